What follows belongs to an exercise in optimizing a design on an open flow for small area; a production flow would make more cautious choices.
At most, simulation tests tie the RTL to the original design; equivalence was not proved.
Runs are listed by start time; runs that overlapped did not see each other's results, and the first one shown may already differ from the original design.
Not every run is shown, and edits may drop behaviour that the tests do not exercise.
Function not checked in runs 2 to 5, 8, 9, 11, 12 and 14: the RTL went through the layout flow alone.
In runs 5 to 18 the design's own scripts or RTL, not TritonCTS, make the clock network.
The flow treats the clock pin as an ideal source. Dropping or thinning the clock tree relies on that and would not hold on a real chip.
Power and IR drop assume default switching activity.

==> flow/design.v <==
module ALU( input [15:0] A,B,
				input [3:0] aluC,
				input carryIn,
				output [15:0] Z,
				output carryOut );
	reg [15:0] aluRes;
	reg [16:0] temp;
	assign Z = aluRes;
	assign carryOut = temp[16];
	always @ (*)
	begin
		temp = {1'b0,A} + {1'b0,B};  
		aluRes = 0;
		case(aluC)
		4'b0000:  
			aluRes = A;
		4'b0001:  
			aluRes = B;
		4'b0010:  
			aluRes = ~A;
		4'b0011:  
			aluRes = ~B;
		4'b0100:  
			aluRes = A + B;
		4'b0101:  
			aluRes = A + B + {15'b0,carryIn};
		4'b0110:  
			aluRes = A | B;	
		4'b0111:  
			aluRes = A & B;
		4'b1000:  
			aluRes = 16'h0000;
		4'b1001:  
			aluRes = 16'h0001;
		4'b1010:  
			aluRes = 16'hFFFF;
		4'b1011:  
			temp[16] = 1'b0;
		4'b1100:  
			temp[16] = 1'b1;
		4'b1101:  
			aluRes = (A>B)?16'h0001:16'h0000;
		4'b1110:  
			aluRes = (A==B)?16'h0001:16'h0000;
		4'b1111:  
			aluRes = A ^ B;
		endcase
	end
endmodule
module shifter( input [15:0] Z,
					 input [1:0] SH,
					 output [15:0] C );
	reg [15:0] shRes;
	assign C = shRes;
	always @ (*)
	begin
		case(SH)
		2'b00:  
			shRes = Z;
		2'b01:  
			shRes = Z >> 1;
		2'b10:  
			shRes = Z << 1;
		2'b11:  
			shRes = Z >>> 1;
		endcase
	end
endmodule
module carryBlock (  input CYout, 
							input clk,  
							input [3:0] aluC,      
							output reg CY);
   always @ (posedge clk)
		begin
			case(aluC)
				4'b0100:  
					CY <= CYout;
				4'b0101:  
					CY <= CYout;
				4'b1011:  
					CY <= CYout;
				4'b1100:  
					CY <= CYout;
			endcase
		end
endmodule
module ALUUnit( input CK4,
                input [15:0] A,
                input [15:0] B,
                input [3:0] aluC,
                input [1:0] SH,
                output [15:0] C,
                output CY );
	wire [15:0] Z;
	wire [15:0] shRes;
	wire carryOut;
	wire carryFlag;
	reg [15:0] OperandRegister1;
	reg [15:0] OperandRegister2;
	reg inst5;
	ALU inst1( .A(A), .B(B), .aluC(aluC), .carryIn(carryFlag),
	           .Z(Z), .carryOut(carryOut) );
	shifter inst2( .Z(Z), .SH(SH), .C(shRes) );
	carryBlock inst( .CYout(carryOut), .clk(CK4), .aluC(aluC), .CY(carryFlag) );
	always @ (posedge CK4)
		OperandRegister1 <= shRes;
	always @ (negedge CK4)
		OperandRegister2 <= OperandRegister1;
	always @ (negedge CK4)
		inst5 <= carryFlag;
	assign C = OperandRegister2;
	assign CY = inst5;
endmodule
==> flow/run.sh <==
#!/bin/bash
# synth_recipe.tcl (not shown) runs the flow's synth.tcl, then flattens the netlist and writes it again
# the make line also repeats each setting of config.mk as NAME=value (left out here)
make -C /OpenROAD-flow-scripts/flow DESIGN_CONFIG=/design/flow/config.mk WORK_HOME=/design/flow/orfs CLKGATE_MAP_FILE= SYNTH_SCRIPT=/design/flow/synth_recipe.tcl finish
==> flow/config.mk <==
export PLATFORM = sky130hd
export DESIGN_NAME = ALUUnit
export DESIGN_NICKNAME = ALUUnit
export VERILOG_FILES = /design/flow/design.v
export SDC_FILE = /design/flow/constraint.sdc
export NUM_CORES = 4
export LEC_CHECK = 0
export CAP_MARGIN = 20
export CORE_MARGIN = 2
export CORE_UTILIZATION = 40
export SLEW_MARGIN = 20
==> flow/constraint.sdc <==
create_clock -name core_clock -period 5.5 [get_ports {CK4}]
set_input_delay 1.1000 -clock core_clock [delete_from_list [all_inputs] [get_ports {CK4}]]
set_output_delay 1.1000 -clock core_clock [all_outputs]
set_load 0.01 [all_outputs]
==> impl_metrics.yaml, run 1 <==
floorplan:
  die-height_um: 107
  placementRows: 37
  start_util_pct: 41.3
  pin_count: 56
  die-area_sq_mm: 0.0115
  die_w_um: 107
  coreArea_sq_mm: 0.0103
synth:
  synth_most_common_cell: "nor2_1"
  synth_fp_nets: 669
  ys_top_cells_by_area: "dfxtp_1 (15%), ha_1 (15%), nor2_1 (6.3%)"
  synth_top_area_share_pct: 15.5
  ys_seq_area_share_pct: 16.2
  synth.avg_cell_area_sq_um: 7.36
  synth-main-ff-cell: "dfxtp_1"
  ys_ff_latch: 34
  syn_inst: 579
  ys_warn_count: 4
  synth_area_sq_mm: 0.00426
  synthArstFlopShare_pct: 0
  ys_types: 86
  yosys-top-cells-count: "nor2_1 (71), ha_1 (50), nand2_1 (49)"
  synth_edf_count: 1
  yosysTopAreaCell: "dfxtp_1"
global_route:
  grt_pass1_wl_mm: 23.8
  antenna_found_initial: 0
  track_usage_pct: 26.7
  grt_max_degree: 30
  overflow: 0
  grt_pass1_vias: 4355
min_path:
  min_path_cells: 8
  hold_class: "reg -> reg"
power:
  p_sw_share_pct: 40.7
  irDropWorstVdd_mv: 0.170
  p_int_w: 0.000588
  cellLeakagePower_nw: 2.18
  p_per_area_mw_per_mm2: 194
  p_switching_w: 0.000404
  p_comb_share_pct: 47.8
  power_frac_seq_pct: 29.7
  clkPwrFrac_pct: 22.5
worst_setup_path:
  end_kind: "output port"
  crit_chain: "clkdlybuf4s50_1"
  required_ps: 4400
  worst-path-stages: 1
  cp_top_family: "buffers and inverters"
  critPathLaunchType: "flop"
  cpPeakStageDelay_ps: 530
  reg2reg_depth: 0
  worst-path-max-fanout: 1
  worstPathArrival_ps: 3920
  cpMaxStageDelayCell: "clkdlybuf4s50_1"
  crit_type: "reg -> out"
  critPathBufInv: 1
cts:
  clkSinkCount: 34
  hold_buffers: 0
  post-cts-setup-buffers: 0
  cts_tree: "built"
  path_clk_slew_ps: 70
  cts_root_buf: "clkbuf_8"
  clockBufferDepth: 2
  clkLatencyLatePin_ps: 340
  cts_htree_levels: 2
  ctsResizeCount: 0
  cts_buffers: 5
sta:
  clock_skew_ps: 63.5
  slew_violations: 0
  setup_viol: 0
  tns_ps: 0
  relSlewSlack_pct: 26.8
  hold_violations: 0
  worst_slew_pin_slew_ps: 1090
  rsz0062_at_grt: "false"
  worst_hold_slack_ps: 1260
finish:
  drive_gt1_share_pct: 6.82
  fillers: 1039
  syn_to_final_growth_pct: 20.1
  fin_cells: 781
  fin_nets: 734
  num_antenna_cells: 0
detailed_routing:
  vias_per_cell: 6.05
  vias: 4726
  totalWireLength_mm: 15.4
  postRouteAntennaNets: 0
  post_drt_wl_per_cell_um: 19.7
  drt_iter0_markers: 346
  drt_pre_antenna_iters: 5
  drc: 0
placement:
  dp_hpwl_mm: 11.9
  io_buffers: 55
  gp_congestion: 1.00
  place_inst: 757
outcome:
  status: "finished clean"
job:
  max-cap-violations: 0
metrics by stage:
stage          cell area (sq um)  worst slack [ps]  util, %  power, W
4_1_cts                     5120               451     49.6  0.000991
3_3_place_gp                4970               825     48.2  0.000778
6_report                    5120               476     49.6  0.000992
3_5_place_dp                4970               764     48.2  0.000782
2_1_floorplan               4260              1320        -  0.000615
5_1_grt                     5120               436     49.6   0.00106
layout by cell type, fill, tap and decap left out, types with 4 or more instances in the layout:
cell type / instances
nor2_1: 71
inv_1: 62
clkdlybuf4s50_1: 55
ha_1: 50
nand2_1: 49
a21oi_1: 45
o21ai_0: 42
dfxtp_1: 33
nor3_1: 16
xnor2_1: 16
nand3_1: 13
buf_4: 12
o22ai_1: 11
a211oi_1: 10
a31oi_1: 8
mux2i_1: 8
nand4_1: 7
o21bai_1: 7
a221oi_1: 7
and2_1: 6
nand2b_1: 6
o21a_1: 6
o211ai_1: 6
a22oi_1: 5
clkbuf_8: 5
a21o_1: 4
o32ai_1: 4
nor2b_1: 4
xor2_1: 4
power groups by stage:
stage | logic [W] | clock network [W] | registers (W)
4_1_cts | 0.000465 | 0.000232 | 0.000295
3_5_place_dp | 0.000463 | 0.0000201 | 0.000299
5_1_grt | 0.000512 | 0.000247 | 0.000297
6_report | 0.000474 | 0.000224 | 0.000294
3_3_place_gp | 0.000460 | 0.0000201 | 0.000298
2_1_floorplan | 0.000287 | 0.0000201 | 0.000308
sequential cells by signal, summed over array words and instances (netlist names):
signal,cells
OperandRegister1,16
OperandRegister2,16
inst.CY,1
inst5,1
path summary, 6_finish.rpt:
kind | slack, ps | to | start
worst max-delay path | 480 | CY | inst5
worst min-delay path | 1260 | OperandRegister1[0] | inst.CY
worst min register to register | 1260 | OperandRegister1[0] | inst.CY
worst max register to register | 2260 | inst5 | inst.CY
cell families (layout without fill, tap and decap cells):
group | count (synthesis) | in the layout | share of synthesized area (%)
adders and majority gates | 51 | 51 | 15.1
AOI/OAI and AO/OA | 192 | 192 | 31.4
muxes | 9 | 9 | 2.14
xor gates and xnor gates | 20 | 20 | 4.11
DFF | 34 | 34 | 16.2
and+or+nand+nor | 200 | 200 | 24.4
buffers and inverters | 73 | 139 | 6.63
metal layers:
metal | vias to the layer above | wire length, um | track usage [%]
met1 | 2255 | 6620 | 34.7
met5 | - | 0 | 0
met4 | 0 | 437 | 9.93
li1 | 2229 | - | -
met3 | 30 | 1350 | 6.17
met2 | 212 | 7010 | 42.9
cell type report:
cell class	count	area, sq um	area share [%]
inverters	47	176	3.44
well taps	136	170	3.32
clock buffers	5	68.8	1.34
flip-flops and latches	34	691	13.5
multi-input cells	472	3290	64.3
clock inverters	20	83.8	1.64
repair buffers	67	641	12.5
==> run 2: changes to the inputs <==
==> flow/design.v (replaced) <==
module ALU( input [15:0] A,B,
				input [3:0] aluC,
				input carryIn,
				output [15:0] nZ,
				output carryOut,
				output carryLoad );
	wire o3 = aluC[3], o2 = aluC[2], o1 = aluC[1], o0 = aluC[0];
	wire x, t, no1, no2, ma, y0, y1, ny0, ny1;
	u_xor2  d0( .A(o1), .B(o0), .Y(x) );
	u_nand2 d1( .A(o3), .B(x), .Y(t) );
	u_mux2i d2( .A0(x), .A1(t), .S(o2), .Y(ny1) );
	u_inv   d3( .A(ny1), .Y(y1) );
	u_inv   d4( .A(o1), .Y(no1) );
	u_mux2i d5( .A0(no1), .A1(t), .S(o2), .Y(y0) );
	u_inv   d6( .A(y0), .Y(ny0) );
	u_inv   d7( .A(o2), .Y(no2) );
	u_o21ai d8( .A1(o3), .A2(o0), .B1(no2), .Y(ma) );
	wire ks  = ~o3 & o2 & ~o1;
	wire kp  = (~o3 & ~o2 & ~o1) | (~o3 & ~o2 & o1) | (aluC == 4'b0110) | (aluC == 4'b1010) | (aluC == 4'b1111);
	wire ke  = ~o3 & o2 & o1;
	wire kgt = (aluC == 4'b1101);
	wire keq = (aluC == 4'b1110);
	wire k1  = (aluC == 4'b1001);
	wire c0 = (aluC == 4'b0101) & carryIn;
	wire [16:0] c;       
	wire [15:0] p;
	wire [15:0] nZa;
	assign c[0] = c0;
	genvar i;
	generate for (i = 0; i < 16; i = i + 1) begin : bits
		if (i % 2 == 0) begin : ev
			aluBitEven b( .a(A[i]), .b(B[i]), .ma(ma), .ny0(ny0), .ny1(ny1),
			              .ks(ks), .kp(kp), .ke(ke),
			              .c(c[i]), .nco(c[i+1]), .p(p[i]), .nz(nZa[i]) );
		end else begin : od
			aluBitOdd b( .a(A[i]), .b(B[i]), .ma(ma), .y0(y0), .y1(y1),
			             .ks(ks), .kp(kp), .ke(ke),
			             .nc(c[i]), .co(c[i+1]), .p(p[i]), .nz(nZa[i]) );
		end
	end endgenerate
	wire allP = &p;
	wire ncmp = ~((c[16] & kgt) | (allP & keq) | k1);
	assign nZ = {nZa[15:1], nZa[0] & ncmp};
	assign carryLoad = (aluC[3:1] == 3'b010) | (aluC == 4'b1011) | (aluC == 4'b1100);
	assign carryOut = aluC[3] ? aluC[2] : (c[16] & ~allP);
endmodule
module aluBitEven( input a, b, ma, ny0, ny1, ks, kp, ke, c,
                   output nco, p, nz );
	wire nam, bm, s, e;
	u_nand2 g0( .A(a), .B(ma), .Y(nam) );
	u_mux2i g1( .A0(ny0), .A1(ny1), .S(b), .Y(bm) );
	u_xnor2 g2( .A(nam), .B(bm), .Y(p) );
	u_mux2i g3( .A0(bm), .A1(c), .S(p), .Y(nco) );
	u_xor2  g4( .A(p), .B(c), .Y(s) );
	u_nor2b g5( .A(nam), .B_N(bm), .Y(e) );
	u_a222oi g6( .A1(s), .A2(ks), .B1(p), .B2(kp), .C1(e), .C2(ke), .Y(nz) );
endmodule
module aluBitOdd( input a, b, ma, y0, y1, ks, kp, ke, nc,
                  output co, p, nz );
	wire nam, nbm, s, e;
	u_nand2 g0( .A(a), .B(ma), .Y(nam) );
	u_mux2i g1( .A0(y0), .A1(y1), .S(b), .Y(nbm) );
	u_xor2  g2( .A(nam), .B(nbm), .Y(p) );
	u_mux2i g3( .A0(nbm), .A1(nc), .S(p), .Y(co) );
	u_xnor2 g4( .A(p), .B(nc), .Y(s) );
	u_nor2  g5( .A(nam), .B(nbm), .Y(e) );
	u_a222oi g6( .A1(s), .A2(ks), .B1(p), .B2(kp), .C1(e), .C2(ke), .Y(nz) );
endmodule
module u_inv(input A, output Y); assign Y = ~A; endmodule
module u_o21ai(input A1, A2, B1, output Y); assign Y = ~((A1 | A2) & B1); endmodule
module u_nand2(input A, B, output Y); assign Y = ~(A & B); endmodule
module u_nor2(input A, B, output Y); assign Y = ~(A | B); endmodule
module u_nor2b(input A, B_N, output Y); assign Y = ~(A | ~B_N); endmodule
module u_xor2(input A, B, output Y); assign Y = A ^ B; endmodule
module u_xnor2(input A, B, output Y); assign Y = ~(A ^ B); endmodule
module u_mux2i(input A0, A1, S, output Y); assign Y = ~(S ? A1 : A0); endmodule
module u_a222oi(input A1, A2, B1, B2, C1, C2, output Y);
	assign Y = ~((A1 & A2) | (B1 & B2) | (C1 & C2));
endmodule
module shifter( input [15:0] nZ,
					 input [1:0] SH,
					 output [15:0] C );
	wire s0 = (SH == 2'b00);
	wire sR = SH[0];
	wire sL = (SH == 2'b10);
	genvar i;
	generate for (i = 1; i < 15; i = i + 1) begin : mid
		u_a222oi g( .A1(nZ[i]), .A2(s0), .B1(nZ[i+1]), .B2(sR), .C1(nZ[i-1]), .C2(sL), .Y(C[i]) );
	end endgenerate
	u_a221oi g15( .A1(nZ[15]), .A2(s0), .B1(nZ[14]), .B2(sL), .C1(sR), .Y(C[15]) );
	u_a221oi g0( .A1(nZ[0]), .A2(s0), .B1(nZ[1]), .B2(sR), .C1(sL), .Y(C[0]) );
endmodule
module u_a221oi(input A1, A2, B1, B2, C1, output Y);
	assign Y = ~((A1 & A2) | (B1 & B2) | C1);
endmodule
module ALUUnit( input CK4,
                input [15:0] A,
                input [15:0] B,
                input [3:0] aluC,
                input [1:0] SH,
                output [15:0] C,
                output CY );
	wire [15:0] nZ;
	wire [15:0] shRes;
	wire carryOut;
	wire carryLoad;
	reg carryFlag;
	reg [15:0] OperandRegister1;
	reg [15:0] OperandRegister2;
	reg inst5;
	ALU inst1( .A(A), .B(B), .aluC(aluC), .carryIn(carryFlag),
	           .nZ(nZ), .carryOut(carryOut), .carryLoad(carryLoad) );
	shifter inst2( .nZ(nZ), .SH(SH), .C(shRes) );
	always @ (posedge CK4)
		if (carryLoad)
			carryFlag <= carryOut;
	always @ (posedge CK4)
		OperandRegister1 <= shRes;
	always @ (negedge CK4)
		OperandRegister2 <= OperandRegister1;
	always @ (negedge CK4)
		inst5 <= carryFlag;
	assign C = OperandRegister2;
	assign CY = inst5;
endmodule
==> flow/flow/run.sh (new file) <==
#!/bin/bash
# Own flow: the standard layout (standard.sh) with a few ORFS hooks.
#  - every port keeps its buffer, made with the smallest buffer cell
#  - before floorplan, combinational cells go to their smallest drive
#    strength; the flow's timing repair upsizes only where timing needs it
#  - power recovery after global routing downsizes cells with slack left
set -euo pipefail
here=$(pwd)
export BUFFER_PORTS_ARGS="-buffer_cell sky130_fd_sc_hd__buf_1"
export PRE_FLOORPLAN_TCL="$here/flow/downsize.tcl"
export RECOVER_POWER=100
bash standard.sh > "$here/standard_flow.log" 2>&1
==> flow/flow/downsize.tcl (new file) <==
# Swap each combinational cell for the smallest cell of its family
# (same function and pins, e.g. a222oi_2 -> a222oi_1).
set db [ord::get_db]
set fam {}
foreach lib [$db getLibs] {
  foreach m [$lib getMasters] {
    set n [$m getName]
    if { [regexp {^(sky130_fd_sc_hd__[a-z0-9]+)_([0-9]+)$} $n -> base drive] } {
      set area [expr { [$m getWidth] * [$m getHeight] }]
      if { ![dict exists $fam $base] || $area < [lindex [dict get $fam $base] 1] || \
           ($area == [lindex [dict get $fam $base] 1] && $drive > [lindex [dict get $fam $base] 2]) } {
        dict set fam $base [list $m $area $drive]
      }
    }
  }
}
set swapped 0
foreach inst [[ord::get_db_block] getInsts] {
  set m [$inst getMaster]
  set n [$m getName]
  if { ![regexp {^(sky130_fd_sc_hd__[a-z0-9]+)_([0-9]+)$} $n -> base drive] } { continue }
  if { [regexp {^sky130_fd_sc_hd__(s?e?df|dl|sdl|clk|conb|tap|fill|decap|diode)} $n] } { continue }
  set best [lindex [dict get $fam $base] 0]
  if { [$best getName] ne $n } {
    $inst swapMaster $best
    incr swapped
  }
}
puts "downsize.tcl: swapped $swapped cells to their smallest drive strength"
==> flow/standard.sh (new file) <==
#!/bin/bash
# synth_recipe.tcl (not shown) runs the flow's synth.tcl, then flattens the netlist and writes it again
# the make line also repeats each setting of config.mk as NAME=value (left out here)
make -C /OpenROAD-flow-scripts/flow DESIGN_CONFIG=/design/flow/config.mk WORK_HOME=/design/flow/orfs CLKGATE_MAP_FILE= SYNTH_SCRIPT=/design/flow/synth_recipe.tcl "${@:-finish}"
--- a/flow/config.mk
+++ b/flow/config.mk
@@ -11 +11,3 @@
 export SLEW_MARGIN = 20
+export SYNTH_HIERARCHICAL = 1
+export SYNTH_MINIMUM_KEEP_SIZE = 0
removed: flow/run.sh
==> impl_metrics.yaml, run 2 <==
detailed_routing:
  drt_pre_antenna_iters: 10
  postRouteAntennaNets: 0
  vias: 1984
  vias_per_cell: 5.13
  totalWireLength_mm: 5.08
  drt_iter0_markers: 255
  post_drt_wl_per_cell_um: 13.1
  drc: 0
worst_setup_path:
  r2r_end: "OperandRegister1[1]"
  reg2reg_slack_ps: 1330
  critPathLaunchType: "input pin"
  critPathBufInv: 4
  crit_type: "in -> reg"
  crit_top_cell: "mux2i_1"
  worstSetupStartpoint: "aluC[0]"
  reg2reg_depth: 22
  worst-path-max-fanout: 3
  r2r-start: "carryFlag"
  end_kind: "flop"
  worstPathArrival_ps: 5360
  cp_top_family: "multiplexers"
  worst-path-stages: 26
  endpoint: "OperandRegister1[14]"
  cpPeakStageDelay_ps: 330
  cpMaxStageDelayCell: "a222oi_1"
  required_ps: 5640
sta:
  period_share_pct: 95.0
  fmax_mhz: 191
  tns_ps: 0
  relSlewSlack_pct: 38.6
  setup_viol: 0
  slew_violations: 0
  hold_violations: 0
  worst_slew_pin_slew_ps: 920
  clock_skew_ps: 48.2
  fin_crit_ps: 5220
  rsz0062_at_grt: "true"
outcome:
  status: "finished clean"
cts:
  cts_root_buf: "clkbuf_8"
  cts_tree: "built"
  cts_buffers: 5
  path_clk_slew_ps: 90
  clockBufferDepth: 2
  hold_buffers: 0
  clkLatencyLatePin_ps: 350
  clkSinkCount: 34
  cts_htree_levels: 2
global_route:
  antenna_found_initial: 0
  track_usage_pct: 18.6
  overflow: 0
  grt_pass1_wl_mm: 8.02
  grt_pass1_vias: 1734
  grt_max_degree: 19
finish:
  fin_cells: 387
  fin_util_pct: 59.6
  drive_gt1_share_pct: 26.9
  final_cell_mix: "buf_1 (52), buf_4 (42), dfxtp_1 (33)"
  final_common_cell: "buf_1"
  fin_nets: 358
  top_regs: "OperandRegister1: 16 flops, OperandRegister2: 16 flops"
  num_antenna_cells: 0
job:
  max-cap-violations: 0
placement:
  gp_congestion: 0.815
  place_inst: 356
  io_buffers: 55
  dp_hpwl_mm: 3.78
synth:
  synth_fp_nets: 255
  syn_inst: 216
  ys_warn_count: 7
power:
  power_frac_seq_pct: 30.9
  clkPwrFrac_pct: 28.1
  irDropWorstVdd_mv: 0.169
  p_sw_share_pct: 36.9
  p_comb_share_pct: 41.0
  p_per_area_mw_per_mm2: 340
  p_int_w: 0.000616
  p_switching_w: 0.000361
  cellLeakagePower_nw: 1.24
floorplan:
  die-height_um: 75.3
  start_util_pct: 42.2
  placementRows: 25
  die_w_um: 75.3
  coreArea_sq_mm: 0.00482
  pin_count: 56
  die-area_sq_mm: 0.00567
min_path:
  hold_class: "reg -> reg"
==> run 2: cell types whose count changed in the layout (fill, tap and decap cells not counted), sizes merged, moves of 13 or more <==
cell	before	now
a21oi	45	1
a222oi	1	30
buf	12	96
clkdlybuf4s50	55	0
ha	50	0
inv	64	23
mux2i	8	34
nand2	49	19
nor2	72	9
nor3	16	0
o21ai	47	5
xor2	4	17
==> run 2: layout make-up <==
| type | instances | area (sq um) |
|---|---|---|
| Fill cell | 446 | 1950 |
| Multi-Input combinational cell | 160 | 1370 |
| Sequential cell | 34 | 691 |
| Timing Repair Buffer | 97 | 542 |
| Clock inverter | 20 | 100 |
| Tap cell | 67 | 83.8 |
| Clock buffer | 5 | 68.8 |
| Inverter | 4 | 15.0 |
==> run 2: how the worst min path moves through the flow <==
stage	from	end	slack, ps	depth (start not counted)
after floorplan	carryFlag	OperandRegister1[0]	1130	7
final	carryFlag	OperandRegister1[0]	1300	7
after global placement	carryFlag	OperandRegister1[0]	1260	7
after detailed placement	carryFlag	OperandRegister1[0]	1250	7
after CTS	carryFlag	OperandRegister1[0]	1290	7
after global routing	aluC[0]	carryFlag	1370	4
==> run 2: per-layer routing <==
metal / track usage [%] / wire, um / vias to the layer above
li1: - / - / 1025
met1: 26.9 / 2460 / 880
met2: 28.8 / 2300 / 73
met3: 2.65 / 255 / 6
met4: 5.26 / 62 / 0
met5: 0 / 0 / -
==> run 2: worst register-to-register path, delay by kind of cell, from the launching register on <==
kind | cells | cell delay [ps]
simple gates | 3 | 460
flops | 1 | 370
mux | 16 | 2720
compound gates | 3 | 530
==> run 2: what timing repair did <==
action	CTS	global route
endpoints found under the setup margin	0	8
resized for setup	0	14
setup buffers	0	7
endpoints found under the hold margin	0	0
==> run 2: power by group through the flow <==
stage | logic [W] | registers [W] | clock network (W)
floorplan | 0.000230 | 0.000317 | 0.0000207
global placement | 0.000364 | 0.000305 | 0.0000207
detailed placement | 0.000368 | 0.000306 | 0.0000207
CTS | 0.000371 | 0.000303 | 0.000282
global route | 0.000437 | 0.000307 | 0.000306
finish | 0.000401 | 0.000302 | 0.000274
==> run 2: per-stage QoR <==
| step | hold slack [ps] | worst slack [ps] | total power [W] | area, sq um |
|---|---|---|---|---|
| 6_report | 1300 | 277 | 0.000977 | 2870 |
| 2_1_floorplan | 1130 | -35.4 | 0.000568 | 2120 |
| 3_5_place_dp | 1250 | -172 | 0.000695 | 2610 |
| 4_1_cts | 1290 | 140 | 0.000956 | 2770 |
| 3_3_place_gp | 1260 | -33.5 | 0.000690 | 2610 |
| 5_1_grt | 1370 | -221 | 0.00105 | 2870 |
==> run 3: changes to the inputs <==
--- a/flow/design.v
+++ b/flow/design.v
@@ -7,3 +7,3 @@
 	wire o3 = aluC[3], o2 = aluC[2], o1 = aluC[1], o0 = aluC[0];
-	wire x, t, no1, no2, ma, y0, y1, ny0, ny1;
+	wire x, t, no1, no2, ma, y0, y1, ny1;
 	u_xor2  d0( .A(o1), .B(o0), .Y(x) );
@@ -14,3 +14,2 @@
 	u_mux2i d5( .A0(no1), .A1(t), .S(o2), .Y(y0) );
-	u_inv   d6( .A(y0), .Y(ny0) );
 	u_inv   d7( .A(o2), .Y(no2) );
@@ -31,3 +30,3 @@
 		if (i % 2 == 0) begin : ev
-			aluBitEven b( .a(A[i]), .b(B[i]), .ma(ma), .ny0(ny0), .ny1(ny1),
+			aluBitEven b( .a(A[i]), .b(B[i]), .ma(ma), .y0(y0), .y1(y1),
 			              .ks(ks), .kp(kp), .ke(ke),
@@ -46,11 +45,11 @@
 endmodule
-module aluBitEven( input a, b, ma, ny0, ny1, ks, kp, ke, c,
+module aluBitEven( input a, b, ma, y0, y1, ks, kp, ke, c,
                    output nco, p, nz );
-	wire nam, bm, s, e;
-	u_nand2 g0( .A(a), .B(ma), .Y(nam) );
-	u_mux2i g1( .A0(ny0), .A1(ny1), .S(b), .Y(bm) );
-	u_xnor2 g2( .A(nam), .B(bm), .Y(p) );
-	u_mux2i g3( .A0(bm), .A1(c), .S(p), .Y(nco) );
-	u_xor2  g4( .A(p), .B(c), .Y(s) );
-	u_nor2b g5( .A(nam), .B_N(bm), .Y(e) );
+	wire nam, nbm, s, e;
+	u_nand2  g0( .A(a), .B(ma), .Y(nam) );
+	u_mux2i  g1( .A0(y0), .A1(y1), .S(b), .Y(nbm) );
+	u_xor2   g2( .A(nam), .B(nbm), .Y(p) );
+	u_nor2   g3( .A(nam), .B(nbm), .Y(e) );
+	u_a21oi  g4( .A1(p), .A2(c), .B1(e), .Y(nco) );
+	u_xor2   g5( .A(p), .B(c), .Y(s) );
 	u_a222oi g6( .A1(s), .A2(ks), .B1(p), .B2(kp), .C1(e), .C2(ke), .Y(nz) );
@@ -59,11 +58,14 @@
                   output co, p, nz );
-	wire nam, nbm, s, e;
-	u_nand2 g0( .A(a), .B(ma), .Y(nam) );
-	u_mux2i g1( .A0(y0), .A1(y1), .S(b), .Y(nbm) );
-	u_xor2  g2( .A(nam), .B(nbm), .Y(p) );
-	u_mux2i g3( .A0(nbm), .A1(nc), .S(p), .Y(co) );
-	u_xnor2 g4( .A(p), .B(nc), .Y(s) );
-	u_nor2  g5( .A(nam), .B(nbm), .Y(e) );
+	wire nam, nbm, np, s, e;
+	u_nand2  g0( .A(a), .B(ma), .Y(nam) );
+	u_mux2i  g1( .A0(y0), .A1(y1), .S(b), .Y(nbm) );
+	u_xnor2  g2( .A(nam), .B(nbm), .Y(np) );
+	u_inv    g7( .A(np), .Y(p) );
+	u_nor2   g3( .A(nam), .B(nbm), .Y(e) );
+	u_o21bai g4( .A1(np), .A2(nc), .B1_N(e), .Y(co) );
+	u_xor2   g5( .A(np), .B(nc), .Y(s) );
 	u_a222oi g6( .A1(s), .A2(ks), .B1(p), .B2(kp), .C1(e), .C2(ke), .Y(nz) );
 endmodule
+module u_a21oi(input A1, A2, B1, output Y); assign Y = ~((A1 & A2) | B1); endmodule
+module u_o21bai(input A1, A2, B1_N, output Y); assign Y = ~((A1 | A2) & ~B1_N); endmodule
 module u_inv(input A, output Y); assign Y = ~A; endmodule
--- a/flow/config.mk
+++ b/flow/config.mk
@@ -10,2 +10,3 @@
 export CORE_UTILIZATION = 40
+export GPL_TIMING_DRIVEN = 0
 export SLEW_MARGIN = 20
==> impl_metrics.yaml, run 3 <==
global_route:
  grt_max_degree: 19
  overflow: 0
  grt_pass1_vias: 1594
  antenna_found_initial: 0
  track_usage_pct: 16.6
  grt_pass1_wl_mm: 7.18
finish:
  top_regs: "OperandRegister1: 16 flops, OperandRegister2: 16 flops"
  num_antenna_cells: 0
  drive_gt1_share_pct: 21.7
  final_cell_mix: "buf_1 (68), dfxtp_1 (33), a222oi_1 (30)"
  fillers: 488
  fin_nets: 352
  fin_cells: 381
  final_area_sq_mm: 0.00262
  final_common_cell: "buf_1"
sta:
  relSlewSlack_pct: 33.4
  slew_violations: 0
  fmax_mhz: 192
  clock_skew_ps: 54.2
  fin_crit_ps: 5200
  worst_hold_slack_ps: 1300
  period_share_pct: 94.6
  worst_slew_pin_slew_ps: 998
  hold_violations: 0
  setup_viol: 0
floorplan:
  start_util_pct: 41.7
  coreArea_sq_mm: 0.00475
  pin_count: 56
  die-area_sq_mm: 0.00553
  die-height_um: 74.4
  die_w_um: 74.4
  placementRows: 25
detailed_routing:
  drt_pre_antenna_iters: 8
  vias: 1948
  drt_iter0_markers: 187
  drc: 0
  totalWireLength_mm: 4.69
  post_drt_wl_per_cell_um: 12.3
  postRouteAntennaNets: 0
  vias_per_cell: 5.11
cts:
  cts_tree: "built"
  clockBufferDepth: 2
  cts_buffers: 5
  hold_buffers: 0
  clkSinkCount: 34
  clkLatencyLatePin_ps: 340
  cts_htree_levels: 2
  path_clk_slew_ps: 80
  cts_root_buf: "clkbuf_8"
power:
  cellLeakagePower_nw: 1.11
  p_per_area_mw_per_mm2: 338
  irDropWorstVdd_mv: 0.258
worst_setup_path:
  cpPeakStageDelay_ps: 360
  crit_type: "in -> reg"
  critPathLaunchType: "input pin"
  cpMaxStageDelayCell: "a222oi_1"
  required_ps: 5610
  crit_top_cell: "a21oi_2"
  worst-path-max-fanout: 10
  end_kind: "flop"
  worstPathArrival_ps: 5310
placement:
  gp_congestion: 0.822
  place_inst: 346
  dp_hpwl_mm: 3.27
  io_buffers: 55
  post_dp_cell_area_sq_mm: 0.00230
synth:
  synth_fp_nets: 262
  ys_warn_count: 7
  syn_inst: 223
outcome:
  status: "finished clean"
job:
  max-cap-violations: 0
min_path:
  hold_class: "in -> reg"
-- run 3: changes by cell type in the layout (fill, tap and decap cells not counted), sizes merged --
cell    previous run  this run
inv               23        28
buf               96        82
xnor2             16         8
o21bai             0         8
bufinv             0         1
clkbuf             6         8
xor2              17        25
nor2               9        17
mux2i             34        18
nor2b             12         4
a21oi              1         9
-- run 3: cell type report --
class / count / area, sq um / area share (%)
Multi-Input combinational cell: 160 / 1260 / 48.2
Buffer: 17 / 65.1 / 2.49
Timing Repair Buffer: 67 / 299 / 11.4
Tap cell: 67 / 83.8 / 3.20
Inverter: 11 / 41.3 / 1.58
Sequential cell: 34 / 691 / 26.4
Clock buffer: 6 / 72.6 / 2.77
Clock inverter: 19 / 103 / 3.92
-- run 3: worst max-delay path, delay by kind of cell --
family	cells	cell delay [ps]
AOI/OAI and AO/OA	16	2600
buffers and inverters	4	630
xor gates and xnor gates	3	480
and+or+nand+nor	1	120
muxes	2	390
-- run 3: repair_timing --
action | CTS | global route
endpoints found under the setup margin | 8 | 8
gates resized for setup | 5 | 13
cloned | 0 | 0
hold endpoints to repair | 0 | 0
pin swaps | 5 | 8
setup buffers | 7 | 4
-- run 3: power breakdown --
part           switching (W)  total [W]  internal [W]  leakage (nW)
Sequential        0.00000871   0.000299      0.000291         0.287
Combinational       0.000172   0.000293      0.000121         0.694
Clock               0.000132   0.000291      0.000159         0.128
-- run 3: path summary, 6_finish.rpt --
kind                            slack (ps)      start  depth (start not counted)                   end
worst max-delay path                   300    aluC[1]                         26  OperandRegister1[14]
worst min-delay path                  1300    aluC[0]                          3             carryFlag
worst max register to register        1590  carryFlag                         21  OperandRegister1[15]
worst min register to register        1350  carryFlag                          7   OperandRegister1[0]
-- run 3: stage by stage --
| stage | TNS (ps) | power [W] | utilization [%] | worst slack, ps |
|---|---|---|---|---|
| after floorplan | 0 | 0.000515 | - | 106 |
| after global placement | -4910 | 0.000574 | 48.0 | -799 |
| after detailed placement | -5530 | 0.000579 | 48.3 | -868 |
| after CTS | 0 | 0.000871 | 53.3 | 13.7 |
| after global routing | -188 | 0.000947 | 55.0 | -65.9 |
| final | 0 | 0.000883 | 55.0 | 296 |
-- run 3: per-layer routing --
layer / wire [um] / track usage, %
met5: 0 / 0
met3: 298 / 2.03
met2: 2120 / 25.5
met1: 2200 / 23.3
met4: 61 / 7.54
==> run 4: changes to the inputs <==
--- a/flow/flow/run.sh
+++ b/flow/flow/run.sh
@@ -6,2 +6,3 @@
 #  - power recovery after global routing downsizes cells with slack left
+#  - CTS: no dummy loads, and the falling-edge registers share one clock inverter
 set -euo pipefail
@@ -11,2 +12,4 @@
 export RECOVER_POWER=100
+export PRE_CTS_TCL="$here/flow/pre_cts.tcl"
+export CTS_ARGS="-sink_clustering_enable -repair_clock_nets -dont_use_dummy_load"
 bash standard.sh > "$here/standard_flow.log" 2>&1
==> flow/flow/pre_cts.tcl (new file) <==
# Keep the falling-edge registers on one shared clock inverter instead of
# one cloned inverter per register; CTS buffers the inverted clock itself.
proc repair_clock_inverters { args } {
  puts "pre_cts.tcl: clock inverters left shared"
}
==> impl_metrics.yaml, run 4 <==
floorplan:
  die_w_um: 74.4
  die-area_sq_mm: 0.00553
  die-height_um: 74.4
  start_util_pct: 41.7
  pin_count: 56
  placementRows: 25
  coreArea_sq_mm: 0.00475
synth:
  ys_warn_count: 7
  synth_fp_nets: 262
  syn_inst: 223
detailed_routing:
  drc: 0
  drt_iter0_markers: 254
  vias: 1901
  postRouteAntennaNets: 0
  vias_per_cell: 5.22
  drt_pre_antenna_iters: 7
  post_drt_wl_per_cell_um: 12.7
  totalWireLength_mm: 4.61
finish:
  fin_util_pct: 53.8
  fillers: 487
  multi_input_area_sq_mm: 0.00125
  final_common_cell: "buf_1"
  num_antenna_cells: 0
  top_regs: "OperandRegister1: 16 flops, OperandRegister2: 16 flops"
  final_cell_mix: "buf_1 (69), dfxtp_1 (33), a222oi_1 (30)"
  final_area_sq_mm: 0.00256
  fin_nets: 338
  drive_gt1_share_pct: 16.2
  regArea_sq_um: 691
worst_setup_path:
  crit_type: "in -> reg"
  critPathLaunchType: "input pin"
  cpPeakStageDelay_ps: 390
  cpMaxStageDelayCell: "a222oi_1"
  required_ps: 5940
  crit_top_cell: "a21oi_2"
  end_kind: "flop"
  worst-path-max-fanout: 16
  worstPathArrival_ps: 5580
sta:
  fmax_mhz: 195
  hold_violations: 0
  fin_crit_ps: 5130
  relSlewSlack_pct: 36.3
  clock_skew_ps: 21.0
  setup_viol: 0
  worst_slew_pin_slew_ps: 954
  slew_violations: 0
  period_share_pct: 93.3
placement:
  io_buffers: 55
  gp_congestion: 0.822
  dp_hpwl_mm: 3.27
  post_dp_cell_area_sq_mm: 0.00230
power:
  p_per_area_mw_per_mm2: 337
  cellLeakagePower_nw: 1.03
  power_w: 0.000863
  irDropWorstVdd_mv: 0.132
cts:
  cts_tree: "built"
  clkLatencyLatePin_ps: 570
  path_clk_slew_ps: 60
min_path:
  hold_class: "in -> reg"
global_route:
  overflow: 0
  grt_pass1_wl_mm: 7.16
  grt_max_degree: 19
  antenna_found_initial: 0
  grt_pass1_vias: 1626
  track_usage_pct: 17.2
outcome:
  status: "finished clean"
job:
  max-cap-violations: 0
## run 4: changes by cell type in the layout (fill, tap and decap cells not counted)
| cell | before | now |
|---|---|---|
| clkbuf_1 | 2 | 1 |
| clkbuf_2 | 1 | 0 |
| inv_2 | 28 | 12 |
| buf_4 | 12 | 7 |
| clkbuf_8 | 5 | 12 |
| bufinv_16 | 1 | 0 |
| buf_1 | 68 | 69 |
| a21oi_2 | 8 | 7 |
| clkinv_4 | 1 | 0 |
| o21bai_2 | 5 | 3 |
| o21bai_1 | 3 | 5 |
| a21oi_1 | 1 | 2 |
## run 4: per-stage QoR
stage	hold slack, ps	worst slack (ps)	TNS (ps)	instances
floorplan	1160	106	0	223
global placement	1320	-799	-4910	345
detailed placement	1310	-868	-5530	346
CTS	1020	29.2	0	361
global route	1060	-3.41	-3.66	364
finish	1040	368	0	364
## run 4: routing by layer
| metal | up-vias | GRT usage, % | routed length [um] |
|---|---|---|---|
| li1 | 983 | - | - |
| met1 | 833 | 23.3 | 2150 |
| met2 | 81 | 25.7 | 2100 |
| met3 | 4 | 3.52 | 325 |
| met4 | 0 | 9.13 | 30 |
| met5 | - | 0 | 0 |
## run 4: area by class of cell
class                      instances  share of cell area (%)
multi-input combinational        160                    48.8
clock buffer                      12                    6.45
inverter                          12                    1.76
timing repair buffer              62                    10.2
buffer                            17                    2.49
sequential                        34                    27.0
tap                               67                    3.27
## run 4: worst max-delay path, delay by kind of cell
family          cells  cell delay [ps]
compound gates     16             2750
xor+xnor            3              520
simple gates        1              120
mux                 2              420
buf+inv             4              670
## run 4: report_power, final
group,switching (W),internal (W),leakage [nW],total (W)
sequential,0.00000840,0.000290,0.287,0.000298
combinational,0.000168,0.000113,0.657,0.000280
clock,0.0000944,0.000190,0.0905,0.000285
total,0.000270,0.000593,1.03,0.000863
## run 4: final timing paths
path,startpoint,to,slack [ps],cells after the start
setup / recovery,aluC[1],OperandRegister1[14],370,26
hold / removal,aluC[0],carryFlag,1040,3
setup reg to reg,carryFlag,OperandRegister1[14],1440,21
hold reg to reg,carryFlag,OperandRegister1[0],1330,7
## run 4: what timing repair did
item	in CTS	in global routing
endpoints found under the hold margin	0	0
hold buffers	0	0
resized for setup	3	11
pin swaps	1	6
setup endpoints to repair	5	7
setup buffers	3	3
==> run 5: changes to the inputs <==
--- a/flow/design.v
+++ b/flow/design.v
@@ -6,15 +6,12 @@
 				output carryLoad );
-	wire o3 = aluC[3], o2 = aluC[2], o1 = aluC[1], o0 = aluC[0];
-	wire x, t, no1, no2, ma, y0, y1, ny1;
-	u_xor2  d0( .A(o1), .B(o0), .Y(x) );
-	u_nand2 d1( .A(o3), .B(x), .Y(t) );
-	u_mux2i d2( .A0(x), .A1(t), .S(o2), .Y(ny1) );
-	u_inv   d3( .A(ny1), .Y(y1) );
-	u_inv   d4( .A(o1), .Y(no1) );
-	u_mux2i d5( .A0(no1), .A1(t), .S(o2), .Y(y0) );
-	u_inv   d7( .A(o2), .Y(no2) );
-	u_o21ai d8( .A1(o3), .A2(o0), .B1(no2), .Y(ma) );
-	wire ks  = ~o3 & o2 & ~o1;
-	wire kp  = (~o3 & ~o2 & ~o1) | (~o3 & ~o2 & o1) | (aluC == 4'b0110) | (aluC == 4'b1010) | (aluC == 4'b1111);
-	wire ke  = ~o3 & o2 & o1;
+	wire x, no2, a32, ma, y0, y1;
+	u_xor2  d0( .A(aluC[1]), .B(aluC[0]), .Y(x) );
+	u_inv   d1( .A(aluC[2]), .Y(no2) );
+	u_and2  d2( .A(aluC[3]), .B(aluC[2]), .X(a32) );
+	u_mux2i d3( .A0(no2), .A1(a32), .S(x), .Y(y1) );
+	u_a22o  d4( .A1(x), .A2(aluC[3]), .B1(aluC[1]), .B2(no2), .X(y0) );
+	u_o21ai d5( .A1(aluC[3]), .A2(aluC[0]), .B1(no2), .Y(ma) );
+	wire ks  = (aluC[3:1] == 3'b010);
+	wire kp  = (aluC[3:2] == 2'b00) | (aluC == 4'b0110) | (aluC == 4'b1010) | (aluC == 4'b1111);
+	wire ke  = (aluC[3:1] == 3'b011);
 	wire kgt = (aluC == 4'b1101);
@@ -22,13 +19,16 @@
 	wire k1  = (aluC == 4'b1001);
-	wire c0 = (aluC == 4'b0101) & carryIn;
 	wire [16:0] c;       
 	wire [15:0] p;
-	wire [15:0] nZa;
-	assign c[0] = c0;
+	wire nZa0;
+	assign c[0] = (aluC == 4'b0101) & carryIn;
 	genvar i;
 	generate for (i = 0; i < 16; i = i + 1) begin : bits
-		if (i % 2 == 0) begin : ev
+		if (i == 0) begin : ev0
 			aluBitEven b( .a(A[i]), .b(B[i]), .ma(ma), .y0(y0), .y1(y1),
 			              .ks(ks), .kp(kp), .ke(ke),
-			              .c(c[i]), .nco(c[i+1]), .p(p[i]), .nz(nZa[i]) );
+			              .c(c[i]), .nco(c[i+1]), .p(p[i]), .nz(nZa0) );
+		end else if (i % 2 == 0) begin : ev
+			aluBitEven b( .a(A[i]), .b(B[i]), .ma(ma), .y0(y0), .y1(y1),
+			              .ks(ks), .kp(kp), .ke(ke),
+			              .c(c[i]), .nco(c[i+1]), .p(p[i]), .nz(nZ[i]) );
 		end else begin : od
@@ -36,3 +36,3 @@
 			             .ks(ks), .kp(kp), .ke(ke),
-			             .nc(c[i]), .co(c[i+1]), .p(p[i]), .nz(nZa[i]) );
+			             .nc(c[i]), .co(c[i+1]), .p(p[i]), .nz(nZ[i]) );
 		end
@@ -41,3 +41,3 @@
 	wire ncmp = ~((c[16] & kgt) | (allP & keq) | k1);
-	assign nZ = {nZa[15:1], nZa[0] & ncmp};
+	assign nZ[0] = nZa0 & ncmp;
 	assign carryLoad = (aluC[3:1] == 3'b010) | (aluC == 4'b1011) | (aluC == 4'b1100);
@@ -68,2 +68,4 @@
 endmodule
+module u_and2(input A, B, output X); assign X = A & B; endmodule
+module u_a22o(input A1, A2, B1, B2, output X); assign X = (A1 & A2) | (B1 & B2); endmodule
 module u_a21oi(input A1, A2, B1, output Y); assign Y = ~((A1 & A2) | B1); endmodule
@@ -85,3 +87,2 @@
 	wire s0 = (SH == 2'b00);
-	wire sR = SH[0];
 	wire sL = (SH == 2'b10);
@@ -89,6 +90,6 @@
 	generate for (i = 1; i < 15; i = i + 1) begin : mid
-		u_a222oi g( .A1(nZ[i]), .A2(s0), .B1(nZ[i+1]), .B2(sR), .C1(nZ[i-1]), .C2(sL), .Y(C[i]) );
+		u_a222oi g( .A1(nZ[i]), .A2(s0), .B1(nZ[i+1]), .B2(SH[0]), .C1(nZ[i-1]), .C2(sL), .Y(C[i]) );
 	end endgenerate
-	u_a221oi g15( .A1(nZ[15]), .A2(s0), .B1(nZ[14]), .B2(sL), .C1(sR), .Y(C[15]) );
-	u_a221oi g0( .A1(nZ[0]), .A2(s0), .B1(nZ[1]), .B2(sR), .C1(sL), .Y(C[0]) );
+	u_a221oi g15( .A1(nZ[15]), .A2(s0), .B1(nZ[14]), .B2(sL), .C1(SH[0]), .Y(C[15]) );
+	u_a221oi g0( .A1(nZ[0]), .A2(s0), .B1(nZ[1]), .B2(SH[0]), .C1(sL), .Y(C[0]) );
 endmodule
==> flow/flow/run.sh (replaced) <==
#!/bin/bash
# Own flow: the standard layout (standard.sh) with a few ORFS hooks.
#  - every port keeps its buffer, made with the smallest buffer cell
#  - before floorplan, combinational cells go to their smallest drive
#    strength; the flow's timing repair upsizes only where timing needs it
#  - the clock network is built by hand (pre_cts.tcl): CK4 drives one clock
#    buffer for the rising-edge registers and the synthesis inverter for the
#    falling-edge ones
#  - power recovery after global routing downsizes cells with slack left
set -euo pipefail
here=$(pwd)
export BUFFER_PORTS_ARGS="-buffer_cell sky130_fd_sc_hd__buf_1"
export PRE_FLOORPLAN_TCL="$here/flow/downsize.tcl"
export PRE_CTS_TCL="$here/flow/pre_cts.tcl"
export FLOW_CLK_BUF=sky130_fd_sc_hd__clkbuf_8
export FLOW_CLK_INV=sky130_fd_sc_hd__clkinv_4
export RECOVER_POWER=100
bash standard.sh > "$here/standard_flow.log" 2>&1
==> flow/flow/pre_cts.tcl (replaced) <==
# Clock network built by hand instead of by CTS.  The design has 18
# rising-edge registers on CK4 and 17 falling-edge registers behind the
# clock inverter that synthesis made.  CK4 drives two cells only: one clock
# buffer for the rising-edge registers and that inverter, sized up, for the
# falling-edge ones.  Each register sees a single clock cell, so the
# registers of each edge get their clock at nearly the same time.
proc repair_clock_inverters { args } {
  puts "pre_cts.tcl: falling-edge registers keep their shared clock inverter"
}

proc my_place_near { inst iterms } {
  set n 0; set sx 0; set sy 0
  foreach it $iterms {
    set loc [[$it getInst] getLocation]
    set sx [expr { $sx + [lindex $loc 0] }]
    set sy [expr { $sy + [lindex $loc 1] }]
    incr n
  }
  $inst setLocation [expr { $sx / $n }] [expr { $sy / $n }]
  $inst setPlacementStatus PLACED
}

rename clock_tree_synthesis my_unused_clock_tree_synthesis
proc clock_tree_synthesis { args } {
  set db [ord::get_db]
  set block [ord::get_db_block]
  set ck [$block findNet CK4]
  set regs {}
  set invs {}
  foreach it [$ck getITerms] {
    set m [[$it getInst] getMaster]
    if { [$m isSequential] } {
      lappend regs $it
    } elseif { [string match "sky130_fd_sc_hd__*inv_*" [$m getName]] } {
      lappend invs $it
    } else {
      error "pre_cts.tcl: unexpected clock load [[$it getInst] getName] ([$m getName])"
    }
  }
  if { [llength $invs] != 1 } { error "pre_cts.tcl: expected one clock inverter, found [llength $invs]" }
  $ck setSigType CLOCK

  # rising edge: CK4 -> clkbuf -> registers
  set buf [odb::dbInst_create $block [$db findMaster $::env(FLOW_CLK_BUF)] clkbuf_0_CK4]
  set net [odb::dbNet_create $block clknet_0_CK4]
  $net setSigType CLOCK
  [$buf findITerm A] connect $ck
  [$buf findITerm X] connect $net
  foreach it $regs {
    $it disconnect
    $it connect $net
  }
  my_place_near $buf $regs

  # falling edge: the synthesis inverter, sized for its registers
  set inv [[lindex $invs 0] getInst]
  $inv swapMaster [$db findMaster $::env(FLOW_CLK_INV)]
  set onet [[$inv findITerm Y] getNet]
  $onet setSigType CLOCK
  set oregs {}
  foreach it [$onet getITerms] {
    if { [[$it getInst] getName] ne [$inv getName] } { lappend oregs $it }
  }
  my_place_near $inv $oregs
  puts "pre_cts.tcl: [llength $regs] rising-edge registers on [$buf getName],\
    [llength $oregs] falling-edge registers on [$inv getName]"
  set_propagated_clock [all_clocks]
}
==> impl_metrics.yaml, run 5 <==
finish:
  final_common_cell: "buf_1"
  drive_gt1_share_pct: 22.0
  final_cell_mix: "buf_1 (51), dfxtp_1 (33), a222oi_1 (30)"
  fillers: 453
  top_regs: "OperandRegister1: 16 flops, OperandRegister2: 16 flops"
  num_antenna_cells: 0
  fin_nets: 314
sta:
  clock_skew_ps: 80.5
  period_share_pct: 94.5
  setup_ws_ps: 301
  slew_violations: 0
  setup_viol: 0
  fin_crit_ps: 5200
  hold_violations: 0
  relSlewSlack_pct: 34.2
  worst_slew_pin_slew_ps: 985
  fmax_mhz: 192
power:
  p_comb_share_pct: 44.5
  power_w: 0.000669
  p_int_w: 0.000438
  clkPwrFrac_pct: 11.1
  power_frac_seq_pct: 44.4
  irDropWorstVdd_mv: 0.114
  p_per_area_mw_per_mm2: 267
  p_switching_w: 0.000231
  p_sw_share_pct: 34.6
  cellLeakagePower_nw: 1.01
floorplan:
  pin_count: 56
  start_util_pct: 40.8
  die_w_um: 72.8
  coreArea_sq_mm: 0.00463
  die-area_sq_mm: 0.00529
  die-height_um: 72.8
  placementRows: 25
synth:
  syn_inst: 200
  synth_fp_nets: 239
  ys_warn_count: 7
detailed_routing:
  drt_pre_antenna_iters: 6
  totalWireLength_mm: 4.42
  postRouteAntennaNets: 0
  post_drt_wl_per_cell_um: 13.5
  vias: 1821
  drc: 0
  drt_iter0_markers: 126
  vias_per_cell: 5.57
worst_setup_path:
  crit_top_cell: "a21oi_2"
  cpPeakStageDelay_ps: 330
  critPathBufInv: 2
  cpMaxStageDelayCell: "a222oi_1"
  r2r-start: "carryFlag"
  cp_top_family: "compound AO/OA/AOI/OAI gates"
  crit_type: "in -> reg"
  worst-path-max-fanout: 6
  critPathLaunchType: "input pin"
  required_ps: 5550
  worstSetupStartpoint: "aluC[0]"
  worstPathArrival_ps: 5250
  end_kind: "flop"
outcome:
  status: "finished clean"
global_route:
  track_usage_pct: 15.2
  grt_max_degree: 19
  overflow: 0
  grt_pass1_wl_mm: 6.67
  grt_pass1_vias: 1494
  antenna_found_initial: 0
cts:
  hold_buffers: 0
  path_clk_slew_ps: 90
  clkLatencyLatePin_ps: 150
placement:
  io_buffers: 55
  dp_hpwl_mm: 3.18
  gp_congestion: 0.819
  preCtsSetupSlack_ps: -1130
job:
  max-cap-violations: 0
min_path:
  hold_class: "reg -> reg"
  hp-start: "carryFlag"
==> run 5: cell types whose count changed in the layout (fill, tap and decap cells not counted), sizes merged, moves of 2 or more <==
cell	delta
nor2b	-2
buf	-7
nand3	-2
clkbuf	-11
inv	-3
o21ai	-2
==> run 5: path summary, 6_finish.rpt <==
check                                            to  slack [ps]  cells past startpoint
worst max-delay path            OperandRegister1[1]         300                     25
worst min register to register  OperandRegister1[0]        1330                      6
worst max register to register  OperandRegister1[1]        1690                     21
worst min-delay path            OperandRegister1[0]        1330                      6
==> run 5: repair_timing <==
item	4_1_cts	5_1_grt
gates resized for setup	13	25
buffers inserted	11	6
pin swaps	15	15
setup endpoints to repair	9	8
==> run 5: power by group through the flow <==
stage          clock network [W]  registers (W)  logic [W]
2_1_floorplan          0.0000207       0.000315   0.000168
3_3_place_gp           0.0000207       0.000304   0.000237
3_5_place_dp           0.0000207       0.000304   0.000241
4_1_cts                0.0000792       0.000298   0.000267
5_1_grt                0.0000870       0.000301   0.000325
6_report               0.0000742       0.000297   0.000297
==> run 5: worst reg2reg max path: stages (launching register included) <==
cell and delay (ps):
edfxtp_1 390, and3_1 220, a21oi_2 90, o21bai_2 190
a21oi_2 100, o21bai_2 190, a21oi_2 90, o21bai_1 230
a21oi_2 100, o21bai_2 180, a21oi_2 80, o21bai_1 230
a21oi_2 100, o21bai_2 200, a21oi_2 100, o21bai_2 200
a21oi_2 90, o21bai_1 190, nor2b_1 80, o31ai_2 240
a21oi_2 80, a222oi_1 330
==> run 5: routing by layer <==
| metal | global-route usage [%] | up-vias | share of wire [%] |
|---|---|---|---|
| met5 | 0 | - | 0 |
| met1 | 21.8 | 842 | 48 |
| met3 | 0.552 | 2 | 3.8 |
| li1 | - | 930 | - |
| met4 | 1.65 | 0 | 0.48 |
| met2 | 26.3 | 47 | 48 |
==> run 5: per-stage QoR <==
stage / area (sq um) / cells / utilization (%) / setup TNS (ps) / hold slack (ps)
CTS: 2350 / 321 / 50.9 / 0 / 1330
global placement: 2190 / 309 / 47.3 / -6380 / 1310
global route: 2500 / 327 / 54.1 / -11.0 / 1390
detailed placement: 2200 / 309 / 47.4 / -7550 / 1290
finish: 2500 / 327 / 54.1 / 0 / 1330
floorplan: 1920 / 200 / - / 0 / 1130
==> run 5: area by class of cell <==
type,instances,area (sq um),area share [%]
Tap cell,54,67.6,2.70
Multi-Input combinational cell,156,1340,53.4
Timing Repair Buffer,72,352,14.0
Buffer,1,13.8,0.550
Sequential cell,34,691,27.6
Inverter,10,42.5,1.70
==> run 6: changes to the inputs <==
--- a/flow/design.v
+++ b/flow/design.v
@@ -19,20 +19,33 @@
 	wire k1  = (aluC == 4'b1001);
-	wire [16:0] c;       
-	wire [15:0] p;
+	wire [8:0] cc;
+	wire [15:0] p, e, nam;
 	wire nZa0;
-	assign c[0] = (aluC == 4'b0101) & carryIn;
-	genvar i;
-	generate for (i = 0; i < 16; i = i + 1) begin : bits
-		if (i == 0) begin : ev0
-			aluBitEven b( .a(A[i]), .b(B[i]), .ma(ma), .y0(y0), .y1(y1),
-			              .ks(ks), .kp(kp), .ke(ke),
-			              .c(c[i]), .nco(c[i+1]), .p(p[i]), .nz(nZa0) );
-		end else if (i % 2 == 0) begin : ev
-			aluBitEven b( .a(A[i]), .b(B[i]), .ma(ma), .y0(y0), .y1(y1),
-			              .ks(ks), .kp(kp), .ke(ke),
-			              .c(c[i]), .nco(c[i+1]), .p(p[i]), .nz(nZ[i]) );
-		end else begin : od
-			aluBitOdd b( .a(A[i]), .b(B[i]), .ma(ma), .y0(y0), .y1(y1),
-			             .ks(ks), .kp(kp), .ke(ke),
-			             .nc(c[i]), .co(c[i+1]), .p(p[i]), .nz(nZ[i]) );
+	assign cc[0] = (aluC == 4'b0101) & carryIn;
+	genvar k;
+	generate for (k = 0; k < 8; k = k + 1) begin : pairs
+		if (k % 2 == 0) begin : t
+			wire nch, G, P;
+			if (k == 0) begin : b0
+				aluBitT lo( .a(A[0]), .b(B[0]), .ma(ma), .y0(y0), .y1(y1), .ks(ks), .kp(kp), .ke(ke),
+				            .c(cc[0]), .nam(nam[0]), .p(p[0]), .e(e[0]), .nz(nZa0) );
+			end else begin : bk
+				aluBitT lo( .a(A[2*k]), .b(B[2*k]), .ma(ma), .y0(y0), .y1(y1), .ks(ks), .kp(kp), .ke(ke),
+				            .c(cc[k]), .nam(nam[2*k]), .p(p[2*k]), .e(e[2*k]), .nz(nZ[2*k]) );
+			end
+			u_a21oi c1( .A1(p[2*k]), .A2(cc[k]), .B1(e[2*k]), .Y(nch) );
+			aluBitN hi( .a(A[2*k+1]), .b(B[2*k+1]), .ma(ma), .y0(y0), .y1(y1), .ks(ks), .kp(kp), .ke(ke),
+			            .nc(nch), .nam(nam[2*k+1]), .p(p[2*k+1]), .e(e[2*k+1]), .nz(nZ[2*k+1]) );
+			u_a21o  g( .A1(p[2*k+1]), .A2(e[2*k]), .B1(e[2*k+1]), .X(G) );
+			u_and2  q( .A(p[2*k+1]), .B(p[2*k]), .X(P) );
+			u_a21oi c2( .A1(P), .A2(cc[k]), .B1(G), .Y(cc[k+1]) );
+		end else begin : n
+			wire ch, nG, nP;
+			aluBitN lo( .a(A[2*k]), .b(B[2*k]), .ma(ma), .y0(y0), .y1(y1), .ks(ks), .kp(kp), .ke(ke),
+			            .nc(cc[k]), .nam(nam[2*k]), .p(p[2*k]), .e(e[2*k]), .nz(nZ[2*k]) );
+			u_mux2i c1( .A0(nam[2*k]), .A1(cc[k]), .S(p[2*k]), .Y(ch) );
+			aluBitT hi( .a(A[2*k+1]), .b(B[2*k+1]), .ma(ma), .y0(y0), .y1(y1), .ks(ks), .kp(kp), .ke(ke),
+			            .c(ch), .nam(nam[2*k+1]), .p(p[2*k+1]), .e(e[2*k+1]), .nz(nZ[2*k+1]) );
+			u_a21oi g( .A1(p[2*k+1]), .A2(e[2*k]), .B1(e[2*k+1]), .Y(nG) );
+			u_nand2 q( .A(p[2*k+1]), .B(p[2*k]), .Y(nP) );
+			u_o21ai c2( .A1(nP), .A2(cc[k]), .B1(nG), .Y(cc[k+1]) );
 		end
@@ -40,10 +53,10 @@
 	wire allP = &p;
-	wire ncmp = ~((c[16] & kgt) | (allP & keq) | k1);
+	wire ncmp = ~((cc[8] & kgt) | (allP & keq) | k1);
 	assign nZ[0] = nZa0 & ncmp;
 	assign carryLoad = (aluC[3:1] == 3'b010) | (aluC == 4'b1011) | (aluC == 4'b1100);
-	assign carryOut = aluC[3] ? aluC[2] : (c[16] & ~allP);
+	assign carryOut = aluC[3] ? aluC[2] : (cc[8] & ~allP);
 endmodule
-module aluBitEven( input a, b, ma, y0, y1, ks, kp, ke, c,
-                   output nco, p, nz );
-	wire nam, nbm, s, e;
+module aluBitT( input a, b, ma, y0, y1, ks, kp, ke, c,
+                output nam, p, e, nz );
+	wire nbm, s;
 	u_nand2  g0( .A(a), .B(ma), .Y(nam) );
@@ -52,3 +65,2 @@
 	u_nor2   g3( .A(nam), .B(nbm), .Y(e) );
-	u_a21oi  g4( .A1(p), .A2(c), .B1(e), .Y(nco) );
 	u_xor2   g5( .A(p), .B(c), .Y(s) );
@@ -56,14 +68,13 @@
 endmodule
-module aluBitOdd( input a, b, ma, y0, y1, ks, kp, ke, nc,
-                  output co, p, nz );
-	wire nam, nbm, np, s, e;
+module aluBitN( input a, b, ma, y0, y1, ks, kp, ke, nc,
+                output nam, p, e, nz );
+	wire nbm, s;
 	u_nand2  g0( .A(a), .B(ma), .Y(nam) );
 	u_mux2i  g1( .A0(y0), .A1(y1), .S(b), .Y(nbm) );
-	u_xnor2  g2( .A(nam), .B(nbm), .Y(np) );
-	u_inv    g7( .A(np), .Y(p) );
+	u_xor2   g2( .A(nam), .B(nbm), .Y(p) );
 	u_nor2   g3( .A(nam), .B(nbm), .Y(e) );
-	u_o21bai g4( .A1(np), .A2(nc), .B1_N(e), .Y(co) );
-	u_xor2   g5( .A(np), .B(nc), .Y(s) );
+	u_xnor2  g5( .A(p), .B(nc), .Y(s) );
 	u_a222oi g6( .A1(s), .A2(ks), .B1(p), .B2(kp), .C1(e), .C2(ke), .Y(nz) );
 endmodule
+module u_a21o(input A1, A2, B1, output X); assign X = (A1 & A2) | B1; endmodule
 module u_and2(input A, B, output X); assign X = A & B; endmodule
@@ -71,3 +82,2 @@
 module u_a21oi(input A1, A2, B1, output Y); assign Y = ~((A1 & A2) | B1); endmodule
-module u_o21bai(input A1, A2, B1_N, output Y); assign Y = ~((A1 | A2) & ~B1_N); endmodule
 module u_inv(input A, output Y); assign Y = ~A; endmodule
==> impl_metrics.yaml, run 6 <==
floorplan:
  start_util_pct: 41.3
  die-area_sq_mm: 0.00545
  placementRows: 25
  die_w_um: 73.8
  die-height_um: 73.8
  coreArea_sq_mm: 0.00472
  pin_count: 56
sta:
  setup_viol: 0
  relSlewSlack_pct: 36.9
  fmax_mhz: 193
  clock_skew_ps: 81.6
  rsz0062_at_grt: "false"
  period_share_pct: 94.2
  fin_crit_ps: 5180
  worst_hold_slack_ps: 1400
  worst_slew_pin_slew_ps: 945
  setup_ws_ps: 318
  hold_violations: 0
  slew_violations: 0
power:
  cellLeakagePower_nw: 0.951
  irDropWorstVdd_mv: 0.104
  p_per_area_mw_per_mm2: 275
worst_setup_path:
  worst-path-max-fanout: 16
  critPathLaunchType: "input pin"
  crit_type: "in -> reg"
  r2r-start: "carryFlag"
  worstPathArrival_ps: 5170
  required_ps: 5490
  worstSetupStartpoint: "aluC[0]"
  end_kind: "flop"
finish:
  final_cell_mix: "buf_1 (52), dfxtp_1 (33), a222oi_1 (30)"
  top_regs: "OperandRegister1: 16 flops, OperandRegister2: 16 flops"
  num_antenna_cells: 0
  drive_gt1_share_pct: 5.97
  fin_nets: 309
  final_common_cell: "buf_1"
outcome:
  status: "finished clean"
global_route:
  use_met1_pct: 24.4
  overflow: 0
  grt_pass1_vias: 1617
  use_met3_pct: 0.549
  grt_busiest_layer: "met2"
  grt_pass1_wl_mm: 7.31
  track_usage_pct: 16.3
  antenna_found_initial: 0
  grt_max_degree: 19
  use_met2_pct: 27.0
detailed_routing:
  drt_iter0_markers: 209
  vias: 1873
  drc: 0
  postRouteAntennaNets: 0
  totalWireLength_mm: 4.49
  vias_per_cell: 5.59
  post_drt_wl_per_cell_um: 13.4
  drt_pre_antenna_iters: 8
synth:
  syn_inst: 208
  synth_fp_nets: 247
  ys_warn_count: 7
placement:
  preCtsSetupSlack_ps: -585
  gp_congestion: 0.930
  io_buffers: 55
  dp_hpwl_mm: 3.38
cts:
  hold_buffers: 0
  clkLatencyLatePin_ps: 150
  path_clk_slew_ps: 100
min_path:
  hold_class: "reg -> reg"
  hp-start: "carryFlag"
job:
  max-cap-violations: 0
==> run 6: worst max-delay path, cell delays in order <==
cell,delay (ps)
clkbuf_2,170
xor2_2,230
a22o_4,350
mux2i_1,300
xor2_2,170
and2_1,160
a21oi_1,310
o21ai_1,190
a21oi_1,290
o21ai_1,170
a21oi_1,290
o21ai_1,180
a21oi_1,300
mux2i_1,140
xor2_1,180
a222oi_1,350
buf_4,180
a221oi_1,70
==> run 6: path summary, 6_finish.rpt <==
path	end	slack [ps]	depth (start not counted)
worst max-delay path	OperandRegister1[15]	320	18
worst min-delay path	OperandRegister1[0]	1400	5
worst max register to register	OperandRegister1[15]	2000	13
worst min register to register	OperandRegister1[0]	1400	5
==> run 6: per-stage QoR <==
step                power (W)  area (sq um)  cells  util, %  TNS [ps]
floorplan            0.000516          1950    208        -         0
global placement     0.000578          2240    330     47.4     -4940
detailed placement   0.000583          2260    331     47.9     -2830
CTS                  0.000646          2320    334     49.1         0
global route         0.000695          2350    335     49.8         0
finish               0.000646          2350    335     49.8         0
==> run 6: layout make-up <==
type / count / area, sq um
Fill cell: 484 / 2370
Multi-Input combinational cell: 172 / 1310
Sequential cell: 34 / 691
Tap cell: 67 / 83.8
Inverter: 2 / 12.5
Timing Repair Buffer: 59 / 239
Buffer: 1 / 13.8
==> run 6: power by group <==
part	switching, W	leakage, nW	internal [W]	total (W)
Combinational	0.000163	0.652	0.000107	0.000270
Sequential	0.00000886	0.287	0.000290	0.000299
Clock	0.0000555	0.0113	0.0000217	0.0000772
==> run 6: timing repair <==
item	in CTS	in global routing
setup endpoints to repair	6	7
setup buffers	2	1
gates cloned	0	0
gates resized for setup	4	5
pin swaps	0	2
==> run 6: routing by layer <==
metal	up-vias	share of wire, %
li1	939	-
met1	866	48
met2	64	46
met3	4	5.3
met4	0	1.0
met5	-	0
==> run 7: changes to the inputs <==
--- a/flow/design.v
+++ b/flow/design.v
@@ -14,3 +14,4 @@
 	wire ks  = (aluC[3:1] == 3'b010);
-	wire kp  = (aluC[3:2] == 2'b00) | (aluC == 4'b0110) | (aluC == 4'b1010) | (aluC == 4'b1111);
+	wire nks = ~ks;
+	wire kq  = (aluC[3:2] == 2'b00) | (aluC[3:1] == 3'b010) | (aluC == 4'b0110) | (aluC == 4'b1010) | (aluC == 4'b1111);
 	wire ke  = (aluC[3:1] == 3'b011);
@@ -28,6 +29,6 @@
 			if (k == 0) begin : b0
-				aluBitT lo( .a(A[0]), .b(B[0]), .ma(ma), .y0(y0), .y1(y1), .ks(ks), .kp(kp), .ke(ke),
+				aluBitT lo( .a(A[0]), .b(B[0]), .ma(ma), .y0(y0), .y1(y1), .kq(kq), .ke(ke), .ks(ks),
 				            .c(cc[0]), .nam(nam[0]), .p(p[0]), .e(e[0]), .nz(nZa0) );
 			end else begin : bk
-				aluBitT lo( .a(A[2*k]), .b(B[2*k]), .ma(ma), .y0(y0), .y1(y1), .ks(ks), .kp(kp), .ke(ke),
+				aluBitT lo( .a(A[2*k]), .b(B[2*k]), .ma(ma), .y0(y0), .y1(y1), .kq(kq), .ke(ke), .ks(ks),
 				            .c(cc[k]), .nam(nam[2*k]), .p(p[2*k]), .e(e[2*k]), .nz(nZ[2*k]) );
@@ -35,3 +36,3 @@
 			u_a21oi c1( .A1(p[2*k]), .A2(cc[k]), .B1(e[2*k]), .Y(nch) );
-			aluBitN hi( .a(A[2*k+1]), .b(B[2*k+1]), .ma(ma), .y0(y0), .y1(y1), .ks(ks), .kp(kp), .ke(ke),
+			aluBitN hi( .a(A[2*k+1]), .b(B[2*k+1]), .ma(ma), .y0(y0), .y1(y1), .kq(kq), .ke(ke), .nks(nks),
 			            .nc(nch), .nam(nam[2*k+1]), .p(p[2*k+1]), .e(e[2*k+1]), .nz(nZ[2*k+1]) );
@@ -42,6 +43,6 @@
 			wire ch, nG, nP;
-			aluBitN lo( .a(A[2*k]), .b(B[2*k]), .ma(ma), .y0(y0), .y1(y1), .ks(ks), .kp(kp), .ke(ke),
+			aluBitN lo( .a(A[2*k]), .b(B[2*k]), .ma(ma), .y0(y0), .y1(y1), .kq(kq), .ke(ke), .nks(nks),
 			            .nc(cc[k]), .nam(nam[2*k]), .p(p[2*k]), .e(e[2*k]), .nz(nZ[2*k]) );
 			u_mux2i c1( .A0(nam[2*k]), .A1(cc[k]), .S(p[2*k]), .Y(ch) );
-			aluBitT hi( .a(A[2*k+1]), .b(B[2*k+1]), .ma(ma), .y0(y0), .y1(y1), .ks(ks), .kp(kp), .ke(ke),
+			aluBitT hi( .a(A[2*k+1]), .b(B[2*k+1]), .ma(ma), .y0(y0), .y1(y1), .kq(kq), .ke(ke), .ks(ks),
 			            .c(ch), .nam(nam[2*k+1]), .p(p[2*k+1]), .e(e[2*k+1]), .nz(nZ[2*k+1]) );
@@ -58,5 +59,5 @@
 endmodule
-module aluBitT( input a, b, ma, y0, y1, ks, kp, ke, c,
+module aluBitT( input a, b, ma, y0, y1, kq, ke, ks, c,
                 output nam, p, e, nz );
-	wire nbm, s;
+	wire nbm, nq, ncg;
 	u_nand2  g0( .A(a), .B(ma), .Y(nam) );
@@ -65,8 +66,9 @@
 	u_nor2   g3( .A(nam), .B(nbm), .Y(e) );
-	u_xor2   g5( .A(p), .B(c), .Y(s) );
-	u_a222oi g6( .A1(s), .A2(ks), .B1(p), .B2(kp), .C1(e), .C2(ke), .Y(nz) );
+	u_a22oi  g4( .A1(p), .A2(kq), .B1(e), .B2(ke), .Y(nq) );
+	u_nand2  g5( .A(c), .B(ks), .Y(ncg) );
+	u_xnor2  g6( .A(nq), .B(ncg), .Y(nz) );
 endmodule
-module aluBitN( input a, b, ma, y0, y1, ks, kp, ke, nc,
+module aluBitN( input a, b, ma, y0, y1, kq, ke, nks, nc,
                 output nam, p, e, nz );
-	wire nbm, s;
+	wire nbm, nq, cg;
 	u_nand2  g0( .A(a), .B(ma), .Y(nam) );
@@ -75,5 +77,7 @@
 	u_nor2   g3( .A(nam), .B(nbm), .Y(e) );
-	u_xnor2  g5( .A(p), .B(nc), .Y(s) );
-	u_a222oi g6( .A1(s), .A2(ks), .B1(p), .B2(kp), .C1(e), .C2(ke), .Y(nz) );
+	u_a22oi  g4( .A1(p), .A2(kq), .B1(e), .B2(ke), .Y(nq) );
+	u_nor2   g5( .A(nc), .B(nks), .Y(cg) );
+	u_xor2   g6( .A(nq), .B(cg), .Y(nz) );
 endmodule
+module u_a22oi(input A1, A2, B1, B2, output Y); assign Y = ~((A1 & A2) | (B1 & B2)); endmodule
 module u_a21o(input A1, A2, B1, output X); assign X = (A1 & A2) | B1; endmodule
==> impl_metrics.yaml, run 7 <==
sta:
  hold_violations: 0
  slew_violations: 0
  tns_ps: 0
  fmax_mhz: 202
  relSlewSlack_pct: 29.2
  worst_slew_pin_slew_ps: 1060
  fin_crit_ps: 4940
  clock_skew_ps: 78.9
  setup_viol: 0
  period_share_pct: 89.9
  setup_ws_ps: 555
detailed_routing:
  vias: 1822
  post_drt_wl_per_cell_um: 12.4
  drt_pre_antenna_iters: 4
  vias_per_cell: 5.15
  drc: 0
  postRouteAntennaNets: 0
  drt_iter0_markers: 160
  totalWireLength_mm: 4.40
cts:
  hold_buffers: 0
  clkLatencyLatePin_ps: 150
  path_clk_slew_ps: 100
synth:
  ys_warn_count: 7
  syn_inst: 229
  synth_fp_nets: 268
worst_setup_path:
  reg2reg_slack_ps: 2160
  worst-path-max-fanout: 7
  reg2reg_depth: 0
  worstPathArrival_ps: 5000
  critPathLaunchType: "input pin"
  crit_type: "in -> reg"
  required_ps: 5560
  end_kind: "flop"
power:
  irDropWorstVdd_mv: 0.122
  cellLeakagePower_nw: 0.941
  p_per_area_mw_per_mm2: 266
finish:
  top_regs: "OperandRegister1: 16 flops, OperandRegister2: 16 flops"
  final_area_sq_mm: 0.00233
  final_common_cell: "buf_1"
  fillers: 506
  fin_nets: 328
  num_antenna_cells: 0
  drive_gt1_share_pct: 3.48
  final_cell_mix: "buf_1 (54), dfxtp_1 (33), nand2_1 (32)"
global_route:
  grt_max_degree: 19
  use_met1_pct: 22.4
  use_met3_pct: 0.678
  grt_pass1_vias: 1618
  overflow: 0
  use_met2_pct: 27.1
  track_usage_pct: 15.5
  grt_pass1_wl_mm: 7.20
  antenna_found_initial: 0
  grt_busiest_layer: "met2"
floorplan:
  die-area_sq_mm: 0.00554
  start_util_pct: 41.7
  pin_count: 56
  placementRows: 25
  die_w_um: 74.4
  coreArea_sq_mm: 0.00475
  die-height_um: 74.4
placement:
  gp_congestion: 0.903
  dp_hpwl_mm: 3.41
  io_buffers: 55
  post_dp_cell_area_sq_mm: 0.00228
  preCtsSetupSlack_ps: 27.6
job:
  max-cap-violations: 0
outcome:
  status: "finished clean"
min_path:
  min_path_cells: 5
  hold_class: "reg -> reg"
run 7: path summary, 6_finish.rpt:
kind              startpoint             endpoint
setup / recovery     aluC[0]  OperandRegister1[0]
hold / removal     carryFlag  OperandRegister1[2]
setup reg to reg   carryFlag                inst5
hold reg to reg    carryFlag  OperandRegister1[2]
run 7: per-layer routing:
layer | wire length (um) | up-vias
met1 | 2170 | 813
met2 | 1990 | 45
met4 | 49 | 0
met3 | 186 | 4
li1 | - | 960
met5 | 0 | -
run 7: where the power goes:
group | total [W] | internal, W | switching, W
Sequential | 0.000300 | 0.000292 | 0.00000856
Combinational | 0.000243 | 0.0000936 | 0.000149
Clock | 0.0000773 | 0.0000217 | 0.0000556
run 7: through the flow:
step / hold WS (ps) / instances / power (W) / utilization, %
after global routing: 1220 / 354 / 0.000669 / 49.0
after global placement: 1130 / 351 / 0.000560 / 47.8
after detailed placement: 1140 / 352 / 0.000563 / 48.0
final: 1170 / 354 / 0.000620 / 49.0
after floorplan: 1010 / 229 / 0.000499 / -
after CTS: 1160 / 353 / 0.000620 / 48.4
run 7: repair_timing:
action,4_1_cts,5_1_grt
gates resized for setup,0,3
endpoints found under the setup margin,0,5
buffers inserted,0,1
run 7: worst max-delay path: stages:
cell and delay, ps:
clkbuf_1 260, xor2_1 440, mux2i_4 360, mux2i_1 150
xor2_1 300, and2_0 180, a21oi_1 100, o21ai_1 240
a21oi_1 140, o21ai_1 240, a21oi_1 150, o21ai_1 250
a21oi_1 150, o21ai_1 200, nor2b_1 70, o31ai_1 220
a21oi_1 100, a221oi_1 340
run 7: layout make-up:
| class | count | area [sq um] | share of cell area [%] |
|---|---|---|---|
| tap | 67 | 83.8 | 3.60 |
| buffer | 2 | 17.5 | 0.752 |
| multi-input combinational | 190 | 1300 | 55.7 |
| inverter | 4 | 20.0 | 0.859 |
| timing repair buffer | 57 | 219 | 9.40 |
| sequential | 34 | 691 | 29.6 |
==> run 8: changes to the inputs <==
--- a/flow/design.v
+++ b/flow/design.v
@@ -24,36 +24,82 @@
 	assign cc[0] = (aluC == 4'b0101) & carryIn;
-	genvar k;
-	generate for (k = 0; k < 8; k = k + 1) begin : pairs
-		if (k % 2 == 0) begin : t
-			wire nch, G, P;
-			if (k == 0) begin : b0
-				aluBitT lo( .a(A[0]), .b(B[0]), .ma(ma), .y0(y0), .y1(y1), .kq(kq), .ke(ke), .ks(ks),
-				            .c(cc[0]), .nam(nam[0]), .p(p[0]), .e(e[0]), .nz(nZa0) );
-			end else begin : bk
-				aluBitT lo( .a(A[2*k]), .b(B[2*k]), .ma(ma), .y0(y0), .y1(y1), .kq(kq), .ke(ke), .ks(ks),
-				            .c(cc[k]), .nam(nam[2*k]), .p(p[2*k]), .e(e[2*k]), .nz(nZ[2*k]) );
-			end
-			u_a21oi c1( .A1(p[2*k]), .A2(cc[k]), .B1(e[2*k]), .Y(nch) );
-			aluBitN hi( .a(A[2*k+1]), .b(B[2*k+1]), .ma(ma), .y0(y0), .y1(y1), .kq(kq), .ke(ke), .nks(nks),
-			            .nc(nch), .nam(nam[2*k+1]), .p(p[2*k+1]), .e(e[2*k+1]), .nz(nZ[2*k+1]) );
-			u_a21o  g( .A1(p[2*k+1]), .A2(e[2*k]), .B1(e[2*k+1]), .X(G) );
-			u_and2  q( .A(p[2*k+1]), .B(p[2*k]), .X(P) );
-			u_a21oi c2( .A1(P), .A2(cc[k]), .B1(G), .Y(cc[k+1]) );
-		end else begin : n
-			wire ch, nG, nP;
-			aluBitN lo( .a(A[2*k]), .b(B[2*k]), .ma(ma), .y0(y0), .y1(y1), .kq(kq), .ke(ke), .nks(nks),
-			            .nc(cc[k]), .nam(nam[2*k]), .p(p[2*k]), .e(e[2*k]), .nz(nZ[2*k]) );
-			u_mux2i c1( .A0(nam[2*k]), .A1(cc[k]), .S(p[2*k]), .Y(ch) );
-			aluBitT hi( .a(A[2*k+1]), .b(B[2*k+1]), .ma(ma), .y0(y0), .y1(y1), .kq(kq), .ke(ke), .ks(ks),
-			            .c(ch), .nam(nam[2*k+1]), .p(p[2*k+1]), .e(e[2*k+1]), .nz(nZ[2*k+1]) );
-			u_a21oi g( .A1(p[2*k+1]), .A2(e[2*k]), .B1(e[2*k+1]), .Y(nG) );
-			u_nand2 q( .A(p[2*k+1]), .B(p[2*k]), .Y(nP) );
-			u_o21ai c2( .A1(nP), .A2(cc[k]), .B1(nG), .Y(cc[k+1]) );
-		end
-	end endgenerate
-	wire allP = &p;
-	wire ncmp = ~((cc[8] & kgt) | (allP & keq) | k1);
+	wire p0_nch;
+	aluBitT p0_lo( .a(A[0]), .b(B[0]), .ma(ma), .y0(y0), .y1(y1), .kq(kq), .ke(ke), .ks(ks),
+	                .c(cc[0]), .nam(nam[0]), .p(p[0]), .e(e[0]), .nz(nZa0) );
+	u_a21oi p0_c1( .A1(p[0]), .A2(cc[0]), .B1(e[0]), .Y(p0_nch) );
+	aluBitN p0_hi( .a(A[1]), .b(B[1]), .ma(ma), .y0(y0), .y1(y1), .kq(kq), .ke(ke), .nks(nks),
+	                .nc(p0_nch), .nam(nam[1]), .p(p[1]), .e(e[1]), .nz(nZ[1]) );
+	wire p0_G, p0_P;
+	u_a21o  p0_g( .A1(p[1]), .A2(e[0]), .B1(e[1]), .X(p0_G) );
+	u_and2  p0_q( .A(p[1]), .B(p[0]), .X(p0_P) );
+	u_a21oi p0_c2( .A1(p0_P), .A2(cc[0]), .B1(p0_G), .Y(cc[1]) );
+	wire p1_ch;
+	aluBitN p1_lo( .a(A[2]), .b(B[2]), .ma(ma), .y0(y0), .y1(y1), .kq(kq), .ke(ke), .nks(nks),
+	                .nc(cc[1]), .nam(nam[2]), .p(p[2]), .e(e[2]), .nz(nZ[2]) );
+	u_mux2i p1_c1( .A0(nam[2]), .A1(cc[1]), .S(p[2]), .Y(p1_ch) );
+	aluBitT p1_hi( .a(A[3]), .b(B[3]), .ma(ma), .y0(y0), .y1(y1), .kq(kq), .ke(ke), .ks(ks),
+	                .c(p1_ch), .nam(nam[3]), .p(p[3]), .e(e[3]), .nz(nZ[3]) );
+	u_a21oi p1_c2( .A1(p[3]), .A2(p1_ch), .B1(e[3]), .Y(cc[2]) );
+	wire p2_ch;
+	aluBitN p2_lo( .a(A[4]), .b(B[4]), .ma(ma), .y0(y0), .y1(y1), .kq(kq), .ke(ke), .nks(nks),
+	                .nc(cc[2]), .nam(nam[4]), .p(p[4]), .e(e[4]), .nz(nZ[4]) );
+	u_mux2i p2_c1( .A0(nam[4]), .A1(cc[2]), .S(p[4]), .Y(p2_ch) );
+	aluBitT p2_hi( .a(A[5]), .b(B[5]), .ma(ma), .y0(y0), .y1(y1), .kq(kq), .ke(ke), .ks(ks),
+	                .c(p2_ch), .nam(nam[5]), .p(p[5]), .e(e[5]), .nz(nZ[5]) );
+	wire p2_nG, p2_nP;
+	u_a21oi p2_g( .A1(p[5]), .A2(e[4]), .B1(e[5]), .Y(p2_nG) );
+	u_nand2 p2_q( .A(p[5]), .B(p[4]), .Y(p2_nP) );
+	u_o21ai p2_c2( .A1(p2_nP), .A2(cc[2]), .B1(p2_nG), .Y(cc[3]) );
+	wire p3_nch;
+	aluBitT p3_lo( .a(A[6]), .b(B[6]), .ma(ma), .y0(y0), .y1(y1), .kq(kq), .ke(ke), .ks(ks),
+	                .c(cc[3]), .nam(nam[6]), .p(p[6]), .e(e[6]), .nz(nZ[6]) );
+	u_a21oi p3_c1( .A1(p[6]), .A2(cc[3]), .B1(e[6]), .Y(p3_nch) );
+	aluBitN p3_hi( .a(A[7]), .b(B[7]), .ma(ma), .y0(y0), .y1(y1), .kq(kq), .ke(ke), .nks(nks),
+	                .nc(p3_nch), .nam(nam[7]), .p(p[7]), .e(e[7]), .nz(nZ[7]) );
+	wire p3_G, p3_P;
+	u_a21o  p3_g( .A1(p[7]), .A2(e[6]), .B1(e[7]), .X(p3_G) );
+	u_and2  p3_q( .A(p[7]), .B(p[6]), .X(p3_P) );
+	u_a21oi p3_c2( .A1(p3_P), .A2(cc[3]), .B1(p3_G), .Y(cc[4]) );
+	wire p4_ch;
+	aluBitN p4_lo( .a(A[8]), .b(B[8]), .ma(ma), .y0(y0), .y1(y1), .kq(kq), .ke(ke), .nks(nks),
+	                .nc(cc[4]), .nam(nam[8]), .p(p[8]), .e(e[8]), .nz(nZ[8]) );
+	u_mux2i p4_c1( .A0(nam[8]), .A1(cc[4]), .S(p[8]), .Y(p4_ch) );
+	aluBitT p4_hi( .a(A[9]), .b(B[9]), .ma(ma), .y0(y0), .y1(y1), .kq(kq), .ke(ke), .ks(ks),
+	                .c(p4_ch), .nam(nam[9]), .p(p[9]), .e(e[9]), .nz(nZ[9]) );
+	u_a21oi p4_c2( .A1(p[9]), .A2(p4_ch), .B1(e[9]), .Y(cc[5]) );
+	wire p5_ch;
+	aluBitN p5_lo( .a(A[10]), .b(B[10]), .ma(ma), .y0(y0), .y1(y1), .kq(kq), .ke(ke), .nks(nks),
+	                .nc(cc[5]), .nam(nam[10]), .p(p[10]), .e(e[10]), .nz(nZ[10]) );
+	u_mux2i p5_c1( .A0(nam[10]), .A1(cc[5]), .S(p[10]), .Y(p5_ch) );
+	aluBitT p5_hi( .a(A[11]), .b(B[11]), .ma(ma), .y0(y0), .y1(y1), .kq(kq), .ke(ke), .ks(ks),
+	                .c(p5_ch), .nam(nam[11]), .p(p[11]), .e(e[11]), .nz(nZ[11]) );
+	wire p5_nG, p5_nP;
+	u_a21oi p5_g( .A1(p[11]), .A2(e[10]), .B1(e[11]), .Y(p5_nG) );
+	u_nand2 p5_q( .A(p[11]), .B(p[10]), .Y(p5_nP) );
+	u_o21ai p5_c2( .A1(p5_nP), .A2(cc[5]), .B1(p5_nG), .Y(cc[6]) );
+	wire p6_nch;
+	aluBitT p6_lo( .a(A[12]), .b(B[12]), .ma(ma), .y0(y0), .y1(y1), .kq(kq), .ke(ke), .ks(ks),
+	                .c(cc[6]), .nam(nam[12]), .p(p[12]), .e(e[12]), .nz(nZ[12]) );
+	u_a21oi p6_c1( .A1(p[12]), .A2(cc[6]), .B1(e[12]), .Y(p6_nch) );
+	aluBitN p6_hi( .a(A[13]), .b(B[13]), .ma(ma), .y0(y0), .y1(y1), .kq(kq), .ke(ke), .nks(nks),
+	                .nc(p6_nch), .nam(nam[13]), .p(p[13]), .e(e[13]), .nz(nZ[13]) );
+	wire p6_G, p6_P;
+	u_a21o  p6_g( .A1(p[13]), .A2(e[12]), .B1(e[13]), .X(p6_G) );
+	u_and2  p6_q( .A(p[13]), .B(p[12]), .X(p6_P) );
+	u_a21oi p6_c2( .A1(p6_P), .A2(cc[6]), .B1(p6_G), .Y(cc[7]) );
+	wire p7_ch;
+	aluBitN p7_lo( .a(A[14]), .b(B[14]), .ma(ma), .y0(y0), .y1(y1), .kq(kq), .ke(ke), .nks(nks),
+	                .nc(cc[7]), .nam(nam[14]), .p(p[14]), .e(e[14]), .nz(nZ[14]) );
+	u_mux2i p7_c1( .A0(nam[14]), .A1(cc[7]), .S(p[14]), .Y(p7_ch) );
+	aluBitT p7_hi( .a(A[15]), .b(B[15]), .ma(ma), .y0(y0), .y1(y1), .kq(kq), .ke(ke), .ks(ks),
+	                .c(p7_ch), .nam(nam[15]), .p(p[15]), .e(e[15]), .nz(nZ[15]) );
+	wire p7_nG, p7_nP;
+	u_a21oi p7_g( .A1(p[15]), .A2(e[14]), .B1(e[15]), .Y(p7_nG) );
+	u_nand2 p7_q( .A(p[15]), .B(p[14]), .Y(p7_nP) );
+	u_o21ai p7_c2( .A1(p7_nP), .A2(cc[7]), .B1(p7_nG), .Y(cc[8]) );
+	wire c16 = cc[8];
+	wire allP = (&{p0_P, p[2], p[3], p3_P, p[8], p[9], p6_P}) & ~(|{p2_nP, p5_nP, p7_nP});
+	wire ncmp = ~((c16 & kgt) | (allP & keq) | k1);
 	assign nZ[0] = nZa0 & ncmp;
 	assign carryLoad = (aluC[3:1] == 3'b010) | (aluC == 4'b1011) | (aluC == 4'b1100);
-	assign carryOut = aluC[3] ? aluC[2] : (cc[8] & ~allP);
+	assign carryOut = aluC[3] ? aluC[2] : (c16 & ~allP);
 endmodule
==> impl_metrics.yaml, run 8 <==
finish:
  multi_input_area_sq_mm: 0.00128
  regArea_sq_um: 691
  fillers: 491
  drive_gt1_share_pct: 5.30
  num_antenna_cells: 0
  final_cell_mix: "buf_1 (53), dfxtp_1 (33), nand2_1 (31)"
  fin_cells: 350
  fin_nets: 324
  top_regs: "OperandRegister1: 16 flops, OperandRegister2: 16 flops"
  fin_util_pct: 49.3
  final_common_cell: "buf_1"
floorplan:
  die_w_um: 73.9
  pin_count: 56
  die-area_sq_mm: 0.00546
  placementRows: 25
  start_util_pct: 41.4
  coreArea_sq_mm: 0.00472
  die-height_um: 73.9
detailed_routing:
  post_drt_wl_per_cell_um: 12.1
  drc: 0
  postRouteAntennaNets: 0
  drt_pre_antenna_iters: 4
  totalWireLength_mm: 4.22
  drt_iter0_markers: 124
  vias: 1775
  vias_per_cell: 5.07
worst_setup_path:
  end_kind: "flop"
  crit_chain: "clkbuf_2 > xor2_2 > a22o_4 > mux2i_1 > xor2_1 > and2_1 > a21oi_1 > mux2i_1 > a21oi_1 > o21ai_1 > a21oi_1 > mux2i_1 > a21oi_1 > o21ai_1 > a21oi_1 > o21ai_1 > nor2b_1 > o31ai_1 > a21oi_1 > a222oi_1"
  required_ps: 5540
  cpMaxStageDelayCell: "a222oi_1"
  critPathLaunchType: "input pin"
  crit_top_cell: "a21oi_1"
  worst-path-max-fanout: 16
  cpPeakStageDelay_ps: 360
  crit_type: "in -> reg"
  worstPathArrival_ps: 4990
global_route:
  antenna_found_initial: 0
  grt_pass1_vias: 1415
  grt_max_degree: 19
  track_usage_pct: 14.6
  overflow: 0
  grt_pass1_wl_mm: 6.64
synth:
  synth_fp_nets: 262
  ys_warn_count: 7
  syn_inst: 223
sta:
  setup_ws_ps: 554
  period_share_pct: 89.9
  fin_crit_ps: 4950
  relSlewSlack_pct: 22.0
  slew_violations: 0
  worst_slew_pin_slew_ps: 1170
  setup_viol: 0
  fmax_mhz: 202
  clock_skew_ps: 75.3
  worst_hold_slack_ps: 1250
  rsz0062_at_grt: "false"
  hold_violations: 0
power:
  irDropWorstVdd_mv: 0.116
  cellLeakagePower_nw: 0.948
  p_per_area_mw_per_mm2: 264
placement:
  preCtsSetupSlack_ps: -208
  gp_congestion: 0.831
  io_buffers: 55
  dp_hpwl_mm: 3.28
  place_inst: 346
min_path:
  hold_class: "reg -> reg"
cts:
  path_clk_slew_ps: 90
  hold_buffers: 0
  clkLatencyLatePin_ps: 150
outcome:
  status: "finished clean"
job:
  max-cap-violations: 0
-- run 8: worst paths after layout --
kind / slack [ps] / end / from / cells after the start
max: 550 / OperandRegister1[1] / aluC[0] / 20
min: 1250 / OperandRegister1[1] / carryFlag / 5
max reg2reg: 2130 / inst5 / carryFlag / 0
min reg2reg: 1250 / OperandRegister1[1] / carryFlag / 5
-- run 8: power by group --
group	total, W	leakage, nW	internal, W	switching (W)
clock network	0.0000743	0.0113	0.0000216	0.0000527
logic	0.000240	0.649	0.0000950	0.000144
registers	0.000301	0.287	0.000292	0.00000896
-- run 8: critical path, delay by kind of cell --
family	cells	cell delay [ps]
muxes	3	630
buffers and inverters	1	150
and+or+nand+nor	2	270
AOI/OAI and AO/OA	12	2390
xor gates and xnor gates	2	470
-- run 8: per-layer routing --
layer,share of wire [%],up-vias,GRT usage [%]
met1,51,769,23.2
met2,43,60,22.9
li1,-,942,-
met5,0,-,0
met4,0.92,0,1.01
met3,5.4,4,0.412
-- run 8: layout make-up --
cell class	count	share of cell area (%)
Multi-Input combinational cell	184	54.9
Buffer	2	0.752
Inverter	4	0.859
Timing Repair Buffer	59	10.3
Sequential cell	34	29.6
Tap cell	67	3.60
-- run 8: stage by stage --
stage	setup TNS, ps	area, sq um	power, W
after floorplan	0	1960	0.000494
after global placement	-1990	2250	0.000555
after detailed placement	-430	2260	0.000558
after CTS	0	2280	0.000613
after global routing	0	2330	0.000661
final	0	2330	0.000614
-- run 8: timing repair --
item                                    in CTS  in global routing
endpoints found under the setup margin       2                  7
resized for setup                            1                  5
buffers inserted                             0                  3
gates cloned                                 0                  0
==> run 9: changes to the inputs <==
--- a/flow/design.v
+++ b/flow/design.v
@@ -30,13 +30,13 @@
 	                .nc(p0_nch), .nam(nam[1]), .p(p[1]), .e(e[1]), .nz(nZ[1]) );
-	wire p0_G, p0_P;
-	u_a21o  p0_g( .A1(p[1]), .A2(e[0]), .B1(e[1]), .X(p0_G) );
-	u_and2  p0_q( .A(p[1]), .B(p[0]), .X(p0_P) );
-	u_a21oi p0_c2( .A1(p0_P), .A2(cc[0]), .B1(p0_G), .Y(cc[1]) );
-	wire p1_ch;
-	aluBitN p1_lo( .a(A[2]), .b(B[2]), .ma(ma), .y0(y0), .y1(y1), .kq(kq), .ke(ke), .nks(nks),
-	                .nc(cc[1]), .nam(nam[2]), .p(p[2]), .e(e[2]), .nz(nZ[2]) );
-	u_mux2i p1_c1( .A0(nam[2]), .A1(cc[1]), .S(p[2]), .Y(p1_ch) );
-	aluBitT p1_hi( .a(A[3]), .b(B[3]), .ma(ma), .y0(y0), .y1(y1), .kq(kq), .ke(ke), .ks(ks),
-	                .c(p1_ch), .nam(nam[3]), .p(p[3]), .e(e[3]), .nz(nZ[3]) );
-	u_a21oi p1_c2( .A1(p[3]), .A2(p1_ch), .B1(e[3]), .Y(cc[2]) );
+	u_mux2i p0_c2( .A0(nam[1]), .A1(p0_nch), .S(p[1]), .Y(cc[1]) );
+	wire p1_nch;
+	aluBitT p1_lo( .a(A[2]), .b(B[2]), .ma(ma), .y0(y0), .y1(y1), .kq(kq), .ke(ke), .ks(ks),
+	                .c(cc[1]), .nam(nam[2]), .p(p[2]), .e(e[2]), .nz(nZ[2]) );
+	u_a21oi p1_c1( .A1(p[2]), .A2(cc[1]), .B1(e[2]), .Y(p1_nch) );
+	aluBitN p1_hi( .a(A[3]), .b(B[3]), .ma(ma), .y0(y0), .y1(y1), .kq(kq), .ke(ke), .nks(nks),
+	                .nc(p1_nch), .nam(nam[3]), .p(p[3]), .e(e[3]), .nz(nZ[3]) );
+	wire p1_G, p1_P;
+	u_a21o  p1_g( .A1(p[3]), .A2(e[2]), .B1(e[3]), .X(p1_G) );
+	u_and2  p1_q( .A(p[3]), .B(p[2]), .X(p1_P) );
+	u_a21oi p1_c2( .A1(p1_P), .A2(cc[1]), .B1(p1_G), .Y(cc[2]) );
 	wire p2_ch;
@@ -47,43 +47,37 @@
 	                .c(p2_ch), .nam(nam[5]), .p(p[5]), .e(e[5]), .nz(nZ[5]) );
-	wire p2_nG, p2_nP;
-	u_a21oi p2_g( .A1(p[5]), .A2(e[4]), .B1(e[5]), .Y(p2_nG) );
-	u_nand2 p2_q( .A(p[5]), .B(p[4]), .Y(p2_nP) );
-	u_o21ai p2_c2( .A1(p2_nP), .A2(cc[2]), .B1(p2_nG), .Y(cc[3]) );
-	wire p3_nch;
-	aluBitT p3_lo( .a(A[6]), .b(B[6]), .ma(ma), .y0(y0), .y1(y1), .kq(kq), .ke(ke), .ks(ks),
-	                .c(cc[3]), .nam(nam[6]), .p(p[6]), .e(e[6]), .nz(nZ[6]) );
-	u_a21oi p3_c1( .A1(p[6]), .A2(cc[3]), .B1(e[6]), .Y(p3_nch) );
-	aluBitN p3_hi( .a(A[7]), .b(B[7]), .ma(ma), .y0(y0), .y1(y1), .kq(kq), .ke(ke), .nks(nks),
-	                .nc(p3_nch), .nam(nam[7]), .p(p[7]), .e(e[7]), .nz(nZ[7]) );
-	wire p3_G, p3_P;
-	u_a21o  p3_g( .A1(p[7]), .A2(e[6]), .B1(e[7]), .X(p3_G) );
-	u_and2  p3_q( .A(p[7]), .B(p[6]), .X(p3_P) );
-	u_a21oi p3_c2( .A1(p3_P), .A2(cc[3]), .B1(p3_G), .Y(cc[4]) );
-	wire p4_ch;
-	aluBitN p4_lo( .a(A[8]), .b(B[8]), .ma(ma), .y0(y0), .y1(y1), .kq(kq), .ke(ke), .nks(nks),
-	                .nc(cc[4]), .nam(nam[8]), .p(p[8]), .e(e[8]), .nz(nZ[8]) );
-	u_mux2i p4_c1( .A0(nam[8]), .A1(cc[4]), .S(p[8]), .Y(p4_ch) );
-	aluBitT p4_hi( .a(A[9]), .b(B[9]), .ma(ma), .y0(y0), .y1(y1), .kq(kq), .ke(ke), .ks(ks),
-	                .c(p4_ch), .nam(nam[9]), .p(p[9]), .e(e[9]), .nz(nZ[9]) );
-	u_a21oi p4_c2( .A1(p[9]), .A2(p4_ch), .B1(e[9]), .Y(cc[5]) );
-	wire p5_ch;
-	aluBitN p5_lo( .a(A[10]), .b(B[10]), .ma(ma), .y0(y0), .y1(y1), .kq(kq), .ke(ke), .nks(nks),
-	                .nc(cc[5]), .nam(nam[10]), .p(p[10]), .e(e[10]), .nz(nZ[10]) );
-	u_mux2i p5_c1( .A0(nam[10]), .A1(cc[5]), .S(p[10]), .Y(p5_ch) );
-	aluBitT p5_hi( .a(A[11]), .b(B[11]), .ma(ma), .y0(y0), .y1(y1), .kq(kq), .ke(ke), .ks(ks),
-	                .c(p5_ch), .nam(nam[11]), .p(p[11]), .e(e[11]), .nz(nZ[11]) );
-	wire p5_nG, p5_nP;
-	u_a21oi p5_g( .A1(p[11]), .A2(e[10]), .B1(e[11]), .Y(p5_nG) );
-	u_nand2 p5_q( .A(p[11]), .B(p[10]), .Y(p5_nP) );
-	u_o21ai p5_c2( .A1(p5_nP), .A2(cc[5]), .B1(p5_nG), .Y(cc[6]) );
-	wire p6_nch;
-	aluBitT p6_lo( .a(A[12]), .b(B[12]), .ma(ma), .y0(y0), .y1(y1), .kq(kq), .ke(ke), .ks(ks),
-	                .c(cc[6]), .nam(nam[12]), .p(p[12]), .e(e[12]), .nz(nZ[12]) );
-	u_a21oi p6_c1( .A1(p[12]), .A2(cc[6]), .B1(e[12]), .Y(p6_nch) );
-	aluBitN p6_hi( .a(A[13]), .b(B[13]), .ma(ma), .y0(y0), .y1(y1), .kq(kq), .ke(ke), .nks(nks),
-	                .nc(p6_nch), .nam(nam[13]), .p(p[13]), .e(e[13]), .nz(nZ[13]) );
-	wire p6_G, p6_P;
-	u_a21o  p6_g( .A1(p[13]), .A2(e[12]), .B1(e[13]), .X(p6_G) );
-	u_and2  p6_q( .A(p[13]), .B(p[12]), .X(p6_P) );
-	u_a21oi p6_c2( .A1(p6_P), .A2(cc[6]), .B1(p6_G), .Y(cc[7]) );
+	u_a21oi p2_c2( .A1(p[5]), .A2(p2_ch), .B1(e[5]), .Y(cc[3]) );
+	wire p3_ch;
+	aluBitN p3_lo( .a(A[6]), .b(B[6]), .ma(ma), .y0(y0), .y1(y1), .kq(kq), .ke(ke), .nks(nks),
+	                .nc(cc[3]), .nam(nam[6]), .p(p[6]), .e(e[6]), .nz(nZ[6]) );
+	u_mux2i p3_c1( .A0(nam[6]), .A1(cc[3]), .S(p[6]), .Y(p3_ch) );
+	aluBitT p3_hi( .a(A[7]), .b(B[7]), .ma(ma), .y0(y0), .y1(y1), .kq(kq), .ke(ke), .ks(ks),
+	                .c(p3_ch), .nam(nam[7]), .p(p[7]), .e(e[7]), .nz(nZ[7]) );
+	wire p3_nG, p3_nP;
+	u_a21oi p3_g( .A1(p[7]), .A2(e[6]), .B1(e[7]), .Y(p3_nG) );
+	u_nand2 p3_q( .A(p[7]), .B(p[6]), .Y(p3_nP) );
+	u_o21ai p3_c2( .A1(p3_nP), .A2(cc[3]), .B1(p3_nG), .Y(cc[4]) );
+	wire p4_nch;
+	aluBitT p4_lo( .a(A[8]), .b(B[8]), .ma(ma), .y0(y0), .y1(y1), .kq(kq), .ke(ke), .ks(ks),
+	                .c(cc[4]), .nam(nam[8]), .p(p[8]), .e(e[8]), .nz(nZ[8]) );
+	u_a21oi p4_c1( .A1(p[8]), .A2(cc[4]), .B1(e[8]), .Y(p4_nch) );
+	aluBitN p4_hi( .a(A[9]), .b(B[9]), .ma(ma), .y0(y0), .y1(y1), .kq(kq), .ke(ke), .nks(nks),
+	                .nc(p4_nch), .nam(nam[9]), .p(p[9]), .e(e[9]), .nz(nZ[9]) );
+	u_mux2i p4_c2( .A0(nam[9]), .A1(p4_nch), .S(p[9]), .Y(cc[5]) );
+	wire p5_nch;
+	aluBitT p5_lo( .a(A[10]), .b(B[10]), .ma(ma), .y0(y0), .y1(y1), .kq(kq), .ke(ke), .ks(ks),
+	                .c(cc[5]), .nam(nam[10]), .p(p[10]), .e(e[10]), .nz(nZ[10]) );
+	u_a21oi p5_c1( .A1(p[10]), .A2(cc[5]), .B1(e[10]), .Y(p5_nch) );
+	aluBitN p5_hi( .a(A[11]), .b(B[11]), .ma(ma), .y0(y0), .y1(y1), .kq(kq), .ke(ke), .nks(nks),
+	                .nc(p5_nch), .nam(nam[11]), .p(p[11]), .e(e[11]), .nz(nZ[11]) );
+	wire p5_G, p5_P;
+	u_a21o  p5_g( .A1(p[11]), .A2(e[10]), .B1(e[11]), .X(p5_G) );
+	u_and2  p5_q( .A(p[11]), .B(p[10]), .X(p5_P) );
+	u_a21oi p5_c2( .A1(p5_P), .A2(cc[5]), .B1(p5_G), .Y(cc[6]) );
+	wire p6_ch;
+	aluBitN p6_lo( .a(A[12]), .b(B[12]), .ma(ma), .y0(y0), .y1(y1), .kq(kq), .ke(ke), .nks(nks),
+	                .nc(cc[6]), .nam(nam[12]), .p(p[12]), .e(e[12]), .nz(nZ[12]) );
+	u_mux2i p6_c1( .A0(nam[12]), .A1(cc[6]), .S(p[12]), .Y(p6_ch) );
+	aluBitT p6_hi( .a(A[13]), .b(B[13]), .ma(ma), .y0(y0), .y1(y1), .kq(kq), .ke(ke), .ks(ks),
+	                .c(p6_ch), .nam(nam[13]), .p(p[13]), .e(e[13]), .nz(nZ[13]) );
+	u_a21oi p6_c2( .A1(p[13]), .A2(p6_ch), .B1(e[13]), .Y(cc[7]) );
 	wire p7_ch;
@@ -99,3 +93,3 @@
 	wire c16 = cc[8];
-	wire allP = (&{p0_P, p[2], p[3], p3_P, p[8], p[9], p6_P}) & ~(|{p2_nP, p5_nP, p7_nP});
+	wire allP = (&{p[0], p[1], p1_P, p[4], p[5], p[8], p[9], p5_P, p[12], p[13]}) & ~(|{p3_nP, p7_nP});
 	wire ncmp = ~((c16 & kgt) | (allP & keq) | k1);
==> impl_metrics.yaml, run 9 <==
detailed_routing:
  drt_pre_antenna_iters: 5
  postRouteAntennaNets: 0
  drc: 0
  drt_iter0_markers: 100
  totalWireLength_mm: 4.21
  post_drt_wl_per_cell_um: 12.7
  vias: 1759
  vias_per_cell: 5.28
sta:
  tns_ps: 0
  period_share_pct: 93.7
  worst_slew_pin_slew_ps: 958
  clock_skew_ps: 77.2
  slew_violations: 0
  worst_hold_slack_ps: 1170
  hold_violations: 0
  relSlewSlack_pct: 36.0
  setup_viol: 0
  fmax_mhz: 194
  fin_crit_ps: 5160
job:
  max-cap-violations: 0
worst_setup_path:
  r2r-start: "carryFlag"
  reg2reg_depth: 17
  required_ps: 5550
  r2r_end: "OperandRegister1[0]"
  critPathLaunchType: "input pin"
  worst-path-max-fanout: 16
  worstPathArrival_ps: 5200
  end_kind: "flop"
  reg2reg_slack_ps: 2100
  crit_type: "in -> reg"
cts:
  hold_buffers: 0
  clkLatencyLatePin_ps: 150
  path_clk_slew_ps: 90
placement:
  gp_congestion: 0.822
  io_buffers: 55
  place_inst: 330
  post_dp_cell_area_sq_mm: 0.00223
  dp_hpwl_mm: 3.31
synth:
  syn_inst: 220
  ys_warn_count: 7
  synth_fp_nets: 259
global_route:
  grt_max_degree: 19
  overflow: 0
  use_met2_pct: 23.6
  grt_busiest_layer: "met2"
  grt_pass1_wl_mm: 6.67
  use_met1_pct: 22.5
  use_met3_pct: 0.823
  track_usage_pct: 14.7
  antenna_found_initial: 0
  grt_pass1_vias: 1464
finish:
  top_regs: "OperandRegister1: 16 flops, OperandRegister2: 16 flops"
  fin_util_pct: 49.1
  final_area_sq_mm: 0.00231
  fin_nets: 320
  fillers: 487
  fin_cells: 333
  final_cell_mix: "buf_1 (53), dfxtp_1 (33), nand2_1 (30)"
  multi_input_area_sq_mm: 0.00128
  regArea_sq_um: 691
  num_antenna_cells: 0
  final_common_cell: "buf_1"
  drive_gt1_share_pct: 4.66
min_path:
  hold_class: "reg -> reg"
  min_path_cells: 6
  min_to: "OperandRegister1[1]"
  hp-start: "carryFlag"
floorplan:
  pin_count: 56
  start_util_pct: 41.5
  die-area_sq_mm: 0.00544
  coreArea_sq_mm: 0.00469
  die_w_um: 73.7
  die-height_um: 73.7
  placementRows: 25
power:
  irDropWorstVdd_mv: 0.0954
  p_per_area_mw_per_mm2: 265
  cellLeakagePower_nw: 0.935
outcome:
  status: "finished clean"
-- run 9: worst max path at each step --
stage | startpoint | depth (start not counted) | end
after floorplan | aluC[0] | 19 | OperandRegister1[1]
after CTS | aluC[0] | 21 | OperandRegister1[0]
after global placement | aluC[0] | 21 | OperandRegister1[1]
final | aluC[1] | 21 | OperandRegister1[0]
after global routing | aluC[1] | 20 | OperandRegister1[0]
after detailed placement | aluC[0] | 21 | OperandRegister1[0]
-- run 9: layout make-up --
cell class / instances / area share, %
multi-input combinational: 181 / 55.3
sequential: 34 / 30.0
timing repair buffer: 58 / 10.1
tap: 54 / 2.93
inverter: 4 / 0.868
buffer: 2 / 0.760
-- run 9: what timing repair did --
action | in CTS | in global routing
endpoints found under the setup margin | 2 | 5
setup buffers | 0 | 1
resized for setup | 1 | 5
-- run 9: worst max-delay path: stages --
cell and delay [ps]:
clkbuf_1 290, xor2_2 180, a22o_4 360, mux2i_1 220, xor2_1 270, a21oi_1 130
mux2i_1 260, a21oi_1 140, mux2i_1 210, a21oi_1 130, o21ai_1 180, a21oi_1 100
mux2i_1 250, a21oi_1 140, mux2i_1 200, a21oi_1 130, o21ai_1 210, nor2b_1 70
o31ai_1 220, a21oi_1 90, a221oi_1 330
-- run 9: where the power goes --
| part | internal (W) | switching (W) | total [W] |
|---|---|---|---|
| Combinational | 0.0000939 | 0.000145 | 0.000239 |
| Sequential | 0.000292 | 0.00000874 | 0.000300 |
| Clock | 0.0000216 | 0.0000502 | 0.0000718 |
-- run 9: per-layer routing --
metal  wire length, um  up-vias
li1                  -      932
met1              2100      767
met2              1870       57
met3               215        3
met4                30        0
met5                 0        -
-- run 9: through the flow --
step | setup WS (ps) | total power, W
after CTS | 44.5 | 0.000610
after global placement | -521 | 0.000553
after global routing | -0.187 | 0.000652
after detailed placement | -276 | 0.000558
after floorplan | 596 | 0.000493
final | 345 | 0.000611
==> run 10: changes to the inputs <==
==> flow/design.v (replaced) <==
module ALU( input [15:0] A,B,
				input [3:0] aluC,
				input carryIn,
				output [15:0] nZ,
				output carryOut,
				output carryLoad );
	wire x, no2, a32, ma, y0, y1;
	u_xor2  d0( .A(aluC[1]), .B(aluC[0]), .Y(x) );
	u_inv   d1( .A(aluC[2]), .Y(no2) );
	u_and2  d2( .A(aluC[3]), .B(aluC[2]), .X(a32) );
	u_mux2i d3( .A0(no2), .A1(a32), .S(x), .Y(y1) );
	u_a22o  d4( .A1(x), .A2(aluC[3]), .B1(aluC[1]), .B2(no2), .X(y0) );
	u_o21ai d5( .A1(aluC[3]), .A2(aluC[0]), .B1(no2), .Y(ma) );
	wire ks  = (aluC[3:1] == 3'b010);
	wire nks = ~ks;
	wire kq  = (aluC[3:2] == 2'b00) | (aluC[3:1] == 3'b010) | (aluC == 4'b0110) | (aluC == 4'b1010) | (aluC == 4'b1111);
	wire ke  = (aluC[3:1] == 3'b011);
	wire kgt = (aluC == 4'b1101);
	wire keq = (aluC == 4'b1110);
	wire k1  = (aluC == 4'b1001);
	wire [8:0] cc;
	wire [7:0] pp;       
	wire [15:0] p, e, nam;
	wire nZa0;
	assign cc[0] = (aluC == 4'b0101) & carryIn;
	genvar k;
	generate for (k = 0; k < 8; k = k + 1) begin : pairs
		if (k % 2 == 0) begin : t
			wire nch, G, P;
			if (k == 0) begin : b0
				aluBitT lo( .a(A[0]), .b(B[0]), .ma(ma), .y0(y0), .y1(y1), .kq(kq), .ke(ke), .ks(ks),
				            .c(cc[0]), .nam(nam[0]), .p(p[0]), .e(e[0]), .nz(nZa0) );
			end else begin : bk
				aluBitT lo( .a(A[2*k]), .b(B[2*k]), .ma(ma), .y0(y0), .y1(y1), .kq(kq), .ke(ke), .ks(ks),
				            .c(cc[k]), .nam(nam[2*k]), .p(p[2*k]), .e(e[2*k]), .nz(nZ[2*k]) );
			end
			u_a21oi c1( .A1(p[2*k]), .A2(cc[k]), .B1(e[2*k]), .Y(nch) );
			aluBitN hi( .a(A[2*k+1]), .b(B[2*k+1]), .ma(ma), .y0(y0), .y1(y1), .kq(kq), .ke(ke), .nks(nks),
			            .nc(nch), .nam(nam[2*k+1]), .p(p[2*k+1]), .e(e[2*k+1]), .nz(nZ[2*k+1]) );
			u_a21o  g( .A1(p[2*k+1]), .A2(e[2*k]), .B1(e[2*k+1]), .X(G) );
			u_and2  q( .A(p[2*k+1]), .B(p[2*k]), .X(P) );
			assign pp[k] = P;
			u_a21oi c2( .A1(P), .A2(cc[k]), .B1(G), .Y(cc[k+1]) );
		end else begin : n
			wire ch, nG, nP;
			aluBitN lo( .a(A[2*k]), .b(B[2*k]), .ma(ma), .y0(y0), .y1(y1), .kq(kq), .ke(ke), .nks(nks),
			            .nc(cc[k]), .nam(nam[2*k]), .p(p[2*k]), .e(e[2*k]), .nz(nZ[2*k]) );
			u_mux2i c1( .A0(nam[2*k]), .A1(cc[k]), .S(p[2*k]), .Y(ch) );
			aluBitT hi( .a(A[2*k+1]), .b(B[2*k+1]), .ma(ma), .y0(y0), .y1(y1), .kq(kq), .ke(ke), .ks(ks),
			            .c(ch), .nam(nam[2*k+1]), .p(p[2*k+1]), .e(e[2*k+1]), .nz(nZ[2*k+1]) );
			u_a21oi g( .A1(p[2*k+1]), .A2(e[2*k]), .B1(e[2*k+1]), .Y(nG) );
			u_nand2 q( .A(p[2*k+1]), .B(p[2*k]), .Y(nP) );
			assign pp[k] = nP;
			u_o21ai c2( .A1(nP), .A2(cc[k]), .B1(nG), .Y(cc[k+1]) );
		end
	end endgenerate
	wire allP = (&{pp[6], pp[4], pp[2], pp[0]}) & ~(|{pp[7], pp[5], pp[3], pp[1]});
	wire ncmp = ~((cc[8] & kgt) | (allP & keq) | k1);
	assign nZ[0] = nZa0 & ncmp;
	assign carryLoad = (aluC[3:1] == 3'b010) | (aluC == 4'b1011) | (aluC == 4'b1100);
	assign carryOut = aluC[3] ? aluC[2] : (cc[8] & ~allP);
endmodule
module aluBitT( input a, b, ma, y0, y1, kq, ke, ks, c,
                output nam, p, e, nz );
	wire nbm, nq, ncg;
	u_nand2  g0( .A(a), .B(ma), .Y(nam) );
	u_mux2i  g1( .A0(y0), .A1(y1), .S(b), .Y(nbm) );
	u_xor2   g2( .A(nam), .B(nbm), .Y(p) );
	u_nor2   g3( .A(nam), .B(nbm), .Y(e) );
	u_a22oi  g4( .A1(p), .A2(kq), .B1(e), .B2(ke), .Y(nq) );
	u_nand2  g5( .A(c), .B(ks), .Y(ncg) );
	u_xnor2  g6( .A(nq), .B(ncg), .Y(nz) );
endmodule
module aluBitN( input a, b, ma, y0, y1, kq, ke, nks, nc,
                output nam, p, e, nz );
	wire nbm, nq, cg;
	u_nand2  g0( .A(a), .B(ma), .Y(nam) );
	u_mux2i  g1( .A0(y0), .A1(y1), .S(b), .Y(nbm) );
	u_xor2   g2( .A(nam), .B(nbm), .Y(p) );
	u_nor2   g3( .A(nam), .B(nbm), .Y(e) );
	u_a22oi  g4( .A1(p), .A2(kq), .B1(e), .B2(ke), .Y(nq) );
	u_nor2   g5( .A(nc), .B(nks), .Y(cg) );
	u_xor2   g6( .A(nq), .B(cg), .Y(nz) );
endmodule
module u_a22oi(input A1, A2, B1, B2, output Y); assign Y = ~((A1 & A2) | (B1 & B2)); endmodule
module u_a21o(input A1, A2, B1, output X); assign X = (A1 & A2) | B1; endmodule
module u_and2(input A, B, output X); assign X = A & B; endmodule
module u_a22o(input A1, A2, B1, B2, output X); assign X = (A1 & A2) | (B1 & B2); endmodule
module u_a21oi(input A1, A2, B1, output Y); assign Y = ~((A1 & A2) | B1); endmodule
module u_inv(input A, output Y); assign Y = ~A; endmodule
module u_o21ai(input A1, A2, B1, output Y); assign Y = ~((A1 | A2) & B1); endmodule
module u_nand2(input A, B, output Y); assign Y = ~(A & B); endmodule
module u_nor2(input A, B, output Y); assign Y = ~(A | B); endmodule
module u_nor2b(input A, B_N, output Y); assign Y = ~(A | ~B_N); endmodule
module u_xor2(input A, B, output Y); assign Y = A ^ B; endmodule
module u_xnor2(input A, B, output Y); assign Y = ~(A ^ B); endmodule
module u_mux2i(input A0, A1, S, output Y); assign Y = ~(S ? A1 : A0); endmodule
module u_a222oi(input A1, A2, B1, B2, C1, C2, output Y);
	assign Y = ~((A1 & A2) | (B1 & B2) | (C1 & C2));
endmodule
module shifter( input [15:0] nZ,
					 input [1:0] SH,
					 output [15:0] C );
	wire s0 = (SH == 2'b00);
	wire sL = (SH == 2'b10);
	genvar i;
	generate for (i = 1; i < 15; i = i + 1) begin : mid
		u_a222oi g( .A1(nZ[i]), .A2(s0), .B1(nZ[i+1]), .B2(SH[0]), .C1(nZ[i-1]), .C2(sL), .Y(C[i]) );
	end endgenerate
	u_a221oi g15( .A1(nZ[15]), .A2(s0), .B1(nZ[14]), .B2(sL), .C1(SH[0]), .Y(C[15]) );
	u_a221oi g0( .A1(nZ[0]), .A2(s0), .B1(nZ[1]), .B2(SH[0]), .C1(sL), .Y(C[0]) );
endmodule
module u_a221oi(input A1, A2, B1, B2, C1, output Y);
	assign Y = ~((A1 & A2) | (B1 & B2) | C1);
endmodule
module ALUUnit( input CK4,
                input [15:0] A,
                input [15:0] B,
                input [3:0] aluC,
                input [1:0] SH,
                output [15:0] C,
                output CY );
	wire [15:0] nZ;
	wire [15:0] shRes;
	wire carryOut;
	wire carryLoad;
	reg carryFlag;
	reg [15:0] OperandRegister1;
	reg [15:0] OperandRegister2;
	reg inst5;
	ALU inst1( .A(A), .B(B), .aluC(aluC), .carryIn(carryFlag),
	           .nZ(nZ), .carryOut(carryOut), .carryLoad(carryLoad) );
	shifter inst2( .nZ(nZ), .SH(SH), .C(shRes) );
	always @ (posedge CK4)
		if (carryLoad)
			carryFlag <= carryOut;
	always @ (posedge CK4)
		OperandRegister1 <= shRes;
	always @ (negedge CK4)
		OperandRegister2 <= OperandRegister1;
	always @ (negedge CK4)
		inst5 <= carryFlag;
	assign C = OperandRegister2;
	assign CY = inst5;
endmodule
==> impl_metrics.yaml, run 10 <==
outcome:
  status: "finished clean"
detailed_routing:
  drt-met1-wl_mm: 2.15
  maxUsedRoutingLayer: "met4"
  drt_pre_antenna_iters: 6
  postRouteAntennaNets: 0
  drc: 0
  vias_per_cell: 5.11
  route.met3.wl_um: 180
  vias: 1805
  wl_met2_mm: 1.87
  drt_iter0_markers: 130
  post_drt_wl_per_cell_um: 12.0
  totalWireLength_mm: 4.24
global_route:
  overflow: 0
  track_usage_pct: 14.7
  antenna_found_initial: 0
  grt_pass1_vias: 1444
  grt_pass1_wl_mm: 6.65
  grt_max_degree: 19
synth:
  ys_warn_count: 7
  synth_fp_nets: 266
  syn_inst: 227
worst_setup_path:
  worstPathArrival_ps: 4980
  end_kind: "flop"
  required_ps: 5540
  worst-path-max-fanout: 16
  crit_type: "in -> reg"
  critPathLaunchType: "input pin"
floorplan:
  pin_count: 56
  die-height_um: 74.2
  die-area_sq_mm: 0.00550
  coreArea_sq_mm: 0.00472
  die_w_um: 74.2
  placementRows: 25
  start_util_pct: 41.7
sta:
  clock_skew_ps: 80.1
  worst_slew_pin_slew_ps: 1030
  fin_crit_ps: 4930
  relSlewSlack_pct: 30.8
  slew_violations: 0
  period_share_pct: 89.7
  rsz0062_at_grt: "false"
  hold_violations: 0
  tns_ps: 0
  setup_viol: 0
  fmax_mhz: 203
finish:
  top_regs: "OperandRegister1: 16 flops, OperandRegister2: 16 flops"
  final_common_cell: "buf_1"
  fin_nets: 327
  final_area_sq_mm: 0.00232
  drive_gt1_share_pct: 3.85
  fin_util_pct: 49.1
  final_cell_mix: "buf_1 (54), dfxtp_1 (33), nand2_1 (32)"
  num_antenna_cells: 0
power:
  irDropWorstVdd_mv: 0.116
  cellLeakagePower_nw: 0.942
  p_per_area_mw_per_mm2: 264
  power_w: 0.000613
placement:
  dp_hpwl_mm: 3.34
  gp_congestion: 0.841
  io_buffers: 55
  post_dp_cell_area_sq_mm: 0.00227
cts:
  path_clk_slew_ps: 90
  hold_buffers: 0
  clkLatencyLatePin_ps: 150
job:
  max-cap-violations: 0
min_path:
  hold_class: "reg -> reg"
-- run 10: through the flow --
step           cells  setup WS [ps]  hold WS [ps]
2_1_floorplan    227            956          1010
3_3_place_gp     349           -175          1180
3_5_place_dp     350           50.9          1210
4_1_cts          351            196          1230
5_1_grt          353           63.5          1340
6_report         353            568          1240
-- run 10: what timing repair did --
item | CTS | global route
hold endpoints to repair | 0 | 0
setup endpoints to repair | 0 | 5
buffers inserted | 0 | 2
gates resized for setup | 0 | 2
-- run 10: metal layers --
layer	vias to the layer above	GRT usage (%)
met4	0	1.01
met2	58	24.8
li1	953	-
met3	3	0.542
met5	-	0
met1	791	21.8
-- run 10: worst max-delay path, cell delays in order --
cell and delay [ps]:
clkbuf_1 160, o21ai_1 840, nand2_1 180, xor2_1 260, and2_1 190, a21oi_1 120
o21ai_1 250, a21oi_1 150, o21ai_1 250, a21oi_1 140, o21ai_1 240, a21oi_1 140
o21ai_1 210, nor2b_1 70, o31ai_1 220, a21oi_1 90, a221oi_1 350
-- run 10: final timing paths --
path	depth (start not counted)	start	to	slack, ps
worst min register to register	5	carryFlag	OperandRegister1[1]	1240
worst max register to register	0	carryFlag	inst5	2130
worst max-delay path	17	aluC[0]	OperandRegister1[0]	570
worst min-delay path	5	carryFlag	OperandRegister1[1]	1240
-- run 10: final cells by class --
class                           instances  area [sq um]
Buffer                                  2          17.5
Fill cell                             497          2410
Inverter                                4          20.0
Multi-Input combinational cell        188          1280
Sequential cell                        34           691
Tap cell                               67          83.8
Timing Repair Buffer                   58           229
-- run 10: power by group --
group	total, W	switching [W]	internal (W)
clock	0.0000734	0.0000518	0.0000216
sequential	0.000300	0.00000849	0.000292
combinational	0.000239	0.000146	0.0000934
==> run 11: changes to the inputs <==
--- a/flow/design.v
+++ b/flow/design.v
@@ -21,3 +21,2 @@
 	wire [8:0] cc;
-	wire [7:0] pp;       
 	wire [15:0] p, e, nam;
@@ -25,38 +24,82 @@
 	assign cc[0] = (aluC == 4'b0101) & carryIn;
-	genvar k;
-	generate for (k = 0; k < 8; k = k + 1) begin : pairs
-		if (k % 2 == 0) begin : t
-			wire nch, G, P;
-			if (k == 0) begin : b0
-				aluBitT lo( .a(A[0]), .b(B[0]), .ma(ma), .y0(y0), .y1(y1), .kq(kq), .ke(ke), .ks(ks),
-				            .c(cc[0]), .nam(nam[0]), .p(p[0]), .e(e[0]), .nz(nZa0) );
-			end else begin : bk
-				aluBitT lo( .a(A[2*k]), .b(B[2*k]), .ma(ma), .y0(y0), .y1(y1), .kq(kq), .ke(ke), .ks(ks),
-				            .c(cc[k]), .nam(nam[2*k]), .p(p[2*k]), .e(e[2*k]), .nz(nZ[2*k]) );
-			end
-			u_a21oi c1( .A1(p[2*k]), .A2(cc[k]), .B1(e[2*k]), .Y(nch) );
-			aluBitN hi( .a(A[2*k+1]), .b(B[2*k+1]), .ma(ma), .y0(y0), .y1(y1), .kq(kq), .ke(ke), .nks(nks),
-			            .nc(nch), .nam(nam[2*k+1]), .p(p[2*k+1]), .e(e[2*k+1]), .nz(nZ[2*k+1]) );
-			u_a21o  g( .A1(p[2*k+1]), .A2(e[2*k]), .B1(e[2*k+1]), .X(G) );
-			u_and2  q( .A(p[2*k+1]), .B(p[2*k]), .X(P) );
-			assign pp[k] = P;
-			u_a21oi c2( .A1(P), .A2(cc[k]), .B1(G), .Y(cc[k+1]) );
-		end else begin : n
-			wire ch, nG, nP;
-			aluBitN lo( .a(A[2*k]), .b(B[2*k]), .ma(ma), .y0(y0), .y1(y1), .kq(kq), .ke(ke), .nks(nks),
-			            .nc(cc[k]), .nam(nam[2*k]), .p(p[2*k]), .e(e[2*k]), .nz(nZ[2*k]) );
-			u_mux2i c1( .A0(nam[2*k]), .A1(cc[k]), .S(p[2*k]), .Y(ch) );
-			aluBitT hi( .a(A[2*k+1]), .b(B[2*k+1]), .ma(ma), .y0(y0), .y1(y1), .kq(kq), .ke(ke), .ks(ks),
-			            .c(ch), .nam(nam[2*k+1]), .p(p[2*k+1]), .e(e[2*k+1]), .nz(nZ[2*k+1]) );
-			u_a21oi g( .A1(p[2*k+1]), .A2(e[2*k]), .B1(e[2*k+1]), .Y(nG) );
-			u_nand2 q( .A(p[2*k+1]), .B(p[2*k]), .Y(nP) );
-			assign pp[k] = nP;
-			u_o21ai c2( .A1(nP), .A2(cc[k]), .B1(nG), .Y(cc[k+1]) );
-		end
-	end endgenerate
-	wire allP = (&{pp[6], pp[4], pp[2], pp[0]}) & ~(|{pp[7], pp[5], pp[3], pp[1]});
-	wire ncmp = ~((cc[8] & kgt) | (allP & keq) | k1);
+	wire p0_nch;
+	aluBitT p0_lo( .a(A[0]), .b(B[0]), .ma(ma), .y0(y0), .y1(y1), .kq(kq), .ke(ke), .ks(ks),
+	                .c(cc[0]), .nam(nam[0]), .p(p[0]), .e(e[0]), .nz(nZa0) );
+	u_a21oi p0_c1( .A1(p[0]), .A2(cc[0]), .B1(e[0]), .Y(p0_nch) );
+	aluBitN p0_hi( .a(A[1]), .b(B[1]), .ma(ma), .y0(y0), .y1(y1), .kq(kq), .ke(ke), .nks(nks),
+	                .nc(p0_nch), .nam(nam[1]), .p(p[1]), .e(e[1]), .nz(nZ[1]) );
+	wire p0_G, p0_P;
+	u_a21o  p0_g( .A1(p[1]), .A2(e[0]), .B1(e[1]), .X(p0_G) );
+	u_and2  p0_q( .A(p[1]), .B(p[0]), .X(p0_P) );
+	u_a21oi p0_c2( .A1(p0_P), .A2(cc[0]), .B1(p0_G), .Y(cc[1]) );
+	wire p1_ch;
+	aluBitN p1_lo( .a(A[2]), .b(B[2]), .ma(ma), .y0(y0), .y1(y1), .kq(kq), .ke(ke), .nks(nks),
+	                .nc(cc[1]), .nam(nam[2]), .p(p[2]), .e(e[2]), .nz(nZ[2]) );
+	u_mux2i p1_c1( .A0(nam[2]), .A1(cc[1]), .S(p[2]), .Y(p1_ch) );
+	aluBitT p1_hi( .a(A[3]), .b(B[3]), .ma(ma), .y0(y0), .y1(y1), .kq(kq), .ke(ke), .ks(ks),
+	                .c(p1_ch), .nam(nam[3]), .p(p[3]), .e(e[3]), .nz(nZ[3]) );
+	u_a21oi p1_c2( .A1(p[3]), .A2(p1_ch), .B1(e[3]), .Y(cc[2]) );
+	wire p2_ch;
+	aluBitN p2_lo( .a(A[4]), .b(B[4]), .ma(ma), .y0(y0), .y1(y1), .kq(kq), .ke(ke), .nks(nks),
+	                .nc(cc[2]), .nam(nam[4]), .p(p[4]), .e(e[4]), .nz(nZ[4]) );
+	u_mux2i p2_c1( .A0(nam[4]), .A1(cc[2]), .S(p[4]), .Y(p2_ch) );
+	aluBitT p2_hi( .a(A[5]), .b(B[5]), .ma(ma), .y0(y0), .y1(y1), .kq(kq), .ke(ke), .ks(ks),
+	                .c(p2_ch), .nam(nam[5]), .p(p[5]), .e(e[5]), .nz(nZ[5]) );
+	wire p2_nG, p2_nP;
+	u_a21oi p2_g( .A1(p[5]), .A2(e[4]), .B1(e[5]), .Y(p2_nG) );
+	u_nand2 p2_q( .A(p[5]), .B(p[4]), .Y(p2_nP) );
+	u_o21ai p2_c2( .A1(p2_nP), .A2(cc[2]), .B1(p2_nG), .Y(cc[3]) );
+	wire p3_nch;
+	aluBitT p3_lo( .a(A[6]), .b(B[6]), .ma(ma), .y0(y0), .y1(y1), .kq(kq), .ke(ke), .ks(ks),
+	                .c(cc[3]), .nam(nam[6]), .p(p[6]), .e(e[6]), .nz(nZ[6]) );
+	u_a21oi p3_c1( .A1(p[6]), .A2(cc[3]), .B1(e[6]), .Y(p3_nch) );
+	aluBitN p3_hi( .a(A[7]), .b(B[7]), .ma(ma), .y0(y0), .y1(y1), .kq(kq), .ke(ke), .nks(nks),
+	                .nc(p3_nch), .nam(nam[7]), .p(p[7]), .e(e[7]), .nz(nZ[7]) );
+	wire p3_G, p3_P;
+	u_a21o  p3_g( .A1(p[7]), .A2(e[6]), .B1(e[7]), .X(p3_G) );
+	u_and2  p3_q( .A(p[7]), .B(p[6]), .X(p3_P) );
+	u_a21oi p3_c2( .A1(p3_P), .A2(cc[3]), .B1(p3_G), .Y(cc[4]) );
+	wire p4_ch;
+	aluBitN p4_lo( .a(A[8]), .b(B[8]), .ma(ma), .y0(y0), .y1(y1), .kq(kq), .ke(ke), .nks(nks),
+	                .nc(cc[4]), .nam(nam[8]), .p(p[8]), .e(e[8]), .nz(nZ[8]) );
+	u_mux2i p4_c1( .A0(nam[8]), .A1(cc[4]), .S(p[8]), .Y(p4_ch) );
+	aluBitT p4_hi( .a(A[9]), .b(B[9]), .ma(ma), .y0(y0), .y1(y1), .kq(kq), .ke(ke), .ks(ks),
+	                .c(p4_ch), .nam(nam[9]), .p(p[9]), .e(e[9]), .nz(nZ[9]) );
+	wire p4_nG, p4_nP;
+	u_a21oi p4_g( .A1(p[9]), .A2(e[8]), .B1(e[9]), .Y(p4_nG) );
+	u_nand2 p4_q( .A(p[9]), .B(p[8]), .Y(p4_nP) );
+	u_o21ai p4_c2( .A1(p4_nP), .A2(cc[4]), .B1(p4_nG), .Y(cc[5]) );
+	wire p5_nch;
+	aluBitT p5_lo( .a(A[10]), .b(B[10]), .ma(ma), .y0(y0), .y1(y1), .kq(kq), .ke(ke), .ks(ks),
+	                .c(cc[5]), .nam(nam[10]), .p(p[10]), .e(e[10]), .nz(nZ[10]) );
+	u_a21oi p5_c1( .A1(p[10]), .A2(cc[5]), .B1(e[10]), .Y(p5_nch) );
+	aluBitN p5_hi( .a(A[11]), .b(B[11]), .ma(ma), .y0(y0), .y1(y1), .kq(kq), .ke(ke), .nks(nks),
+	                .nc(p5_nch), .nam(nam[11]), .p(p[11]), .e(e[11]), .nz(nZ[11]) );
+	u_mux2i p5_c2( .A0(nam[11]), .A1(p5_nch), .S(p[11]), .Y(cc[6]) );
+	wire p6_nch;
+	aluBitT p6_lo( .a(A[12]), .b(B[12]), .ma(ma), .y0(y0), .y1(y1), .kq(kq), .ke(ke), .ks(ks),
+	                .c(cc[6]), .nam(nam[12]), .p(p[12]), .e(e[12]), .nz(nZ[12]) );
+	u_a21oi p6_c1( .A1(p[12]), .A2(cc[6]), .B1(e[12]), .Y(p6_nch) );
+	aluBitN p6_hi( .a(A[13]), .b(B[13]), .ma(ma), .y0(y0), .y1(y1), .kq(kq), .ke(ke), .nks(nks),
+	                .nc(p6_nch), .nam(nam[13]), .p(p[13]), .e(e[13]), .nz(nZ[13]) );
+	wire p6_G, p6_P;
+	u_a21o  p6_g( .A1(p[13]), .A2(e[12]), .B1(e[13]), .X(p6_G) );
+	u_and2  p6_q( .A(p[13]), .B(p[12]), .X(p6_P) );
+	u_a21oi p6_c2( .A1(p6_P), .A2(cc[6]), .B1(p6_G), .Y(cc[7]) );
+	wire p7_ch;
+	aluBitN p7_lo( .a(A[14]), .b(B[14]), .ma(ma), .y0(y0), .y1(y1), .kq(kq), .ke(ke), .nks(nks),
+	                .nc(cc[7]), .nam(nam[14]), .p(p[14]), .e(e[14]), .nz(nZ[14]) );
+	u_mux2i p7_c1( .A0(nam[14]), .A1(cc[7]), .S(p[14]), .Y(p7_ch) );
+	aluBitT p7_hi( .a(A[15]), .b(B[15]), .ma(ma), .y0(y0), .y1(y1), .kq(kq), .ke(ke), .ks(ks),
+	                .c(p7_ch), .nam(nam[15]), .p(p[15]), .e(e[15]), .nz(nZ[15]) );
+	wire p7_nG, p7_nP;
+	u_a21oi p7_g( .A1(p[15]), .A2(e[14]), .B1(e[15]), .Y(p7_nG) );
+	u_nand2 p7_q( .A(p[15]), .B(p[14]), .Y(p7_nP) );
+	u_o21ai p7_c2( .A1(p7_nP), .A2(cc[7]), .B1(p7_nG), .Y(cc[8]) );
+	wire c16 = cc[8];
+	wire allP = (&{p0_P, p[2], p[3], p3_P, p[10], p[11], p6_P}) & ~(|{p2_nP, p4_nP, p7_nP});
+	wire ncmp = ~((c16 & kgt) | (allP & keq) | k1);
 	assign nZ[0] = nZa0 & ncmp;
 	assign carryLoad = (aluC[3:1] == 3'b010) | (aluC == 4'b1011) | (aluC == 4'b1100);
-	assign carryOut = aluC[3] ? aluC[2] : (cc[8] & ~allP);
+	assign carryOut = aluC[3] ? aluC[2] : (c16 & ~allP);
 endmodule
--- a/flow/config.mk
+++ b/flow/config.mk
@@ -7,3 +7,3 @@
 export LEC_CHECK = 0
-export CAP_MARGIN = 20
+export CAP_MARGIN = 0
 export CORE_MARGIN = 2
@@ -11,3 +11,4 @@
 export GPL_TIMING_DRIVEN = 0
-export SLEW_MARGIN = 20
+export SETUP_SLACK_MARGIN = -0.2
+export SLEW_MARGIN = 0
 export SYNTH_HIERARCHICAL = 1
==> impl_metrics.yaml, run 11 <==
outcome:
  status: "finished clean"
finish:
  num_antenna_cells: 0
  top_regs: "OperandRegister1: 16 flops, OperandRegister2: 16 flops"
  final_common_cell: "buf_1"
  fillers: 505
  fin_nets: 324
  fin_util_pct: 49.0
  final_cell_mix: "buf_1 (55), dfxtp_1 (33), nand2_1 (31)"
  drive_gt1_share_pct: 4.24
power:
  power_frac_seq_pct: 49.0
  clkPwrFrac_pct: 12.1
  p_switching_w: 0.000207
  p_comb_share_pct: 38.8
  irDropWorstVdd_mv: 0.100
  cellLeakagePower_nw: 0.938
  p_int_w: 0.000407
  power_w: 0.000614
  p_per_area_mw_per_mm2: 265
  p_sw_share_pct: 33.7
sta:
  period_share_pct: 93.7
  hold_violations: 0
  worst_hold_slack_ps: 1210
  setup_viol: 0
  clock_skew_ps: 79.8
  relSlewSlack_pct: 24.0
  fin_crit_ps: 5150
  fmax_mhz: 194
  worst_slew_pin_slew_ps: 1140
  slew_violations: 0
floorplan:
  die_w_um: 73.9
  die-height_um: 73.9
  pin_count: 56
  die-area_sq_mm: 0.00546
  placementRows: 25
  coreArea_sq_mm: 0.00472
  start_util_pct: 41.4
detailed_routing:
  drt_pre_antenna_iters: 5
  postRouteAntennaNets: 0
  drt_iter0_markers: 129
  drc: 0
  vias: 1772
  post_drt_wl_per_cell_um: 12.2
  vias_per_cell: 5.06
  totalWireLength_mm: 4.27
worst_setup_path:
  cp_top_family: "compound AO/OA/AOI/OAI gates"
  cpMaxStageDelayCell: "a22o_2"
  cpPeakStageDelay_ps: 420
  crit_chain: "buf_1 > xor2_1 > a22o_2 > mux2i_1 > xor2_1 > and2_1 > a21oi_1 > mux2i_1 > a21oi_1 > o21ai_1 > a21oi_1 > o21ai_1 > a21oi_1 > mux2i_1 > a21oi_1 > o21ai_1 > nor2b_1 > o31ai_1 > a21oi_1 > a222oi_1"
  critPathLaunchType: "input pin"
  worst-path-max-fanout: 16
  crit_type: "in -> reg"
  worstPathArrival_ps: 5200
  crit_top_cell: "a21oi_1"
  end_kind: "flop"
  required_ps: 5540
  critPathBufInv: 1
cts:
  path_clk_slew_ps: 90
  hold_buffers: 0
  clkLatencyLatePin_ps: 150
placement:
  gp_congestion: 0.861
  dp_hpwl_mm: 3.27
  io_buffers: 55
synth:
  ys_warn_count: 7
  synth_fp_nets: 262
  syn_inst: 223
global_route:
  overflow: 0
  grt_pass1_vias: 1534
  antenna_found_initial: 0
  grt_max_degree: 19
  track_usage_pct: 15.4
  grt_pass1_wl_mm: 6.91
job:
  max-cap-violations: 0
min_path:
  hold_class: "reg -> reg"
==> run 11: layout make-up <==
cell class                 count  area (sq um)  area share, %
inverter                       4          20.0          0.866
multi-input combinational    184          1260           54.7
tap                           67          83.8           3.63
buffer                         2          17.5          0.758
timing repair buffer          59           236           10.2
sequential                    34           691           29.9
==> run 11: repair_timing <==
action / CTS / global route
gates resized for setup: 1 / 3
endpoints found under the setup margin: 2 / 5
setup buffers: 0 / 3
==> run 11: routing by layer <==
layer	wire [um]	vias up	GRT usage [%]	share of wire, %
li1	-	944	-	-
met1	2110	768	23.5	49
met2	1910	58	25.2	45
met3	220	2	0.549	5.2
met4	32	0	1.01	0.75
met5	0	-	0	0
==> run 11: stage by stage <==
step	cells	setup WS [ps]	setup TNS, ps	area [sq um]
after CTS	346	-11.3	-11.3	2270
final	350	345	0	2310
after global routing	350	-139	-185	2310
after floorplan	223	732	0	1960
after global placement	345	-421	-1630	2250
after detailed placement	345	-474	-2020	2250
==> run 11: power by group through the flow <==
| stage | Clock [W] | Sequential (W) | Combinational [W] |
|---|---|---|---|
| global placement | 0.0000207 | 0.000306 | 0.000228 |
| detailed placement | 0.0000207 | 0.000307 | 0.000229 |
| finish | 0.0000745 | 0.000301 | 0.000238 |
| floorplan | 0.0000207 | 0.000318 | 0.000156 |
| global route | 0.0000870 | 0.000305 | 0.000267 |
| CTS | 0.0000784 | 0.000302 | 0.000231 |
==> run 11: final timing paths <==
| kind | from | to | slack (ps) | cells after the start |
|---|---|---|---|---|
| worst min-delay path | carryFlag | OperandRegister1[0] | 1210 | 5 |
| worst max register to register | carryFlag | inst5 | 2110 | 0 |
| worst max-delay path | aluC[0] | OperandRegister1[1] | 350 | 20 |
| worst min register to register | carryFlag | OperandRegister1[0] | 1210 | 5 |
==> run 11: tightest hold or removal path: stages (launching register included) <==
cell      delay [ps]
edfxtp_1         390
and3_1           210
a21oi_1           70
nor2_1           110
xor2_1           130
a221oi_1         250
==> run 12: changes to the inputs <==
--- a/flow/design.v
+++ b/flow/design.v
@@ -57,45 +57,42 @@
 	                .nc(p3_nch), .nam(nam[7]), .p(p[7]), .e(e[7]), .nz(nZ[7]) );
-	wire p3_G, p3_P;
-	u_a21o  p3_g( .A1(p[7]), .A2(e[6]), .B1(e[7]), .X(p3_G) );
-	u_and2  p3_q( .A(p[7]), .B(p[6]), .X(p3_P) );
-	u_a21oi p3_c2( .A1(p3_P), .A2(cc[3]), .B1(p3_G), .Y(cc[4]) );
-	wire p4_ch;
-	aluBitN p4_lo( .a(A[8]), .b(B[8]), .ma(ma), .y0(y0), .y1(y1), .kq(kq), .ke(ke), .nks(nks),
-	                .nc(cc[4]), .nam(nam[8]), .p(p[8]), .e(e[8]), .nz(nZ[8]) );
-	u_mux2i p4_c1( .A0(nam[8]), .A1(cc[4]), .S(p[8]), .Y(p4_ch) );
-	aluBitT p4_hi( .a(A[9]), .b(B[9]), .ma(ma), .y0(y0), .y1(y1), .kq(kq), .ke(ke), .ks(ks),
-	                .c(p4_ch), .nam(nam[9]), .p(p[9]), .e(e[9]), .nz(nZ[9]) );
-	wire p4_nG, p4_nP;
-	u_a21oi p4_g( .A1(p[9]), .A2(e[8]), .B1(e[9]), .Y(p4_nG) );
-	u_nand2 p4_q( .A(p[9]), .B(p[8]), .Y(p4_nP) );
-	u_o21ai p4_c2( .A1(p4_nP), .A2(cc[4]), .B1(p4_nG), .Y(cc[5]) );
-	wire p5_nch;
-	aluBitT p5_lo( .a(A[10]), .b(B[10]), .ma(ma), .y0(y0), .y1(y1), .kq(kq), .ke(ke), .ks(ks),
-	                .c(cc[5]), .nam(nam[10]), .p(p[10]), .e(e[10]), .nz(nZ[10]) );
-	u_a21oi p5_c1( .A1(p[10]), .A2(cc[5]), .B1(e[10]), .Y(p5_nch) );
-	aluBitN p5_hi( .a(A[11]), .b(B[11]), .ma(ma), .y0(y0), .y1(y1), .kq(kq), .ke(ke), .nks(nks),
-	                .nc(p5_nch), .nam(nam[11]), .p(p[11]), .e(e[11]), .nz(nZ[11]) );
-	u_mux2i p5_c2( .A0(nam[11]), .A1(p5_nch), .S(p[11]), .Y(cc[6]) );
-	wire p6_nch;
-	aluBitT p6_lo( .a(A[12]), .b(B[12]), .ma(ma), .y0(y0), .y1(y1), .kq(kq), .ke(ke), .ks(ks),
-	                .c(cc[6]), .nam(nam[12]), .p(p[12]), .e(e[12]), .nz(nZ[12]) );
-	u_a21oi p6_c1( .A1(p[12]), .A2(cc[6]), .B1(e[12]), .Y(p6_nch) );
-	aluBitN p6_hi( .a(A[13]), .b(B[13]), .ma(ma), .y0(y0), .y1(y1), .kq(kq), .ke(ke), .nks(nks),
-	                .nc(p6_nch), .nam(nam[13]), .p(p[13]), .e(e[13]), .nz(nZ[13]) );
-	wire p6_G, p6_P;
-	u_a21o  p6_g( .A1(p[13]), .A2(e[12]), .B1(e[13]), .X(p6_G) );
-	u_and2  p6_q( .A(p[13]), .B(p[12]), .X(p6_P) );
-	u_a21oi p6_c2( .A1(p6_P), .A2(cc[6]), .B1(p6_G), .Y(cc[7]) );
-	wire p7_ch;
-	aluBitN p7_lo( .a(A[14]), .b(B[14]), .ma(ma), .y0(y0), .y1(y1), .kq(kq), .ke(ke), .nks(nks),
-	                .nc(cc[7]), .nam(nam[14]), .p(p[14]), .e(e[14]), .nz(nZ[14]) );
-	u_mux2i p7_c1( .A0(nam[14]), .A1(cc[7]), .S(p[14]), .Y(p7_ch) );
-	aluBitT p7_hi( .a(A[15]), .b(B[15]), .ma(ma), .y0(y0), .y1(y1), .kq(kq), .ke(ke), .ks(ks),
-	                .c(p7_ch), .nam(nam[15]), .p(p[15]), .e(e[15]), .nz(nZ[15]) );
-	wire p7_nG, p7_nP;
-	u_a21oi p7_g( .A1(p[15]), .A2(e[14]), .B1(e[15]), .Y(p7_nG) );
-	u_nand2 p7_q( .A(p[15]), .B(p[14]), .Y(p7_nP) );
-	u_o21ai p7_c2( .A1(p7_nP), .A2(cc[7]), .B1(p7_nG), .Y(cc[8]) );
-	wire c16 = cc[8];
-	wire allP = (&{p0_P, p[2], p[3], p3_P, p[10], p[11], p6_P}) & ~(|{p2_nP, p4_nP, p7_nP});
+	u_mux2i p3_c2( .A0(nam[7]), .A1(p3_nch), .S(p[7]), .Y(cc[4]) );
+	wire p4_nch;
+	aluBitT p4_lo( .a(A[8]), .b(B[8]), .ma(ma), .y0(y0), .y1(y1), .kq(kq), .ke(ke), .ks(ks),
+	                .c(cc[4]), .nam(nam[8]), .p(p[8]), .e(e[8]), .nz(nZ[8]) );
+	u_a21oi p4_c1( .A1(p[8]), .A2(cc[4]), .B1(e[8]), .Y(p4_nch) );
+	aluBitN p4_hi( .a(A[9]), .b(B[9]), .ma(ma), .y0(y0), .y1(y1), .kq(kq), .ke(ke), .nks(nks),
+	                .nc(p4_nch), .nam(nam[9]), .p(p[9]), .e(e[9]), .nz(nZ[9]) );
+	wire p4_G, p4_P;
+	u_a21o  p4_g( .A1(p[9]), .A2(e[8]), .B1(e[9]), .X(p4_G) );
+	u_and2  p4_q( .A(p[9]), .B(p[8]), .X(p4_P) );
+	u_a21oi p4_c2( .A1(p4_P), .A2(cc[4]), .B1(p4_G), .Y(cc[5]) );
+	wire p5_ch;
+	aluBitN p5_lo( .a(A[10]), .b(B[10]), .ma(ma), .y0(y0), .y1(y1), .kq(kq), .ke(ke), .nks(nks),
+	                .nc(cc[5]), .nam(nam[10]), .p(p[10]), .e(e[10]), .nz(nZ[10]) );
+	u_mux2i p5_c1( .A0(nam[10]), .A1(cc[5]), .S(p[10]), .Y(p5_ch) );
+	aluBitT p5_hi( .a(A[11]), .b(B[11]), .ma(ma), .y0(y0), .y1(y1), .kq(kq), .ke(ke), .ks(ks),
+	                .c(p5_ch), .nam(nam[11]), .p(p[11]), .e(e[11]), .nz(nZ[11]) );
+	u_a21oi p5_c2( .A1(p[11]), .A2(p5_ch), .B1(e[11]), .Y(cc[6]) );
+	wire p6_ch;
+	aluBitN p6_lo( .a(A[12]), .b(B[12]), .ma(ma), .y0(y0), .y1(y1), .kq(kq), .ke(ke), .nks(nks),
+	                .nc(cc[6]), .nam(nam[12]), .p(p[12]), .e(e[12]), .nz(nZ[12]) );
+	u_mux2i p6_c1( .A0(nam[12]), .A1(cc[6]), .S(p[12]), .Y(p6_ch) );
+	aluBitT p6_hi( .a(A[13]), .b(B[13]), .ma(ma), .y0(y0), .y1(y1), .kq(kq), .ke(ke), .ks(ks),
+	                .c(p6_ch), .nam(nam[13]), .p(p[13]), .e(e[13]), .nz(nZ[13]) );
+	wire p6_nG, p6_nP;
+	u_a21oi p6_g( .A1(p[13]), .A2(e[12]), .B1(e[13]), .Y(p6_nG) );
+	u_nand2 p6_q( .A(p[13]), .B(p[12]), .Y(p6_nP) );
+	u_o21ai p6_c2( .A1(p6_nP), .A2(cc[6]), .B1(p6_nG), .Y(cc[7]) );
+	wire p7_nch;
+	aluBitT p7_lo( .a(A[14]), .b(B[14]), .ma(ma), .y0(y0), .y1(y1), .kq(kq), .ke(ke), .ks(ks),
+	                .c(cc[7]), .nam(nam[14]), .p(p[14]), .e(e[14]), .nz(nZ[14]) );
+	u_a21oi p7_c1( .A1(p[14]), .A2(cc[7]), .B1(e[14]), .Y(p7_nch) );
+	aluBitN p7_hi( .a(A[15]), .b(B[15]), .ma(ma), .y0(y0), .y1(y1), .kq(kq), .ke(ke), .nks(nks),
+	                .nc(p7_nch), .nam(nam[15]), .p(p[15]), .e(e[15]), .nz(nZ[15]) );
+	wire p7_G, p7_P;
+	u_a21o  p7_g( .A1(p[15]), .A2(e[14]), .B1(e[15]), .X(p7_G) );
+	u_and2  p7_q( .A(p[15]), .B(p[14]), .X(p7_P) );
+	u_a21oi p7_c2( .A1(p7_P), .A2(cc[7]), .B1(p7_G), .Y(cc[8]) );
+	wire c16 = ~cc[8];
+	wire allP = (&{p0_P, p[2], p[3], p[6], p[7], p4_P, p[10], p[11], p7_P}) & ~(|{p2_nP, p6_nP});
 	wire ncmp = ~((c16 & kgt) | (allP & keq) | k1);
==> impl_metrics.yaml, run 12 <==
worst_setup_path:
  crit_type: "in -> reg"
  worst-path-max-fanout: 7
  worstPathArrival_ps: 5270
  cpPeakStageDelay_ps: 370
  crit_top_cell: "a21oi_1"
  critPathLaunchType: "input pin"
  required_ps: 5540
  end_kind: "flop"
  cpMaxStageDelayCell: "mux2i_4"
  crit_chain: "buf_1 > xor2_2 > mux2i_4 > mux2i_1 > xor2_1 > and2_1 > a21oi_1 > mux2i_1 > a21oi_1 > o21ai_1 > a21oi_1 > mux2i_1 > a21oi_1 > mux2i_1 > a21oi_1 > o21ai_1 > a21oi_1 > and2_1 > o31ai_1 > a21oi_1 > a222oi_1"
finish:
  fillers: 494
  fin_nets: 320
  final_common_cell: "buf_1"
  regArea_sq_um: 691
  num_antenna_cells: 0
  multi_input_area_sq_mm: 0.00127
  fin_util_pct: 48.8
  top_regs: "OperandRegister1: 16 flops, OperandRegister2: 16 flops"
  drive_gt1_share_pct: 3.94
  final_cell_mix: "buf_1 (55), dfxtp_1 (33), nand2_1 (30)"
floorplan:
  die-height_um: 73.8
  coreArea_sq_mm: 0.00472
  die_w_um: 73.8
  die-area_sq_mm: 0.00545
  start_util_pct: 41.3
  placementRows: 25
  pin_count: 56
detailed_routing:
  drt-met1-wl_mm: 2.14
  drt_pre_antenna_iters: 6
  postRouteAntennaNets: 0
  maxUsedRoutingLayer: "met4"
  drc: 0
  drt_iter0_markers: 134
  totalWireLength_mm: 4.25
  wl_met2_mm: 1.88
  post_drt_wl_per_cell_um: 12.3
  vias_per_cell: 5.16
  route.met3.wl_um: 187
  vias: 1784
sta:
  setup_viol: 0
  hold_violations: 0
  slew_violations: 0
  setup_ws_ps: 273
  fmax_mhz: 191
  worst_slew_pin_slew_ps: 1350
  relSlewSlack_pct: 9.90
  fin_crit_ps: 5230
  clock_skew_ps: 78.6
  period_share_pct: 95.0
placement:
  gp_congestion: 0.828
  dp_hpwl_mm: 3.24
  io_buffers: 55
  preCtsSetupSlack_ps: -683
power:
  cellLeakagePower_nw: 0.930
  irDropWorstVdd_mv: 0.114
  p_per_area_mw_per_mm2: 265
global_route:
  overflow: 0
  grt_pass1_wl_mm: 6.96
  antenna_found_initial: 0
  track_usage_pct: 15.2
  grt_pass1_vias: 1516
  grt_max_degree: 19
outcome:
  status: "finished clean"
synth:
  ys_warn_count: 7
  synth_fp_nets: 260
  syn_inst: 221
cts:
  clkLatencyLatePin_ps: 150
  path_clk_slew_ps: 90
job:
  max-cap-violations: 0
min_path:
  hold_class: "reg -> reg"
run 12: worst paths after layout:
kind / slack [ps] / depth (start not counted) / endpoint / start
worst max-delay path: 270 / 21 / OperandRegister1[1] / aluC[0]
worst min register to register: 1190 / 5 / OperandRegister1[0] / carryFlag
worst min-delay path: 1190 / 5 / OperandRegister1[0] / carryFlag
worst max register to register: 2140 / 0 / inst5 / carryFlag
run 12: routing by layer:
metal / up-vias / global-route usage [%]
met5: - / 0
met4: 0 / 0.606
met3: 2 / 0.549
met2: 52 / 24.4
met1: 797 / 23.6
li1: 933 / -
run 12: layout make-up:
cell class | count | share of cell area, %
buffer | 2 | 0.760
inverter | 4 | 0.868
multi-input combinational | 182 | 55.2
sequential | 34 | 30.0
tap | 67 | 3.64
timing repair buffer | 57 | 9.60
run 12: through the flow:
step	cells	total power, W	hold WS [ps]	setup TNS (ps)	area, sq um
after floorplan	221	0.000493	1010	0	1950
after global placement	343	0.000555	1180	-3110	2240
after detailed placement	343	0.000556	1170	-3370	2240
after CTS	344	0.000611	1190	-32.6	2270
after global routing	346	0.000660	1320	-309	2310
final	346	0.000611	1190	0	2310
run 12: worst max-delay path, delay by kind of cell:
| kind | cells | cell delay (ps) |
|---|---|---|
| xor+xnor | 2 | 560 |
| compound gates | 11 | 1800 |
| buf+inv | 1 | 300 |
| mux | 5 | 1160 |
| simple gates | 2 | 350 |
run 12: what timing repair did:
item	4_1_cts	5_1_grt
hold buffers	0	0
hold endpoints to repair	0	0
buffers inserted	0	2
gates resized for setup	2	4
cloned	0	0
setup endpoints to repair	5	4
run 12: where the power goes:
part           switching [W]  internal (W)
clock network      0.0000515     0.0000216
registers         0.00000907      0.000292
logic               0.000144     0.0000933
==> run 13: changes to the inputs <==
==> flow/design.v: back to that of run 10 <==
==> impl_metrics.yaml, run 13 <==
cts:
  hold_buffers: 0
  clkLatencyLatePin_ps: 150
  ctsResizeCount: 0
  path_clk_slew_ps: 90
  post-cts-setup-buffers: 0
sta:
  period_share_pct: 90.5
  worst_slew_pin_slew_ps: 1370
  tns_ps: 0
  setup_viol: 0
  relSlewSlack_pct: 8.76
  slew_violations: 0
  setup_ws_ps: 521
  fmax_mhz: 201
  hold_violations: 0
  clock_skew_ps: 74.4
  fin_crit_ps: 4980
global_route:
  grt_pass1_wl_mm: 6.54
  grt_max_degree: 19
  grt_pass1_vias: 1455
  overflow: 0
  track_usage_pct: 14.3
  antenna_found_initial: 0
power:
  p_int_w: 0.000403
  power_frac_seq_pct: 49.4
  p_per_area_mw_per_mm2: 266
  p_comb_share_pct: 38.6
  clkPwrFrac_pct: 12.0
  cellLeakagePower_nw: 0.933
  irDropWorstVdd_mv: 0.106
  p_switching_w: 0.000205
  p_sw_share_pct: 33.6
detailed_routing:
  drt_pre_antenna_iters: 6
  post_drt_wl_per_cell_um: 11.9
  drt_iter0_markers: 133
  vias_per_cell: 5.00
  postRouteAntennaNets: 0
  drc: 0
  totalWireLength_mm: 4.19
  vias: 1756
placement:
  preCtsSetupSlack_ps: -235
  io_buffers: 55
  place_inst: 349
  gp_congestion: 0.841
  dp_hpwl_mm: 3.23
worst_setup_path:
  critPathLaunchType: "input pin"
  required_ps: 5540
  crit_type: "in -> reg"
  end_kind: "flop"
  worst-path-max-fanout: 16
  worstPathArrival_ps: 5020
floorplan:
  die-area_sq_mm: 0.00550
  coreArea_sq_mm: 0.00472
  pin_count: 56
  start_util_pct: 41.7
  die_w_um: 74.2
  die-height_um: 74.2
  placementRows: 25
finish:
  fin_cells: 351
  final_cell_mix: "buf_1 (55), dfxtp_1 (33), nand2_1 (32)"
  num_antenna_cells: 0
  drive_gt1_share_pct: 2.11
  top_regs: "OperandRegister1: 16 flops, OperandRegister2: 16 flops"
  final_common_cell: "buf_1"
  fin_nets: 325
outcome:
  status: "finished clean"
job:
  max-cap-violations: 0
synth:
  synth_fp_nets: 266
  syn_inst: 227
  ys_warn_count: 7
min_path:
  hold_class: "reg -> reg"
-- run 13: final timing paths --
kind         startpoint                  end  slack (ps)  cells past startpoint
min           carryFlag  OperandRegister1[1]        1210                      6
min reg2reg   carryFlag  OperandRegister1[1]        1210                      6
max reg2reg   carryFlag                inst5        2140                      0
max             aluC[0]  OperandRegister1[1]         520                     18
-- run 13: routing by layer --
layer | global-route usage (%) | part of all wire [%] | vias to the layer above
met5 | 0 | 0 | -
met4 | 1.41 | 0.91 | 0
met3 | 0.949 | 4.2 | 2
met2 | 23.8 | 44 | 54
met1 | 21.2 | 51 | 749
li1 | - | - | 951
-- run 13: power by group through the flow --
stage	logic [W]	clock network, W	registers [W]
global route	0.000262	0.0000855	0.000304
finish	0.000235	0.0000731	0.000300
floorplan	0.000157	0.0000207	0.000318
global placement	0.000230	0.0000207	0.000306
detailed placement	0.000230	0.0000207	0.000307
CTS	0.000232	0.0000782	0.000301
-- run 13: cell type report --
class / count / area (sq um)
plain buffers: 2 / 17.5
fillers: 489 / 2440
inverters: 4 / 20.0
multi-input cells: 188 / 1260
flip-flops and latches: 34 / 691
well taps: 67 / 83.8
repair buffers: 56 / 214
-- run 13: stage by stage --
step           power [W]  hold slack [ps]  util [%]  area [sq um]
2_1_floorplan   0.000495             1010         -          1970
3_3_place_gp    0.000557             1180      47.8          2260
3_5_place_dp    0.000558             1190      47.8          2260
4_1_cts         0.000611             1210      48.2          2280
5_1_grt         0.000652             1300      48.4          2290
6_report        0.000608             1210      48.4          2290
-- run 13: critical path, cell delays in order --
cell and delay, ps:
buf_1 240, xor2_1 250, a22o_1 520, mux2i_1 200, xor2_1 270, and2_1 200, a21oi_1 120, o21ai_1 240
a21oi_1 150, o21ai_1 250, a21oi_1 150, o21ai_1 240, a21oi_1 140, o21ai_1 210, nor2b_1 70, o31ai_1 240
a21oi_1 90, a222oi_1 320
==> run 14: changes to the inputs <==
==> flow/design.v: back to that of run 11 <==
--- a/flow/config.mk
+++ b/flow/config.mk
@@ -11,3 +11,3 @@
 export GPL_TIMING_DRIVEN = 0
-export SETUP_SLACK_MARGIN = -0.2
+export SETUP_SLACK_MARGIN = -0.5
 export SLEW_MARGIN = 0
==> impl_metrics.yaml, run 14 <==
sta:
  period_share_pct: 96.8
  clock_skew_ps: 79.9
  fin_crit_ps: 5320
  fmax_mhz: 188
  worst_slew_pin_slew_ps: 1160
  slew_violations: 0
  hold_violations: 0
  relSlewSlack_pct: 22.3
  setup_viol: 0
synth:
  ys_warn_count: 7
  syn_inst: 223
  synth_fp_nets: 262
power:
  cellLeakagePower_nw: 0.922
  clkPwrFrac_pct: 12.2
  p_switching_w: 0.000205
  p_per_area_mw_per_mm2: 267
  irDropWorstVdd_mv: 0.101
  power_frac_seq_pct: 49.4
  p_int_w: 0.000404
  p_sw_share_pct: 33.7
  p_comb_share_pct: 38.4
finish:
  drive_gt1_share_pct: 2.50
  num_antenna_cells: 0
  fin_cells: 347
  final_common_cell: "buf_1"
  final_area_sq_mm: 0.00228
  final_cell_mix: "buf_1 (55), dfxtp_1 (33), nand2_1 (31)"
  fillers: 503
  fin_nets: 321
  top_regs: "OperandRegister1: 16 flops, OperandRegister2: 16 flops"
floorplan:
  placementRows: 25
  start_util_pct: 41.4
  pin_count: 56
  die_w_um: 73.9
  die-area_sq_mm: 0.00546
  coreArea_sq_mm: 0.00472
  die-height_um: 73.9
outcome:
  status: "finished clean"
worst_setup_path:
  worst-path-max-fanout: 16
  end_kind: "flop"
  reg2reg_depth: 0
  critPathLaunchType: "input pin"
  cpPeakStageDelay_ps: 570
  reg2reg_slack_ps: 2120
  r2r_end: "inst5"
  required_ps: 5540
  crit_type: "in -> reg"
  critPathBufInv: 1
  crit_top_cell: "a21oi_1"
  worstPathArrival_ps: 5360
  r2r-start: "carryFlag"
  cp_top_family: "compound AO/OA/AOI/OAI gates"
  cpMaxStageDelayCell: "a22o_1"
  crit_chain: "buf_1 > xor2_1 > a22o_1 > mux2i_1 > xor2_1 > and2_1 > a21oi_1 > mux2i_1 > a21oi_1 > o21ai_1 > a21oi_1 > o21ai_1 > a21oi_1 > mux2i_1 > a21oi_1 > o21ai_1 > nor2b_1 > o31ai_1 > a21oi_1 > a222oi_1"
placement:
  gp_congestion: 0.861
  post_dp_cell_area_sq_mm: 0.00225
  dp_hpwl_mm: 3.27
  io_buffers: 55
  place_inst: 345
min_path:
  min_to: "OperandRegister1[0]"
  hold_class: "reg -> reg"
  min_path_cells: 5
  hp-start: "carryFlag"
global_route:
  antenna_found_initial: 0
  track_usage_pct: 15.3
  overflow: 0
  grt_pass1_vias: 1531
  grt_max_degree: 19
  grt_pass1_wl_mm: 6.87
detailed_routing:
  post_drt_wl_per_cell_um: 12.1
  postRouteAntennaNets: 0
  totalWireLength_mm: 4.20
  vias: 1759
  drc: 0
  drt_iter0_markers: 144
  drt_pre_antenna_iters: 6
  vias_per_cell: 5.07
cts:
  clkLatencyLatePin_ps: 150
  hold_buffers: 0
  post-cts-setup-buffers: 0
  path_clk_slew_ps: 90
job:
  max-cap-violations: 0
==> run 14: area by class of cell <==
type	instances	area [sq um]	area share [%]
plain buffers	2	17.5	0.767
inverters	4	20.0	0.876
flip-flops and latches	34	691	30.2
well taps	67	83.8	3.67
repair buffers	56	214	9.36
multi-input cells	184	1260	55.1
==> run 14: power groups by stage <==
stage / sequential, W / clock (W) / combinational, W
floorplan: 0.000318 / 0.0000207 / 0.000156
global placement: 0.000306 / 0.0000207 / 0.000228
detailed placement: 0.000307 / 0.0000207 / 0.000229
CTS: 0.000302 / 0.0000784 / 0.000230
global route: 0.000305 / 0.0000870 / 0.000263
finish: 0.000301 / 0.0000746 / 0.000234
==> run 14: layer usage <==
layer | track usage (%) | up-vias | wire [um]
met5 | 0 | - | 0
met4 | 1.01 | 0 | 32
met3 | 0.549 | 2 | 232
met2 | 25.2 | 63 | 1850
met1 | 23.2 | 760 | 2090
li1 | - | 934 | -
==> run 14: worst max-delay path by stage <==
stage | endpoint | startpoint | depth (start not counted) | slack, ps
6_report | OperandRegister1[1] | aluC[0] | 20 | 180
5_1_grt | OperandRegister1[1] | aluC[0] | 20 | -350
4_1_cts | OperandRegister1[1] | aluC[0] | 20 | -330
2_1_floorplan | OperandRegister1[1] | aluC[0] | 19 | 730
3_3_place_gp | OperandRegister1[1] | aluC[0] | 20 | -420
3_5_place_dp | OperandRegister1[1] | aluC[0] | 20 | -470
==> run 14: per-stage QoR <==
| step | power, W | utilization [%] | TNS, ps | hold slack, ps | setup WS, ps |
|---|---|---|---|---|---|
| 6_report | 0.000609 | 48.4 | 0 | 1210 | 179 |
| 5_1_grt | 0.000655 | 48.4 | -995 | 1320 | -347 |
| 4_1_cts | 0.000610 | 47.9 | -1020 | 1210 | -330 |
| 3_5_place_dp | 0.000557 | 47.5 | -2020 | 1190 | -474 |
| 3_3_place_gp | 0.000555 | 47.5 | -1630 | 1170 | -421 |
| 2_1_floorplan | 0.000494 | - | 0 | 1010 | 732 |
==> run 14: timing repair <==
| item | in CTS | in global routing |
|---|---|---|
| resized for setup | 0 | 1 |
| setup endpoints to repair | 0 | 1 |
| endpoints found under the hold margin | 0 | 0 |
==> run 15: changes to the inputs <==
==> flow/design.v (replaced) <==
module ALU( input [15:0] A,B,
				input [3:0] aluC,
				input carryIn,
				output [15:0] nZ,
				output carryOut,
				output carryLoad );
	wire x, t, no2, ma, y0, y1;
	u_xor2  d0( .A(aluC[1]), .B(aluC[0]), .Y(x) );
	u_inv   d1( .A(aluC[2]), .Y(no2) );
	u_nand2 d2( .A(x), .B(aluC[3]), .Y(t) );
	u_mux2  d3( .A0(x), .A1(t), .S(aluC[2]), .X(y1) );
	u_a22o  d4( .A1(x), .A2(aluC[3]), .B1(aluC[1]), .B2(no2), .X(y0) );
	u_o21ai d5( .A1(aluC[3]), .A2(aluC[0]), .B1(no2), .Y(ma) );
	wire ks  = (aluC[3:1] == 3'b010);
	wire nks = ~ks;
	wire kq  = (aluC[3:2] == 2'b00) | (aluC[3:1] == 3'b010) | (aluC == 4'b0110) | (aluC == 4'b1010) | (aluC == 4'b1111);
	wire ke  = (aluC[3:1] == 3'b011);
	wire kgt = (aluC == 4'b1101);
	wire keq = (aluC == 4'b1110);
	wire k1  = (aluC == 4'b1001);
	wire [8:0] cc;
	wire [7:0] pp;       
	wire [15:0] p, e, nam;
	wire nZa0;
	assign cc[0] = (aluC == 4'b0101) & carryIn;
	genvar k;
	generate for (k = 0; k < 8; k = k + 1) begin : pairs
		if (k % 2 == 0) begin : t
			wire nch, G, P;
			if (k == 0) begin : b0
				aluBitT lo( .a(A[0]), .b(B[0]), .ma(ma), .y0(y0), .y1(y1), .kq(kq), .ke(ke), .ks(ks),
				            .c(cc[0]), .nam(nam[0]), .p(p[0]), .e(e[0]), .nz(nZa0) );
			end else begin : bk
				aluBitT lo( .a(A[2*k]), .b(B[2*k]), .ma(ma), .y0(y0), .y1(y1), .kq(kq), .ke(ke), .ks(ks),
				            .c(cc[k]), .nam(nam[2*k]), .p(p[2*k]), .e(e[2*k]), .nz(nZ[2*k]) );
			end
			u_a21oi c1( .A1(p[2*k]), .A2(cc[k]), .B1(e[2*k]), .Y(nch) );
			aluBitN hi( .a(A[2*k+1]), .b(B[2*k+1]), .ma(ma), .y0(y0), .y1(y1), .kq(kq), .ke(ke), .nks(nks),
			            .nc(nch), .nam(nam[2*k+1]), .p(p[2*k+1]), .e(e[2*k+1]), .nz(nZ[2*k+1]) );
			u_a21o  g( .A1(p[2*k+1]), .A2(e[2*k]), .B1(e[2*k+1]), .X(G) );
			u_and2  q( .A(p[2*k+1]), .B(p[2*k]), .X(P) );
			assign pp[k] = P;
			u_a21oi c2( .A1(P), .A2(cc[k]), .B1(G), .Y(cc[k+1]) );
		end else begin : n
			wire ch, nG, nP;
			aluBitN lo( .a(A[2*k]), .b(B[2*k]), .ma(ma), .y0(y0), .y1(y1), .kq(kq), .ke(ke), .nks(nks),
			            .nc(cc[k]), .nam(nam[2*k]), .p(p[2*k]), .e(e[2*k]), .nz(nZ[2*k]) );
			u_mux2i c1( .A0(nam[2*k]), .A1(cc[k]), .S(p[2*k]), .Y(ch) );
			aluBitT hi( .a(A[2*k+1]), .b(B[2*k+1]), .ma(ma), .y0(y0), .y1(y1), .kq(kq), .ke(ke), .ks(ks),
			            .c(ch), .nam(nam[2*k+1]), .p(p[2*k+1]), .e(e[2*k+1]), .nz(nZ[2*k+1]) );
			u_a21oi g( .A1(p[2*k+1]), .A2(e[2*k]), .B1(e[2*k+1]), .Y(nG) );
			u_nand2 q( .A(p[2*k+1]), .B(p[2*k]), .Y(nP) );
			assign pp[k] = nP;
			u_o21ai c2( .A1(nP), .A2(cc[k]), .B1(nG), .Y(cc[k+1]) );
		end
	end endgenerate
	wire allP = (&{pp[6], pp[4], pp[2], pp[0]}) & ~(|{pp[7], pp[5], pp[3], pp[1]});
	wire ncmp = ~((cc[8] & kgt) | (allP & keq) | k1);
	assign nZ[0] = nZa0 & ncmp;
	assign carryLoad = (aluC[3:1] == 3'b010) | (aluC == 4'b1011) | (aluC == 4'b1100);
	assign carryOut = aluC[3] ? aluC[2] : (cc[8] & ~allP);
endmodule
module aluBitT( input a, b, ma, y0, y1, kq, ke, ks, c,
                output nam, p, e, nz );
	wire nbm, nq, ncg;
	u_nand2  g0( .A(a), .B(ma), .Y(nam) );
	u_mux2i  g1( .A0(y0), .A1(y1), .S(b), .Y(nbm) );
	u_xor2   g2( .A(nam), .B(nbm), .Y(p) );
	u_nor2   g3( .A(nam), .B(nbm), .Y(e) );
	u_a22oi  g4( .A1(p), .A2(kq), .B1(e), .B2(ke), .Y(nq) );
	u_nand2  g5( .A(c), .B(ks), .Y(ncg) );
	u_xnor2  g6( .A(nq), .B(ncg), .Y(nz) );
endmodule
module aluBitN( input a, b, ma, y0, y1, kq, ke, nks, nc,
                output nam, p, e, nz );
	wire nbm, nq, cg;
	u_nand2  g0( .A(a), .B(ma), .Y(nam) );
	u_mux2i  g1( .A0(y0), .A1(y1), .S(b), .Y(nbm) );
	u_xor2   g2( .A(nam), .B(nbm), .Y(p) );
	u_nor2   g3( .A(nam), .B(nbm), .Y(e) );
	u_a22oi  g4( .A1(p), .A2(kq), .B1(e), .B2(ke), .Y(nq) );
	u_nor2   g5( .A(nc), .B(nks), .Y(cg) );
	u_xor2   g6( .A(nq), .B(cg), .Y(nz) );
endmodule
module u_a22oi(input A1, A2, B1, B2, output Y); assign Y = ~((A1 & A2) | (B1 & B2)); endmodule
module u_a21o(input A1, A2, B1, output X); assign X = (A1 & A2) | B1; endmodule
module u_and2(input A, B, output X); assign X = A & B; endmodule
module u_mux2(input A0, A1, S, output X); assign X = S ? A1 : A0; endmodule
module u_a22o(input A1, A2, B1, B2, output X); assign X = (A1 & A2) | (B1 & B2); endmodule
module u_a21oi(input A1, A2, B1, output Y); assign Y = ~((A1 & A2) | B1); endmodule
module u_inv(input A, output Y); assign Y = ~A; endmodule
module u_o21ai(input A1, A2, B1, output Y); assign Y = ~((A1 | A2) & B1); endmodule
module u_nand2(input A, B, output Y); assign Y = ~(A & B); endmodule
module u_nor2(input A, B, output Y); assign Y = ~(A | B); endmodule
module u_nor2b(input A, B_N, output Y); assign Y = ~(A | ~B_N); endmodule
module u_xor2(input A, B, output Y); assign Y = A ^ B; endmodule
module u_xnor2(input A, B, output Y); assign Y = ~(A ^ B); endmodule
module u_mux2i(input A0, A1, S, output Y); assign Y = ~(S ? A1 : A0); endmodule
module u_a222oi(input A1, A2, B1, B2, C1, C2, output Y);
	assign Y = ~((A1 & A2) | (B1 & B2) | (C1 & C2));
endmodule
module shifter( input [15:0] nZ,
					 input [1:0] SH,
					 output [15:0] C );
	wire s0 = (SH == 2'b00);
	wire sL = (SH == 2'b10);
	genvar i;
	generate for (i = 1; i < 15; i = i + 1) begin : mid
		u_a222oi g( .A1(nZ[i]), .A2(s0), .B1(nZ[i+1]), .B2(SH[0]), .C1(nZ[i-1]), .C2(sL), .Y(C[i]) );
	end endgenerate
	u_a221oi g15( .A1(nZ[15]), .A2(s0), .B1(nZ[14]), .B2(sL), .C1(SH[0]), .Y(C[15]) );
	u_a221oi g0( .A1(nZ[0]), .A2(s0), .B1(nZ[1]), .B2(SH[0]), .C1(sL), .Y(C[0]) );
endmodule
module u_a221oi(input A1, A2, B1, B2, C1, output Y);
	assign Y = ~((A1 & A2) | (B1 & B2) | C1);
endmodule
module ALUUnit( input CK4,
                input [15:0] A,
                input [15:0] B,
                input [3:0] aluC,
                input [1:0] SH,
                output [15:0] C,
                output CY );
	wire [15:0] nZ;
	wire [15:0] shRes;
	wire carryOut;
	wire carryLoad;
	reg carryFlag;
	reg [15:0] OperandRegister1;
	reg [15:0] OperandRegister2;
	reg inst5;
	ALU inst1( .A(A), .B(B), .aluC(aluC), .carryIn(carryFlag),
	           .nZ(nZ), .carryOut(carryOut), .carryLoad(carryLoad) );
	shifter inst2( .nZ(nZ), .SH(SH), .C(shRes) );
	always @ (posedge CK4)
		if (carryLoad)
			carryFlag <= carryOut;
	always @ (posedge CK4)
		OperandRegister1 <= shRes;
	always @ (negedge CK4)
		OperandRegister2 <= OperandRegister1;
	always @ (negedge CK4)
		inst5 <= carryFlag;
	assign C = OperandRegister2;
	assign CY = inst5;
endmodule
--- a/flow/config.mk
+++ b/flow/config.mk
@@ -11,3 +11,3 @@
 export GPL_TIMING_DRIVEN = 0
-export SETUP_SLACK_MARGIN = -0.5
+export SETUP_SLACK_MARGIN = -0.2
 export SLEW_MARGIN = 0
==> impl_metrics.yaml, run 15 <==
outcome:
  status: "finished clean"
finish:
  top_regs: "OperandRegister1: 16 flops, OperandRegister2: 16 flops"
  final_cell_mix: "buf_1 (54), dfxtp_1 (33), nand2_1 (33)"
  num_antenna_cells: 0
  fin_util_pct: 48.4
  drive_gt1_share_pct: 2.46
  final_common_cell: "buf_1"
  fin_nets: 325
  fillers: 498
floorplan:
  coreArea_sq_mm: 0.00472
  die-height_um: 74.1
  die-area_sq_mm: 0.00550
  pin_count: 56
  placementRows: 25
  die_w_um: 74.1
  start_util_pct: 41.7
sta:
  tns_ps: 0
  worst_slew_pin_slew_ps: 1140
  rsz0062_at_grt: "false"
  clock_skew_ps: 77.3
  hold_violations: 0
  period_share_pct: 90.3
  fin_crit_ps: 4970
  fmax_mhz: 201
  relSlewSlack_pct: 23.5
  setup_ws_ps: 531
  setup_viol: 0
  slew_violations: 0
worst_setup_path:
  required_ps: 5550
  critPathLaunchType: "input pin"
  crit_type: "in -> reg"
  end_kind: "flop"
  worst-path-max-fanout: 16
  worstPathArrival_ps: 5020
detailed_routing:
  vias_per_cell: 5.11
  drt_pre_antenna_iters: 5
  drc: 0
  totalWireLength_mm: 4.36
  postRouteAntennaNets: 0
  vias: 1792
  drt_iter0_markers: 106
  post_drt_wl_per_cell_um: 12.4
job:
  max-cap-violations: 0
global_route:
  grt_pass1_vias: 1541
  use_met3_pct: 0.813
  grt_max_degree: 19
  antenna_found_initial: 0
  use_met1_pct: 22.6
  grt_pass1_wl_mm: 7.02
  use_met2_pct: 26.3
  track_usage_pct: 15.6
  grt_busiest_layer: "met2"
  overflow: 0
power:
  cellLeakagePower_nw: 0.930
  p_per_area_mw_per_mm2: 270
  irDropWorstVdd_mv: 0.122
  power_w: 0.000616
placement:
  io_buffers: 55
  preCtsSetupSlack_ps: 391
  gp_congestion: 0.872
  dp_hpwl_mm: 3.34
synth:
  synth_fp_nets: 266
  syn_inst: 227
  ys_warn_count: 7
cts:
  ctsResizeCount: 0
  path_clk_slew_ps: 90
  post-cts-setup-buffers: 0
  hold_buffers: 0
  clkLatencyLatePin_ps: 150
min_path:
  hold_class: "reg -> reg"
==> run 15: changes by cell type in the layout (fill, tap and decap cells not counted), sizes merged <==
cell and delta:
mux2i -2, nand2 +2, a21o +1, a21oi +1, buf -1, clkbuf +1
mux2 +1, nand4b -1, nor2 +1, nor4 -1, o21ai +1, or4 +1
==> run 15: worst paths after layout <==
check	start	slack [ps]	to	cells after the start
max	aluC[0]	530	OperandRegister1[1]	18
min	carryFlag	1220	OperandRegister1[0]	5
max reg2reg	carryFlag	2120	inst5	0
min reg2reg	carryFlag	1220	OperandRegister1[0]	5
==> run 15: critical path: stages <==
cell and delay [ps]:
clkbuf_1 250, xor2_1 260, a22o_1 570, mux2i_1 210, xor2_1 270, and2_1 190, a21oi_1 100, o21ai_1 260
a21oi_1 160, o21ai_1 230, a21oi_1 130, o21ai_1 230, a21oi_1 150, o21ai_1 200, nor2b_1 70, o31ai_1 220
a21oi_1 90, a222oi_1 320
==> run 15: final cells by class <==
cell class,instances,area (sq um),share of cell area (%)
repair buffers,56,214,9.36
plain buffers,2,17.5,0.767
well taps,67,83.8,3.67
multi-input cells,188,1260,55.1
inverters,4,20.0,0.876
flip-flops and latches,34,691,30.2
==> run 15: power by group <==
group | internal (W) | switching, W | total (W)
Clock | 0.0000216 | 0.0000527 | 0.0000743
Sequential | 0.000292 | 0.00000881 | 0.000301
Combinational | 0.0000921 | 0.000148 | 0.000240
Total | 0.000406 | 0.000210 | 0.000616
==> run 15: per-layer routing <==
layer | share of wire, % | vias up | wire [um]
met5 | 0 | - | 0
met4 | 1.1 | 0 | 48
met3 | 5.6 | 4 | 246
met2 | 45 | 60 | 1960
met1 | 48 | 774 | 2100
li1 | - | 954 | -
==> run 15: metrics by stage <==
stage / std cells / instance area (sq um) / hold WS (ps)
finish: 351 / 2280 / 1220
global route: 351 / 2280 / 1360
CTS: 350 / 2280 / 1230
detailed placement: 349 / 2260 / 1190
global placement: 349 / 2260 / 1190
floorplan: 227 / 1970 / 1010
==> run 16: changes to the inputs <==
--- a/flow/config.mk
+++ b/flow/config.mk
@@ -9,3 +9,3 @@
 export CORE_MARGIN = 2
-export CORE_UTILIZATION = 40
+export CORE_UTILIZATION = 50
 export GPL_TIMING_DRIVEN = 0
==> impl_metrics.yaml, run 16 <==
sta:
  fin_crit_ps: 5030
  tns_ps: 0
  setup_viol: 0
  relSlewSlack_pct: 13.5
  worst_slew_pin_slew_ps: 1300
  fmax_mhz: 199
  slew_violations: 0
  period_share_pct: 91.4
  clock_skew_ps: 75.6
  hold_violations: 0
power:
  p_int_w: 0.000405
  cellLeakagePower_nw: 0.925
  p_sw_share_pct: 34.0
  p_comb_share_pct: 38.8
  p_switching_w: 0.000209
  irDropWorstVdd_mv: 0.121
  clkPwrFrac_pct: 12.1
  p_per_area_mw_per_mm2: 273
  power_frac_seq_pct: 49.1
  power_w: 0.000614
worst_setup_path:
  end_kind: "flop"
  r2r-start: "carryFlag"
  worstSetupStartpoint: "aluC[0]"
  endpoint: "OperandRegister1[1]"
  reg2reg_depth: 0
  crit_type: "in -> reg"
  worst-path-max-fanout: 16
  r2r_end: "inst5"
  required_ps: 5550
  reg2reg_slack_ps: 2120
  worstPathArrival_ps: 5080
  critPathLaunchType: "input pin"
cts:
  clkLatencyLatePin_ps: 150
  ctsResizeCount: 0
  hold_buffers: 0
  post-cts-setup-buffers: 0
  path_clk_slew_ps: 90
synth:
  ys_warn_count: 7
  syn_inst: 227
  synth_fp_nets: 266
finish:
  drive_gt1_share_pct: 2.12
  num_antenna_cells: 0
  multi_input_area_sq_mm: 0.00126
  regArea_sq_um: 691
  fillers: 358
  fin_util_pct: 60.6
  fin_nets: 324
  top_regs: "OperandRegister1: 16 flops, OperandRegister2: 16 flops"
  final_common_cell: "buf_1"
  final_cell_mix: "buf_1 (55), dfxtp_1 (33), nand2_1 (33)"
placement:
  gp_congestion: 0.908
  dp_hpwl_mm: 3.25
  io_buffers: 55
floorplan:
  start_util_pct: 53.0
  pin_count: 56
  die-height_um: 66.7
  die-area_sq_mm: 0.00445
  placementRows: 22
  die_w_um: 66.7
  coreArea_sq_mm: 0.00372
detailed_routing:
  post_drt_wl_per_cell_um: 12.5
  vias_per_cell: 5.46
  drt_iter0_markers: 69
  totalWireLength_mm: 4.14
  drc: 0
  postRouteAntennaNets: 0
  drt_pre_antenna_iters: 5
  vias: 1806
job:
  max-cap-violations: 0
global_route:
  grt_max_degree: 19
  track_usage_pct: 19.4
  antenna_found_initial: 0
  grt_pass1_wl_mm: 7.00
  overflow: 0
  grt_pass1_vias: 1615
min_path:
  hold_class: "reg -> reg"
outcome:
  status: "finished clean"
run 16: changes by cell type in the layout (fill, tap and decap cells not counted), sizes merged:
cell	delta
clkbuf	-1
run 16: area by class of cell:
class,instances,area share [%]
Multi-Input combinational cell,188,55.9
Sequential cell,34,30.6
Tap cell,48,2.67
Buffer,2,0.777
Timing Repair Buffer,55,9.16
Inverter,4,0.888
run 16: power groups by stage:
stage	sequential (W)	combinational [W]	clock [W]
3_5_place_dp	0.000309	0.000235	0.0000207
2_1_floorplan	0.000319	0.000161	0.0000207
6_report	0.000302	0.000238	0.0000744
5_1_grt	0.000307	0.000269	0.0000857
4_1_cts	0.000303	0.000236	0.0000765
3_3_place_gp	0.000307	0.000235	0.0000207
run 16: worst min path at each step:
stage,startpoint,end,slack (ps),cells past startpoint
after floorplan,carryFlag,OperandRegister1[0],1010,5
after global placement,carryFlag,OperandRegister1[0],1210,5
after detailed placement,carryFlag,OperandRegister1[0],1200,5
after CTS,carryFlag,OperandRegister1[0],1230,5
after global routing,carryFlag,OperandRegister1[0],1340,6
final,carryFlag,OperandRegister1[0],1230,5
run 16: per-stage QoR:
stage,cell area (sq um),hold WS [ps],std cells,worst slack [ps]
global route,2250,1340,331,-78.0
CTS,2250,1230,331,468
detailed placement,2230,1200,330,310
global placement,2230,1210,330,305
finish,2250,1230,331,473
floorplan,1970,1010,227,1300
run 16: worst max-delay path: stages:
cell      delay (ps)
buf_1            160
o21ai_1          890
nand2_1          190
xor2_1           280
and2_1           220
a21oi_1          130
o21ai_1          230
a21oi_1          140
o21ai_1          230
a21oi_1          150
o21ai_1          270
a21oi_1          160
o21ai_1          230
nor2b_1           70
o31ai_1          240
a21oi_1          100
a222oi_1         310
run 16: metal layers:
metal	GRT usage, %	vias up	wire length, um
met3	0.338	4	220
met1	25.7	794	1980
met4	2.55	0	41
met5	0	-	0
li1	-	946	-
met2	35.8	62	1900
==> run 17: changes to the inputs <==
--- a/flow/design.v
+++ b/flow/design.v
@@ -10,3 +10,3 @@
 	u_nand2 d2( .A(x), .B(aluC[3]), .Y(t) );
-	u_mux2  d3( .A0(x), .A1(t), .S(aluC[2]), .X(y1) );
+	u_a22o  d3( .A1(aluC[2]), .A2(t), .B1(no2), .B2(x), .X(y1) );
 	u_a22o  d4( .A1(x), .A2(aluC[3]), .B1(aluC[1]), .B2(no2), .X(y0) );
@@ -87,3 +87,2 @@
 module u_and2(input A, B, output X); assign X = A & B; endmodule
-module u_mux2(input A0, A1, S, output X); assign X = S ? A1 : A0; endmodule
 module u_a22o(input A1, A2, B1, B2, output X); assign X = (A1 & A2) | (B1 & B2); endmodule
==> impl_metrics.yaml, run 17 <==
synth:
  syn_inst: 227
  synth_fp_nets: 266
  ys_warn_count: 7
finish:
  num_antenna_cells: 0
  final_area_sq_mm: 0.00225
  fin_util_pct: 60.6
  fin_nets: 324
  final_common_cell: "buf_1"
  top_regs: "OperandRegister1: 16 flops, OperandRegister2: 16 flops"
  final_cell_mix: "buf_1 (55), dfxtp_1 (33), nand2_1 (33)"
  drive_gt1_share_pct: 1.77
placement:
  dp_hpwl_mm: 3.24
  preCtsSetupSlack_ps: 364
  post_dp_cell_area_sq_mm: 0.00223
  gp_congestion: 0.929
  io_buffers: 55
cts:
  clkLatencyLatePin_ps: 150
  ctsResizeCount: 0
  hold_buffers: 0
  path_clk_slew_ps: 90
  post-cts-setup-buffers: 0
sta:
  clock_skew_ps: 80.1
  worst_hold_slack_ps: 1250
  fin_crit_ps: 5070
  relSlewSlack_pct: 12.5
  setup_ws_ps: 434
  fmax_mhz: 197
  slew_violations: 0
  hold_violations: 0
  worst_slew_pin_slew_ps: 1310
  period_share_pct: 92.1
  tns_ps: 0
  setup_viol: 0
global_route:
  grt_pass1_wl_mm: 7.23
  grt_pass1_vias: 1634
  track_usage_pct: 19.9
  overflow: 0
  antenna_found_initial: 0
  grt_max_degree: 19
power:
  cellLeakagePower_nw: 0.918
  p_per_area_mw_per_mm2: 268
  irDropWorstVdd_mv: 0.127
detailed_routing:
  vias: 1813
  drt_iter0_markers: 80
  drt_pre_antenna_iters: 8
  postRouteAntennaNets: 0
  totalWireLength_mm: 4.07
  post_drt_wl_per_cell_um: 12.3
  drc: 0
  vias_per_cell: 5.48
worst_setup_path:
  critPathLaunchType: "input pin"
  worst-path-max-fanout: 16
  crit_type: "in -> reg"
  end_kind: "flop"
  required_ps: 5550
  worstPathArrival_ps: 5110
floorplan:
  pin_count: 56
  die_w_um: 66.7
  coreArea_sq_mm: 0.00372
  die-area_sq_mm: 0.00445
  die-height_um: 66.7
  placementRows: 22
  start_util_pct: 52.9
outcome:
  status: "finished clean"
min_path:
  hold_class: "reg -> reg"
job:
  max-cap-violations: 0
[run 17: changes by cell type in the layout (fill, tap and decap cells not counted), sizes merged]
cell and change:
a22o +1, mux2 -1
[run 17: through the flow]
step                      power [W]  instances
final                      0.000603        331
after global routing       0.000652        331
after CTS                  0.000606        331
after detailed placement   0.000554        330
after global placement     0.000553        330
after floorplan            0.000492        227
[run 17: where the power goes]
group | internal, W | total, W | switching (W)
Combinational | 0.0000881 | 0.000229 | 0.000141
Sequential | 0.000291 | 0.000300 | 0.00000888
Clock | 0.0000216 | 0.0000739 | 0.0000522
[run 17: metal layers]
layer  GRT usage, %  wire length [um]
met5              0                 0
met4           2.04                40
met1           28.3              2000
met2           34.9              1820
met3          0.507               205
[run 17: final cells by class]
cell class,instances,area [sq um]
well taps,48,60.1
multi-input cells,188,1260
inverters,4,20.0
plain buffers,2,17.5
repair buffers,55,206
flip-flops and latches,34,691
fillers,373,1470
[run 17: worst max-delay path, stage by stage]
cell,delay [ps]
buf_1,230
xor2_1,260
nand2_1,80
a22o_1,400
mux2i_1,300
xor2_1,240
and2_1,210
a21oi_1,120
o21ai_1,230
a21oi_1,140
o21ai_1,230
a21oi_1,160
o21ai_1,250
a21oi_1,160
o21ai_1,240
nor2b_1,70
o31ai_1,240
a21oi_1,90
a221oi_1,340
[run 17: path summary, 6_finish.rpt]
kind,startpoint,endpoint,slack (ps),cells past startpoint
setup / recovery,aluC[0],OperandRegister1[0],430,19
hold / removal,carryFlag,OperandRegister1[1],1250,6
setup reg to reg,carryFlag,inst5,2120,0
hold reg to reg,carryFlag,OperandRegister1[1],1250,6
==> run 18: changes to the inputs <==
--- a/flow/flow/run.sh
+++ b/flow/flow/run.sh
@@ -14,3 +14,3 @@
 export PRE_CTS_TCL="$here/flow/pre_cts.tcl"
-export FLOW_CLK_BUF=sky130_fd_sc_hd__clkbuf_8
+export FLOW_CLK_BUF=sky130_fd_sc_hd__buf_6
 export FLOW_CLK_INV=sky130_fd_sc_hd__clkinv_4
==> impl_metrics.yaml, run 18 <==
outcome:
  status: "finished clean"
sta:
  worst_hold_slack_ps: 1270
  relSlewSlack_pct: 12.5
  worst_slew_pin_slew_ps: 1310
  hold_violations: 0
  fin_crit_ps: 5110
  period_share_pct: 92.9
  tns_ps: 0
  slew_violations: 0
  fmax_mhz: 196
  clock_skew_ps: 56.1
  setup_viol: 0
min_path:
  hp-start: "carryFlag"
  min_to: "OperandRegister1[1]"
  min_path_cells: 5
  hold_class: "reg -> reg"
floorplan:
  die_w_um: 66.7
  coreArea_sq_mm: 0.00372
  placementRows: 22
  die-area_sq_mm: 0.00445
  die-height_um: 66.7
  start_util_pct: 52.9
  pin_count: 56
worst_setup_path:
  reg2reg_depth: 0
  r2r-start: "carryFlag"
  crit_chain: "buf_1 > xor2_1 > nand2_1 > a22o_1 > mux2i_1 > xor2_1 > and2_1 > a21oi_1 > o21ai_1 > a21oi_1 > o21ai_1 > a21oi_1 > o21ai_1 > a21oi_1 > o21ai_1 > nor2b_1 > o31ai_1 > a21oi_1 > a221oi_1"
  crit_top_cell: "a21oi_1"
  end_kind: "flop"
  crit_type: "in -> reg"
  r2r_end: "inst5"
  cpMaxStageDelayCell: "a22o_1"
  critPathLaunchType: "input pin"
  worstPathArrival_ps: 5130
  reg2reg_slack_ps: 2140
  worst-path-max-fanout: 16
  cpPeakStageDelay_ps: 400
  required_ps: 5520
cts:
  path_clk_slew_ps: 100
  clkLatencyLatePin_ps: 130
  post-cts-setup-buffers: 0
  hold_buffers: 0
  ctsResizeCount: 0
power:
  power_frac_seq_pct: 49.9
  p_sw_share_pct: 33.6
  p_switching_w: 0.000202
  p_per_area_mw_per_mm2: 267
  cellLeakagePower_nw: 0.917
  clkPwrFrac_pct: 11.9
  p_comb_share_pct: 38.2
  irDropWorstVdd_mv: 0.123
  p_int_w: 0.000399
detailed_routing:
  drt_pre_antenna_iters: 7
  vias: 1802
  drc: 0
  postRouteAntennaNets: 0
  totalWireLength_mm: 4.05
  drt_iter0_markers: 77
  post_drt_wl_per_cell_um: 12.2
  vias_per_cell: 5.44
finish:
  drive_gt1_share_pct: 1.77
  fin_nets: 324
  final_cell_mix: "buf_1 (55), dfxtp_1 (33), nand2_1 (33)"
  top_regs: "OperandRegister1: 16 flops, OperandRegister2: 16 flops"
  num_antenna_cells: 0
  final_area_sq_mm: 0.00225
  final_common_cell: "buf_1"
placement:
  dp_hpwl_mm: 3.24
  io_buffers: 55
  gp_congestion: 0.929
  post_dp_cell_area_sq_mm: 0.00223
global_route:
  use_met3_pct: 0.507
  grt_pass1_wl_mm: 7.23
  grt_pass1_vias: 1634
  use_met2_pct: 34.9
  use_met1_pct: 28.3
  grt_max_degree: 19
  antenna_found_initial: 0
  grt_busiest_layer: "met2"
  overflow: 0
  track_usage_pct: 19.9
job:
  max-cap-violations: 0
synth:
  ys_warn_count: 7
  syn_inst: 227
  synth_fp_nets: 266
## run 18: power by group through the flow
stage	Sequential (W)	Combinational, W	Clock (W)
global placement	0.000305	0.000227	0.0000207
finish	0.000300	0.000229	0.0000714
floorplan	0.000317	0.000155	0.0000207
CTS	0.000301	0.000228	0.0000755
detailed placement	0.000306	0.000227	0.0000207
global route	0.000305	0.000260	0.0000845
## run 18: through the flow
stage,util [%],std cells,total power (W),setup slack (ps)
6_report,60.5,331,0.000601,393
5_1_grt,60.5,331,0.000650,-30.6
4_1_cts,60.5,331,0.000604,504
3_3_place_gp,60.1,330,0.000553,344
2_1_floorplan,-,227,0.000492,1290
3_5_place_dp,60.1,330,0.000554,364
## run 18: layout make-up
cell class | instances | area, sq um
multi-input combinational | 188 | 1260
tap | 48 | 60.1
buffer | 2 | 15.0
timing repair buffer | 55 | 206
fill | 374 | 1470
sequential | 34 | 691
inverter | 4 | 20.0
## run 18: metal layers
layer  vias to the layer above  routed length (um)
met4                         0                  40
li1                        952                   -
met1                       791                2000
met2                        54                1820
met5                         -                   0
met3                         5                 187
## run 18: worst max path at each step
| stage | endpoint | startpoint | slack (ps) |
|---|---|---|---|
| floorplan | OperandRegister1[1] | aluC[0] | 1290 |
| global placement | OperandRegister1[1] | aluC[0] | 340 |
| detailed placement | OperandRegister1[0] | aluC[0] | 360 |
| CTS | OperandRegister1[1] | aluC[0] | 500 |
| global route | OperandRegister1[0] | aluC[0] | -30 |
| finish | OperandRegister1[0] | aluC[0] | 390 |
## run 18: critical path: cells and delay by family
| family | cells | cell delay, ps |
|---|---|---|
| compound gates | 12 | 2620 |
| xor+xnor | 2 | 500 |
| simple gates | 3 | 360 |
| mux | 1 | 300 |
| buf+inv | 1 | 240 |
